Context: an optimization exercise on an open-source flow, tuned for small area, a short achievable clock period and few clock cycles. The choices shown serve that exercise and are no tape-out recipe.
At most, simulation tests tie the RTL to the original design; equivalence was not proved.
The runs stand in the order in which they began. Some may have run side by side, so a run need not build on the results above it, and the first need not be the original design.
Some runs may be left out. An edit can pass the tests and still lose a function that they never use.
No functional check of the RTL was part of runs 2 to 5 and 14.
In runs 20 and 21 the design's own scripts or RTL, not TritonCTS, make the clock network.
The flow treats the clock pin as an ideal source. Dropping or thinning the clock tree relies on that and would not hold on a real chip.
Power and IR drop assume default switching activity.

<file path="design/flow/run.sh">
#!/bin/bash
# synth_recipe.tcl (not shown) runs the flow's synth.tcl, then flattens the netlist and writes it again
# the make line also repeats each setting of config.mk as NAME=value (left out here)
make -C /OpenROAD-flow-scripts/flow DESIGN_CONFIG=/design/flow/config.mk WORK_HOME=/design/flow/orfs CLKGATE_MAP_FILE= SYNTH_SCRIPT=/design/flow/synth_recipe.tcl finish
</file>
<file path="design/flow/config.mk">
export PLATFORM = sky130hd
export DESIGN_NAME = LBP
export DESIGN_NICKNAME = LBP
export VERILOG_FILES = /design/flow/design.v
export SDC_FILE = /design/flow/constraint.sdc
export NUM_CORES = 4
export LEC_CHECK = 0
export CAP_MARGIN = 20
export CORE_MARGIN = 2
export CORE_UTILIZATION = 40
export SLEW_MARGIN = 20
</file>
<file path="design/flow/constraint.sdc">
create_clock -name core_clock -period 5.0 [get_ports {clk}]
set_input_delay 1.0000 -clock core_clock [delete_from_list [all_inputs] [get_ports {clk}]]
set_output_delay 1.0000 -clock core_clock [all_outputs]
set_load 0.01 [all_outputs]
</file>
<file path="design/flow/design.v">
`timescale 1ns/10ps
module LBP ( clk, reset, gray_addr, gray_req, gray_ready, gray_data, lbp_addr, lbp_valid, lbp_data, finish);
input   clk;
input   reset;
output  [13:0]gray_addr;
output  gray_req;
input   gray_ready;
input   [7:0]gray_data;
output  [13:0]lbp_addr;
output  lbp_valid;
output  [7:0]lbp_data;
output  finish;
reg [2:0] j;         
reg [6:0] row;       
reg [6:0] col;       
reg [13:0] lbp_addr;
reg [7:0] lbp_data;
reg lbp_valid;
reg finish;
assign gray_addr = {row, col};
assign gray_req  = 1'b1;
wire j_last   = &j;
wire col_last = &col;
wire last_rd  = (&row) & col_last;
always @(posedge clk) begin
	if (!gray_ready) begin
		j   <= 3'd0;
		row <= 7'd0;
		col <= 7'd0;
	end else begin
		j <= j + 3'd1;
		if (j_last) col <= col + 7'd1;
		if (!j_last)       row <= row + 7'd1;
		else if (!col_last) row <= row - 7'd7;
		else               row <= row - 7'd1;
	end
end
always @(posedge clk) begin
	if (reset) finish <= 1'b0;
	else if (gray_ready && last_rd) finish <= 1'b1;
end
wire [7:0] x = gray_data;
reg [7:0] p1, p2, p3, p4, p5, p6, p7, p8, p9;
reg [3:0] a1, a2, a3, a4, a5, a6, a7, a8, a9;
reg b6_2, b6_3, b6_4, b6_5, b6_6, b6_7, b6_8, b6_9;
reg b2_8, b2_9;
reg b4_9;
wire x_ge_p1 = x >= p1;  wire p1_ge_x = p1 >= x;    
wire x_ge_p7 = x >= p7;  wire p7_ge_x = p7 >= x;    
wire x_ge_p8 = x >= p8;  wire p8_ge_x = p8 >= x;    
wire x_ge_p9 = x >= p9;  wire p9_ge_x = p9 >= x;    
always @(posedge clk) begin
	p1 <= x;  p2 <= p1; p3 <= p2; p4 <= p3; p5 <= p4;
	p6 <= p5; p7 <= p6; p8 <= p7; p9 <= p8;
	a1 <= {p7_ge_x, p8_ge_x, p1_ge_x, p9_ge_x};
	a2 <= a1; a3 <= a2; a4 <= a3; a5 <= a4; a6 <= a5; a7 <= a6; a8 <= a7; a9 <= a8;
	b6_2 <= x_ge_p1;
	b6_3 <= b6_2; b6_4 <= b6_3; b6_5 <= b6_4; b6_6 <= b6_5; b6_7 <= b6_6; b6_8 <= b6_7; b6_9 <= b6_8;
	b2_8 <= x_ge_p7; b2_9 <= b2_8;
	b4_9 <= x_ge_p8;
	lbp_data <= {x_ge_p9, b6_9, a9[3], b4_9, a9[2], b2_9, a9[1], a9[0]};
	lbp_addr <= {row - 7'd1, col - 7'd1};
	lbp_valid <= gray_ready && !finish && (|j[2:1]) && (|col[6:1]);
end
endmodule
</file>
==> results of run 1 <==
## cells in the mapped netlist, types with 2 or more instances
library cell / n
xnor2_1: 12
a21oi_1: 9
and2_1: 11
ha_1: 38
o21ai_1: 2
inv_1: 23
nor3_1: 4
mux2i_1: 2
o22ai_1: 3
buf_6: 2
dfxtp_1: 160
a41oi_1: 2
nand3_1: 6
nor2_1: 15
o21bai_1: 2
or3_1: 5
buf_2: 4
o21a_1: 4
clkbuf_1: 3
nor2b_1: 8
and3_1: 2
nand2_1: 13
nand2b_1: 5
o21ai_0: 8
a21o_1: 4
xor2_1: 10
a31oi_1: 3
nand4_1: 8
## logic make-up after synthesis
kind of cell / share of synthesized area, %
mux: 0.421
compound gates: 5.77
buf+inv: 3.18
flops: 67.4
fa+ha+maj: 10.0
xor+xnor: 4.05
simple gates: 9.11
other cells: 0.0789
## layout make-up
class	count	area, sq um	area share, %
timing repair buffer	48	480	8.09
inverter	24	90.1	1.52
tap	143	179	3.01
sequential	160	3200	53.9
clock buffer	17	425	7.16
multi-input combinational	186	1400	23.6
clock inverter	15	163	2.74
## registers in the layout, summed over array words and instances, names as in the netlist, 3 cells and up
name      count
lbp_addr     14
lbp_data      8
p1            8
p2            8
p3            8
p4            8
p5            8
p6            8
p7            8
p8            8
p9            8
col           7
row           7
a1            4
a2            4
a3            4
a4            4
a5            4
a6            4
a7            4
a8            4
a9            4
j             3
## metal layers
| layer | up-vias | share of wire, % |
|---|---|---|
| met5 | - | 0 |
| met4 | 0 | 1.8 |
| met3 | 9 | 6.1 |
| met2 | 65 | 47 |
| met1 | 1229 | 45 |
| li1 | 1384 | - |
## path summary, 6_finish.rpt
kind / startpoint / to / slack, ns
max: row[3] / gray_addr[10] / 2.37
min: b6_7 / b6_8 / 0.32
max reg2reg: j[1] / row[2] / 2.76
min reg2reg: b6_7 / b6_8 / 0.32
## metrics by stage
| step | cell area [sq um] | std cells | total power, mW |
|---|---|---|---|
| detailed placement | 5350 | 561 | 1.59 |
| floorplan | 4750 | 380 | 1.51 |
| CTS | 5940 | 593 | 2.86 |
| global route | 5940 | 593 | 2.95 |
| global placement | 5350 | 561 | 1.58 |
| finish | 5940 | 593 | 2.82 |
## worst register-to-register path: cells and delay by family (launching register included)
family	cells	cell delay (ns)
muxes	1	0.17
and+or+nand+nor	3	0.81
adders and majority gates	2	0.68
DFF	1	0.34
xor gates and xnor gates	1	0.13
## power groups by stage
stage / registers [mW] / logic (mW) / clock network [mW]
finish: 1.41 / 0.146 / 1.27
global route: 1.42 / 0.166 / 1.36
CTS: 1.41 / 0.149 / 1.30
detailed placement: 1.44 / 0.148 / 0
global placement: 1.43 / 0.144 / 0
floorplan: 1.44 / 0.0719 / 0
==> impl_metrics.toml, run 1 <==
[worst_setup_path]
slowest_stage = "clkdlybuf4s50_1"
worstSetupPathType = "register to output port"
cp-end-kind = "output port"
r2r_cells = 7
path_cells = "clkdlybuf4s50_1"
crit_family = "buffers and inverters"
crit_required_ns = 4.00
crit_arrival_ns = 1.63
cp.depth = 1
start_kind = "register"
crit_path_max_incr_delay_ns = 0.62
cp_num_buf_inv = 1
crit_fanout = 12

[power]
powerDensity_mw_per_mm2 = 475
irDropWorstVdd_mv = 0.315
comb_power_share_pct = 5.2
pwr-share-seq_pct = 49.9
switching_share_pct = 23.0
p_leak_nw = 2.57
clkPwrFrac_pct = 44.9
p_int_mw = 2.17
power_switching_mw = 0.648

[die]
dieWidth_microns = 113
die_y_microns = 113
std_cell_rows = 39
start_util_pct = 41.3
coreArea_sq_mm = 0.0115
io_pins = 50
dieArea_sq_mm = 0.0128

[layout]
nFillCells = 1035
layout-drive-gt1-share_pct = 7.56
final_common_cell = "dfxtp_1"
layout.nets = 486
antennaDiodeCount = 0
final_cell_mix = "160 x dfxtp_1, 48 x clkdlybuf4s50_1, 38 x ha_1"
final_util_pct = 51.6
syn2layout_area_growth_pct = 25.0

[cts]
cts.htree.levels = 4
cts_root_buf = "clkbuf_16"
postCtsSetupRepairBufs = 0
clock_sinks = 160
cts_tree = "yes"
path_clk_slew_ns = 0.07
worstSkewPairLatency_ns = 0.42
cts_made_buffers = 17
cts_hold_buf = 0
clock_path_buffers = 2
cts-resized-gates = 0

[yosys]
ys_warn_count = 1
synth_cells = 380
synth_edf_count = 0
async_flop_share_pct = 0
yosysUniqueCellTypes = 40
synthFlopType = "dfxtp_1"
synth_area_leaders = "dfxtp_1 67%, ha_1 10%, xnor2_1 2.2%"
synth_area_leader_cell = "dfxtp_1"
yosysSeqAreaShare_pct = 67.4
yosys_register_bits = 160
syn-num-nets = 429
syn_area_sq_mm = 0.00475
synth_area_per_cell_sq_um = 12.5
synth_top_area_share_pct = 67.4

[timing]
hold_slack_ns = 0.321
fmax_mhz = 380
worst_pin_slew_ns = 0.594
hold_violations = 0
fin_tns_setup_ns = 0
slew_violations = 0
skew_ns = 0.00982
layout_min_cycle_time_ns = 2.63
rsz0062_at_grt = "false"
relSlewSlack_pct = 60.4
fin_crit_sh_pct = 52.6
setup_ws_ns = 2.37
setup-violations-final = 0

[global_route]
grt_overflow = 0
met2_usage_pct = 19.0
grt_util_met3_pct = 5.73
antenna_found_initial = 0
grt_pass1_vias = 2619
gr-usage-met1_pct = 13.9
grt_pass1_wl_microns = 11800
grtUsageTotal_pct = 12.2
busiest_layer = "met2"
grt_max_degree = 20

[place]
routabilityCongestion = 0.761
hpwl_microns = 4810
preCtsSetupSlack_ns = 2.12
io_buffers = 48

[run]
drv_cap = 0

[detailed_routing]
first_pass_iters = 15
via_per_inst = 4.53
remaining_drc_errors = 0
postRouteAntennaNets = 0
drtIter0Drc = 109
via_count = 2687
routedWlPerCell_microns = 11.4
routed_wl_microns = 6760

[worst_hold_path]
worstHoldPathCells = 0
hold_class = "register to register"

[outcome]
status = "timing/DRC/antenna clean"
Testbench counts, summed over its fixed seeds: cycles 86,020.
==> run 2, diff against run 1 <==
--- a/design/flow/design.v
+++ b/design/flow/design.v
@@ -43,7 +43,6 @@
 reg [7:0] p1, p2, p3, p4, p5, p6, p7, p8, p9;
-reg [3:0] a1, a2, a3, a4, a5, a6, a7, a8, a9;
-reg b6_2, b6_3, b6_4, b6_5, b6_6, b6_7, b6_8, b6_9;
+reg [2:0] a1, a2, a3, a4, a5, a6, a7, a8, a9;
+reg b1_9;    
 reg b2_8, b2_9;
 reg b4_9;
-wire x_ge_p1 = x >= p1;  wire p1_ge_x = p1 >= x;    
 wire x_ge_p7 = x >= p7;  wire p7_ge_x = p7 >= x;    
@@ -51,2 +50,3 @@
 wire x_ge_p9 = x >= p9;  wire p9_ge_x = p9 >= x;    
+wire p8_ge_p9 = p8 >= p9; wire p9_ge_p8 = p9 >= p8;  
 always @(posedge clk) begin
@@ -54,9 +54,8 @@
 	p6 <= p5; p7 <= p6; p8 <= p7; p9 <= p8;
-	a1 <= {p7_ge_x, p8_ge_x, p1_ge_x, p9_ge_x};
+	a1 <= {p7_ge_x, p8_ge_x, p9_ge_x};
 	a2 <= a1; a3 <= a2; a4 <= a3; a5 <= a4; a6 <= a5; a7 <= a6; a8 <= a7; a9 <= a8;
-	b6_2 <= x_ge_p1;
-	b6_3 <= b6_2; b6_4 <= b6_3; b6_5 <= b6_4; b6_6 <= b6_5; b6_7 <= b6_6; b6_8 <= b6_7; b6_9 <= b6_8;
+	b1_9 <= p9_ge_p8;
 	b2_8 <= x_ge_p7; b2_9 <= b2_8;
 	b4_9 <= x_ge_p8;
-	lbp_data <= {x_ge_p9, b6_9, a9[3], b4_9, a9[2], b2_9, a9[1], a9[0]};
+	lbp_data <= {x_ge_p9, p8_ge_p9, a9[2], b4_9, a9[1], b2_9, b1_9, a9[0]};
 	lbp_addr <= {row - 7'd1, col - 7'd1};
==> run 2 against run 1 <==
  * Still clean on timing, DRC and antenna
  * Setup slack lost 0.099 ns
  * Register-to-register slack better by 0.08 ns
  * Final area shrank 4.9%
  * Count of clock-buffer cells in the layout stayed put
  * Via count decreased by 2.8%
  * Sequential share of layout area is 2.9 points lower
  * Synthesized cell count is 3.2% lower
  * Combinational power is essentially flat
  * Critical path depth did not move
  * Sequential power shrank 11%
  * Critical path type unchanged
  * Critical endpoint is now gray_addr[2]
  * Largest cell class unchanged
  * Largest power group unchanged
==> impl_metrics.toml, run 2 <==
[outcome]
status = "timing/DRC/antenna clean"

[die]
std_cell_rows = 38
start_util_pct = 41.2
coreArea_sq_mm = 0.0109
io_pins = 50
dieArea_sq_mm = 0.0121
die_y_microns = 110
dieWidth_microns = 110

[cts]
cts.htree.levels = 4
worstSkewPairLatency_ns = 0.51
cts_hold_buf = 0
path_clk_slew_ns = 0.07
cts-resized-gates = 0
clock_sinks = 144
cts_made_buffers = 17
clock_path_buffers = 2
cts_root_buf = "clkbuf_8"
postCtsSetupRepairBufs = 0
cts_tree = "yes"

[timing]
worst_pin_slew_ns = 0.588
hold_violations = 0
relSlewSlack_pct = 60.6
fin_tns_setup_ns = 0
setup_ws_ns = 2.27
fmax_mhz = 367
rsz0062_at_grt = "false"
fin_crit_sh_pct = 54.6
skew_ns = 0.0101
setup-violations-final = 0
layout_min_cycle_time_ns = 2.73
slew_violations = 0

[global_route]
grt_overflow = 0
grt_max_degree = 20
grt_pass1_wl_microns = 11500
antenna_found_initial = 0
grtUsageTotal_pct = 12.6
grt_pass1_vias = 2521

[yosys]
ys_warn_count = 1
syn_area_sq_mm = 0.00449
synth_edf_count = 0
synth_common_cells = "144 x dfxtp_1, 38 x ha_1, 28 x inv_1"
async_flop_share_pct = 0
synth_area_leaders = "dfxtp_1 64%, ha_1 11%, xnor2_1 2.5%"
yosysUniqueCellTypes = 37
synth_most_common_cell = "dfxtp_1"
synth_cells = 368
synth_area_leader_cell = "dfxtp_1"
synthFlopType = "dfxtp_1"
syn-num-nets = 417
synth_top_area_share_pct = 64.3
synth_area_per_cell_sq_um = 12.2
yosysSeqAreaShare_pct = 64.3
yosys_register_bits = 144

[layout]
design_area_sq_mm = 0.00565
largest_register = "lbp_addr"
largest_register_ffs = 14
final_cell_mix = "144 x dfxtp_1, 48 x clkdlybuf4s50_1, 38 x ha_1"
final_common_cell = "dfxtp_1"
syn2layout_area_growth_pct = 25.9
layout-drive-gt1-share_pct = 8.01
final_util_pct = 51.9
nFillCells = 986
layout.nets = 473
antennaDiodeCount = 0

[detailed_routing]
via_count = 2611
via_per_inst = 4.53
first_pass_iters = 4
routed_wl_microns = 6830
routedWlPerCell_microns = 11.8
drtIter0Drc = 59
remaining_drc_errors = 0
postRouteAntennaNets = 0

[power]
p_leak_nw = 2.43
irDropWorstVdd_mv = 0.252
powerDensity_mw_per_mm2 = 472

[worst_setup_path]
crit_required_ns = 4.00
critPathLaunch = "col[2]"
cp_num_buf_inv = 1
crit_family = "buffers and inverters"
start_kind = "register"
path_cells = "clkdlybuf4s50_1"
r2r-start = "j[1]"
crit_arrival_ns = 1.73
crit_path_max_incr_delay_ns = 0.63
crit_fanout = 12
slowest_stage = "clkdlybuf4s50_1"
worstSetupPathType = "register to output port"
cp-end-kind = "output port"

[worst_hold_path]
holdCritStartpoint = "p3[2]"
hold_class = "register to register"

[place]
preCtsSetupSlack_ns = 2.11
io_buffers = 48
dpl_cell_area_sq_mm = 0.00504
routabilityCongestion = 0.830
hpwl_microns = 4760

[run]
drv_cap = 0
==> run 2: final cells by class <==
cell class	instances	area (sq um)	area share, %
flip-flops and latches	144	2880	51.1
repair buffers	48	480	8.51
clock inverters	15	189	3.35
inverters	28	105	1.86
clock buffers	17	414	7.33
multi-input cells	185	1400	24.8
well taps	140	175	3.10
==> run 2: through the flow <==
| step | total power [mW] | cells | hold slack, ns |
|---|---|---|---|
| after floorplan | 1.36 | 368 | 0.310 |
| after global placement | 1.43 | 545 | 0.310 |
| after detailed placement | 1.43 | 545 | 0.312 |
| after CTS | 2.70 | 577 | 0.327 |
| after global routing | 2.78 | 577 | 0.333 |
| final | 2.66 | 577 | 0.324 |
==> run 2: worst paths after layout <==
kind	to	slack, ns	depth (start not counted)
worst max register to register	row[6]	2.84	7
worst min register to register	p4[2]	0.32	0
worst min-delay path	p4[2]	0.32	0
worst max-delay path	gray_addr[2]	2.27	1
==> run 2: cell families after synthesis <==
| kind of cell | Yosys count | synth area share (%) |
|---|---|---|
| flip-flops | 144 | 64.3 |
| multiplexers | 4 | 0.893 |
| buffers and inverters | 39 | 4.52 |
| AND/OR/NAND/NOR | 83 | 10.4 |
| adder cells (fa/ha/maj) | 38 | 10.6 |
| XOR/XNOR | 21 | 4.10 |
| AO/OA/AOI/OAI | 38 | 5.16 |
| other | 1 | 0.0836 |
==> run 2: power by group <==
group	leakage (nW)	switching, mW	internal [mW]
clock	0.296	0.522	0.737
combinational	0.925	0.0639	0.0798
sequential	1.21	0.0281	1.23
==> run 2: metal layers <==
metal,track usage [%],routed length (microns)
met5,0,0
met4,6.78,114
met3,4.51,357
met2,19.8,3150
met1,15.1,3210
==> run 3, diff against run 2 <==
--- a/design/flow/config.mk
+++ b/design/flow/config.mk
@@ -10,2 +10,3 @@
 export CORE_UTILIZATION = 40
+export SETUP_SLACK_MARGIN = 3.0
 export SLEW_MARGIN = 20
==> run 3 against run 2 <==
  * Final cell count is 3.5% higher
  * Still clean on timing, DRC and antenna
  * Register-to-register slack better by 0.34 ns
  * Global-route usage is 0.65 points higher
  * Clock power is 7% lower
  * Hold slack worse by 0.0085 ns
  * Sequential power hardly changed
  * Critical path type unchanged
  * Combinational power is 7% higher
  * Critical endpoint is now gray_addr[4]
==> impl_metrics.toml, run 3 <==
[power]
irDropWorstVdd_mv = 0.326
p_int_mw = 1.99
switching_share_pct = 22.8
p_leak_nw = 2.56
powerDensity_mw_per_mm2 = 436
clkPwrFrac_pct = 45.2
pwr-share-seq_pct = 48.8
power_switching_mw = 0.588
comb_power_share_pct = 6.0

[layout]
final_cell_mix = "123 x dfxtp_1, 27 x ha_1, 21 x inv_1, 21 x buf_6, 20 x buf_4"
layout-drive-gt1-share_pct = 29.5
layout.nets = 493
final_common_cell = "dfxtp_1"
largest_register_ffs = 14
syn2layout_area_growth_pct = 31.7
largest_register = "lbp_addr"
antennaDiodeCount = 0

[cts]
path_clk_slew_ns = 0.06
cts_made_buffers = 17
clock_path_buffers = 2
cts_tree = "yes"
cts_root_buf = "clkbuf_8"
worstSkewPairLatency_ns = 0.53
cts.htree.levels = 4
clock_sinks = 144
cts_hold_buf = 0

[detailed_routing]
first_pass_iters = 4
drtIter0Drc = 48
remaining_drc_errors = 0
routed_wl_microns = 7230
via_count = 2706
postRouteAntennaNets = 0
routedWlPerCell_microns = 12.1
via_per_inst = 4.53

[yosys]
syn_area_sq_mm = 0.00449
synth_most_common_cell = "dfxtp_1"
synth_edf_count = 0
synth_area_per_cell_sq_um = 12.2
synth_top_family_by_area = "adder cells"
yosys.area_share.adder_pct = 10.6
synth_common_cells = "144 x dfxtp_1, 38 x ha_1, 28 x inv_1"
yosys_register_bits = 144
syn-num-nets = 417
synth_top_area_share_pct = 64.3
synth_compound_area_share_pct = 5.16
yosys.area_share.simple_pct = 10.4
synth_cells = 368
synthFlopType = "dfxtp_1"
synth_area_leader_cell = "dfxtp_1"
synth-xor-area-share_pct = 4.10
synth_area_leaders = "dfxtp_1 64%, ha_1 11%, xnor2_1 2.5%"
yosysUniqueCellTypes = 37
yosysSeqAreaShare_pct = 64.3
ys_warn_count = 1
async_flop_share_pct = 0
muxShareOfSynthArea_pct = 0.893

[run]
drv_cap = 0

[die]
dieArea_sq_mm = 0.0121
start_util_pct = 41.2
coreArea_sq_mm = 0.0109
io_pins = 50
std_cell_rows = 38
dieWidth_microns = 110
die_y_microns = 110

[global_route]
antenna_found_initial = 0
grtUsageTotal_pct = 13.3
grt_pass1_wl_microns = 11800
grt_overflow = 0
grt_pass1_vias = 2649
grt_max_degree = 20

[worst_setup_path]
cp_num_buf_inv = 1
crit_path_max_incr_delay_ns = 0.35
crit_fanout = 2
r2r-start = "col[1]"
cp-end-kind = "output port"
crit_arrival_ns = 0.99
crit_family = "flip-flops"
crit_required_ns = 4.00
r2r_cells = 7
timing.rr.end = "row[3]"
path_cells = "buf_6"
reg2reg_slack_ns = 3.18
slowest_stage = "dfxtp_4"
worstSetupPathType = "register to output port"
start_kind = "register"

[timing]
skew_ns = 0.0136
layout_min_cycle_time_ns = 1.99
fin_crit_sh_pct = 39.9
rsz0062_at_grt = "true"
setup-violations-final = 0
hold_slack_ns = 0.316
hold_violations = 0
relSlewSlack_pct = 62.6
fmax_mhz = 502
fin_tns_setup_ns = 0
worst_pin_slew_ns = 0.561
slew_violations = 0

[outcome]
status = "timing/DRC/antenna clean"

[place]
hpwl_microns = 4720
io_buffers = 48
routabilityCongestion = 0.811

[worst_hold_path]
worstHoldPathCells = 0
hold_class = "register to register"
holdCritStartpoint = "p4[7]"
holdPathEnd = "p5[7]"
[run 3: cell types whose count changed in the layout (fill, tap and decap cells not counted), moves of 11 or more]
cell / previous run / this run
buf_2: 0 / 17
buf_4: 0 / 20
buf_6: 0 / 21
clkdlybuf4s50_1: 48 / 2
dfxtp_1: 144 / 123
dfxtp_4: 0 / 13
ha_1: 38 / 27
ha_4: 0 / 11
[run 3: metrics by stage]
step                      util [%]  instances  cell area, sq um  worst slack [ns]  power [mW]
after global routing          54.3        597              5910              2.95        2.69
after detailed placement      47.0        545              5120              2.20        1.44
after global placement        47.0        545              5120              2.23        1.44
after floorplan                  -        368              4560              2.90        1.37
final                         54.3        597              5910              3.01        2.58
after CTS                     53.1        592              5790              2.96        2.60
[run 3: worst max path at each step]
| stage | startpoint | to | slack, ns | cells after the start |
|---|---|---|---|---|
| after floorplan | gray_data[1] | a1[2] | 2.90 | 7 |
| after global placement | gray_data[1] | a1[0] | 2.23 | 8 |
| after detailed placement | gray_data[1] | a1[2] | 2.20 | 8 |
| after CTS | col[2] | gray_addr[2] | 2.96 | 1 |
| after global routing | gray_data[3] | b4_9 | 2.95 | 8 |
| final | col[4] | gray_addr[4] | 3.01 | 1 |
[run 3: power by group through the flow]
stage / clock network, mW / registers, mW / logic [mW]
finish: 1.17 / 1.26 / 0.154
CTS: 1.20 / 1.26 / 0.149
detailed placement: 0 / 1.29 / 0.152
global route: 1.25 / 1.27 / 0.175
global placement: 0 / 1.29 / 0.149
floorplan: 0 / 1.29 / 0.0760
[run 3: logic make-up (layout without fill, tap and decap cells)]
group / Yosys count / count (layout)
adder cells (fa/ha/maj): 38 / 38
buffers and inverters: 39 / 128
XOR/XNOR: 21 / 21
AO/OA/AOI/OAI: 38 / 38
flip-flops: 144 / 144
other: 1 / 1
multiplexers: 4 / 4
AND/OR/NAND/NOR: 83 / 83
[run 3: layout make-up]
type / instances / area [sq um]
sequential: 144 / 2940
inverter: 28 / 120
fill: 957 / 4980
timing repair buffer: 68 / 563
tap: 140 / 175
multi-input combinational: 185 / 1550
clock buffer: 19 / 432
clock inverter: 13 / 128
[run 3: routing by layer]
metal  share of wire, %  track usage, %
met2                 46            21.2
met5                  0               0
met3                6.1            6.05
met4                1.2            7.05
met1                 46            14.7
[run 3: what timing repair did]
action	4_1_cts	5_1_grt
pin swaps	6	2
setup buffers	15	5
resized for setup	214	21
setup endpoints to repair	46	28
==> run 4, diff against run 3 <==
--- a/design/flow/config.mk
+++ b/design/flow/config.mk
@@ -10,3 +10,3 @@
 export CORE_UTILIZATION = 40
-export SETUP_SLACK_MARGIN = 3.0
+export SETUP_SLACK_MARGIN = 3.8
 export SLEW_MARGIN = 20
==> run 4 against run 3 <==
  * Fmax up 0.37%
  * Power increased by 4.1%
  * Register-to-register slack gained 0.09 ns
  * Sequential cell count unchanged
  * Setup slack improved by 0.0073 ns
  * Synthesized cell count stayed put
  * Via count is 1.6% higher
  * Largest cell class unchanged
==> impl_metrics.toml, run 4 <==
[yosys]
async_flop_share_pct = 0
synth_cells = 368
yosysUniqueCellTypes = 37
synth_top_family_by_area = "adder cells"
synth_area_per_cell_sq_um = 12.2
synthFlopType = "dfxtp_1"
synth_compound_area_share_pct = 5.16
synth_area_leader_cell = "dfxtp_1"
synth-xor-area-share_pct = 4.10
synth_area_leaders = "dfxtp_1 64%, ha_1 11%, xnor2_1 2.5%"
yosys.area_share.adder_pct = 10.6
ys_warn_count = 1
yosys.area_share.simple_pct = 10.4
syn-num-nets = 417
synth_most_common_cell = "dfxtp_1"
synth_common_cells = "144 x dfxtp_1, 38 x ha_1, 28 x inv_1"
synth_top_area_share_pct = 64.3
syn_area_sq_mm = 0.00449
muxShareOfSynthArea_pct = 0.893
yosys_register_bits = 144
yosysSeqAreaShare_pct = 64.3
synth_edf_count = 0

[detailed_routing]
via_per_inst = 4.49
postRouteAntennaNets = 0
routed_wl_microns = 7480
drtIter0Drc = 34
remaining_drc_errors = 0
routedWlPerCell_microns = 12.2
via_count = 2750
first_pass_iters = 4

[die]
std_cell_rows = 38
die_y_microns = 110
coreArea_sq_mm = 0.0109
dieWidth_microns = 110
start_util_pct = 41.2
io_pins = 50
dieArea_sq_mm = 0.0121

[layout]
syn2layout_area_growth_pct = 45.8
instances_no_fill = 612
design_area_sq_mm = 0.00654
antennaDiodeCount = 0
largest_register = "lbp_addr"
layout-drive-gt1-share_pct = 47.0
final_common_cell = "dfxtp_1"
layout.nets = 508
largest_register_ffs = 14
final_cell_mix = "98 x dfxtp_1, 47 x buf_6, 30 x dfxtp_2"

[power]
powerDensity_mw_per_mm2 = 410
irDropWorstVdd_mv = 0.319
pwr-share-seq_pct = 47.1
p_int_mw = 2.06
clkPwrFrac_pct = 45.0
power_switching_mw = 0.623
p_total_mw = 2.68
switching_share_pct = 23.2
comb_power_share_pct = 7.9
p_leak_nw = 2.76

[outcome]
status = "timing/DRC/antenna clean"

[place]
dpl_cell_area_sq_mm = 0.00531
hpwl_microns = 4820
placedCellCount = 545
io_buffers = 48
routabilityCongestion = 0.746

[cts]
cts_root_buf = "clkbuf_8"
cts_tree = "yes"
worstSkewPairLatency_ns = 0.52
cts_made_buffers = 17
cts_hold_buf = 0
cts.htree.levels = 4
clock_sinks = 144
clock_path_buffers = 2
path_clk_slew_ns = 0.06

[timing]
rsz0062_at_grt = "true"
fin_crit_sh_pct = 39.7
fin_tns_setup_ns = 0
fmax_mhz = 503
slew_violations = 0
setup-violations-final = 0
skew_ns = 0.00719
hold_violations = 0
layout_min_cycle_time_ns = 1.99
hold_slack_ns = 0.322

[worst_setup_path]
timing.rr.end = "finish"
worstSetupPathType = "register to output port"
start_kind = "register"
cp-end-kind = "output port"
r2r_cells = 6
crit_family = "flip-flops"
slowest_stage = "dfxtp_4"
path_cells = "buf_6"
crit_path_max_incr_delay_ns = 0.35
reg2reg_slack_ns = 3.27
crit_required_ns = 4.00
cp_num_buf_inv = 1
crit_fanout = 2
r2r-start = "col[0]"
crit_arrival_ns = 0.99

[worst_hold_path]
holdCritStartpoint = "a5[0]"
hold_class = "register to register"
holdPathEnd = "a6[0]"
worstHoldPathCells = 0

[global_route]
antenna_found_initial = 0
grtUsageTotal_pct = 13.8
grt_pass1_wl_microns = 12400
grt_overflow = 0
grt_max_degree = 20
grt_pass1_vias = 2694

[run]
drv_cap = 0
==> run 4: changes by cell type in the layout (fill, tap and decap cells not counted), sizes merged <==
cell	change
clkdlybuf4s50	-1
clkinvlp	-3
buf	+24
dlymetal6s2s	-1
dlygate4sd2	-5
inv	+2
clkdlybuf4s15	-1
clkinv	+1
clkbuf	-1
==> run 4: logic make-up (layout without fill, tap and decap cells) <==
group                    count (synthesis)  in the layout
XOR/XNOR                                21             21
adder cells (fa/ha/maj)                 38             38
buffers and inverters                   39            143
flip-flops                             144            144
other                                    1              1
AND/OR/NAND/NOR                         83             83
AO/OA/AOI/OAI                           38             38
multiplexers                             4              4
==> run 4: area by class of cell <==
cell class	instances	area (sq um)
repair buffers	83	830
multi-input cells	185	1820
fillers	859	4350
flip-flops and latches	144	2980
well taps	140	175
inverters	28	154
clock inverters	13	143
clock buffers	19	442
==> run 4: timing repair <==
action / 4_1_cts / 5_1_grt
buffers inserted: 31 / 4
setup endpoints to repair: 69 / 63
pin swaps: 34 / 21
gates resized for setup: 284 / 27
==> run 4: worst max path at each step <==
stage / startpoint / end / cells past startpoint / slack, ns
5_1_grt: row[2] / gray_addr[9] / 1 / 2.98
4_1_cts: row[2] / gray_addr[9] / 1 / 3.00
3_5_place_dp: gray_data[5] / a1[2] / 8 / 2.15
2_1_floorplan: gray_data[6] / a1[2] / 6 / 2.91
6_report: col[1] / gray_addr[1] / 1 / 3.01
3_3_place_gp: gray_data[5] / a1[2] / 8 / 2.17
==> run 4: routing by layer <==
layer	share of wire, %	global-route usage, %
met5	0	0
met4	1.8	7.32
met3	4.2	4.86
met2	47	22.0
met1	47	16.3
==> run 4: stage by stage <==
step | utilization [%] | setup slack, ns
2_1_floorplan | - | 2.91
3_3_place_gp | 48.8 | 2.17
3_5_place_dp | 48.8 | 2.15
4_1_cts | 58.8 | 3.00
5_1_grt | 60.1 | 2.98
6_report | 60.1 | 3.01
==> run 4: power groups by stage <==
stage / combinational [mW] / clock, mW / sequential (mW)
2_1_floorplan: 0.0870 / 0 / 1.29
3_3_place_gp: 0.161 / 0 / 1.29
3_5_place_dp: 0.165 / 0 / 1.29
6_report: 0.211 / 1.21 / 1.26
5_1_grt: 0.236 / 1.30 / 1.27
4_1_cts: 0.204 / 1.24 / 1.27
==> run 5, diff against run 4 <==
--- a/design/flow/config.mk
+++ b/design/flow/config.mk
@@ -10,3 +10,3 @@
 export CORE_UTILIZATION = 40
-export SETUP_SLACK_MARGIN = 3.8
+export SETUP_SLACK_MARGIN = 3.4
 export SLEW_MARGIN = 20
==> run 5 against run 4 <==
  * Clock skew increased by 0.0035 ns
  * Synthesized cell count unchanged
  * Area after synthesis unchanged
  * Sequential cell count unchanged
  * Die area unchanged
  * Final area decreased by 2.7%
  * Critical endpoint unchanged
==> impl_metrics.toml, run 5 <==
[power]
comb_power_share_pct = 7.2
powerDensity_mw_per_mm2 = 422
p_int_mw = 2.10
power_switching_mw = 0.587
pwr-share-seq_pct = 47.0
p_leak_nw = 2.68
switching_share_pct = 21.9
irDropWorstVdd_mv = 0.232
clkPwrFrac_pct = 45.9
p_total_mw = 2.68

[yosys]
synth_cells = 368
synth_top_area_share_pct = 64.3
ys_warn_count = 1
yosysSeqAreaShare_pct = 64.3
synth_area_leader_cell = "dfxtp_1"
syn_area_sq_mm = 0.00449
synthFlopType = "dfxtp_1"
synth_most_common_cell = "dfxtp_1"
synth_area_leaders = "dfxtp_1 64%, ha_1 11%, xnor2_1 2.5%"
synth_edf_count = 0
async_flop_share_pct = 0
yosysUniqueCellTypes = 37
yosys_register_bits = 144
syn-num-nets = 417
synth_area_per_cell_sq_um = 12.2
synth_common_cells = "144 x dfxtp_1, 38 x ha_1, 28 x inv_1"

[layout]
nFillCells = 924
syn2layout_area_growth_pct = 41.8
largest_register = "lbp_addr"
antennaDiodeCount = 0
final_common_cell = "dfxtp_1"
layout-drive-gt1-share_pct = 42.9
largest_register_ffs = 14
design_area_sq_mm = 0.00636
final_util_pct = 58.4
layout.nets = 504
final_cell_mix = "119 x dfxtp_1, 26 x buf_6, 25 x buf_2, 25 x buf_4, 22 x ha_4"

[worst_setup_path]
worstSetupPathType = "register to output port"
cp_num_buf_inv = 1
slowest_stage = "dfxtp_4"
crit_required_ns = 4.00
reg2reg_slack_ns = 3.28
crit_fanout = 2
cp-end-kind = "output port"
crit_path_max_incr_delay_ns = 0.35
crit_arrival_ns = 0.97
path_cells = "buf_6"
start_kind = "register"
crit_family = "flip-flops"

[timing]
fmax_mhz = 507
fin_crit_sh_pct = 39.5
slew_violations = 0
setup_ws_ns = 3.03
hold_violations = 0
setup-violations-final = 0
rsz0062_at_grt = "true"
fin_tns_setup_ns = 0
layout_min_cycle_time_ns = 1.97
skew_ns = 0.0107

[cts]
cts_root_buf = "clkbuf_8"
cts_tree = "yes"
cts.htree.levels = 4
clock_sinks = 144
clock_path_buffers = 2
cts_made_buffers = 17
path_clk_slew_ns = 0.06
worstSkewPairLatency_ns = 0.51

[die]
dieArea_sq_mm = 0.0121
std_cell_rows = 38
start_util_pct = 41.2
io_pins = 50
die_y_microns = 110
coreArea_sq_mm = 0.0109
dieWidth_microns = 110

[place]
io_buffers = 48
hpwl_microns = 4920
routabilityCongestion = 0.815
preCtsSetupSlack_ns = 2.13
dpl_cell_area_sq_mm = 0.00521

[detailed_routing]
drtIter0Drc = 56
postRouteAntennaNets = 0
via_count = 2821
routedWlPerCell_microns = 13.5
routed_wl_microns = 8180
first_pass_iters = 4
via_per_inst = 4.64
remaining_drc_errors = 0

[outcome]
status = "timing/DRC/antenna clean"

[global_route]
grtUsageTotal_pct = 14.3
grt_pass1_wl_microns = 12900
grt_pass1_vias = 2808
antenna_found_initial = 0
grt_overflow = 0
grt_max_degree = 20

[worst_hold_path]
hold_class = "register to register"

[run]
drv_cap = 0
[run 5: cell count changes in the layout (fill, tap and decap cells not counted), sizes merged]
cell | before | now
clkinv | 3 | 6
bufinv | 1 | 3
clkinvlp | 2 | 1
inv | 35 | 30
buf | 82 | 77
clkbuf | 19 | 21
[run 5: path summary, 6_finish.rpt]
kind,startpoint,endpoint,cells past startpoint
worst max-delay path,col[1],gray_addr[1],1
worst min-delay path,p5[5],p6[5],0
worst max register to register,col[0],row[3],8
worst min register to register,p5[5],p6[5],0
[run 5: cells by family (layout without fill, tap and decap cells)]
kind of cell | Yosys count | after routing | synth area share [%]
AOI/OAI and AO/OA | 38 | 38 | 5.16
xor gates and xnor gates | 21 | 21 | 4.10
adders and majority gates | 38 | 38 | 10.6
buffers and inverters | 39 | 139 | 4.52
DFF | 144 | 144 | 64.3
muxes | 4 | 4 | 0.893
other | 1 | 1 | 0.0836
and+or+nand+nor | 83 | 83 | 10.4
[run 5: repair_timing]
action / in CTS / in global routing
endpoints found under the setup margin: 58 / 55
gates resized for setup: 270 / 50
pin swaps: 36 / 17
buffers inserted: 27 / 4
hold buffers: 0 / 0
[run 5: power groups by stage]
stage / clock network (mW) / logic [mW] / registers, mW
2_1_floorplan: 0 / 0.0810 / 1.29
3_3_place_gp: 0 / 0.155 / 1.29
3_5_place_dp: 0 / 0.159 / 1.29
4_1_cts: 1.26 / 0.168 / 1.26
5_1_grt: 1.32 / 0.216 / 1.27
6_report: 1.23 / 0.193 / 1.26
[run 5: through the flow]
stage,instances,hold slack (ns)
detailed placement,545,0.312
global route,608,0.328
CTS,604,0.327
finish,608,0.324
global placement,545,0.310
floorplan,368,0.310
[run 5: final cells by class]
type | instances | area, sq um | area share, %
multi-input combinational | 185 | 1860 | 29.2
inverter | 28 | 149 | 2.34
timing repair buffer | 79 | 641 | 10.1
clock inverter | 12 | 160 | 2.52
tap | 140 | 175 | 2.75
sequential | 144 | 2950 | 46.4
clock buffer | 20 | 425 | 6.69
[run 5: metal layers]
layer	global-route usage (%)	wire length [microns]	share of wire [%]
met1	16.9	3540	43
met2	23.5	4060	50
met3	5.04	455	5.6
met4	6.15	131	1.6
met5	0	0	0
==> run 6, diff against run 5 <==
--- a/design/flow/design.v
+++ b/design/flow/design.v
@@ -47,6 +47,30 @@
 reg b4_9;
-wire x_ge_p7 = x >= p7;  wire p7_ge_x = p7 >= x;    
-wire x_ge_p8 = x >= p8;  wire p8_ge_x = p8 >= x;    
-wire x_ge_p9 = x >= p9;  wire p9_ge_x = p9 >= x;    
-wire p8_ge_p9 = p8 >= p9; wire p9_ge_p8 = p9 >= p8;  
+function [1:0] cmp2;
+	input [7:0] a, b;
+	reg [7:0] g, l;
+	reg [3:0] g1, l1;
+	reg [1:0] g2, l2;
+	reg g3, l3;
+	integer k;
+	begin
+		g = a & ~b;
+		l = ~a & b;
+		for (k = 0; k < 4; k = k + 1) begin
+			g1[k] = g[2*k+1] | ~l[2*k+1] & g[2*k];
+			l1[k] = l[2*k+1] | ~g[2*k+1] & l[2*k];
+		end
+		for (k = 0; k < 2; k = k + 1) begin
+			g2[k] = g1[2*k+1] | ~l1[2*k+1] & g1[2*k];
+			l2[k] = l1[2*k+1] | ~g1[2*k+1] & l1[2*k];
+		end
+		g3 = g2[1] | ~l2[1] & g2[0];
+		l3 = l2[1] | ~g2[1] & l2[0];
+		cmp2 = {~l3, ~g3};
+	end
+endfunction
+wire x_ge_p7, p7_ge_x, x_ge_p8, p8_ge_x, x_ge_p9, p9_ge_x, p8_ge_p9, p9_ge_p8;
+assign {x_ge_p7, p7_ge_x} = cmp2(x, p7);     
+assign {x_ge_p8, p8_ge_x} = cmp2(x, p8);     
+assign {x_ge_p9, p9_ge_x} = cmp2(x, p9);     
+assign {p8_ge_p9, p9_ge_p8} = cmp2(p8, p9);  
 always @(posedge clk) begin
--- a/design/flow/config.mk
+++ b/design/flow/config.mk
@@ -10,3 +10,3 @@
 export CORE_UTILIZATION = 40
-export SETUP_SLACK_MARGIN = 3.4
+export SETUP_SLACK_MARGIN = 3.0
 export SLEW_MARGIN = 20
==> run 6 against run 5 <==
  * Still clean
  * Combinational power fell by 22%
  * Die area decreased by 0.19%
  * Final area shrank 9.7%
  * Critical path type unchanged
  * Largest power group unchanged
==> impl_metrics.toml, run 6 <==
[yosys]
yosys_register_bits = 144
muxShareOfSynthArea_pct = 1.12
yosys.area_share.adder_pct = 7.21
synth_area_leaders = "dfxtp_1 64%, maj3_2 3.5%, xnor2_1 2.2%"
synth_compound_area_share_pct = 6.90
synth-xor-area-share_pct = 3.33
synth_edf_count = 0
synth_cells = 381
synth_common_cells = "144 x dfxtp_1, 25 x inv_1, 21 x nor2_1"
yosysUniqueCellTypes = 51
synth_top_area_share_pct = 64.4
async_flop_share_pct = 0
synth_most_common_cell = "dfxtp_1"
syn_area_sq_mm = 0.00448
synthFlopType = "dfxtp_1"
synth_area_per_cell_sq_um = 11.8
yosysSeqAreaShare_pct = 64.4
yosys.area_share.simple_pct = 13.8
syn-num-nets = 398
ys_warn_count = 1
synth_top_family_by_area = "simple AND/OR/NAND/NOR gates"
synth_area_leader_cell = "dfxtp_1"

[worst_hold_path]
worstHoldPathCells = 0
holdCritStartpoint = "a5[0]"
holdPathEnd = "a6[0]"
hold_class = "register to register"

[layout]
multi_input_area_sq_mm = 0.00147
final_common_cell = "dfxtp_1"
layout-drive-gt1-share_pct = 27.1
instances_no_fill = 605
seqCellArea_sq_mm = 0.00293
largest_register_ffs = 14
syn2layout_area_growth_pct = 28.4
nFillCells = 987
final_cell_mix = "129 x dfxtp_1, 25 x inv_1, 25 x buf_2"
antennaDiodeCount = 0
layout.nets = 470
largest_register = "lbp_addr"

[die]
dieArea_sq_mm = 0.0121
io_pins = 50
coreArea_sq_mm = 0.0109
start_util_pct = 41.1
dieWidth_microns = 110
die_y_microns = 110
std_cell_rows = 38

[place]
hpwl_microns = 4790
routabilityCongestion = 0.816
placedCellCount = 559
io_buffers = 48

[global_route]
grtUsageTotal_pct = 13.3
grt_pass1_wl_microns = 12000
grt_pass1_vias = 2663
antenna_found_initial = 0
grt_max_degree = 22
grt_overflow = 0

[worst_setup_path]
timing.rr.end = "row[2]"
crit_path_max_incr_delay_ns = 0.35
reg2reg_slack_ns = 3.13
cp_num_buf_inv = 1
crit_required_ns = 4.00
r2r-start = "col[0]"
start_kind = "register"
crit_family = "flip-flops"
crit_fanout = 2
cp-end-kind = "output port"
slowest_stage = "dfxtp_4"
r2r_cells = 7
critPathLaunch = "row[1]"
path_cells = "buf_6"
crit_arrival_ns = 0.97
worstSetupPathType = "register to output port"

[timing]
slew_violations = 0
rsz0062_at_grt = "true"
hold_violations = 0
layout_min_cycle_time_ns = 1.97
worst_pin_slew_ns = 0.692
relSlewSlack_pct = 53.8
skew_ns = 0.0133
fin_tns_setup_ns = 0
fin_crit_sh_pct = 39.3
setup-violations-final = 0
fmax_mhz = 508

[power]
irDropWorstVdd_mv = 0.300
p_total_mw = 2.65
powerDensity_mw_per_mm2 = 462
p_leak_nw = 2.45

[cts]
path_clk_slew_ns = 0.06
cts_hold_buf = 0
clock_sinks = 144
worstSkewPairLatency_ns = 0.50
cts_made_buffers = 17
cts.htree.levels = 4
cts_tree = "yes"
clock_path_buffers = 2
cts_root_buf = "clkbuf_8"

[detailed_routing]
wirelength_met1_microns = 3410
drtIter0Drc = 43
dr.max_layer_used = "met4"
via_count = 2776
remaining_drc_errors = 0
postRouteAntennaNets = 0
via_per_inst = 4.59
met3_length_microns = 370
routed_wl_microns = 7280
wl_met2_microns = 3370
routedWlPerCell_microns = 12.0
first_pass_iters = 4

[run]
drv_cap = 0

[outcome]
status = "timing/DRC/antenna clean"
-- run 6: timing repair --
action,CTS,global route
endpoints found under the setup margin,45,12
resized for setup,199,18
setup buffers,15,0
-- run 6: metrics by stage --
stage	setup slack [ns]	utilization, %	cell area [sq um]	hold slack [ns]
after global placement	2.20	46.7	5080	0.310
after CTS	2.91	52.4	5710	0.325
after floorplan	2.83	-	4480	0.310
final	3.03	52.8	5750	0.322
after detailed placement	2.17	46.7	5080	0.312
after global routing	2.95	52.8	5750	0.326
-- run 6: worst max-delay path by stage --
stage	endpoint	cells past startpoint
2_1_floorplan	a1[1]	5
3_3_place_gp	a1[1]	6
3_5_place_dp	a1[1]	6
4_1_cts	gray_addr[2]	1
5_1_grt	b4_9	6
6_report	gray_addr[8]	1
-- run 6: routing by layer --
layer	vias up	track usage, %
met2	55	21.9
met5	-	0
met4	0	6.51
met3	10	3.97
li1	1413	-
met1	1298	15.7
-- run 6: report_power, final --
part / internal, mW / leakage, nW / switching [mW]
clock network: 0.765 / 0.286 / 0.479
registers: 1.23 / 1.22 / 0.0296
logic: 0.0749 / 0.946 / 0.0752
total: 2.07 / 2.45 / 0.584
-- run 6: worst register-to-register path, cell delays in order (launching register included) --
cell	delay [ns]
dfxtp_4	0.36
buf_4	0.14
ha_1	0.21
nand4_2	0.18
or3_1	0.41
mux2i_1	0.24
xnor2_1	0.08
and2_1	0.15
-- run 6: final cells by class --
| type | count | share of cell area, % |
|---|---|---|
| Multi-Input combinational cell | 202 | 25.6 |
| Clock buffer | 17 | 7.21 |
| Sequential cell | 144 | 51.1 |
| Tap cell | 140 | 3.05 |
| Timing Repair Buffer | 63 | 8.36 |
| Clock inverter | 14 | 3.07 |
| Inverter | 25 | 1.63 |
-- run 6: cell families after synthesis --
family          Yosys count
compound gates           40
other cells               1
xor+xnor                 17
flops                   144
buf+inv                  35
simple gates            110
fa+ha+maj                29
mux                       5
Testbench counts for the RTL of run 6, summed over its fixed seeds: cycles 86,020.
==> run 7, diff against run 6 <==
--- a/design/flow/config.mk
+++ b/design/flow/config.mk
@@ -10,2 +10,4 @@
 export CORE_UTILIZATION = 40
+export CTS_BUF_LIST = sky130_fd_sc_hd__clkbuf_8
+export CTS_CLUSTER_SIZE = 24
 export SETUP_SLACK_MARGIN = 3.0
==> run 7 against run 6 <==
  * Final cell count grew 0.17%
  * Register-to-register slack better by 0.02 ns
  * Fmax barely moved
  * Clock power shrank 24%
  * Sequential cell count unchanged
  * Synthesized cell count unchanged
  * Critical endpoint is now a1[1]
  * Highest routed layer unchanged
==> impl_metrics.toml, run 7 <==
[yosys]
yosysUniqueCellTypes = 51
syn-num-nets = 398
synthFlopType = "dfxtp_1"
synth_edf_count = 0
yosysSeqAreaShare_pct = 64.4
yosys_register_bits = 144
synth_area_leaders = "dfxtp_1 64%, maj3_2 3.5%, xnor2_1 2.2%"
synth_area_leader_cell = "dfxtp_1"
synth_top_area_share_pct = 64.4
synth_cells = 381
ys_warn_count = 1
synth_most_common_cell = "dfxtp_1"
async_flop_share_pct = 0
syn_area_sq_mm = 0.00448
synth_area_per_cell_sq_um = 11.8
synth_common_cells = "144 x dfxtp_1, 25 x inv_1, 21 x nor2_1"

[cts]
worstSkewPairLatency_ns = 0.42
path_clk_slew_ns = 0.08
cts_root_buf = "clkbuf_8"
cts_made_buffers = 17
clock_path_buffers = 2
clock_sinks = 144
cts.htree.levels = 4
cts_tree = "yes"

[outcome]
status = "timing/DRC/antenna clean"

[detailed_routing]
routedWlPerCell_microns = 11.8
routed_wl_microns = 7140
via_count = 2777
first_pass_iters = 6
drtIter0Drc = 46
postRouteAntennaNets = 0
remaining_drc_errors = 0
via_per_inst = 4.58

[layout]
final_common_cell = "dfxtp_1"
final_util_pct = 50.3
antennaDiodeCount = 0
largest_register = "lbp_addr"
layout.nets = 471
nFillCells = 1022
largest_register_ffs = 14
layout-drive-gt1-share_pct = 28.3
final_cell_mix = "127 x dfxtp_1, 25 x inv_1, 23 x buf_2"
instances_no_fill = 606
syn2layout_area_growth_pct = 22.3

[worst_setup_path]
timing.rr.end = "row[3]"
start_kind = "primary input"
crit_path_frequent_cell = "maj3_2"
r2r-start = "col[0]"
slowest_stage = "maj3_2"
cp_num_buf_inv = 1
crit_path_max_incr_delay_ns = 0.32
crit_fanout = 9
reg2reg_slack_ns = 3.15
cp-end-kind = "register"
cp.depth = 6
crit_required_ns = 5.36
path_cells = "buf_2 -> nor2b_4 -> maj3_2 -> maj3_2 -> maj3_2 -> a21oi_2"
worstSetupPathType = "primary input to register"
r2r_cells = 7
crit_family = "adder cells"
crit_arrival_ns = 2.33

[die]
dieArea_sq_mm = 0.0121
io_pins = 50
start_util_pct = 41.1
std_cell_rows = 38
coreArea_sq_mm = 0.0109
dieWidth_microns = 110
die_y_microns = 110

[place]
io_buffers = 48
hpwl_microns = 4790
placedCellCount = 559
routabilityCongestion = 0.816

[timing]
skew_ns = 0.0141
relSlewSlack_pct = 57.0
setup-violations-final = 0
fin_crit_sh_pct = 39.3
worst_pin_slew_ns = 0.645
hold_violations = 0
fin_tns_setup_ns = 0
layout_min_cycle_time_ns = 1.97
fmax_mhz = 509
rsz0062_at_grt = "true"
slew_violations = 0

[global_route]
gr-usage-met1_pct = 15.5
grt_util_met3_pct = 4.74
grt_pass1_wl_microns = 11800
grt_pass1_vias = 2630
grtUsageTotal_pct = 13.1
grt_overflow = 0
met2_usage_pct = 21.0
busiest_layer = "met2"
antenna_found_initial = 0
grt_max_degree = 22

[worst_hold_path]
worstHoldPathCells = 0
hold_class = "register to register"
holdPathEnd = "p7[2]"
holdCritStartpoint = "p6[2]"

[run]
drv_cap = 0

[power]
irDropWorstVdd_mv = 0.224
p_leak_nw = 2.35
powerDensity_mw_per_mm2 = 427
==> run 7: cell counts after synthesis <==
No cell type changed its count.
==> run 7: report_power, final <==
group / leakage (nW) / switching (mW) / internal [mW]
Combinational: 0.934 / 0.0741 / 0.0703
Sequential: 1.22 / 0.0287 / 1.23
Clock: 0.204 / 0.438 / 0.499
==> run 7: worst max-delay path by stage <==
stage	start	endpoint	slack [ns]
after floorplan	gray_data[0]	a1[1]	2.83
after global placement	gray_data[0]	a1[1]	2.20
after CTS	col[2]	gray_addr[2]	2.98
after detailed placement	gray_data[0]	a1[1]	2.17
after global routing	gray_data[7]	b4_9	2.97
final	gray_data[0]	a1[1]	3.03
==> run 7: layout make-up <==
cell class	instances	area [sq um]	share of cell area, %
repair buffers	64	390	7.13
flip-flops and latches	144	2930	53.6
multi-input cells	202	1470	26.9
clock inverters	14	176	3.22
well taps	140	175	3.20
clock buffers	17	234	4.27
inverters	25	93.8	1.71
==> run 7: kinds of logic after synthesis <==
group / after synthesis / synth area share (%)
AOI/OAI and AO/OA: 40 / 6.90
other: 1 / 0.0838
xor gates and xnor gates: 17 / 3.33
adders and majority gates: 29 / 7.21
and+or+nand+nor: 110 / 13.8
buffers and inverters: 35 / 3.21
DFF: 144 / 64.4
muxes: 5 / 1.12
==> run 7: layer usage <==
layer	vias up	share of wire (%)	wire, microns
met4	0	0.87	62
li1	1413	-	-
met3	6	5.8	414
met2	59	47	3340
met5	-	0	0
met1	1299	47	3330
==> run 7: worst reg2reg max path: stages, from the launching register on <==
cell	delay (ns)
dfxtp_4	0.36
buf_4	0.14
ha_1	0.21
nand4_2	0.17
or3_1	0.40
a31oi_1	0.23
xnor2_1	0.08
and2_1	0.15
==> run 7: repair_timing <==
| item | CTS | global route |
|---|---|---|
| pin swaps | 0 | 0 |
| setup buffers | 15 | 1 |
| hold buffers | 0 | 0 |
| setup endpoints to repair | 46 | 29 |
| gates resized for setup | 159 | 30 |
==> run 7: through the flow <==
stage | power, mW | cell area (sq um) | hold WS, ns | setup slack, ns
after floorplan | 1.38 | 4480 | 0.310 | 2.83
after global placement | 1.45 | 5080 | 0.310 | 2.20
after detailed placement | 1.45 | 5080 | 0.312 | 2.17
after CTS | 2.38 | 5580 | 0.326 | 2.98
after global routing | 2.45 | 5480 | 0.328 | 2.97
final | 2.34 | 5480 | 0.326 | 3.03
==> run 8, diff against run 7 <==
==> design/flow/flow/run.sh (new file) <==
#!/bin/bash
# The standard layout, with the clock tree built from clkbuf_8 and no dummy loads.
set -euo pipefail
CTS="-sink_clustering_enable -repair_clock_nets -buf_list sky130_fd_sc_hd__clkbuf_8 -dont_use_dummy_load"
bash standard.sh "CTS_ARGS=$CTS" finish > make_finish.log 2>&1
==> design/flow/standard.sh (new file) <==
#!/bin/bash
# synth_recipe.tcl (not shown) runs the flow's synth.tcl, then flattens the netlist and writes it again
# the make line also repeats each setting of config.mk as NAME=value (left out here)
make -C /OpenROAD-flow-scripts/flow DESIGN_CONFIG=/design/flow/config.mk WORK_HOME=/design/flow/orfs CLKGATE_MAP_FILE= SYNTH_SCRIPT=/design/flow/synth_recipe.tcl "${@:-finish}"
removed: design/flow/run.sh
==> run 8 against run 7 <==
  * Sequential share of layout area is 1.4 points higher
  * Hold slack worse by 0.028 ns
  * Largest cell class unchanged
  * Sequential cell count stayed put
  * Fmax hardly changed
  * Die area stayed put
  * Register-to-register slack worse by 0.04 ns
  * Sequential power hardly changed
  * Final cell count is 2.1% lower
  * Global-route usage is 0.058 points lower
  * Via count is 1.4% lower
  * Final area is 2.4% lower
  * Clock skew is 0.012 ns higher
==> impl_metrics.toml, run 8 <==
[global_route]
grt_overflow = 0
antenna_found_initial = 0
grt_max_degree = 22
grtUsageTotal_pct = 13.0
grt_pass1_wl_microns = 11700
grt_pass1_vias = 2605

[cts]
worstSkewPairLatency_ns = 0.42
cts_hold_buf = 0
cts_made_buffers = 17
cts_tree = "yes"
clock_path_buffers = 2
cts_root_buf = "clkbuf_8"
path_clk_slew_ns = 0.08
cts.htree.levels = 4
clock_sinks = 144

[yosys]
synth_common_cells = "144 x dfxtp_1, 25 x inv_1, 21 x nor2_1"
syn_area_sq_mm = 0.00448
async_flop_share_pct = 0
synthFlopType = "dfxtp_1"
synth_area_per_cell_sq_um = 11.8
synth_area_leader_cell = "dfxtp_1"
yosys_register_bits = 144
synth_edf_count = 0
synth_most_common_cell = "dfxtp_1"
synth_area_leaders = "dfxtp_1 64%, maj3_2 3.5%, xnor2_1 2.2%"
yosysUniqueCellTypes = 51
synth_cells = 381
synth_top_area_share_pct = 64.4
yosysSeqAreaShare_pct = 64.4
syn-num-nets = 398
ys_warn_count = 1

[power]
p_leak_nw = 2.28
p_total_mw = 2.05
irDropWorstVdd_mv = 0.240
powerDensity_mw_per_mm2 = 383

[worst_setup_path]
r2r-start = "col[0]"
start_kind = "primary input"
path_cells = "clkdlybuf4s15_2 -> maj3_2 -> maj3_2 -> maj3_2 -> a21oi_2"
crit_path_max_incr_delay_ns = 0.34
reg2reg_slack_ns = 3.11
worstSetupPathType = "primary input to register"
critPathLaunch = "gray_data[1]"
r2r_cells = 7
cp_num_buf_inv = 1
crit_family = "adder cells"
cp.depth = 5
timing.rr.end = "row[3]"
cp-end-kind = "register"
slowest_stage = "maj3_2"
crit_path_frequent_cell = "maj3_2"
crit_arrival_ns = 2.32
crit_fanout = 8
crit_end = "a1[1]"
crit_required_ns = 5.35

[layout]
final_common_cell = "dfxtp_1"
final_cell_mix = "128 x dfxtp_1, 25 x inv_1, 21 x nor2_1"
layout-drive-gt1-share_pct = 24.5
largest_register = "lbp_addr"
instances_no_fill = 593
design_area_sq_mm = 0.00534
antennaDiodeCount = 0
syn2layout_area_growth_pct = 19.3
nFillCells = 1032
largest_register_ffs = 14
final_util_pct = 49.1
layout.nets = 472

[detailed_routing]
wirelength_met1_microns = 3330
via_count = 2739
first_pass_iters = 4
wl_met2_microns = 3350
routedWlPerCell_microns = 12.0
postRouteAntennaNets = 0
remaining_drc_errors = 0
via_per_inst = 4.62
drtIter0Drc = 47
met3_length_microns = 368
routed_wl_microns = 7120
dr.max_layer_used = "met4"

[die]
start_util_pct = 41.1
io_pins = 50
coreArea_sq_mm = 0.0109
dieWidth_microns = 110
std_cell_rows = 38
die_y_microns = 110
dieArea_sq_mm = 0.0121

[timing]
setup-violations-final = 0
layout_min_cycle_time_ns = 1.97
worst_pin_slew_ns = 0.658
fin_tns_setup_ns = 0
fmax_mhz = 508
fin_crit_sh_pct = 39.4
skew_ns = 0.0263
slew_violations = 0
relSlewSlack_pct = 56.1
rsz0062_at_grt = "true"
hold_violations = 0

[place]
dpl_cell_area_sq_mm = 0.00508
hpwl_microns = 4790
routabilityCongestion = 0.816
io_buffers = 48
placedCellCount = 559

[outcome]
status = "timing/DRC/antenna clean"

[worst_hold_path]
hold_class = "register to register"

[run]
drv_cap = 0
run 8: cell count changes in the layout (fill, tap and decap cells not counted), moves of 2 or more:
cell / change
clkdlybuf4s15_1: +6
dfxtp_2: -2
clkbuf_2: -3
buf_2: -4
clkinv_2: -2
bufinv_16: -3
inv_6: -6
clkinvlp_4: -2
run 8: cell families (layout without fill, tap and decap cells):
family          Yosys count  after routing  synth area share, %
compound gates           40             40                 6.90
xor+xnor                 17             17                 3.33
mux                       5              5                 1.12
other cells               1              1               0.0838
buf+inv                  35            107                 3.21
flops                   144            144                 64.4
simple gates            110            110                 13.8
fa+ha+maj                29             29                 7.21
run 8: worst min-delay path by stage:
stage               start           to  cells after the start
floorplan           a1[0]        a2[0]                      0
global placement    a9[1]  lbp_data[3]                      0
detailed placement  p3[5]        p4[5]                      0
CTS                 p6[2]        p7[2]                      0
global route        p6[2]        p7[2]                      0
finish              p6[2]        p7[2]                      0
run 8: routing by layer:
metal | up-vias | track usage [%]
li1 | 1399 | -
met1 | 1277 | 15.2
met2 | 56 | 21.4
met3 | 7 | 4.27
met4 | 0 | 6.60
met5 | - | 0
run 8: worst reg2reg max path, cell delays in order (launching register included):
cell	delay, ns
dfxtp_4	0.35
buf_4	0.14
ha_1	0.21
nand4_2	0.18
or3_1	0.41
a31oi_1	0.26
xnor2_1	0.09
and2_1	0.15
run 8: per-stage QoR:
step	hold WS [ns]	setup WS (ns)
2_1_floorplan	0.310	2.83
3_3_place_gp	0.310	2.20
3_5_place_dp	0.312	2.17
4_1_cts	0.299	2.88
5_1_grt	0.308	2.96
6_report	0.298	3.03
run 8: final cells by class:
class / instances / area (sq um) / area share, %
repair buffers: 65 / 434 / 8.13
flip-flops and latches: 144 / 2940 / 54.9
multi-input cells: 202 / 1470 / 27.5
well taps: 140 / 175 / 3.28
inverters: 25 / 93.8 / 1.76
clock buffers: 17 / 234 / 4.38
run 8: where the power goes:
part           switching, mW  internal [mW]  total [mW]
sequential            0.0289           1.23        1.26
clock                  0.342          0.299       0.641
combinational         0.0740         0.0712       0.145
total                  0.445           1.60        2.05
run 8: what timing repair did:
| item | CTS | global route |
|---|---|---|
| gates resized for setup | 145 | 33 |
| buffers inserted | 12 | 5 |
| cloned | 0 | 0 |
| setup endpoints to repair | 46 | 31 |
| pin swaps | 0 | 0 |
==> run 9, diff against run 8 <==
==> design/flow/flow/run.sh (replaced) <==
#!/bin/bash
# The standard layout, with the clock tree built from clkbuf_8 and no dummy loads.
set -euo pipefail
CTS="-sink_clustering_enable -repair_clock_nets -buf_list sky130_fd_sc_hd__clkbuf_8 -dont_use_dummy_load -sink_buffer_max_cap_derate 0.5"
bash standard.sh "CTS_ARGS=$CTS" finish > make_finish.log 2>&1
==> run 9 against run 8 <==
  * Sequential power about the same
  * Critical path type unchanged
  * Power stayed put
  * Clock power about the same
  * Largest cell class unchanged
  * Still clean on timing, DRC and antenna
  * First-iteration DRC count stayed put
==> impl_metrics.toml, run 9 <==
[cts]
cts_tree = "yes"
cts_root_buf = "clkbuf_8"
clock_path_buffers = 2
cts.htree.levels = 4
cts_hold_buf = 0
clock_sinks = 144
worstSkewPairLatency_ns = 0.42
path_clk_slew_ns = 0.08
cts_made_buffers = 17

[yosys]
syn_area_sq_mm = 0.00448
syn-num-nets = 398
synthFlopType = "dfxtp_1"
async_flop_share_pct = 0
synth_edf_count = 0
ys_warn_count = 1
synth_area_per_cell_sq_um = 11.8
synth_area_leader_cell = "dfxtp_1"
synth_common_cells = "144 x dfxtp_1, 25 x inv_1, 21 x nor2_1"
synth_cells = 381
yosysSeqAreaShare_pct = 64.4
synth_most_common_cell = "dfxtp_1"
synth_top_area_share_pct = 64.4
yosys_register_bits = 144
yosysUniqueCellTypes = 51
synth_area_leaders = "dfxtp_1 64%, maj3_2 3.5%, xnor2_1 2.2%"

[detailed_routing]
wl_met2_microns = 3350
wirelength_met1_microns = 3330
routed_wl_microns = 7120
routedWlPerCell_microns = 12.0
remaining_drc_errors = 0
met3_length_microns = 368
postRouteAntennaNets = 0
dr.max_layer_used = "met4"
via_count = 2739
drtIter0Drc = 47
via_per_inst = 4.62
first_pass_iters = 4

[timing]
skew_ns = 0.0263
worst_pin_slew_ns = 0.658
hold_slack_ns = 0.298
hold_violations = 0
rsz0062_at_grt = "true"
fin_tns_setup_ns = 0
layout_min_cycle_time_ns = 1.97
slew_violations = 0
setup-violations-final = 0
setup_ws_ns = 3.03
fin_crit_sh_pct = 39.4
relSlewSlack_pct = 56.1
fmax_mhz = 508

[worst_setup_path]
crit_required_ns = 5.35
worstSetupPathType = "primary input to register"
cp-end-kind = "register"
start_kind = "primary input"
crit_arrival_ns = 2.32
reg2reg_slack_ns = 3.11
crit_fanout = 8

[worst_hold_path]
hold_class = "register to register"

[die]
coreArea_sq_mm = 0.0109
dieWidth_microns = 110
io_pins = 50
start_util_pct = 41.1
die_y_microns = 110
std_cell_rows = 38
dieArea_sq_mm = 0.0121

[global_route]
grt_pass1_vias = 2605
grt_max_degree = 22
grt_overflow = 0
grtUsageTotal_pct = 13.0
antenna_found_initial = 0
grt_pass1_wl_microns = 11700

[place]
hpwl_microns = 4790
dpl_cell_area_sq_mm = 0.00508
routabilityCongestion = 0.816
io_buffers = 48
preCtsSetupSlack_ns = 2.17

[layout]
syn2layout_area_growth_pct = 19.3
final_cell_mix = "128 x dfxtp_1, 25 x inv_1, 21 x nor2_1"
layout.nets = 472
largest_register_ffs = 14
antennaDiodeCount = 0
largest_register = "lbp_addr"
final_util_pct = 49.1
final_common_cell = "dfxtp_1"
design_area_sq_mm = 0.00534
layout-drive-gt1-share_pct = 24.5

[run]
drv_cap = 0

[power]
p_leak_nw = 2.28
irDropWorstVdd_mv = 0.240
powerDensity_mw_per_mm2 = 383

[outcome]
status = "timing/DRC/antenna clean"
-- run 9: cell counts in the layout (fill, tap and decap cells not counted) --
Identical to the previous run, type by type.
-- run 9: timing repair --
| action | 4_1_cts | 5_1_grt |
|---|---|---|
| endpoints found under the setup margin | 46 | 31 |
| resized for setup | 145 | 33 |
| setup buffers | 12 | 5 |
-- run 9: cells by family (layout without fill, tap and decap cells) --
family                     after synthesis  count (layout)  synth area share [%]
AOI/OAI and AO/OA                       40              40                  6.90
xor gates and xnor gates                17              17                  3.33
adders and majority gates               29              29                  7.21
buffers and inverters                   35             107                  3.21
DFF                                    144             144                  64.4
muxes                                    5               5                  1.12
other                                    1               1                0.0838
and+or+nand+nor                        110             110                  13.8
-- run 9: routing by layer --
| metal | up-vias | global-route usage (%) |
|---|---|---|
| met5 | - | 0 |
| met4 | 0 | 6.60 |
| met3 | 7 | 4.27 |
| met2 | 56 | 21.4 |
| met1 | 1277 | 15.2 |
| li1 | 1399 | - |
-- run 9: cell type report --
cell class | instances | area (sq um)
clock buffer | 17 | 234
tap | 140 | 175
timing repair buffer | 65 | 434
inverter | 25 | 93.8
sequential | 144 | 2940
multi-input combinational | 202 | 1470
fill | 1032 | 5550
-- run 9: worst paths after layout --
kind | from | end | depth (start not counted)
worst min register to register | p6[2] | p7[2] | 0
worst min-delay path | p6[2] | p7[2] | 0
worst max register to register | col[0] | row[3] | 7
worst max-delay path | gray_data[1] | a1[1] | 5
-- run 9: metrics by stage --
| step | std cells | total power [mW] |
|---|---|---|
| after floorplan | 381 | 1.38 |
| after global placement | 559 | 1.45 |
| after detailed placement | 559 | 1.45 |
| after CTS | 588 | 2.09 |
| after global routing | 593 | 2.15 |
| final | 593 | 2.05 |
-- run 9: critical path, cell delays in order --
cell and delay [ns]:
clkdlybuf4s15_2 0.25, maj3_2 0.34, maj3_2 0.31, maj3_2 0.31, a21oi_2 0.11
-- run 9: power by group --
part / leakage (nW) / total [mW] / switching (mW) / internal (mW)
Clock: 0.122 / 0.641 / 0.342 / 0.299
Combinational: 0.939 / 0.145 / 0.0740 / 0.0712
Sequential: 1.22 / 1.26 / 0.0289 / 1.23
Total: 2.28 / 2.05 / 0.445 / 1.60
==> run 10, diff against run 9 <==
==> design/flow/flow/run.sh (replaced) <==
#!/bin/bash
# The standard layout, with the clock tree built from clkbuf_8 and no dummy loads.
set -euo pipefail
CTS="-sink_clustering_enable -repair_clock_nets -buf_list sky130_fd_sc_hd__clkbuf_8 -dont_use_dummy_load -sink_clustering_size 30 -sink_clustering_max_diameter 80 -sink_clustering_levels 1"
bash standard.sh "CTS_ARGS=$CTS" finish > make_finish.log 2>&1
==> run 10 against run 9 <==
  * Setup slack stayed put
  * Power stayed put
  * Count of clock-buffer cells in the layout unchanged
  * Critical endpoint unchanged
  * Non-clock buffer count unchanged
  * Still clean on timing, DRC and antenna
  * Highest routed layer unchanged
  * Utilization did not move
  * Die area did not move
  * Hold slack did not move
==> impl_metrics.toml, run 10 <==
[place]
routabilityCongestion = 0.816
hpwl_microns = 4790
io_buffers = 48

[global_route]
grt_pass1_vias = 2605
grt_max_degree = 22
grtUsageTotal_pct = 13.0
grt_pass1_wl_microns = 11700
antenna_found_initial = 0
grt_overflow = 0

[worst_setup_path]
slowest_stage = "maj3_2"
crit_family = "adder cells"
crit_arrival_ns = 2.32
cp_num_buf_inv = 1
crit_path_max_incr_delay_ns = 0.34
start_kind = "primary input"
crit_fanout = 8
worstSetupPathType = "primary input to register"
path_cells = "clkdlybuf4s15_2 -> maj3_2 -> maj3_2 -> maj3_2 -> a21oi_2"
crit_path_frequent_cell = "maj3_2"
cp-end-kind = "register"
crit_required_ns = 5.35

[outcome]
status = "timing/DRC/antenna clean"

[power]
p_leak_nw = 2.28
p_total_mw = 2.05
powerDensity_mw_per_mm2 = 383
irDropWorstVdd_mv = 0.240

[detailed_routing]
postRouteAntennaNets = 0
remaining_drc_errors = 0
routed_wl_microns = 7120
via_per_inst = 4.62
routedWlPerCell_microns = 12.0
drtIter0Drc = 47
via_count = 2739
first_pass_iters = 4

[layout]
final_cell_mix = "128 x dfxtp_1, 25 x inv_1, 21 x nor2_1"
layout-drive-gt1-share_pct = 24.5
largest_register_ffs = 14
largest_register = "lbp_addr"
antennaDiodeCount = 0
layout.nets = 472
final_util_pct = 49.1
syn2layout_area_growth_pct = 19.3
final_common_cell = "dfxtp_1"

[cts]
clock_sinks = 144
clock_path_buffers = 2
cts_root_buf = "clkbuf_8"
worstSkewPairLatency_ns = 0.42
cts_hold_buf = 0
cts_made_buffers = 17
cts_tree = "yes"
path_clk_slew_ns = 0.08
cts.htree.levels = 4

[yosys]
synth_area_leaders = "dfxtp_1 64%, maj3_2 3.5%, xnor2_1 2.2%"
synth_area_leader_cell = "dfxtp_1"
synth_cells = 381
synth_edf_count = 0
yosysUniqueCellTypes = 51
synth_most_common_cell = "dfxtp_1"
syn_area_sq_mm = 0.00448
async_flop_share_pct = 0
yosysSeqAreaShare_pct = 64.4
synthFlopType = "dfxtp_1"
synth_common_cells = "144 x dfxtp_1, 25 x inv_1, 21 x nor2_1"
synth_top_area_share_pct = 64.4
yosys_register_bits = 144
synth_area_per_cell_sq_um = 11.8
ys_warn_count = 1
syn-num-nets = 398

[timing]
setup-violations-final = 0
rsz0062_at_grt = "true"
slew_violations = 0
fin_tns_setup_ns = 0
hold_violations = 0
skew_ns = 0.0263
layout_min_cycle_time_ns = 1.97
fmax_mhz = 508
relSlewSlack_pct = 56.1
fin_crit_sh_pct = 39.4
worst_pin_slew_ns = 0.658

[worst_hold_path]
hold_class = "register to register"

[die]
coreArea_sq_mm = 0.0109
die_y_microns = 110
std_cell_rows = 38
io_pins = 50
dieWidth_microns = 110
dieArea_sq_mm = 0.0121
start_util_pct = 41.1

[run]
drv_cap = 0
## run 10: cell counts after synthesis
Identical to the previous run, type by type.
## run 10: metrics by stage
| step | instance area, sq um | setup slack [ns] | cells | hold WS (ns) |
|---|---|---|---|---|
| final | 5340 | 3.03 | 593 | 0.298 |
| after global routing | 5340 | 2.96 | 593 | 0.308 |
| after CTS | 5410 | 2.88 | 588 | 0.299 |
| after detailed placement | 5080 | 2.17 | 559 | 0.312 |
| after global placement | 5080 | 2.20 | 559 | 0.310 |
| after floorplan | 4480 | 2.83 | 381 | 0.310 |
## run 10: logic make-up after synthesis
| logic type | synth area share (%) |
|---|---|
| flip-flops | 64.4 |
| AND/OR/NAND/NOR | 13.8 |
| AO/OA/AOI/OAI | 6.90 |
| buffers and inverters | 3.21 |
| adder cells (fa/ha/maj) | 7.21 |
| XOR/XNOR | 3.33 |
| multiplexers | 1.12 |
| other | 0.0838 |
## run 10: path summary, 6_finish.rpt
check / end / slack [ns] / depth (start not counted) / from
worst max-delay path: a1[1] / 3.03 / 5 / gray_data[1]
worst min-delay path: p7[2] / 0.30 / 0 / p6[2]
worst max register to register: row[3] / 3.11 / 7 / col[0]
worst min register to register: p7[2] / 0.30 / 0 / p6[2]
## run 10: metal layers
metal	routed length [microns]	global-route usage, %	vias to the layer above
li1	-	-	1399
met1	3330	15.2	1277
met2	3350	21.4	56
met3	368	4.27	7
met4	74	6.60	0
met5	0	0	-
## run 10: worst reg2reg max path, delay by kind of cell (launching register included)
kind | cells | cell delay, ns
AND/OR/NAND/NOR | 3 | 0.74
flip-flops | 1 | 0.35
AO/OA/AOI/OAI | 1 | 0.26
adder cells (fa/ha/maj) | 1 | 0.21
buffers and inverters | 1 | 0.14
XOR/XNOR | 1 | 0.09
## run 10: repair_timing
item	in CTS	in global routing
setup buffers	12	5
pin swaps	0	0
setup endpoints to repair	46	31
cloned	0	0
gates resized for setup	145	33
## run 10: cell type report
class,count,area (sq um)
inverter,25,93.8
tap,140,175
fill,1032,5550
timing repair buffer,65,434
multi-input combinational,202,1470
clock buffer,17,234
sequential,144,2940
## run 10: report_power, final
group          total (mW)  switching, mW  internal [mW]
sequential           1.26         0.0289           1.23
combinational       0.145         0.0740         0.0712
clock               0.641          0.342          0.299
==> run 11, diff against run 10 <==
==> design/flow/flow/run.sh (replaced) <==
#!/bin/bash
# The standard layout, with the clock tree built from clkbuf_8 and no dummy loads.
set -euo pipefail
CTS="-sink_clustering_enable -repair_clock_nets -buf_list sky130_fd_sc_hd__clkbuf_8 -dont_use_dummy_load"
bash standard.sh "CTS_ARGS=$CTS" finish > make_finish.log 2>&1
--- a/design/flow/config.mk
+++ b/design/flow/config.mk
@@ -7,2 +7,3 @@
 export LEC_CHECK = 0
+export ABC_AREA = 1
 export CAP_MARGIN = 20
@@ -10,4 +11,2 @@
 export CORE_UTILIZATION = 40
-export CTS_BUF_LIST = sky130_fd_sc_hd__clkbuf_8
-export CTS_CLUSTER_SIZE = 24
 export SETUP_SLACK_MARGIN = 3.0
==> run 11 against run 10 <==
  * Area after synthesis down 1.6%
  * Power decreased by 0.95%
  * Hold slack better by 0.012 ns
  * Die area fell by 1.5%
  * Sequential share of layout area increased by 0.89 points
  * Clock skew grew 0.012 ns
  * Sequential cell count unchanged
  * First-iteration DRC count up 130%
  * Final area shrank 1.8%
  * Critical path type is now register to output port
==> impl_metrics.toml, run 11 <==
[yosys]
yosysSeqAreaShare_pct = 65.4
synth_most_common_cell = "dfxtp_1"
yosys_register_bits = 144
synth_area_leaders = "dfxtp_1 65%, nand2_1 8.3%, inv_1 5.1%"
ys_warn_count = 1
synth_area_per_cell_sq_um = 9.52
async_flop_share_pct = 0
synth_area_leader_cell = "dfxtp_1"
synthFlopType = "dfxtp_1"
syn-num-nets = 480
synth_cells = 463
synth_common_cells = "144 x dfxtp_1, 98 x nand2_1, 60 x inv_1"
synth_top_area_share_pct = 65.4
yosysUniqueCellTypes = 26
synth_edf_count = 0
syn_area_sq_mm = 0.00441

[power]
clkPwrFrac_pct = 31.2
powerDensity_mw_per_mm2 = 386
p_leak_nw = 2.54
pwr-share-seq_pct = 62.1
p_int_mw = 1.59
power_switching_mw = 0.441
switching_share_pct = 21.7
irDropWorstVdd_mv = 0.161
comb_power_share_pct = 6.7

[global_route]
grtUsageTotal_pct = 14.2
grt_max_degree = 17
grt_pass1_vias = 2881
grt_pass1_wl_microns = 12800
antenna_found_initial = 0
grt_overflow = 0

[detailed_routing]
routedWlPerCell_microns = 11.1
drtIter0Drc = 109
via_count = 3056
remaining_drc_errors = 0
first_pass_iters = 4
via_per_inst = 4.53
routed_wl_microns = 7520
postRouteAntennaNets = 0

[layout]
nFillCells = 1038
antennaDiodeCount = 0
instances_no_fill = 675
final_cell_mix = "129 x dfxtp_1, 98 x nand2_1, 60 x inv_1"
largest_register = "lbp_addr"
design_area_sq_mm = 0.00525
largest_register_ffs = 14
syn2layout_area_growth_pct = 19.1
layout-drive-gt1-share_pct = 16.6
final_common_cell = "dfxtp_1"
layout.nets = 554

[die]
coreArea_sq_mm = 0.0108
die_y_microns = 109
start_util_pct = 40.8
io_pins = 50
dieArea_sq_mm = 0.0119
dieWidth_microns = 109
std_cell_rows = 38

[timing]
fin_tns_setup_ns = 0
skew_ns = 0.0378
slew_violations = 0
worst_pin_slew_ns = 0.577
rsz0062_at_grt = "true"
relSlewSlack_pct = 61.4
hold_violations = 0
fmax_mhz = 510
layout_min_cycle_time_ns = 1.96
fin_crit_sh_pct = 39.2
setup-violations-final = 0

[worst_setup_path]
crit_fanout = 2
crit_required_ns = 4.00
cp_num_buf_inv = 1
worstSetupPathType = "register to output port"
path_cells = "clkdlybuf4s15_1"
crit_arrival_ns = 0.96
crit_path_max_incr_delay_ns = 0.34
slowest_stage = "dfxtp_4"
cp-end-kind = "output port"
start_kind = "register"
crit_family = "flip-flops"

[place]
io_buffers = 48
placedCellCount = 646
routabilityCongestion = 0.845
dpl_cell_area_sq_mm = 0.00502
hpwl_microns = 5250

[cts]
clock_sinks = 144
cts_root_buf = "clkbuf_8"
worstSkewPairLatency_ns = 0.42
cts_tree = "yes"
cts.htree.levels = 4
path_clk_slew_ns = 0.07
clock_path_buffers = 2
cts_hold_buf = 0
cts_made_buffers = 17

[outcome]
status = "timing/DRC/antenna clean"

[run]
drv_cap = 0

[worst_hold_path]
hold_class = "register to register"
[run 11: changes by cell type after synthesis, sizes merged, moves of 5 or more]
cell    change
a21oi      +16
and2        -9
inv        +35
maj3       -23
mux2i       -5
nand2      +79
nand2b     -12
nand3      +32
nor2       +24
nor2b      -15
o21ai       +9
xnor2      -11
[run 11: logic make-up (layout without fill, tap and decap cells)]
kind of cell / Yosys count / in the layout / share of synthesized area, %
simple gates: 188 / 188 / 18.5
flops: 144 / 144 / 65.4
buf+inv: 65 / 137 / 5.99
compound gates: 50 / 50 / 6.50
xor+xnor: 9 / 9 / 1.79
fa+ha+maj: 6 / 6 / 1.70
other cells: 1 / 1 / 0.0851
[run 11: worst paths after layout]
path	from	endpoint	slack, ns	cells past startpoint
setup / recovery	row[4]	gray_addr[11]	3.04	1
hold reg to reg	p4[2]	p5[2]	0.31	0
hold / removal	p4[2]	p5[2]	0.31	0
setup reg to reg	j[0]	row[2]	3.39	8
[run 11: final cells by class]
type	count	area, sq um	share of cell area [%]
inverter	60	225	4.29
clock buffer	17	234	4.46
tap	140	175	3.34
timing repair buffer	60	418	7.97
sequential	144	2930	55.8
multi-input combinational	254	1260	24.1
[run 11: repair_timing]
action / in CTS / in global routing
resized for setup: 115 / 43
pin swaps: 0 / 1
buffers inserted: 11 / 1
setup endpoints to repair: 38 / 39
hold endpoints to repair: 0 / 0
[run 11: stage by stage]
step           util, %  setup slack [ns]  power [mW]  hold WS [ns]
2_1_floorplan        -              3.33        1.36         0.310
3_3_place_gp      46.5              2.61        1.44         0.311
3_5_place_dp      46.5              2.61        1.44         0.312
4_1_cts           49.7              2.85        2.07         0.321
5_1_grt           48.6              2.97        2.14         0.320
6_report          48.6              3.04        2.03         0.310
[run 11: power by group through the flow]
stage                     logic, mW  registers [mW]  clock network (mW)
after floorplan              0.0707            1.29                   0
after global placement        0.148            1.29                   0
after detailed placement      0.149            1.29                   0
after CTS                     0.145            1.26               0.664
after global routing          0.157            1.27               0.714
final                         0.136            1.26               0.632
[run 11: layer usage]
metal | track usage, % | up-vias | wire length (microns)
li1 | - | 1587 | -
met1 | 17.0 | 1369 | 3480
met2 | 22.0 | 82 | 3400
met3 | 5.68 | 18 | 429
met4 | 7.42 | 0 | 209
met5 | 0 | - | 0
==> run 12, diff against run 11 <==
--- a/design/flow/config.mk
+++ b/design/flow/config.mk
@@ -7,3 +7,2 @@
 export LEC_CHECK = 0
-export ABC_AREA = 1
 export CAP_MARGIN = 20
@@ -11,3 +10,3 @@
 export CORE_UTILIZATION = 40
-export SETUP_SLACK_MARGIN = 3.0
+export SETUP_SLACK_MARGIN = 3.1
 export SLEW_MARGIN = 20
==> run 12 against run 11 <==
  * Global-route usage is 1.2 points lower
  * Sequential share of layout area is 1.7 points lower
  * Wire length decreased by 6.1%
  * Utilization up 1.2 points
  * Power increased by 1.1%
  * Non-clock buffer count increased by 5
  * Final area increased by 3.5%
  * Area after synthesis grew 1.6%
  * Critical endpoint is now a1[1]
  * Highest routed layer unchanged
==> impl_metrics.toml, run 12 <==
[global_route]
grt_overflow = 0
antenna_found_initial = 0
grt_pass1_wl_microns = 11800
grtUsageTotal_pct = 13.0
grt_max_degree = 22
grt_pass1_vias = 2594

[detailed_routing]
wirelength_met1_microns = 3300
remaining_drc_errors = 0
postRouteAntennaNets = 0
first_pass_iters = 4
via_count = 2724
via_per_inst = 4.59
met3_length_microns = 451
dr.max_layer_used = "met4"
routedWlPerCell_microns = 11.9
wl_met2_microns = 3240
routed_wl_microns = 7060
drtIter0Drc = 67

[place]
io_buffers = 48
preCtsSetupSlack_ns = 2.14
routabilityCongestion = 0.791
hpwl_microns = 4680

[worst_hold_path]
worstHoldPathCells = 0
hold_class = "register to register"

[layout]
syn2layout_area_growth_pct = 21.2
layout.nets = 472
largest_register_ffs = 14
final_common_cell = "dfxtp_1"
multi_input_area_sq_mm = 0.00150
antennaDiodeCount = 0
seqCellArea_sq_mm = 0.00294
nFillCells = 1010
layout-drive-gt1-share_pct = 28.0
final_cell_mix = "127 x dfxtp_1, 24 x inv_1, 24 x buf_2"
largest_register = "lbp_addr"

[yosys]
async_flop_share_pct = 0
synth_area_leader_cell = "dfxtp_1"
synthFlopType = "dfxtp_1"
synth_edf_count = 0
syn-num-nets = 398
yosys_register_bits = 144
synth_most_common_cell = "dfxtp_1"
synth_area_per_cell_sq_um = 11.8
synth_top_area_share_pct = 64.4
synth_common_cells = "144 x dfxtp_1, 25 x inv_1, 21 x nor2_1"
syn_area_sq_mm = 0.00448
ys_warn_count = 1
yosysUniqueCellTypes = 51
synth_area_leaders = "dfxtp_1 64%, maj3_2 3.5%, xnor2_1 2.2%"
yosysSeqAreaShare_pct = 64.4
synth_cells = 381

[power]
powerDensity_mw_per_mm2 = 377
power_switching_mw = 0.442
irDropWorstVdd_mv = 0.174
comb_power_share_pct = 7.3
clkPwrFrac_pct = 31.2
pwr-share-seq_pct = 61.5
p_leak_nw = 2.28
switching_share_pct = 21.6
p_int_mw = 1.61

[cts]
cts_hold_buf = 0
clock_path_buffers = 2
path_clk_slew_ns = 0.08
cts_made_buffers = 17
worstSkewPairLatency_ns = 0.43
cts_tree = "yes"
cts.htree.levels = 4
clock_sinks = 144
cts_root_buf = "clkbuf_8"

[worst_setup_path]
cp-end-kind = "register"
crit_path_max_incr_delay_ns = 0.30
crit_fanout = 9
path_cells = "buf_6 -> nor2b_4 -> maj3_2 -> maj3_2 -> maj3_2 -> a21oi_2"
r2r_cells = 7
start_kind = "primary input"
slowest_stage = "maj3_2"
crit_required_ns = 5.34
reg2reg_slack_ns = 3.20
crit_path_frequent_cell = "maj3_2"
worstSetupPathType = "primary input to register"
crit_arrival_ns = 2.23

[timing]
hold_violations = 0
layout_min_cycle_time_ns = 1.90
fmax_mhz = 527
relSlewSlack_pct = 58.3
fin_tns_setup_ns = 0
fin_crit_sh_pct = 37.9
setup_ws_ns = 3.10
rsz0062_at_grt = "true"
worst_pin_slew_ns = 0.625
slew_violations = 0
setup-violations-final = 0
skew_ns = 0.0309

[die]
dieArea_sq_mm = 0.0121
io_pins = 50
std_cell_rows = 38
die_y_microns = 110
start_util_pct = 41.1
coreArea_sq_mm = 0.0109
dieWidth_microns = 110

[outcome]
status = "timing/DRC/antenna clean"

[run]
drv_cap = 0
==> run 12: repair_timing <==
item,4_1_cts,5_1_grt
endpoints found under the setup margin,47,29
resized for setup,220,24
pin swaps,3,0
setup buffers,13,4
cloned,0,0
==> run 12: stage by stage <==
stage	hold slack [ns]	total power [mW]	std cells	area, sq um	utilization, %
2_1_floorplan	0.310	1.38	381	4480	-
3_3_place_gp	0.310	1.45	559	5080	46.7
3_5_place_dp	0.312	1.45	559	5080	46.7
4_1_cts	0.297	2.08	589	5370	49.3
5_1_grt	0.305	2.15	593	5430	49.9
6_report	0.300	2.05	593	5430	49.9
==> run 12: power by group through the flow <==
stage	registers (mW)	logic (mW)	clock network (mW)
2_1_floorplan	1.29	0.0825	0
3_3_place_gp	1.29	0.158	0
3_5_place_dp	1.29	0.160	0
4_1_cts	1.26	0.150	0.667
5_1_grt	1.27	0.168	0.715
6_report	1.26	0.150	0.638
==> run 12: layer usage <==
| layer | track usage (%) | vias to the layer above |
|---|---|---|
| met2 | 20.1 | 58 |
| li1 | - | 1403 |
| met4 | 5.70 | 0 |
| met1 | 16.3 | 1256 |
| met3 | 4.80 | 7 |
| met5 | 0 | - |
==> run 12: final cells by class <==
| cell class | count | share of cell area (%) |
|---|---|---|
| multi-input combinational | 202 | 27.6 |
| inverter | 25 | 1.73 |
| clock buffer | 17 | 4.31 |
| timing repair buffer | 65 | 8.99 |
| sequential | 144 | 54.1 |
| tap | 140 | 3.23 |
==> run 12: cells by family after synthesis <==
logic type      synth area share (%)
fa+ha+maj                       7.21
buf+inv                         3.21
compound gates                  6.90
simple gates                    13.8
other cells                   0.0838
mux                             1.12
xor+xnor                        3.33
flops                           64.4
==> run 12: worst paths after layout <==
check,to,start
setup / recovery,a1[1],gray_data[0]
hold / removal,a5[1],a4[1]
setup reg to reg,row[2],col[0]
hold reg to reg,a5[1],a4[1]
==> run 12: worst max-delay path, delay by kind of cell <==
family,cells,cell delay (ns)
fa+ha+maj,3,0.90
simple gates,1,0.12
buf+inv,1,0.11
compound gates,1,0.10
==> run 13, diff against run 12 <==
--- a/design/flow/config.mk
+++ b/design/flow/config.mk
@@ -7,2 +7,3 @@
 export LEC_CHECK = 0
+export ABC_AREA = 1
 export CAP_MARGIN = 20
@@ -10,3 +11,3 @@
 export CORE_UTILIZATION = 40
-export SETUP_SLACK_MARGIN = 3.1
+export SETUP_SLACK_MARGIN = 3.2
 export SLEW_MARGIN = 20
==> run 13 against run 12 <==
  * Final cell count up 14%
  * Critical path type is now register to output port
  * Highest routed layer unchanged
  * Power down 0.49%
  * Sequential cell count unchanged
  * Die area down 1.5%
  * Via count up 13%
  * Wire length up 7.5%
  * Fmax up 0.61%
  * Critical path depth down 5
==> impl_metrics.toml, run 13 <==
[outcome]
status = "timing/DRC/antenna clean"

[yosys]
yosysUniqueCellTypes = 26
synth_most_common_cell = "dfxtp_1"
synth_area_leader_cell = "dfxtp_1"
syn_area_sq_mm = 0.00441
ys_warn_count = 1
synth_compound_area_share_pct = 6.50
synth-xor-area-share_pct = 1.79
yosys.area_share.simple_pct = 18.5
async_flop_share_pct = 0
synth_top_area_share_pct = 65.4
synth_area_leaders = "dfxtp_1 65%, nand2_1 8.3%, inv_1 5.1%"
synth_top_family_by_area = "simple AND/OR/NAND/NOR gates"
synth_cells = 463
yosys.area_share.adder_pct = 1.70
synth_edf_count = 0
yosys_register_bits = 144
syn-num-nets = 480
synthFlopType = "dfxtp_1"
yosysSeqAreaShare_pct = 65.4
muxShareOfSynthArea_pct = 0
synth_area_per_cell_sq_um = 9.52
synth_common_cells = "144 x dfxtp_1, 98 x nand2_1, 60 x inv_1"

[timing]
hold_violations = 0
slew_violations = 0
rsz0062_at_grt = "true"
fmax_mhz = 531
worst_pin_slew_ns = 0.568
relSlewSlack_pct = 62.1
fin_crit_sh_pct = 37.7
skew_ns = 0.0356
layout_min_cycle_time_ns = 1.88
fin_tns_setup_ns = 0
setup-violations-final = 0

[detailed_routing]
via_count = 3067
routedWlPerCell_microns = 11.2
routed_wl_microns = 7590
via_per_inst = 4.53
first_pass_iters = 4
remaining_drc_errors = 0
postRouteAntennaNets = 0
drtIter0Drc = 117

[cts]
worstSkewPairLatency_ns = 0.42
path_clk_slew_ns = 0.08
cts_made_buffers = 17
cts_root_buf = "clkbuf_8"
cts_tree = "yes"
clock_path_buffers = 2
clock_sinks = 144
cts.htree.levels = 4

[place]
io_buffers = 48
hpwl_microns = 5250
routabilityCongestion = 0.845
placedCellCount = 646

[power]
p_leak_nw = 2.58
p_int_mw = 1.59
pwr-share-seq_pct = 61.8
clkPwrFrac_pct = 31.0
switching_share_pct = 21.8
powerDensity_mw_per_mm2 = 378
power_switching_mw = 0.444
comb_power_share_pct = 7.1
irDropWorstVdd_mv = 0.162

[worst_setup_path]
crit_fanout = 2
crit_path_max_incr_delay_ns = 0.35
r2r-start = "row[0]"
r2r_cells = 10
path_cells = "buf_6"
crit_family = "flip-flops"
reg2reg_slack_ns = 3.48
critPathLaunch = "col[3]"
slowest_stage = "dfxtp_4"
crit_required_ns = 4.00
cp_num_buf_inv = 1
start_kind = "register"
worstSetupPathType = "register to output port"
cp-end-kind = "output port"
crit_arrival_ns = 0.88
timing.rr.end = "row[6]"

[worst_hold_path]
hold_class = "register to register"
worstHoldPathCells = 0
holdCritStartpoint = "a2[2]"
holdPathEnd = "a3[2]"

[layout]
final_common_cell = "dfxtp_1"
largest_register = "lbp_addr"
final_cell_mix = "124 x dfxtp_1, 97 x nand2_1, 56 x inv_1"
layout-drive-gt1-share_pct = 20.3
layout.nets = 556
instances_no_fill = 677
largest_register_ffs = 14
antennaDiodeCount = 0
final_util_pct = 49.9
syn2layout_area_growth_pct = 22.2

[global_route]
grt_overflow = 0
antenna_found_initial = 0
grt_max_degree = 17
grt_pass1_vias = 2933
grt_pass1_wl_microns = 12900
grtUsageTotal_pct = 14.3

[die]
dieWidth_microns = 109
dieArea_sq_mm = 0.0119
std_cell_rows = 38
start_util_pct = 40.8
io_pins = 50
coreArea_sq_mm = 0.0108
die_y_microns = 109

[run]
drv_cap = 0
## run 13: cell types whose count changed after synthesis, moves of 11 or more
cell and delta:
a21oi_1 +17, nor2_1 +20, xnor2_1 -11, nor2b_1 -13, nand3_1 +29, inv_1 +35
maj3_2 -14, nand2_1 +78, o21ai_0 +12, nand2b_1 -12
## run 13: kinds of logic (layout without fill, tap and decap cells)
logic type,after synthesis,in the layout
compound gates,50,50
xor+xnor,9,9
fa+ha+maj,6,6
buf+inv,65,139
flops,144,144
other cells,1,1
simple gates,188,188
## run 13: cell type report
cell class	count	area, sq um
sequential	144	2940
fill	1018	5410
tap	140	175
timing repair buffer	62	524
clock buffer	17	234
inverter	60	225
multi-input combinational	254	1290
## run 13: worst max-delay path by stage
stage / end / depth (start not counted) / slack, ns
finish: gray_addr[3] / 1 / 3.12
floorplan: b4_9 / 6 / 3.33
global route: gray_addr[3] / 1 / 3.07
detailed placement: lbp_data[7] / 8 / 2.61
CTS: gray_addr[3] / 1 / 3.09
global placement: b4_9 / 8 / 2.61
## run 13: through the flow
stage                     setup WS (ns)  total power, mW  hold slack (ns)  area, sq um
after floorplan                    3.33             1.36            0.310         4410
after global placement             2.61             1.44            0.311         5020
after detailed placement           2.61             1.44            0.312         5020
after CTS                          3.09             2.06            0.321         5310
after global routing               3.07             2.15            0.321         5390
final                              3.12             2.04            0.315         5390
## run 13: metal layers
layer / track usage, % / share of wire, % / up-vias
met2: 22.3 / 46 / 87
met1: 17.0 / 45 / 1364
li1: - / - / 1594
met4: 7.88 / 3.1 / 0
met3: 5.62 / 5.9 / 22
met5: 0 / 0 / -
## run 13: power by group through the flow
stage | sequential, mW | combinational, mW | clock (mW)
6_report | 1.26 | 0.145 | 0.633
5_1_grt | 1.27 | 0.166 | 0.711
4_1_cts | 1.26 | 0.139 | 0.664
3_5_place_dp | 1.29 | 0.149 | 0
3_3_place_gp | 1.29 | 0.148 | 0
2_1_floorplan | 1.29 | 0.0707 | 0
## run 13: timing repair
item                                    in CTS  in global routing
gates resized for setup                    208                 22
hold buffers                                 0                  0
pin swaps                                    2                  1
gates cloned                                 0                  0
setup buffers                               13                  1
endpoints found under the setup margin      50                 48
==> run 14, diff against run 13 <==
--- a/design/flow/design.v
+++ b/design/flow/design.v
@@ -49,21 +49,7 @@
 	input [7:0] a, b;
-	reg [7:0] g, l;
-	reg [3:0] g1, l1;
-	reg [1:0] g2, l2;
-	reg g3, l3;
-	integer k;
+	reg gh, lh, gl, ll;
 	begin
-		g = a & ~b;
-		l = ~a & b;
-		for (k = 0; k < 4; k = k + 1) begin
-			g1[k] = g[2*k+1] | ~l[2*k+1] & g[2*k];
-			l1[k] = l[2*k+1] | ~g[2*k+1] & l[2*k];
-		end
-		for (k = 0; k < 2; k = k + 1) begin
-			g2[k] = g1[2*k+1] | ~l1[2*k+1] & g1[2*k];
-			l2[k] = l1[2*k+1] | ~g1[2*k+1] & l1[2*k];
-		end
-		g3 = g2[1] | ~l2[1] & g2[0];
-		l3 = l2[1] | ~g2[1] & l2[0];
-		cmp2 = {~l3, ~g3};
+		gh = a[7:4] > b[7:4];  lh = a[7:4] < b[7:4];
+		gl = a[3:0] > b[3:0];  ll = a[3:0] < b[3:0];
+		cmp2 = {~(lh | ~gh & ll), ~(gh | ~lh & gl)};
 	end
--- a/design/flow/config.mk
+++ b/design/flow/config.mk
@@ -11,3 +11,3 @@
 export CORE_UTILIZATION = 40
-export SETUP_SLACK_MARGIN = 3.2
+export SETUP_SLACK_MARGIN = 3.1
 export SLEW_MARGIN = 20
==> run 14 against run 13 <==
  * Highest routed layer unchanged
  * Critical path depth did not move
  * Synthesized cell count decreased by 5.0%
  * Sequential cell count unchanged
  * Utilization decreased by 0.25 points
  * Clock power is 0.9% higher
  * Largest cell class unchanged
  * Critical endpoint is now gray_addr[12]
==> impl_metrics.toml, run 14 <==
[die]
dieWidth_microns = 111
coreArea_sq_mm = 0.0113
std_cell_rows = 39
die_y_microns = 111
dieArea_sq_mm = 0.0123
io_pins = 50
start_util_pct = 40.5

[worst_setup_path]
start_kind = "register"
crit_required_ns = 4.00
r2r-start = "j[0]"
path_cells = "buf_6"
slowest_stage = "dfxtp_4"
crit_path_max_incr_delay_ns = 0.35
cp-end-kind = "output port"
worstSetupPathType = "register to output port"
crit_family = "flip-flops"
r2r_cells = 8
timing.rr.end = "row[5]"
cp_num_buf_inv = 1
reg2reg_slack_ns = 3.27
crit_arrival_ns = 0.89
crit_fanout = 2

[detailed_routing]
dr.max_layer_used = "met4"
via_per_inst = 4.46
remaining_drc_errors = 0
met3_length_microns = 404
postRouteAntennaNets = 0
first_pass_iters = 4
wl_met2_microns = 3490
wirelength_met1_microns = 3650
drtIter0Drc = 99
via_count = 2936
routedWlPerCell_microns = 11.8
routed_wl_microns = 7800

[timing]
fmax_mhz = 530
slew_violations = 0
fin_crit_sh_pct = 37.7
fin_tns_setup_ns = 0
skew_ns = 0.0310
setup-violations-final = 0
relSlewSlack_pct = 59.7
worst_pin_slew_ns = 0.604
layout_min_cycle_time_ns = 1.89
hold_violations = 0
rsz0062_at_grt = "true"

[power]
powerDensity_mw_per_mm2 = 367
pwr-share-seq_pct = 61.0
clkPwrFrac_pct = 31.0
p_leak_nw = 2.68
power_switching_mw = 0.454
p_int_mw = 1.61
switching_share_pct = 22.0
irDropWorstVdd_mv = 0.223
comb_power_share_pct = 8.0

[layout]
layout-drive-gt1-share_pct = 22.1
final_common_cell = "dfxtp_1"
multi_input_area_sq_mm = 0.00146
nFillCells = 1050
largest_register_ffs = 14
final_cell_mix = "118 x dfxtp_1, 63 x nand2_1, 62 x inv_1"
antennaDiodeCount = 0
seqCellArea_sq_mm = 0.00295
layout.nets = 567
syn2layout_area_growth_pct = 22.7
largest_register = "lbp_addr"
design_area_sq_mm = 0.00562

[cts]
path_clk_slew_ns = 0.08
cts_root_buf = "clkbuf_8"
clock_path_buffers = 2
clock_sinks = 144
cts_made_buffers = 17
cts_hold_buf = 0
cts_tree = "yes"
cts.htree.levels = 4
worstSkewPairLatency_ns = 0.43

[yosys]
synth_common_cells = "144 x dfxtp_1, 64 x inv_1, 63 x nand2_1"
synth_area_leaders = "dfxtp_1 63%, ha_1 10%, inv_1 5.2%"
synth_edf_count = 0
synth_area_per_cell_sq_um = 10.4
syn_area_sq_mm = 0.00458
yosys_register_bits = 144
syn-num-nets = 489
yosysSeqAreaShare_pct = 62.9
ys_warn_count = 1
synth_most_common_cell = "dfxtp_1"
yosysUniqueCellTypes = 28
synth_top_area_share_pct = 62.9
synth_cells = 440
synthFlopType = "dfxtp_1"
async_flop_share_pct = 0
synth_area_leader_cell = "dfxtp_1"

[place]
dpl_cell_area_sq_mm = 0.00520
routabilityCongestion = 0.905
hpwl_microns = 5340
io_buffers = 48

[global_route]
grt_overflow = 0
grtUsageTotal_pct = 13.9
grt_pass1_vias = 2910
grt_pass1_wl_microns = 13400
antenna_found_initial = 0
grt_max_degree = 17

[worst_hold_path]
hold_class = "register to register"
worstHoldPathCells = 0
holdPathEnd = "p2[6]"
holdCritStartpoint = "p1[6]"

[outcome]
status = "timing/DRC/antenna clean"

[run]
drv_cap = 0
[run 14: cell types whose count changed after synthesis, moves of 4 or more]
cell / change
nand2_1: -35
ha_1: +32
nor2_1: -12
nand3_1: -10
nand4_1: +9
a21boi_0: -7
o21ai_0: -7
inv_1: +4
[run 14: power groups by stage]
| stage | combinational [mW] | sequential [mW] | clock, mW |
|---|---|---|---|
| 2_1_floorplan | 0.0827 | 1.29 | 0 |
| 3_3_place_gp | 0.164 | 1.29 | 0 |
| 3_5_place_dp | 0.165 | 1.29 | 0 |
| 4_1_cts | 0.157 | 1.26 | 0.670 |
| 5_1_grt | 0.187 | 1.27 | 0.720 |
| 6_report | 0.166 | 1.26 | 0.639 |
[run 14: kinds of logic (layout without fill, tap and decap cells)]
kind of cell	Yosys count	in the layout	synth area share, %
compound gates	34	34	4.21
xor+xnor	12	12	2.46
fa+ha+maj	38	38	10.4
buf+inv	70	146	6.17
flops	144	144	62.9
other cells	1	1	0.0818
simple gates	141	141	13.8
[run 14: worst max path at each step]
| stage | from | endpoint | slack [ns] | cells after the start |
|---|---|---|---|---|
| floorplan | gray_data[3] | a1[0] | 3.17 | 4 |
| global placement | gray_data[3] | b2_8 | 2.55 | 6 |
| detailed placement | gray_data[3] | a1[0] | 2.55 | 5 |
| CTS | row[5] | gray_addr[12] | 3.07 | 1 |
| global route | row[5] | gray_addr[12] | 3.06 | 1 |
| finish | row[5] | gray_addr[12] | 3.11 | 1 |
[run 14: repair_timing]
item                       CTS  global route
pin swaps                    4             2
setup buffers               14             2
resized for setup          209            23
setup endpoints to repair   45            31
gates cloned                 0             0
[run 14: area by class of cell]
class                      count  share of cell area (%)
multi-input combinational    226                    25.9
clock buffer                  17                    4.16
sequential                   144                    52.4
timing repair buffer          64                    10.0
tap                          143                    3.18
inverter                      65                    4.34
[run 14: routing by layer]
metal / global-route usage [%] / vias up
li1: - / 1536
met5: 0 / -
met4: 8.56 / 0
met3: 4.81 / 23
met2: 20.9 / 71
met1: 17.0 / 1306
[run 14: through the flow]
step                setup slack (ns)  cells  power [mW]  utilization (%)  hold WS (ns)
finish                          3.11    659        2.06             49.7         0.310
global placement                2.55    626        1.45             46.0         0.310
global route                    3.06    659        2.17             49.7         0.307
detailed placement              2.55    626        1.46             46.0         0.312
floorplan                       3.17    440        1.38                -         0.310
CTS                             3.07    657        2.09             48.7         0.305
==> run 15, diff against run 14 <==
--- a/design/flow/design.v
+++ b/design/flow/design.v
@@ -43,20 +43,34 @@
 reg [7:0] p1, p2, p3, p4, p5, p6, p7, p8, p9;
-reg [2:0] a1, a2, a3, a4, a5, a6, a7, a8, a9;
-reg b1_9;    
-reg b2_8, b2_9;
-reg b4_9;
+reg c0_1, c0_2, c0_3, c0_4, c0_5, c0_6, c0_7, c0_8, c0_9;    
+reg c3_2, c3_3, c3_4, c3_5, c3_6, c3_7, c3_8, c3_9;          
+reg c5_3, c5_4, c5_5, c5_6, c5_7, c5_8, c5_9;                
+reg c1_9;                                                    
 function [1:0] cmp2;
 	input [7:0] a, b;
-	reg gh, lh, gl, ll;
+	reg [7:0] g, l;
+	reg [3:0] g1, l1;
+	reg [1:0] g2, l2;
+	reg g3, l3;
+	integer k;
 	begin
-		gh = a[7:4] > b[7:4];  lh = a[7:4] < b[7:4];
-		gl = a[3:0] > b[3:0];  ll = a[3:0] < b[3:0];
-		cmp2 = {~(lh | ~gh & ll), ~(gh | ~lh & gl)};
+		g = a & ~b;
+		l = ~a & b;
+		for (k = 0; k < 4; k = k + 1) begin
+			g1[k] = g[2*k+1] | ~l[2*k+1] & g[2*k];
+			l1[k] = l[2*k+1] | ~g[2*k+1] & l[2*k];
+		end
+		for (k = 0; k < 2; k = k + 1) begin
+			g2[k] = g1[2*k+1] | ~l1[2*k+1] & g1[2*k];
+			l2[k] = l1[2*k+1] | ~g1[2*k+1] & l1[2*k];
+		end
+		g3 = g2[1] | ~l2[1] & g2[0];
+		l3 = l2[1] | ~g2[1] & l2[0];
+		cmp2 = {~l3, ~g3};
 	end
 endfunction
-wire x_ge_p7, p7_ge_x, x_ge_p8, p8_ge_x, x_ge_p9, p9_ge_x, p8_ge_p9, p9_ge_p8;
-assign {x_ge_p7, p7_ge_x} = cmp2(x, p7);     
-assign {x_ge_p8, p8_ge_x} = cmp2(x, p8);     
-assign {x_ge_p9, p9_ge_x} = cmp2(x, p9);     
-assign {p8_ge_p9, p9_ge_p8} = cmp2(p8, p9);  
+wire x_ge_y, y_ge_x, p1_ge_y, y_ge_p1, p2_ge_y, y_ge_p2, p8_ge_y, y_ge_p8;
+assign {x_ge_y,  y_ge_x}  = cmp2(x,  p9);
+assign {p1_ge_y, y_ge_p1} = cmp2(p1, p9);
+assign {p2_ge_y, y_ge_p2} = cmp2(p2, p9);
+assign {p8_ge_y, y_ge_p8} = cmp2(p8, p9);
 always @(posedge clk) begin
@@ -64,8 +78,10 @@
 	p6 <= p5; p7 <= p6; p8 <= p7; p9 <= p8;
-	a1 <= {p7_ge_x, p8_ge_x, p9_ge_x};
-	a2 <= a1; a3 <= a2; a4 <= a3; a5 <= a4; a6 <= a5; a7 <= a6; a8 <= a7; a9 <= a8;
-	b1_9 <= p9_ge_p8;
-	b2_8 <= x_ge_p7; b2_9 <= b2_8;
-	b4_9 <= x_ge_p8;
-	lbp_data <= {x_ge_p9, p8_ge_p9, a9[2], b4_9, a9[1], b2_9, b1_9, a9[0]};
+	c0_1 <= y_ge_x;
+	c0_2 <= c0_1; c0_3 <= c0_2; c0_4 <= c0_3; c0_5 <= c0_4; c0_6 <= c0_5; c0_7 <= c0_6; c0_8 <= c0_7; c0_9 <= c0_8;
+	c3_2 <= y_ge_p1;
+	c3_3 <= c3_2; c3_4 <= c3_3; c3_5 <= c3_4; c3_6 <= c3_5; c3_7 <= c3_6; c3_8 <= c3_7; c3_9 <= c3_8;
+	c5_3 <= y_ge_p2;
+	c5_4 <= c5_3; c5_5 <= c5_4; c5_6 <= c5_5; c5_7 <= c5_6; c5_8 <= c5_7; c5_9 <= c5_8;
+	c1_9 <= y_ge_p8;
+	lbp_data <= {x_ge_y, p8_ge_y, c5_9, p1_ge_y, c3_9, p2_ge_y, c1_9, c0_9};
 	lbp_addr <= {row - 7'd1, col - 7'd1};
--- a/design/flow/config.mk
+++ b/design/flow/config.mk
@@ -11,3 +11,3 @@
 export CORE_UTILIZATION = 40
-export SETUP_SLACK_MARGIN = 3.1
+export SETUP_SLACK_MARGIN = 3.2
 export SLEW_MARGIN = 20
==> run 15 against run 14 <==
  * Still clean on timing, DRC and antenna
  * Die area down 5.5%
  * Clock skew is 0.011 ns lower
  * Sequential share of layout area up 0.94 points
  * Critical path type unchanged
  * Critical endpoint is now gray_addr[0]
  * Largest cell class unchanged
  * Highest routed layer unchanged
==> impl_metrics.toml, run 15 <==
[cts]
clock_sinks = 138
cts_tree = "yes"
clock_path_buffers = 2
path_clk_slew_ns = 0.07
worstSkewPairLatency_ns = 0.41
cts_root_buf = "clkbuf_8"
cts_hold_buf = 0
cts_made_buffers = 17
cts.htree.levels = 4

[worst_setup_path]
crit_path_max_incr_delay_ns = 0.35
path_cells = "buf_6"
slowest_stage = "dfxtp_2"
reg2reg_slack_ns = 3.39
worstSetupPathType = "register to output port"
start_kind = "register"
crit_arrival_ns = 0.86
crit_family = "flip-flops"
cp_num_buf_inv = 1
cp-end-kind = "output port"
crit_required_ns = 4.00
crit_fanout = 2

[yosys]
syn-num-nets = 480
synth_common_cells = "138 x dfxtp_1, 111 x nand2_1, 49 x nor2_1"
async_flop_share_pct = 0
synth_area_leader_cell = "dfxtp_1"
yosysUniqueCellTypes = 33
synth_most_common_cell = "dfxtp_1"
syn_area_sq_mm = 0.00432
synth_edf_count = 0
synth_area_leaders = "dfxtp_1 64%, nand2_1 9.6%, nor2_1 4.3%"
synth_area_per_cell_sq_um = 9.33
ys_warn_count = 1
synth_top_area_share_pct = 63.9
yosysSeqAreaShare_pct = 63.9
yosys_register_bits = 138
synth_cells = 463
synthFlopType = "dfxtp_1"

[die]
coreArea_sq_mm = 0.0104
std_cell_rows = 37
dieArea_sq_mm = 0.0116
start_util_pct = 41.5
dieWidth_microns = 108
io_pins = 50
die_y_microns = 108

[layout]
antennaDiodeCount = 0
instances_no_fill = 674
layout.nets = 557
largest_register_ffs = 14
nFillCells = 948
final_cell_mix = "117 x dfxtp_1, 111 x nand2_1, 49 x nor2_1"
largest_register = "lbp_addr"
final_common_cell = "dfxtp_1"
layout-drive-gt1-share_pct = 19.1
syn2layout_area_growth_pct = 22.2

[timing]
slew_violations = 0
hold_violations = 0
skew_ns = 0.0203
fin_crit_sh_pct = 37.2
hold_slack_ns = 0.308
setup_ws_ns = 3.14
fmax_mhz = 537
setup-violations-final = 0
fin_tns_setup_ns = 0
rsz0062_at_grt = "true"
layout_min_cycle_time_ns = 1.86

[place]
preCtsSetupSlack_ns = 2.62
hpwl_microns = 5270
io_buffers = 48
routabilityCongestion = 0.839
placedCellCount = 642

[outcome]
status = "timing/DRC/antenna clean"

[power]
irDropWorstVdd_mv = 0.174
powerDensity_mw_per_mm2 = 375
p_leak_nw = 2.48

[run]
drv_cap = 0

[detailed_routing]
via_per_inst = 4.43
via_count = 2987
remaining_drc_errors = 0
routedWlPerCell_microns = 11.1
routed_wl_microns = 7490
drtIter0Drc = 128
first_pass_iters = 5
postRouteAntennaNets = 0

[global_route]
grt_pass1_wl_microns = 12700
grt_max_degree = 17
grtUsageTotal_pct = 14.2
antenna_found_initial = 0
grt_overflow = 0
grt_pass1_vias = 2861

[worst_hold_path]
hold_class = "register to register"
[run 15: changes by cell type in the layout (fill, tap and decap cells not counted), moves of 5 or more]
cell	delta
nand4_1	-8
ha_1	-31
o21ai_0	+5
nand3_1	+9
nand2_1	+48
inv_1	-17
dlygate4sd2_1	-6
nor2_1	+20
clkdlybuf4s50_1	+8
[run 15: timing repair]
| action | 4_1_cts | 5_1_grt |
|---|---|---|
| setup endpoints to repair | 46 | 41 |
| resized for setup | 199 | 8 |
| setup buffers | 15 | 0 |
| pin swaps | 0 | 0 |
| cloned | 0 | 0 |
[run 15: metrics by stage]
step | util [%] | area, sq um | power [mW]
after floorplan | - | 4320 | 1.32
after global placement | 47.4 | 4940 | 1.39
after detailed placement | 47.4 | 4940 | 1.39
after CTS | 50.4 | 5250 | 2.00
after global routing | 50.7 | 5280 | 2.09
final | 50.7 | 5280 | 1.98
[run 15: cell families after synthesis]
logic type / synth area share (%)
buf+inv: 4.95
simple gates: 21.3
xor+xnor: 2.03
flops: 63.9
compound gates: 5.91
fa+ha+maj: 1.74
other cells: 0.0868
[run 15: worst paths after layout]
| kind | startpoint | cells past startpoint | endpoint |
|---|---|---|---|
| setup / recovery | col[0] | 1 | gray_addr[0] |
| hold / removal | p5[6] | 0 | p6[6] |
| setup reg to reg | j[1] | 7 | row[3] |
| hold reg to reg | p5[6] | 0 | p6[6] |
[run 15: per-layer routing]
| metal | GRT usage (%) | wire (microns) | vias to the layer above |
|---|---|---|---|
| li1 | - | - | 1590 |
| met1 | 17.4 | 3610 | 1338 |
| met2 | 22.6 | 3500 | 55 |
| met3 | 5.08 | 324 | 4 |
| met4 | 5.95 | 53 | 0 |
| met5 | 0 | 0 | - |
[run 15: layout make-up]
class	instances	area, sq um	share of cell area, %
clock buffer	17	234	4.43
inverter	48	181	3.44
multi-input combinational	272	1350	25.5
sequential	138	2820	53.3
tap	136	170	3.22
timing repair buffer	63	533	10.1
[run 15: power breakdown]
part	internal (mW)	switching [mW]
registers	1.18	0.0260
clock network	0.299	0.325
logic	0.0662	0.0837
Testbench counts for the RTL of run 15, summed over its fixed seeds: cycles 86,020.
==> run 16, diff against run 15 <==
--- a/design/flow/config.mk
+++ b/design/flow/config.mk
@@ -11,3 +11,3 @@
 export CORE_UTILIZATION = 40
-export SETUP_SLACK_MARGIN = 3.2
+export SETUP_SLACK_MARGIN = 3.1
 export SLEW_MARGIN = 20
==> run 16 against run 15 <==
  * Still clean
  * Hold slack hardly changed
  * Register-to-register slack got worse by 0.02 ns
  * Clock skew is essentially flat
  * Area after synthesis did not move
  * Highest routed layer unchanged
==> impl_metrics.toml, run 16 <==
[outcome]
status = "timing/DRC/antenna clean"

[power]
irDropWorstVdd_mv = 0.172
comb_power_share_pct = 7.4
p_total_mw = 1.97
p_int_mw = 1.54
clkPwrFrac_pct = 31.6
switching_share_pct = 22.0
pwr-share-seq_pct = 61.0
powerDensity_mw_per_mm2 = 377
p_leak_nw = 2.47
power_switching_mw = 0.434

[yosys]
synthFlopType = "dfxtp_1"
synth_area_leaders = "dfxtp_1 64%, nand2_1 9.6%, nor2_1 4.3%"
yosys_register_bits = 138
syn_area_sq_mm = 0.00432
ys_warn_count = 1
async_flop_share_pct = 0
synth_area_leader_cell = "dfxtp_1"
synth_area_per_cell_sq_um = 9.33
synth_common_cells = "138 x dfxtp_1, 111 x nand2_1, 49 x nor2_1"
synth_top_area_share_pct = 63.9
yosysUniqueCellTypes = 33
yosysSeqAreaShare_pct = 63.9
synth_cells = 463
syn-num-nets = 480
synth_edf_count = 0
synth_most_common_cell = "dfxtp_1"

[timing]
setup_ws_ns = 3.14
fmax_mhz = 537
fin_tns_setup_ns = 0
hold_violations = 0
hold_slack_ns = 0.308
layout_min_cycle_time_ns = 1.86
fin_crit_sh_pct = 37.2
rsz0062_at_grt = "true"
setup-violations-final = 0
slew_violations = 0
skew_ns = 0.0203

[worst_setup_path]
critPathLaunch = "row[3]"
reg2reg_slack_ns = 3.37
crit_family = "flip-flops"
r2r-start = "j[1]"
cp-end-kind = "output port"
cp_num_buf_inv = 1
crit_end = "gray_addr[10]"
worstSetupPathType = "register to output port"
crit_path_max_incr_delay_ns = 0.35
cp.depth = 1
crit_fanout = 2
start_kind = "register"
slowest_stage = "dfxtp_4"
timing.rr.end = "row[3]"
path_cells = "buf_6"
r2r_cells = 7
crit_arrival_ns = 0.86
crit_required_ns = 4.00

[detailed_routing]
postRouteAntennaNets = 0
routedWlPerCell_microns = 11.2
routed_wl_microns = 7540
via_per_inst = 4.49
drtIter0Drc = 142
remaining_drc_errors = 0
via_count = 3029
first_pass_iters = 4

[die]
io_pins = 50
die_y_microns = 108
std_cell_rows = 37
dieWidth_microns = 108
coreArea_sq_mm = 0.0104
start_util_pct = 41.5
dieArea_sq_mm = 0.0116

[place]
dpl_cell_area_sq_mm = 0.00494
routabilityCongestion = 0.839
placedCellCount = 642
preCtsSetupSlack_ns = 2.62
hpwl_microns = 5270
io_buffers = 48

[layout]
layout-drive-gt1-share_pct = 18.4
final_util_pct = 50.2
final_cell_mix = "121 x dfxtp_1, 111 x nand2_1, 49 x nor2_1"
instances_no_fill = 674
design_area_sq_mm = 0.00523
nFillCells = 951
antennaDiodeCount = 0
final_common_cell = "dfxtp_1"
largest_register_ffs = 14
largest_register = "lbp_addr"
syn2layout_area_growth_pct = 21.1
layout.nets = 557

[global_route]
antenna_found_initial = 0
grt_overflow = 0
grt_pass1_vias = 2881
grtUsageTotal_pct = 14.3
grt_max_degree = 17
grt_pass1_wl_microns = 12800

[cts]
cts_tree = "yes"
cts_hold_buf = 0
cts_made_buffers = 17
cts.htree.levels = 4
worstSkewPairLatency_ns = 0.41
cts_root_buf = "clkbuf_8"
path_clk_slew_ns = 0.07
clock_sinks = 138
clock_path_buffers = 2

[run]
drv_cap = 0

[worst_hold_path]
hold_class = "register to register"
## run 16: how the worst min path moves through the flow
stage | from | end | cells after the start
after CTS | p5[6] | p6[6] | 0
after floorplan | c0_1 | c0_2 | 0
after global routing | p7[6] | p8[6] | 0
after global placement | c5_8 | c5_9 | 0
after detailed placement | c0_5 | c0_6 | 0
final | p5[6] | p6[6] | 0
## run 16: layer usage
metal / wire length, microns / global-route usage, % / part of all wire [%]
met3: 351 / 5.27 / 4.7
met1: 3620 / 17.4 / 48
met2: 3510 / 22.8 / 47
met4: 62 / 5.95 / 0.82
met5: 0 / 0 / 0
## run 16: what timing repair did
| item | 4_1_cts | 5_1_grt |
|---|---|---|
| endpoints found under the setup margin | 40 | 16 |
| gates resized for setup | 186 | 10 |
| buffers inserted | 15 | 0 |
## run 16: cell families (layout without fill, tap and decap cells)
| logic type | Yosys count | count (layout) | synth area share, % |
|---|---|---|---|
| AND/OR/NAND/NOR | 212 | 212 | 21.3 |
| flip-flops | 138 | 138 | 63.9 |
| buffers and inverters | 53 | 128 | 4.95 |
| AO/OA/AOI/OAI | 43 | 43 | 5.91 |
| XOR/XNOR | 10 | 10 | 2.03 |
| adder cells (fa/ha/maj) | 6 | 6 | 1.74 |
| other | 1 | 1 | 0.0868 |
## run 16: area by class of cell
class	count	area [sq um]	area share, %
Inverter	48	181	3.47
Tap cell	136	170	3.25
Clock buffer	17	234	4.47
Multi-Input combinational cell	272	1350	25.7
Sequential cell	138	2810	53.7
Timing Repair Buffer	63	489	9.35
## run 16: power groups by stage
stage	Sequential, mW	Combinational, mW	Clock (mW)
after global placement	1.23	0.155	0
after detailed placement	1.24	0.157	0
after global routing	1.21	0.167	0.700
after floorplan	1.24	0.0793	0
after CTS	1.20	0.147	0.649
final	1.20	0.146	0.624
==> run 17, diff against run 16 <==
--- a/design/flow/config.mk
+++ b/design/flow/config.mk
@@ -10,3 +10,3 @@
 export CORE_MARGIN = 2
-export CORE_UTILIZATION = 40
+export CORE_UTILIZATION = 60
 export SETUP_SLACK_MARGIN = 3.1
==> run 17 against run 16 <==
  * Clock power rose by 0.6%
  * Die area shrank 32%
  * Setup slack lost 0.019 ns
  * Utilization is 26 points higher
==> impl_metrics.toml, run 17 <==
[layout]
largest_register = "lbp_addr"
layout-drive-gt1-share_pct = 19.3
final_util_pct = 75.9
seqCellArea_sq_mm = 0.00282
final_cell_mix = "117 x dfxtp_1, 111 x nand2_1, 49 x nor2_1"
syn2layout_area_growth_pct = 20.6
final_common_cell = "dfxtp_1"
nFillCells = 503
antennaDiodeCount = 0
multi_input_area_sq_mm = 0.00135
largest_register_ffs = 14
layout.nets = 558
design_area_sq_mm = 0.00521

[worst_setup_path]
reg2reg_slack_ns = 3.37
path_cells = "buf_6"
worstSetupPathType = "register to output port"
crit_path_max_incr_delay_ns = 0.35
crit_arrival_ns = 0.88
r2r_cells = 7
cp-end-kind = "output port"
slowest_stage = "dfxtp_4"
timing.rr.end = "row[3]"
crit_fanout = 2
crit_required_ns = 4.00
start_kind = "register"
crit_family = "flip-flops"
cp_num_buf_inv = 1
r2r-start = "j[1]"

[cts]
clock_path_buffers = 2
cts.htree.levels = 4
worstSkewPairLatency_ns = 0.43
cts_made_buffers = 17
clock_sinks = 138
cts_root_buf = "clkbuf_8"
path_clk_slew_ns = 0.08
cts_tree = "yes"
cts_hold_buf = 0

[global_route]
grt_pass1_wl_microns = 12800
grt_overflow = 0
antenna_found_initial = 0
grtUsageTotal_pct = 21.6
grt_pass1_vias = 2954
grt_max_degree = 17

[die]
die_y_microns = 88.9
io_pins = 50
dieArea_sq_mm = 0.00790
dieWidth_microns = 88.9
std_cell_rows = 30
coreArea_sq_mm = 0.00687
start_util_pct = 62.9

[timing]
fin_tns_setup_ns = 0
setup-violations-final = 0
hold_violations = 0
layout_min_cycle_time_ns = 1.88
rsz0062_at_grt = "true"
fmax_mhz = 532
skew_ns = 0.0249
slew_violations = 0
fin_crit_sh_pct = 37.6
hold_slack_ns = 0.307

[yosys]
syn-num-nets = 480
yosys_register_bits = 138
ys_warn_count = 1
synthFlopType = "dfxtp_1"
synth_area_leaders = "dfxtp_1 64%, nand2_1 9.6%, nor2_1 4.3%"
synth_top_area_share_pct = 63.9
async_flop_share_pct = 0
synth_common_cells = "138 x dfxtp_1, 111 x nand2_1, 49 x nor2_1"
yosysSeqAreaShare_pct = 63.9
synth_area_per_cell_sq_um = 9.33
synth_area_leader_cell = "dfxtp_1"
synth_edf_count = 0
syn_area_sq_mm = 0.00432
yosysUniqueCellTypes = 33
synth_most_common_cell = "dfxtp_1"
synth_cells = 463

[power]
irDropWorstVdd_mv = 0.213
p_leak_nw = 2.49
powerDensity_mw_per_mm2 = 381

[place]
dpl_cell_area_sq_mm = 0.00489
routabilityCongestion = 0.860
hpwl_microns = 5310
io_buffers = 48

[worst_hold_path]
hold_class = "register to register"
holdPathEnd = "c0_7"
holdCritStartpoint = "c0_6"
worstHoldPathCells = 0

[detailed_routing]
remaining_drc_errors = 0
first_pass_iters = 4
via_per_inst = 4.99
drtIter0Drc = 104
via_count = 3170
postRouteAntennaNets = 0
routed_wl_microns = 7910
routedWlPerCell_microns = 12.5

[run]
drv_cap = 0

[outcome]
status = "timing/DRC/antenna clean"
[run 17: cell families after synthesis]
kind of cell	synth area share, %
AOI/OAI and AO/OA	5.91
xor gates and xnor gates	2.03
adders and majority gates	1.74
buffers and inverters	4.95
DFF	63.9
other	0.0868
and+or+nand+nor	21.3
[run 17: how the worst max path moves through the flow]
stage	start	to	cells past startpoint
floorplan	gray_data[6]	c0_1	6
global placement	gray_ready	lbp_valid	5
detailed placement	gray_ready	lbp_valid	5
CTS	row[2]	gray_addr[9]	1
global route	lbp_data[5]	lbp_data[5]	1
finish	row[2]	gray_addr[9]	1
[run 17: worst reg2reg max path: stages (launching register included)]
cell and delay, ns:
dfxtp_1 0.35, ha_1 0.16, ha_2 0.30, inv_1 0.14
nor2_1 0.27, inv_1 0.07, o21ai_0 0.16, nor2_1 0.06
[run 17: final cells by class]
type / count / share of cell area, %
Tap cell: 96 / 2.30
Timing Repair Buffer: 64 / 9.84
Clock buffer: 17 / 4.49
Inverter: 48 / 3.48
Multi-Input combinational cell: 272 / 25.8
Sequential cell: 138 / 54.0
[run 17: routing by layer]
| metal | up-vias | part of all wire, % | wire [microns] | track usage, % |
|---|---|---|---|---|
| met3 | 12 | 4.8 | 382 | 6.34 |
| met1 | 1470 | 42 | 3360 | 24.9 |
| met4 | 0 | 1.3 | 100 | 11.2 |
| li1 | 1606 | - | - | - |
| met5 | - | 0 | 0 | 0 |
| met2 | 82 | 51 | 4070 | 36.3 |
[run 17: through the flow]
stage,worst slack [ns],total power [mW],cells
final,3.12,1.99,635
after global routing,3.09,2.07,635
after CTS,3.09,2.00,633
after detailed placement,2.71,1.40,602
after global placement,2.70,1.39,602
after floorplan,3.46,1.32,463
[run 17: what timing repair did]
item	4_1_cts	5_1_grt
setup endpoints to repair	38	29
buffers inserted	14	2
resized for setup	187	15
[run 17: power by group]
part	leakage [nW]	total, mW	internal [mW]	switching, mW
Sequential	1.17	1.21	1.18	0.0277
Clock	0.122	0.628	0.299	0.329
Combinational	1.20	0.151	0.0658	0.0854
==> run 18, diff against run 17 <==
--- a/design/flow/config.mk
+++ b/design/flow/config.mk
@@ -10,3 +10,3 @@
 export CORE_MARGIN = 2
-export CORE_UTILIZATION = 60
+export CORE_UTILIZATION = 75
 export SETUP_SLACK_MARGIN = 3.1
==> run 18 against run 17 <==
  * Synthesized cell count is the same
  * Global-route usage grew 22 points
  * Final cell count shrank 3.6%
  * Largest power group unchanged
  * Sequential cell count unchanged
  * Sequential share of layout area grew 0.14 points
  * Area after synthesis stayed put
  * Clock power increased by 6.8%
==> impl_metrics.toml, run 18 <==
[timing]
hold_slack_ns = 0.314
skew_ns = 0.0191
fmax_mhz = 516
setup_ws_ns = 3.06
fin_crit_sh_pct = 38.8
setup-violations-final = 0
slew_violations = 0
layout_min_cycle_time_ns = 1.94
fin_tns_setup_ns = 0
rsz0062_at_grt = "true"
hold_violations = 0

[worst_hold_path]
holdCritStartpoint = "p3[3]"
hold_class = "register to register"

[run]
drv_cap = 0

[yosys]
syn-num-nets = 480
yosysSeqAreaShare_pct = 63.9
synth_most_common_cell = "dfxtp_1"
synth_area_per_cell_sq_um = 9.33
syn_area_sq_mm = 0.00432
synth_cells = 463
synth_common_cells = "138 x dfxtp_1, 111 x nand2_1, 49 x nor2_1"
yosys_register_bits = 138
async_flop_share_pct = 0
synth_top_area_share_pct = 63.9
ys_warn_count = 1
synth_edf_count = 0
synth_area_leader_cell = "dfxtp_1"
synthFlopType = "dfxtp_1"
synth_area_leaders = "dfxtp_1 64%, nand2_1 9.6%, nor2_1 4.3%"
yosysUniqueCellTypes = 33

[layout]
largest_register_ffs = 14
final_cell_mix = "117 x dfxtp_1, 110 x nand2_1, 49 x nor2_1"
final_common_cell = "dfxtp_1"
syn2layout_area_growth_pct = 20.4
layout.nets = 559
layout-drive-gt1-share_pct = 19.6
seqCellArea_sq_mm = 0.00282
design_area_sq_mm = 0.00520
multi_input_area_sq_mm = 0.00136
nFillCells = 172
largest_register = "lbp_addr"
antennaDiodeCount = 0

[place]
io_buffers = 48
routabilityCongestion = 0.881
dpl_cell_area_sq_mm = 0.00486
hpwl_microns = 6650
preCtsSetupSlack_ns = 2.68

[worst_setup_path]
slowest_stage = "clkdlybuf4s50_1"
worstSetupPathType = "primary input to register"
cp-end-kind = "register"
crit_path_frequent_cell = "nor2_1"
crit_family = "simple AND/OR/NAND/NOR gates"
path_cells = "clkdlybuf4s50_1 -> nor2_1 -> nand2_1 -> nand2_1 -> nor2_1 -> nor2_1 -> a21boi_1"
crit_required_ns = 5.36
crit_arrival_ns = 2.30
start_kind = "primary input"
crit_path_max_incr_delay_ns = 0.45
cp_num_buf_inv = 1
r2r-start = "j[0]"
critPathLaunch = "gray_data[6]"
crit_fanout = 3

[die]
dieArea_sq_mm = 0.00638
coreArea_sq_mm = 0.00554
start_util_pct = 78.0
std_cell_rows = 27
dieWidth_microns = 79.9
io_pins = 50
die_y_microns = 79.9

[cts]
cts_root_buf = "clkbuf_8"
worstSkewPairLatency_ns = 0.43
cts_tree = "yes"
path_clk_slew_ns = 0.07
clock_sinks = 138
cts.htree.levels = 4
clock_path_buffers = 2
cts_hold_buf = 0
cts_made_buffers = 17

[outcome]
status = "timing/DRC/antenna clean"

[global_route]
grt_pass1_wl_microns = 19900
grtUsageTotal_pct = 43.6
grt_pass1_vias = 3825
antenna_found_initial = 0
grt_overflow = 0
grt_max_degree = 17

[power]
comb_power_share_pct = 8.9
irDropWorstVdd_mv = 0.349
pwr-share-seq_pct = 58.7
powerDensity_mw_per_mm2 = 399
p_int_mw = 1.54
p_total_mw = 2.08
switching_share_pct = 25.7
power_switching_mw = 0.533
clkPwrFrac_pct = 32.3
p_leak_nw = 2.50

[detailed_routing]
first_pass_iters = 10
routedWlPerCell_microns = 23.6
drtIter0Drc = 529
via_per_inst = 6.53
remaining_drc_errors = 0
routed_wl_microns = 14400
via_count = 3999
postRouteAntennaNets = 0
## run 18: what timing repair did
action,in CTS,in global routing
setup buffers,15,2
resized for setup,193,14
setup endpoints to repair,39,20
## run 18: through the flow
stage | instances | utilization (%)
finish | 612 | 93.9
floorplan | 463 | -
detailed placement | 578 | 87.7
CTS | 610 | 92.8
global placement | 578 | 87.7
global route | 612 | 93.9
## run 18: cells by family (layout without fill, tap and decap cells)
logic type | Yosys count | count (layout) | share of synthesized area, %
AND/OR/NAND/NOR | 212 | 212 | 21.3
flip-flops | 138 | 138 | 63.9
buffers and inverters | 53 | 130 | 4.95
AO/OA/AOI/OAI | 43 | 43 | 5.91
XOR/XNOR | 10 | 10 | 2.03
adder cells (fa/ha/maj) | 6 | 6 | 1.74
other | 1 | 1 | 0.0868
## run 18: worst paths after layout
path                               end  slack (ns)  cells past startpoint
worst max-delay path              c0_1        3.06                      7
worst min-delay path             p4[3]        0.31                      0
worst max register to register  col[5]        3.17                      7
worst min register to register   p4[3]        0.31                      0
## run 18: routing by layer
layer	up-vias	track usage, %	part of all wire [%]
li1	1602	-	-
met1	1808	43.2	32
met2	432	75.5	47
met3	157	14.9	11
met4	0	31.0	11
met5	-	0	0
## run 18: final cells by class
class,count,area share (%)
Sequential cell,138,54.2
Multi-Input combinational cell,272,26.1
Timing Repair Buffer,65,9.98
Tap cell,72,1.73
Clock buffer,17,4.50
Inverter,48,3.49
## run 18: power groups by stage
stage	Combinational [mW]	Sequential [mW]	Clock, mW
2_1_floorplan	0.0793	1.24	0
3_3_place_gp	0.151	1.23	0
3_5_place_dp	0.164	1.24	0
4_1_cts	0.161	1.21	0.639
5_1_grt	0.195	1.22	0.704
6_report	0.185	1.22	0.671
==> run 19, diff against run 18 <==
==> design/flow/flow/run.sh (replaced) <==
#!/bin/bash
# The standard layout, with buf_2 as the port buffers and a clock tree of clkbuf_8
# without dummy loads.
set -euo pipefail
CTS="-sink_clustering_enable -repair_clock_nets -buf_list sky130_fd_sc_hd__clkbuf_8 -dont_use_dummy_load"
bash standard.sh "CTS_ARGS=$CTS" "BUFFER_PORTS_ARGS=-buffer_cell sky130_fd_sc_hd__buf_2" finish > make_finish.log 2>&1
--- a/design/flow/config.mk
+++ b/design/flow/config.mk
@@ -10,3 +10,3 @@
 export CORE_MARGIN = 2
-export CORE_UTILIZATION = 75
+export CORE_UTILIZATION = 40
 export SETUP_SLACK_MARGIN = 3.1
==> run 19 against run 18 <==
  * Still clean on timing, DRC and antenna
  * Fmax grew 3.3%
  * Sequential cell count unchanged
  * Final cell count grew 10%
  * Setup slack improved by 0.061 ns
  * Via count fell by 22%
  * Count of clock-buffer cells in the layout unchanged
  * Sequential power hardly changed
  * Non-clock buffer count down 2
  * First-iteration DRC count shrank 73%
  * Utilization is 44 points lower
  * Power fell by 4.8%
  * Critical path type is now register to output port
==> impl_metrics.toml, run 19 <==
[worst_setup_path]
critPathLaunch = "row[0]"
cp-end-kind = "output port"
slowest_stage = "dfxtp_4"
crit_arrival_ns = 0.88
crit_fanout = 2
crit_required_ns = 4.00
crit_family = "flip-flops"
path_cells = "buf_6"
r2r-start = "j[0]"
worstSetupPathType = "register to output port"
cp_num_buf_inv = 1
start_kind = "register"
crit_path_max_incr_delay_ns = 0.35

[global_route]
grtUsageTotal_pct = 14.0
grt_overflow = 0
grt_max_degree = 17
grt_pass1_vias = 2857
antenna_found_initial = 0
grt_pass1_wl_microns = 12500

[yosys]
yosysUniqueCellTypes = 33
syn-num-nets = 480
synthFlopType = "dfxtp_1"
async_flop_share_pct = 0
yosys_register_bits = 138
synth_area_leader_cell = "dfxtp_1"
synth_common_cells = "138 x dfxtp_1, 111 x nand2_1, 49 x nor2_1"
ys_warn_count = 1
synth_top_area_share_pct = 63.9
yosysSeqAreaShare_pct = 63.9
synth_area_leaders = "dfxtp_1 64%, nand2_1 9.6%, nor2_1 4.3%"
synth_most_common_cell = "dfxtp_1"
synth_cells = 463
synth_edf_count = 0
syn_area_sq_mm = 0.00432
synth_area_per_cell_sq_um = 9.33

[layout]
syn2layout_area_growth_pct = 20.2
layout.nets = 557
largest_register_ffs = 14
final_common_cell = "dfxtp_1"
largest_register = "lbp_addr"
design_area_sq_mm = 0.00519
instances_no_fill = 674
layout-drive-gt1-share_pct = 20.6
final_cell_mix = "118 x dfxtp_1, 111 x nand2_1, 49 x nor2_1"
antennaDiodeCount = 0

[cts]
path_clk_slew_ns = 0.07
cts.htree.levels = 4
cts_root_buf = "clkbuf_8"
cts_tree = "yes"
cts_hold_buf = 0
worstSkewPairLatency_ns = 0.42
cts_made_buffers = 17
clock_sinks = 138
clock_path_buffers = 2

[detailed_routing]
remaining_drc_errors = 0
routedWlPerCell_microns = 11.3
first_pass_iters = 4
postRouteAntennaNets = 0
via_count = 3104
drtIter0Drc = 142
via_per_inst = 4.61
routed_wl_microns = 7600

[power]
p_leak_nw = 2.47
pwr-share-seq_pct = 61.1
clkPwrFrac_pct = 31.6
power_switching_mw = 0.436
p_total_mw = 1.98
comb_power_share_pct = 7.3
irDropWorstVdd_mv = 0.162
powerDensity_mw_per_mm2 = 381
p_int_mw = 1.54
switching_share_pct = 22.1

[timing]
rsz0062_at_grt = "true"
setup_ws_ns = 3.12
hold_violations = 0
skew_ns = 0.0303
fmax_mhz = 532
layout_min_cycle_time_ns = 1.88
fin_crit_sh_pct = 37.6
slew_violations = 0
fin_tns_setup_ns = 0
setup-violations-final = 0

[die]
dieArea_sq_mm = 0.0116
dieWidth_microns = 108
std_cell_rows = 37
coreArea_sq_mm = 0.0104
die_y_microns = 108
io_pins = 50
start_util_pct = 41.5

[place]
io_buffers = 48
hpwl_microns = 5320
preCtsSetupSlack_ns = 3.24
placedCellCount = 642
routabilityCongestion = 0.856
dpl_cell_area_sq_mm = 0.00470

[worst_hold_path]
hold_class = "register to register"
holdCritStartpoint = "p3[2]"

[run]
drv_cap = 0

[outcome]
status = "timing/DRC/antenna clean"
[run 19: worst paths after layout]
path,end,slack (ns),cells after the start
worst max-delay path,gray_addr[7],3.12,1
worst max register to register,row[3],3.26,7
worst min-delay path,p4[2],0.31,0
worst min register to register,p4[2],0.31,0
[run 19: power groups by stage]
stage / Sequential (mW) / Combinational (mW) / Clock (mW)
after global placement: 1.23 / 0.130 / 0
after global routing: 1.21 / 0.165 / 0.702
after detailed placement: 1.24 / 0.132 / 0
final: 1.21 / 0.145 / 0.625
after floorplan: 1.24 / 0.0793 / 0
after CTS: 1.21 / 0.144 / 0.650
[run 19: final cells by class]
cell class / instances / area (sq um)
fillers: 993 / 5230
flip-flops and latches: 138 / 2820
multi-input cells: 272 / 1340
repair buffers: 63 / 447
clock buffers: 17 / 234
inverters: 48 / 181
well taps: 136 / 170
[run 19: what timing repair did]
item                       4_1_cts  5_1_grt
resized for setup               38        8
setup endpoints to repair       17       18
setup buffers                   14        1
[run 19: through the flow]
step | utilization, % | hold WS, ns
floorplan | - | 0.310
global placement | 45.1 | 0.310
detailed placement | 45.1 | 0.312
CTS | 49.4 | 0.309
global route | 49.8 | 0.311
finish | 49.8 | 0.307
[run 19: kinds of logic after synthesis]
group / share of synthesized area [%]
AOI/OAI and AO/OA: 5.91
xor gates and xnor gates: 2.03
DFF: 63.9
other: 0.0868
and+or+nand+nor: 21.3
adders and majority gates: 1.74
buffers and inverters: 4.95
[run 19: routing by layer]
metal | routed length (microns) | vias up | GRT usage (%)
li1 | - | 1599 | -
met1 | 3570 | 1418 | 16.7
met2 | 3510 | 76 | 23.0
met3 | 367 | 11 | 4.66
met4 | 141 | 0 | 6.50
met5 | 0 | - | 0
==> run 20, diff against run 19 <==
==> design/flow/flow/run.sh (replaced) <==
#!/bin/bash
# The standard layout with two changes: buf_2 as the port buffers, and a clock tree of
# four clkbuf_16, each driving a quarter of the flip-flops (flow/mycts.tcl, run at the
# start of the CTS step in place of clock_tree_synthesis). ORFS writes each step's log
# under orfs/logs; make's own output goes to make_finish.log.
set -euo pipefail
here=$(pwd)
bash standard.sh "PRE_CTS_TCL=$here/flow/mycts.tcl" "MANUAL_CTS_BUF=sky130_fd_sc_hd__clkbuf_16" \
  "BUFFER_PORTS_ARGS=-buffer_cell sky130_fd_sc_hd__buf_2" finish > make_finish.log 2>&1
==> design/flow/flow/mycts.tcl (new file) <==
# Clock tree made here in place of clock_tree_synthesis: the flip-flops are split into
# four groups by position (halves in x, then halves in y), and each group is driven by
# one clkbuf_16 placed at the group's centre, fed from the clock port.
set block [ord::get_db_block]
set db [ord::get_db]
set clknet [$block findNet clk]
set sinks {}
foreach it [$clknet getITerms] {
  set inst [$it getInst]
  set loc [$inst getLocation]
  lappend sinks [list $it [lindex $loc 0] [lindex $loc 1]]
}
puts "manual clock tree: [llength $sinks] sinks"
proc halves {lst idx} {
  set s [lsort -integer -index $idx $lst]
  set n [expr {[llength $s] / 2}]
  return [list [lrange $s 0 [expr {$n - 1}]] [lrange $s $n end]]
}
set groups {}
foreach h [halves $sinks 1] {
  foreach q [halves $h 2] { lappend groups $q }
}
set master [$db findMaster $::env(MANUAL_CTS_BUF)]
set k 0
foreach g $groups {
  set sx 0; set sy 0
  foreach s $g { incr sx [lindex $s 1]; incr sy [lindex $s 2] }
  set cx [expr {$sx / [llength $g]}]
  set cy [expr {$sy / [llength $g]}]
  set buf [odb::dbInst_create $block $master "clkbuf_m$k"]
  set net [odb::dbNet_create $block "clknet_m$k"]
  $net setSigType CLOCK
  [$buf findITerm A] connect $clknet
  [$buf findITerm X] connect $net
  foreach s $g {
    set it [lindex $s 0]
    $it disconnect
    $it connect $net
  }
  $buf setLocation $cx $cy
  $buf setPlacementStatus PLACED
  puts "clkbuf_m$k: [llength $g] sinks at $cx $cy"
  incr k
}
set_propagated_clock [all_clocks]
# clock_tree_synthesis is not wanted after this
rename clock_tree_synthesis orig_clock_tree_synthesis
proc clock_tree_synthesis {args} { puts "clock tree made by mycts.tcl" }
--- a/design/flow/config.mk
+++ b/design/flow/config.mk
@@ -11,3 +11,3 @@
 export CORE_UTILIZATION = 40
-export SETUP_SLACK_MARGIN = 3.1
+export SETUP_SLACK_MARGIN = 3.3
 export SLEW_MARGIN = 20
==> run 20 against run 19 <==
  * Still clean
  * Via count decreased by 2.8%
  * Power decreased by 12%
  * Register-to-register slack improved by 0.21 ns
  * First-iteration DRC count decreased by 13%
  * Clock skew decreased by 0.022 ns
  * Sequential cell count unchanged
  * Combinational power decreased by 5%
  * Fmax increased by 12%
  * Final cell count decreased by 1.9%
  * Clock power decreased by 35%
  * Utilization decreased by 2.1 points
  * Setup slack improved by 0.20 ns
  * Largest cell class unchanged
  * Largest power group unchanged
  * Highest routed layer unchanged
==> impl_metrics.toml, run 20 <==
[layout]
final_common_cell = "dfxtp_1"
layout.nets = 544
largest_register_ffs = 14
final_cell_mix = "123 x dfxtp_1, 111 x nand2_1, 48 x nor2_1"
design_area_sq_mm = 0.00498
syn2layout_area_growth_pct = 15.2
layout-drive-gt1-share_pct = 18.1
final_util_pct = 47.8
largest_register = "lbp_addr"
nFillCells = 1009
instances_no_fill = 661
antennaDiodeCount = 0

[yosys]
synth_cells = 463
synth_area_leaders = "dfxtp_1 64%, nand2_1 9.6%, nor2_1 4.3%"
synth_top_area_share_pct = 63.9
yosysSeqAreaShare_pct = 63.9
yosysUniqueCellTypes = 33
syn-num-nets = 480
synth_edf_count = 0
synth_area_per_cell_sq_um = 9.33
synth_area_leader_cell = "dfxtp_1"
async_flop_share_pct = 0
syn_area_sq_mm = 0.00432
synth_common_cells = "138 x dfxtp_1, 111 x nand2_1, 49 x nor2_1"
yosys_register_bits = 138
synthFlopType = "dfxtp_1"
ys_warn_count = 1
synth_most_common_cell = "dfxtp_1"

[cts]
worstSkewPairLatency_ns = 0.18
path_clk_slew_ns = 0.12
cts_hold_buf = 0

[die]
dieWidth_microns = 108
dieArea_sq_mm = 0.0116
start_util_pct = 41.5
std_cell_rows = 37
die_y_microns = 108
io_pins = 50
coreArea_sq_mm = 0.0104

[power]
powerDensity_mw_per_mm2 = 351
irDropWorstVdd_mv = 0.182
p_leak_nw = 2.39

[global_route]
grt_max_degree = 36
grtUsageTotal_pct = 12.2
grt_pass1_vias = 2699
grt_pass1_wl_microns = 12000
antenna_found_initial = 0
grt_overflow = 0

[worst_setup_path]
crit_path_max_incr_delay_ns = 0.37
crit_fanout = 4
crit_required_ns = 4.00
cp_num_buf_inv = 1
cp-end-kind = "output port"
worstSetupPathType = "register to output port"
path_cells = "buf_2"
slowest_stage = "dfxtp_4"
crit_family = "flip-flops"
crit_arrival_ns = 0.68
start_kind = "register"

[place]
dpl_cell_area_sq_mm = 0.00470
io_buffers = 48
hpwl_microns = 5320
placedCellCount = 642
routabilityCongestion = 0.856

[worst_hold_path]
hold_class = "register to register"

[timing]
fin_crit_sh_pct = 33.6
slew_violations = 0
layout_min_cycle_time_ns = 1.68
fmax_mhz = 595
hold_violations = 0
rsz0062_at_grt = "true"
setup-violations-final = 0
skew_ns = 0.00801
fin_tns_setup_ns = 0

[detailed_routing]
remaining_drc_errors = 0
routed_wl_microns = 7420
routedWlPerCell_microns = 11.2
first_pass_iters = 4
via_count = 3017
postRouteAntennaNets = 0
via_per_inst = 4.56
drtIter0Drc = 124

[run]
drv_cap = 0

[outcome]
status = "timing/DRC/antenna clean"
run 20: cell types whose count changed in the layout (fill, tap and decap cells not counted), sizes merged:
| cell | change |
|---|---|
| clkbuf | -13 |
run 20: where the power goes:
part	switching (mW)	leakage, nW	internal, mW	total [mW]
combinational	0.0825	1.17	0.0559	0.138
clock	0.258	0.0493	0.150	0.408
sequential	0.0263	1.17	1.18	1.20
run 20: worst paths after layout:
| check | cells after the start | to | slack, ns | from |
|---|---|---|---|---|
| setup / recovery | 1 | gray_addr[9] | 3.32 | row[2] |
| hold / removal | 0 | c0_7 | 0.34 | c0_6 |
| setup reg to reg | 7 | row[3] | 3.47 | j[0] |
| hold reg to reg | 0 | c0_7 | 0.34 | c0_6 |
run 20: final cells by class:
type	instances	area, sq um	area share (%)
Buffer	4	100	2.01
Timing Repair Buffer	63	365	7.34
Multi-Input combinational cell	272	1350	27.1
Sequential cell	138	2810	56.5
Tap cell	136	170	3.42
Inverter	48	181	3.65
run 20: cell families after synthesis:
| kind of cell | count (synthesis) | share of synthesized area, % |
|---|---|---|
| xor gates and xnor gates | 10 | 2.03 |
| AOI/OAI and AO/OA | 43 | 5.91 |
| and+or+nand+nor | 212 | 21.3 |
| buffers and inverters | 53 | 4.95 |
| DFF | 138 | 63.9 |
| adders and majority gates | 6 | 1.74 |
| other | 1 | 0.0868 |
run 20: metrics by stage:
stage	power, mW	setup slack (ns)	hold slack, ns
after CTS	1.77	3.24	0.340
after detailed placement	1.37	3.24	0.312
after floorplan	1.32	3.46	0.310
after global routing	1.83	3.29	0.345
final	1.75	3.32	0.338
after global placement	1.36	3.28	0.310
run 20: routing by layer:
metal	routed length [microns]	track usage [%]	vias up
li1	-	-	1573
met1	3600	16.4	1368
met2	3410	22.3	69
met3	337	1.03	7
met4	78	1.28	0
met5	0	0	-
run 20: timing repair:
item	CTS	global route
buffers inserted	12	3
hold endpoints to repair	0	0
setup endpoints to repair	18	6
gates resized for setup	28	3
==> run 21, diff against run 20 <==
--- a/design/flow/design.v
+++ b/design/flow/design.v
@@ -25,3 +25,3 @@
 always @(posedge clk) begin
-	if (!gray_ready) begin
+	if (reset || !gray_ready) begin
 		j   <= 3'd0;
@@ -87,3 +87,3 @@
 	lbp_addr <= {row - 7'd1, col - 7'd1};
-	lbp_valid <= gray_ready && !finish && (|j[2:1]) && (|col[6:1]);
+	lbp_valid <= !reset && gray_ready && !finish && (|j[2:1]) && (|col[6:1]);
 end
==> run 21 against run 20 <==
  * Still clean
  * Via count fell by 1.1%
  * Setup slack improved by 0.0084 ns
  * Area after synthesis rose by 0.70%
  * Critical path depth did not move
  * Die area rose by 0.68%
  * Register-to-register slack got worse by 0.02 ns
  * Synthesized cell count rose by 1.5%
  * First-iteration DRC count fell by 14%
  * Sequential cell count did not move
  * Power fell by 2.6%
  * Critical endpoint is now gray_addr[7]
==> impl_metrics.toml, run 21 <==
[timing]
setup-violations-final = 0
layout_min_cycle_time_ns = 1.67
skew_ns = 0.0110
fin_tns_setup_ns = 0
hold_violations = 0
rsz0062_at_grt = "true"
fin_crit_sh_pct = 33.5
fmax_mhz = 598
slew_violations = 0

[yosys]
synth_top_area_share_pct = 63.5
async_flop_share_pct = 0
yosysUniqueCellTypes = 31
synth_area_leader_cell = "dfxtp_1"
synth_area_per_cell_sq_um = 9.26
syn-num-nets = 487
synth_edf_count = 0
synth_cells = 470
synth_area_leaders = "dfxtp_1 64%, nand2_1 10%, inv_1 4.4%"
synth_common_cells = "138 x dfxtp_1, 118 x nand2_1, 51 x inv_1"
yosysSeqAreaShare_pct = 63.5
syn_area_sq_mm = 0.00435
synthFlopType = "dfxtp_1"
ys_warn_count = 1
yosys_register_bits = 138
synth_most_common_cell = "dfxtp_1"

[layout]
design_area_sq_mm = 0.00504
largest_register_ffs = 14
final_cell_mix = "123 x dfxtp_1, 118 x nand2_1, 51 x inv_1"
antennaDiodeCount = 0
layout-drive-gt1-share_pct = 19.0
syn2layout_area_growth_pct = 15.8
final_common_cell = "dfxtp_1"
largest_register = "lbp_addr"
layout.nets = 551

[worst_setup_path]
timing.rr.end = "row[6]"
crit_required_ns = 4.00
reg2reg_slack_ns = 3.45
r2r_cells = 9
slowest_stage = "dfxtp_4"
start_kind = "register"
path_cells = "buf_2"
crit_path_max_incr_delay_ns = 0.37
crit_fanout = 2
r2r-start = "j[1]"
crit_family = "flip-flops"
crit_arrival_ns = 0.67
cp-end-kind = "output port"
worstSetupPathType = "register to output port"
cp_num_buf_inv = 1

[power]
p_leak_nw = 2.37
irDropWorstVdd_mv = 0.272
powerDensity_mw_per_mm2 = 338

[global_route]
grt_pass1_vias = 2727
grt_overflow = 0
grtUsageTotal_pct = 12.3
grt_pass1_wl_microns = 12100
antenna_found_initial = 0
grt_max_degree = 36

[place]
io_buffers = 48
routabilityCongestion = 0.841
hpwl_microns = 5360
dpl_cell_area_sq_mm = 0.00473

[run]
drv_cap = 0

[worst_hold_path]
hold_class = "register to register"
worstHoldPathCells = 0
holdCritStartpoint = "p7[3]"
holdPathEnd = "p8[3]"

[detailed_routing]
via_count = 2985
first_pass_iters = 4
via_per_inst = 4.44
postRouteAntennaNets = 0
remaining_drc_errors = 0
routedWlPerCell_microns = 11.0
routed_wl_microns = 7420
drtIter0Drc = 107

[die]
coreArea_sq_mm = 0.0107
dieArea_sq_mm = 0.0117
die_y_microns = 108
io_pins = 50
std_cell_rows = 38
start_util_pct = 40.5
dieWidth_microns = 108

[outcome]
status = "timing/DRC/antenna clean"

[cts]
worstSkewPairLatency_ns = 0.18
path_clk_slew_ns = 0.12
cts_hold_buf = 0
## run 21: per-stage QoR
stage / power [mW] / worst slack [ns] / std cells / hold slack (ns) / utilization [%]
floorplan: 1.29 / 3.40 / 470 / 0.310 / -
global placement: 1.32 / 2.69 / 653 / 0.310 / 44.0
detailed placement: 1.33 / 2.57 / 653 / 0.312 / 44.0
CTS: 1.72 / 3.30 / 670 / 0.336 / 46.4
global route: 1.79 / 3.30 / 672 / 0.340 / 46.9
finish: 1.70 / 3.33 / 672 / 0.336 / 46.9
## run 21: area by class of cell
class / count / area, sq um
Buffer: 4 / 100
Fill cell: 1072 / 5710
Inverter: 54 / 204
Multi-Input combinational cell: 273 / 1360
Sequential cell: 138 / 2810
Tap cell: 140 / 175
Timing Repair Buffer: 63 / 390
## run 21: kinds of logic (layout without fill, tap and decap cells)
kind of cell    count (synthesis)  after routing  synth area share, %
other cells                     1              1               0.0862
simple gates                  220            220                 21.8
compound gates                 35             35                 5.18
xor+xnor                       11             11                 2.21
buf+inv                        59            121                 5.49
flops                         138            138                 63.5
fa+ha+maj                       6              6                 1.73
## run 21: worst max-delay path by stage
stage,startpoint,end,slack (ns),cells after the start
2_1_floorplan,gray_data[3],c0_1,3.40,6
3_3_place_gp,reset,col[3],2.69,4
3_5_place_dp,reset,col[3],2.57,4
4_1_cts,row[1],gray_addr[8],3.30,1
5_1_grt,j[1],row[6],3.30,9
6_report,row[0],gray_addr[7],3.33,1
## run 21: report_power, final
group          internal [mW]  switching (mW)
sequential              1.17          0.0233
clock                  0.150           0.254
combinational         0.0439          0.0642
## run 21: routing by layer
layer  share of wire, %  wire, microns  vias up  global-route usage (%)
li1                   -              -     1576                       -
met1                 49           3620     1327                    17.7
met4                1.8            136        0                    2.11
met2                 44           3240       72                    20.8
met5                  0              0        -                       0
met3                5.7            425       10                   0.784
## run 21: what timing repair did
item / CTS / global route
resized for setup: 27 / 10
setup endpoints to repair: 33 / 16
pin swaps: 1 / 0
setup buffers: 13 / 2
Testbench counts for the RTL of run 21, summed over its fixed seeds: cycles 86,020.

static timing again, ports no longer ideal:
Ports are ideal in the flow. The routed layouts listed here were re-timed in OpenROAD. Step 1: set_driving_cell puts a clkbuf_16 on clk and a buf_2 on each other input, an assumption about the parent block. Step 2 moves the port delays by t, midway between the first and last clock arrival at a register: inputs arrive t later, outputs are due t later. That takes back most of the time a late clock gives input paths. Slacks: no drivers / after step 1 / after step 2; pairs: no drivers / after step 1.
| run | shift t [ns] | slack for setup (ns) | worst setup path at the end |
|---|---|---|---|
| run 1 | 0.454 | 2.371 / 2.335 / 2.098 | input to register |
| run 2 | 0.537 | 2.272 / 2.242 / 2.090 | input to register |
| run 3 | 0.555 | 3.007 / 2.977 / 2.482 | input to register |
| run 4 | 0.548 | 3.014 / 2.982 / 2.702 | input to register |
| run 5 | 0.536 | 3.026 / 2.995 / 2.673 | input to register |
| run 6 | 0.528 | 3.033 / 3.001 / 2.554 | input to register |
| run 7 | 0.446 | 3.034 / 3.047 / 2.601 | input to register |
| run 8 | 0.438 | 3.032 / 3.030 / 2.606 | input to register |
| run 9 | 0.438 | 3.032 / 3.030 / 2.606 | input to register |
| run 10 | 0.438 | 3.032 / 3.030 / 2.606 | input to register |
| run 11 | 0.431 | 3.039 / 3.009 / 2.651 | input to register |
| run 12 | 0.440 | 3.104 / 3.092 / 2.665 | input to register |
| run 13 | 0.431 | 3.115 / 3.083 / 2.854 | input to register |
| run 14 | 0.447 | 3.115 / 3.081 / 2.697 | input to register |
| run 15 | 0.428 | 3.139 / 3.110 / 2.863 | input to register |
| run 16 | 0.430 | 3.138 / 3.109 / 2.863 | input to register |
| run 17 | 0.436 | 3.119 / 3.092 / 2.853 | input to register |
| run 18 | 0.450 | 3.061 / 3.055 / 2.615 | input to register |
| run 19 | 0.436 | 3.122 / 3.089 / 3.221 | input to register |
| run 20 | 0.253 | 3.319 / 3.240 / 3.227 | input to register |
| run 21 | 0.253 | 3.327 / 3.245 / 3.203 | input to register |
After both steps setup and hold are still met in every run listed. The setup slack of run 3, which loses most, moves by -0.030 ns with the drivers and by -0.525 ns with both steps.
